Context: an optimization exercise on an open-source flow, tuned for small area, a short achievable clock period and few clock cycles. The choices shown serve that exercise and are no tape-out recipe. Where RTL was checked, it was by simulation tests only, not by an equivalence proof against the original. Order is by start time. A run may have started before the one above it ended, and the first run may already hold edits. Not every run is shown, and edits may drop behaviour that the tests do not exercise. Function not checked in runs 5 to 14, 27 and 28: the RTL went through the layout flow alone.

==> flow/design.v <==
module DIV(
  input         clock,
  input         reset,
  output        io_in_ready,
  input         io_in_valid,
  input         io_in_bits_ctrl_flow_divw,
  input         io_in_bits_ctrl_flow_div_signed,
  input         io_in_bits_ctrl_flow_flush,
  input  [31:0] io_in_bits_ctrl_data_src1,
  input  [31:0] io_in_bits_ctrl_data_src2,
  input         io_out_ready,
  output        io_out_valid,
  output [31:0] io_out_bits_result_quotient,
  output [31:0] io_out_bits_result_remainder
);
  reg [63:0] dividend;  
  reg [31:0] divisor;  
  reg [31:0] S;  
  reg [1:0] state;  
  wire  _T = state == 2'h1;  
  reg [4:0] count;  
  wire  wrap_wrap = count == 5'h1f;  
  wire [4:0] _wrap_value_T_1 = count + 5'h1;  
  wire  s = _T & wrap_wrap;  
  wire [32:0] _res_div_T_1 = {1'h0,divisor};  
  wire [32:0] res_div = dividend[63:31] - _res_div_T_1;  
  wire [1:0] _GEN_2 = state == 2'h0 ? 2'h1 : state;  
  wire [31:0] _dividend_T_4 = 32'h0 - io_in_bits_ctrl_data_src1;  
  wire [31:0] _dividend_T_5 = io_in_bits_ctrl_flow_div_signed & io_in_bits_ctrl_data_src1[31] ? _dividend_T_4 :
    io_in_bits_ctrl_data_src1;  
  wire [63:0] _dividend_T_6 = {32'h0,_dividend_T_5};  
  wire [31:0] _divisor_T_3 = 32'h0 - io_in_bits_ctrl_data_src2;  
  wire  _S_T_1 = ~res_div[32];  
  wire [31:0] _S_T_3 = {S[31:1],1'h1};  
  wire [31:0] _S_T_5 = {S[31:1],1'h0};  
  wire [31:0] _S_T_6 = ~res_div[32] ? _S_T_3 : _S_T_5;  
  wire [32:0] _S_T_7 = {_S_T_6, 1'h0};  
  wire [32:0] _GEN_6 = count != 5'h1f ? _S_T_7 : {{1'd0}, _S_T_6};  
  wire [63:0] _dividend_T_14 = {res_div,dividend[30:0]};  
  wire [63:0] _dividend_T_15 = _S_T_1 ? _dividend_T_14 : dividend;  
  wire [64:0] _dividend_T_16 = {_dividend_T_15, 1'h0};  
  wire [32:0] _GEN_7 = 2'h1 == state ? _GEN_6 : {{1'd0}, S};  
  wire [64:0] _GEN_8 = 2'h1 == state ? _dividend_T_16 : {{1'd0}, dividend};  
  wire [64:0] _GEN_9 = 2'h0 == state ? {{1'd0}, _dividend_T_6} : _GEN_8;  
  wire [32:0] _GEN_11 = 2'h0 == state ? {{1'd0}, S} : _GEN_7;  
  wire [31:0] negative_s = 32'h0 - S;  
  wire [31:0] negative_r = 32'h0 - dividend[63:32];  
  wire [31:0] _T_13 = S[31] ? negative_s : S;  
  wire [31:0] _T_16 = dividend[63] ? negative_r : dividend[63:32];  
  wire [31:0] _T_18 = S[31] ? S : negative_s;  
  wire [31:0] _T_26 = dividend[63] ? dividend[63:32] : negative_r;  
  wire [1:0] _s_o_T_2 = {io_in_bits_ctrl_data_src1[31],io_in_bits_ctrl_data_src2[31]};  
  wire  _s_o_T_3 = 2'h0 == _s_o_T_2;  
  wire  _s_o_T_4 = 2'h1 == _s_o_T_2;  
  wire  _s_o_T_5 = 2'h2 == _s_o_T_2;  
  wire  _s_o_T_6 = 2'h3 == _s_o_T_2;  
  wire [31:0] _s_o_T_7 = _s_o_T_3 ? _T_13 : 32'h0;  
  wire [31:0] _s_o_T_8 = _s_o_T_4 ? _T_18 : 32'h0;  
  wire [31:0] _s_o_T_9 = _s_o_T_5 ? _T_18 : 32'h0;  
  wire [31:0] _s_o_T_10 = _s_o_T_6 ? _T_13 : 32'h0;  
  wire [31:0] _s_o_T_11 = _s_o_T_7 | _s_o_T_8;  
  wire [31:0] _s_o_T_12 = _s_o_T_11 | _s_o_T_9;  
  wire [31:0] s_o = _s_o_T_12 | _s_o_T_10;  
  wire [31:0] _r_o_T_7 = _s_o_T_3 ? _T_16 : 32'h0;  
  wire [31:0] _r_o_T_8 = _s_o_T_4 ? _T_16 : 32'h0;  
  wire [31:0] _r_o_T_9 = _s_o_T_5 ? _T_26 : 32'h0;  
  wire [31:0] _r_o_T_10 = _s_o_T_6 ? _T_26 : 32'h0;  
  wire [31:0] _r_o_T_11 = _r_o_T_7 | _r_o_T_8;  
  wire [31:0] _r_o_T_12 = _r_o_T_11 | _r_o_T_9;  
  wire [31:0] r_o = _r_o_T_12 | _r_o_T_10;  
  wire [64:0] _GEN_12 = reset ? 65'h0 : _GEN_9;  
  wire [32:0] _GEN_13 = reset ? 33'h0 : _GEN_11;  
  assign io_in_ready = 1'h1;  
  assign io_out_valid = state == 2'h2;  
  assign io_out_bits_result_quotient = io_in_bits_ctrl_flow_div_signed ? s_o : S;  
  assign io_out_bits_result_remainder = io_in_bits_ctrl_flow_div_signed ? r_o : dividend[63:32];  
  always @(posedge clock) begin
    dividend <= _GEN_12[63:0];  
    if (reset) begin  
      divisor <= 32'h0;  
    end else if (2'h0 == state) begin  
      if (io_in_bits_ctrl_flow_div_signed & io_in_bits_ctrl_data_src2[31]) begin  
        divisor <= _divisor_T_3;
      end else begin
        divisor <= io_in_bits_ctrl_data_src2;
      end
    end
    S <= _GEN_13[31:0];  
    if (reset) begin  
      state <= 2'h0;  
    end else if (io_in_valid & ~io_in_bits_ctrl_flow_flush) begin  
      if (state == 2'h2) begin  
        state <= 2'h0;  
      end else if (_T & s) begin  
        state <= 2'h2;  
      end else begin
        state <= _GEN_2;
      end
    end else begin
      state <= 2'h0;  
    end
    if (reset) begin  
      count <= 5'h0;  
    end else if (_T & io_in_valid & ~io_in_bits_ctrl_flow_flush) begin  
      count <= _wrap_value_T_1;  
    end else begin
      count <= 5'h0;  
    end
  end
endmodule
==> flow/run.sh <==
#!/bin/bash
# synth_recipe.tcl (not shown) runs the flow's synth.tcl, then flattens the netlist and writes it again
# the make line also repeats each setting of config.mk as NAME=value (left out here)
make -C /OpenROAD-flow-scripts/flow DESIGN_CONFIG=/design/flow/config.mk WORK_HOME=/design/flow/orfs CLKGATE_MAP_FILE= SYNTH_SCRIPT=/design/flow/synth_recipe.tcl finish
==> flow/config.mk <==
export PLATFORM = sky130hd
export DESIGN_NAME = DIV
export DESIGN_NICKNAME = DIV
export VERILOG_FILES = /design/flow/design.v
export SDC_FILE = /design/flow/constraint.sdc
export NUM_CORES = 4
export LEC_CHECK = 0
export CAP_MARGIN = 20
export CORE_MARGIN = 2
export CORE_UTILIZATION = 40
export PLACE_DENSITY = 0.6
export SLEW_MARGIN = 20
==> flow/constraint.sdc <==
create_clock -name core_clock -period 8.0 [get_ports {clock}]
set_input_delay 1.6000 -clock core_clock [delete_from_list [all_inputs] [get_ports {clock}]]
set_output_delay 1.6000 -clock core_clock [all_outputs]
set_load 0.01 [all_outputs]
==> results of run 1 <==
cells by family after synthesis:
group | after synthesis | share of synthesized area
and+or+nand+nor | 456 | 0.216
AOI/OAI and AO/OA | 384 | 0.233
xor gates and xnor gates | 137 | 0.126
DFF | 135 | 0.277
buffers and inverters | 135 | 0.0566
muxes | 40 | 0.0413
adders and majority gates | 39 | 0.0508
other | 1 | 0.000384
cells in the final DEF (no fill, tap or decap), types with 15 or more instances in the layout:
cell	netlist	routed
nor4_1	15	15
nor2_1	143	140
o31ai_1	15	15
clkbuf_16	0	17
a211oi_1	25	25
nor3_1	39	39
o21ai_0	90	90
xor2_1	64	64
a21oi_1	169	169
mux2i_1	38	38
a21o_1	18	18
inv_1	57	57
xnor2_1	71	71
ha_1	38	38
clkdlybuf4s50_1	0	132
nand2_1	144	144
nand3_1	27	27
dfxtp_1	135	133
metal layers:
metal / global-route usage / up-vias / wire length, µm / part of all wire
met4: 0.0410 / 4 / 239 / 0.0091
met3: 0.0540 / 24 / 1580 / 0.060
met5: 0 / - / 26 / 0.00099
met2: 0.317 / 184 / 11700 / 0.45
met1: 0.291 / 4284 / 12700 / 0.48
li1: - / 4832 / - / -
final timing paths:
| path | start | to | slack, ns | cells past startpoint |
|---|---|---|---|---|
| min | divisor[31] | divisor[31] | 0.45 | 2 |
| max reg2reg | dividend[32] | dividend[54] | 4.50 | 12 |
| min reg2reg | divisor[31] | divisor[31] | 0.45 | 2 |
| max | io_in_bits_ctrl_data_src1[31] | io_out_bits_result_quotient[4] | 2.17 | 7 |
per-stage QoR:
step / instances / area, µm² / utilization
global placement: 1712 / 11200 / 0.465
CTS: 1744 / 11900 / 0.492
floorplan: 1327 / 9760 / -
finish: 1744 / 11900 / 0.492
global route: 1744 / 11900 / 0.492
detailed placement: 1712 / 11200 / 0.465
final cells by class:
class                           count  area share
Tap cell                          324      0.0342
Sequential cell                   135       0.228
Clock inverter                     14      0.0168
Timing Repair Buffer              139       0.116
Multi-Input combinational cell   1057       0.550
Clock buffer                       18      0.0370
Inverter                           57      0.0180
cell usage after synthesis (3+ instances only):
master | n | area share
a211oi_1 | 25 | 0.019
a21o_1 | 18 | 0.014
a21oi_1 | 169 | 0.087
a221oi_1 | 3 | 0.0027
a311oi_1 | 5 | 0.0045
a31oi_1 | 14 | 0.0090
and2_1 | 8 | 0.0051
and3_1 | 8 | 0.0051
and3b_1 | 3 | 0.0027
buf_1 | 6 | 0.0023
buf_2 | 3 | 0.0015
buf_4 | 3 | 0.0023
buf_6 | 4 | 0.0046
clkbuf_1 | 62 | 0.024
dfxtp_1 | 135 | 0.28
ha_1 | 38 | 0.049
inv_1 | 57 | 0.022
mux2i_1 | 38 | 0.039
nand2_1 | 144 | 0.055
nand2b_1 | 8 | 0.0051
nand3_1 | 27 | 0.014
nand4_1 | 14 | 0.0090
nand4b_1 | 3 | 0.0027
nor2_1 | 143 | 0.055
nor2b_1 | 10 | 0.0064
nor3_1 | 39 | 0.020
nor3b_1 | 5 | 0.0038
nor4_1 | 15 | 0.0096
o211ai_1 | 8 | 0.0062
o21a_1 | 4 | 0.0031
o21ai_0 | 90 | 0.046
o21ai_1 | 8 | 0.0041
o31ai_1 | 15 | 0.012
o41ai_1 | 4 | 0.0036
or2_2 | 3 | 0.0019
or3_1 | 12 | 0.0077
or4_1 | 8 | 0.0062
xnor2_1 | 71 | 0.064
xor2_1 | 64 | 0.057
worst register-to-register path, stage by stage, from the launching register on:
cell and delay [ns]:
dfxtp_1 0.45, inv_1 0.17, fa_1 0.46, nor2b_1 0.18
o2111ai_1 0.17, a21oi_1 0.28, o21a_1 0.27, a31oi_4 0.15
o2bb2ai_4 0.22, xnor2_4 0.14, buf_4 0.47, mux2i_1 0.18
a211oi_1 0.25
sequential cells by signal (all words and copies together) (netlist names):
name,cells
divisor,32
count,5
S,32
state,2
dividend,64
==> results_dict.tcl, run 1 <==
set metrics [dict create \
    gp_congestion 0.923 \
    place.port_buffers 133 \
    wire_per_inst_um 15.1 \
    hold_violations 0 \
    cp_max_fo 17 \
    insertion_delay_ns 0.42 \
    multiInputGateArea_um2 6530 \
    cts_max_level 4 \
    synth-edff-count 0 \
    grt_pass1_wl_um 43300 \
    status "no timing/DRC/antenna violations" \
    drtPass1Iterations 5 \
    die_h_um 160 \
    crit_path_top_delay_cell "clkdlybuf4s50_1" \
    num_antenna_cells 0 \
    clkTransAtPathRegs_ns 0.06 \
    grt_max_degree 92 \
    die_w_um 160 \
    crit_path_cell_trace "clkdlybuf4s50_1 -> xor2_1 -> xor2_1 -> nand2_1 -> a21oi_1 -> xor2_1 -> clkdlybuf4s50_1" \
    fmax_mhz 171 \
    netlist_area_um2 9760 \
    nNetsFinal 1517 \
    core-area_um2 24100 \
    cts_resized 0 \
    fin_skew_ns 0.00731 \
    rsz0062_at_grt "no" \
    maxSlewViolCount 0 \
    cts_tree "done" \
    antenna_found_initial 4 \
    fin_crit_sh 0.729 \
    drtIter0Drc 545 \
    overflow 0 \
    cp.arrival_ns 4.23 \
    grt_pass1_vias 8474 \
    end_kind "output port" \
    setup_ws_ns 2.17 \
    core.rowCount 57 \
    ys_seq_area_frac 0.277 \
    worst_pin_slew_ns 1.02 \
    routed_wirelength_um 26300 \
    clk_root_buffer_cell "clkbuf_16" \
    crit_buf_inv 2 \
    synth_seq_cells 135 \
    fin_crit_ns 5.83 \
    max-cap-violations 0 \
    ff_latch_area_um2 2710 \
    grt_usage 0.206 \
    hold_path_class "flop to flop" \
    clk_path_buf_depth 2 \
    cpMostUsedCell "xor2_1" \
    critPathMaxStageDelay_ns 0.72 \
    setup_viol 0 \
    initial_core_util 0.405 \
    ys_types 66 \
    yosysWarnings 1 \
    drc 0 \
    num_vias 9328 \
    io_pins 137 \
    dp_hpwl_um 19400 \
    worst_setup_path_start_kind "primary input" \
    setup.worst_path.class "primary input to output port" \
    nFillCells 2405 \
    hold_buffers 0 \
    clock-sinks 135 \
    synth_nets 1437 \
    syn_inst 1327 \
    cpLargestDelayFamily "buffers and inverters" \
    avgSynthCellArea_um2 7.35 \
    tns_ns 0 \
    fin_hold_ws_ns 0.452 \
    post_cts_buffers 0 \
    area_growth_syn_to_layout_pct 21.6 \
    async_reset_ff_frac 0 \
    routed_via_density 5.35 \
    die_area_um2 25700 \
    max-slew-margin-rel 0.321 \
    final_antenna_net_count 0 \
    cts_buffers 17 \
    synth-main-ff-cell "dfxtp_1" \
    place_ws_ns 2.12 \
    critPathRequiredTime_ns 6.40 \
    drive_gt1_frac 0.0437 \
]
Testbench counts, summed over its fixed seeds: cycles 54,400.
Power of run 1 is not shown: the default activity estimate is doubtful for this run.
==> run 2, diff against run 1 <==
==> flow/design.v (replaced) <==
module DIV(
  input         clock,
  input         reset,
  output        io_in_ready,
  input         io_in_valid,
  input         io_in_bits_ctrl_flow_divw,
  input         io_in_bits_ctrl_flow_div_signed,
  input         io_in_bits_ctrl_flow_flush,
  input  [31:0] io_in_bits_ctrl_data_src1,
  input  [31:0] io_in_bits_ctrl_data_src2,
  input         io_out_ready,
  output        io_out_valid,
  output [31:0] io_out_bits_result_quotient,
  output [31:0] io_out_bits_result_remainder
);
  localparam [1:0] S_LOAD = 2'd0, S_ALIGN = 2'd1, S_ITER = 2'd2, S_DONE = 2'd3;
  function [1:0] lz2(input [1:0] v);
    lz2 = {~v[1] & ~v[0], ~v[1]};
  endfunction
  function [2:0] lz4(input [3:0] v);
    reg [1:0] h, l;
    begin
      h = lz2(v[3:2]); l = lz2(v[1:0]);
      lz4 = {h[1] & l[1], h[1], h[1] ? l[0] : h[0]};
    end
  endfunction
  function [3:0] lz8(input [7:0] v);
    reg [2:0] h, l;
    begin
      h = lz4(v[7:4]); l = lz4(v[3:0]);
      lz8 = {h[2] & l[2], h[2], h[2] ? l[1:0] : h[1:0]};
    end
  endfunction
  function [4:0] lz16(input [15:0] v);
    reg [3:0] h, l;
    begin
      h = lz8(v[15:8]); l = lz8(v[7:0]);
      lz16 = {h[3] & l[3], h[3], h[3] ? l[2:0] : h[2:0]};
    end
  endfunction
  function [5:0] lzc32(input [31:0] v);
    reg [4:0] h, l;
    begin
      h = lz16(v[31:16]); l = lz16(v[15:0]);
      lzc32 = (h[4] & l[4]) ? 6'd32 : {1'b0, h[4], h[4] ? l[3:0] : h[3:0]};
    end
  endfunction
  wire [31:0] a  = io_in_bits_ctrl_data_src1;
  wire [31:0] b  = io_in_bits_ctrl_data_src2;
  wire        sg = io_in_bits_ctrl_flow_div_signed;
  wire        go = io_in_valid & ~io_in_bits_ctrl_flow_flush;
  reg  [1:0]  state;
  reg  [32:0] X;       
  reg  [32:0] E;       
  reg  [31:0] Q;       
  reg  [4:0]  cnt;     
  reg         neg_a;   
  reg         neg_q;   
  wire        sa  = sg & a[31];
  wire        sb  = sg & b[31];
  wire        nq  = sa ^ sb;
  wire [31:0] ap  = a ^ {32{sa}};    
  wire [31:0] bp  = b ^ {32{sb}};    
  wire        dz  = (b == 32'd0);
  wire [6:0]  sfull = {1'b0, lzc32(bp)} - {1'b0, lzc32(ap)} + {6'd0, sa};
  wire        short = sfull[6];                
  wire [4:0]  s   = (sfull[5] | sfull[4:0] == 5'd31) ? 5'd31 : sfull[4:0];
  wire [31:0] qdz = (sg & ~a[31]) ? 32'd1 : 32'hffffffff;
  wire        cin  = ~neg_q;
  wire [32:0] T    = X + E + {32'd0, cin};
  wire        tz   = ((X ^ E) == {(X[31:0] | E[31:0]), cin});
  wire        acc  = neg_a ? (T[32] | tz) : ~T[32];
  wire [32:0] Esh  = (E << cnt) | ({33{~neg_q}} & ~({33{1'b1}} << cnt));
  always @(posedge clock) begin
    if (reset) begin
      state <= S_LOAD;
    end else if (!go) begin
      state <= S_LOAD;
    end else begin
      case (state)
        S_LOAD:  state <= (dz | short) ? S_DONE : S_ALIGN;
        S_ALIGN: state <= (neg_q & ~acc) ? S_DONE : S_ITER;
        S_ITER:  state <= (cnt == 5'd0) ? S_DONE : S_ITER;
        default: state <= S_LOAD;
      endcase
    end
  end
  always @(posedge clock) begin
    case (state)
      S_LOAD: begin
        X     <= {sa, a};
        E     <= {b[31] & sg, b} ^ {33{~nq}};
        Q     <= dz ? qdz : 32'd0;
        cnt   <= s;
        neg_a <= sa;
        neg_q <= nq;
      end
      S_ALIGN: begin
        if (neg_q & acc) X <= T;
        Q <= {32{neg_q & acc}};
        E <= Esh;
      end
      S_ITER: begin
        if (acc) X <= T;
        Q   <= {Q[30:0], acc ^ neg_q};
        E   <= {E[32], E[32:1]};
        cnt <= cnt - 5'd1;
      end
      default: ;
    endcase
  end
  assign io_in_ready = 1'b1;
  assign io_out_valid = (state == S_DONE);
  assign io_out_bits_result_quotient = Q;
  assign io_out_bits_result_remainder = X[31:0];
endmodule
==> results_dict.tcl, run 2 <==
set metrics [dict create \
    status "no timing/DRC/antenna violations" \
    initial_core_util 0.406 \
    drive_gt1_frac 0.0693 \
    fmax_mhz 152 \
    overflow 0 \
    r2r_start "neg_q" \
    die_area_um2 30400 \
    max-cap-violations 0 \
    grt_pass1_wl_um 55200 \
    wire_per_inst_um 20.0 \
    synth_nets 1532 \
    cpMostUsedCell "a21oi_1" \
    avgSynthCellArea_um2 8.47 \
    place.port_buffers 133 \
    synth-main-ff-cell "edfxtp_1" \
    syn_inst 1372 \
    synth.top_cell.area_share 0.271 \
    rrSetupSlack_ns 3.35 \
    worst_setup_path_start_kind "primary input" \
    grt_usage 0.230 \
    cp_max_fo 18 \
    antenna_found_initial 0 \
    setup.worst_path.class "primary input to flop" \
    cts_tree "done" \
    worst_pin_slew_ns 1.10 \
    area_growth_syn_to_layout_pct 14.1 \
    fin_hold_ws_ns 0.538 \
    synth_seq_cells 107 \
    critPathRequiredTime_ns 8.09 \
    fin_crit_ns 6.56 \
    drtPass1Iterations 6 \
    crit_path_top_delay_cell "clkdlybuf4s50_1" \
    setup_viol 0 \
    cts_resized 0 \
    fin_skew_ns 0.0152 \
    finish.utilization 0.463 \
    end_kind "flop" \
    netlist.top_cell.by_area "edfxtp_1" \
    top_regs "E x33, X x33, Q x32" \
    crit_buf_inv 3 \
    nNetsFinal 1569 \
    io_pins 137 \
    cpLargestDelayFamily "compound AO/OA/AOI/OAI gates" \
    final_antenna_net_count 0 \
    hold_buffers 0 \
    clock-sinks 107 \
    gp_congestion 0.944 \
    clk_root_buffer_cell "clkbuf_16" \
    hold_path_class "flop to flop" \
    fin_crit_sh 0.820 \
    die_h_um 174 \
    tns_ns 0 \
    crit_start "io_in_bits_ctrl_data_src1[31]" \
    crit_path_cell_trace "clkdlybuf4s50_1 -> nand2_2 -> inv_1 -> nor2_1 -> a2bb2oi_1 -> a21oi_1 -> buf_4 -> a21oi_1 -> a2bb2oi_1 -> o221ai_1 -> a21o_1 -> ha_1 -> ha_1 -> a21o_1 -> a21oi_1 -> o21bai_1 -> a21oi_1 -> xnor2_1 -> or2_2 -> nor2_1 -> a21oi_1" \
    critical_path_depth 21 \
    cts_buffers 9 \
    yosysWarnings 1 \
    ys_seq_area_frac 0.275 \
    rsz0062_at_grt "no" \
    drc 0 \
    async_reset_ff_frac 0 \
    final_common_cell "nand2_1" \
    grt_max_degree 56 \
    r2r_cells 16 \
    ys_top_cells_by_area "edfxtp_1, ha_1, nand2_1, a21oi_1, mux4_2" \
    cp.arrival_ns 6.65 \
    num_vias 10400 \
    clk_path_buf_depth 2 \
    r2r-end "X[3]" \
    yosys.cell_count.top_type "nand2_1" \
    routed_wirelength_um 35900 \
    netlist_area_um2 11600 \
    ys_types 81 \
    die_w_um 174 \
    dp_hpwl_um 27000 \
    critPathMaxStageDelay_ns 0.78 \
    insertion_delay_ns 0.38 \
    max-slew-margin-rel 0.266 \
    mostFrequentLayoutCells "nand2_1, clkdlybuf4s50_1, edfxtp_1, inv_1, nor2_1" \
    cts_max_level 3 \
    worstSetupEndpoint "cnt[1]" \
    synthTopCellsByCount "nand2_1, edfxtp_1, inv_1, nor2_1, a21oi_1" \
    hold_violations 0 \
    drtIter0Drc 1139 \
    core.rowCount 62 \
    core-area_um2 28600 \
    synth-edff-count 105 \
    routed_via_density 5.80 \
    num_antenna_cells 0 \
    grt_pass1_vias 9746 \
    clkTransAtPathRegs_ns 0.09 \
    post_cts_buffers 0 \
    maxSlewViolCount 0 \
]
run 2: cell count changes after synthesis, moves of 23 or more:
cell / change
ha_1: +48
inv_1: +43
a21o_1: +38
buf_4: +32
a21oi_1: -76
nor2_1: -47
xnor2_1: -23
edfxtp_1: +105
dfxtp_1: -133
run 2: how the worst min path moves through the flow:
stage / start / to / depth (start not counted)
2_1_floorplan: Q[9] / Q[10] / 1
3_3_place_gp: Q[2] / Q[3] / 1
5_1_grt: Q[25] / Q[26] / 1
3_5_place_dp: Q[13] / Q[14] / 1
4_1_cts: Q[28] / Q[29] / 1
6_report: Q[28] / Q[29] / 1
run 2: kinds of logic after synthesis:
family	after synthesis	share of synthesized area
multiplexers	68	0.0816
adder cells (fa/ha/maj)	89	0.0977
buffers and inverters	227	0.0880
AND/OR/NAND/NOR	397	0.156
flip-flops	107	0.275
other	1	0.000323
AO/OA/AOI/OAI	390	0.231
XOR/XNOR	93	0.0701
run 2: worst reg2reg max path: cells and delay by family, from the launching register on:
kind	cells	cell delay (ns)
AOI/OAI and AO/OA	5	1.30
xor gates and xnor gates	1	0.20
adders and majority gates	3	0.89
buffers and inverters	5	1.03
DFF	1	0.34
muxes	1	0.23
and+or+nand+nor	1	0.25
run 2: cell type report:
type                       count  area (µm²)
multi-input combinational   1038        7430
fill                        2823       15400
tap                          384         480
timing repair buffer         150        1460
sequential                   107        3190
clock inverter                 7        88.8
inverter                     103         387
clock buffer                   9         225
run 2: metal layers:
metal / routed length [µm] / part of all wire / vias up / track usage
li1: - / - / 5001 / -
met1: 16200 / 0.45 / 5022 / 0.317
met2: 16800 / 0.47 / 372 / 0.376
met3: 1960 / 0.054 / 39 / 0.0271
met4: 944 / 0.026 / 0 / 0.0707
met5: 0 / 0 / - / 0
run 2: stage by stage:
stage               cell area [µm²]  instances  worst slack, ns
CTS                           13300       1798             1.49
global route                  13300       1798             1.17
global placement              12900       1781             1.28
finish                        13300       1798             1.44
floorplan                     11600       1372             2.96
detailed placement            12900       1782             1.12
Testbench counts for the RTL of run 2, summed over its fixed seeds: cycles 16,851.
Power of run 2 is not shown: the default activity estimate is doubtful for this run.
==> run 3, diff against run 2 <==
--- a/flow/config.mk
+++ b/flow/config.mk
@@ -6,7 +6,9 @@
 export NUM_CORES = 4
 export LEC_CHECK = 0
+export ABC_CLOCK_PERIOD_IN_PS = 2000
 export CAP_MARGIN = 20
 export CORE_MARGIN = 2
 export CORE_UTILIZATION = 40
 export PLACE_DENSITY = 0.6
+export SETUP_SLACK_MARGIN = 5
 export SLEW_MARGIN = 20
==> results_dict.tcl, run 3 <==
set metrics [dict create \
    status "no timing/DRC/antenna violations" \
    multiInputGateArea_um2 8250 \
    place.port_buffers 133 \
    insertion_delay_ns 0.37 \
    busiest_layer "met2" \
    critPathMaxStageDelay_ns 0.57 \
    synth_seq_cells 107 \
    grt_usage 0.254 \
    cp.arrival_ns 4.94 \
    nFillCells 2644 \
    yosys.cell_count.top_type "nand2_1" \
    hold_path_class "flop to flop" \
    fin_crit_sh 0.579 \
    fin_skew_ns 0.0126 \
    crit_path_cell_trace "buf_2 -> or4_4 -> o22ai_4 -> nand4_1 -> and3_4 -> a32oi_4 -> ha_4 -> inv_2 -> ha_4 -> fa_2 -> a21oi_2 -> nor2_1 -> nor2_2 -> o21bai_1 -> a21oi_1 -> xor2_1 -> o21ai_1 -> a21oi_1" \
    dp_hpwl_um 27500 \
    synth-main-ff-cell "edfxtp_1" \
    core-area_um2 28600 \
    die_w_um 174 \
    mostFrequentLayoutCells "nand2_1, buf_4, edfxtp_1, inv_1, nor2_1" \
    clock-sinks 107 \
    hold_buffers 0 \
    fin_crit_ns 4.63 \
    worst_setup_path_start_kind "primary input" \
    setup.worst_path.class "primary input to flop" \
    critPathRequiredTime_ns 8.31 \
    worst_pin_slew_ns 0.872 \
    avgSynthCellArea_um2 8.47 \
    nNetsFinal 1685 \
    drive_gt1_frac 0.237 \
    drtIter0Drc 1031 \
    area_growth_syn_to_layout_pct 30.4 \
    overflow 0 \
    drtPass1Iterations 5 \
    crit_path_top_delay_cell "or4_4" \
    max-slew-margin-rel 0.418 \
    async_reset_ff_frac 0 \
    antenna_found_initial 0 \
    final_common_cell "nand2_1" \
    syn_inst 1372 \
    ff_latch_area_um2 3200 \
    synthTopCellsByCount "nand2_1, edfxtp_1, inv_1, nor2_1, a21oi_1" \
    netlist.top_cell.by_area "edfxtp_1" \
    initial_core_util 0.406 \
    ys_top_cells_by_area "edfxtp_1, ha_1, nand2_1, a21oi_1, mux4_2" \
    num_vias 11100 \
    core.rowCount 62 \
    gp_congestion 0.897 \
    cts_tree "done" \
    die_h_um 174 \
    gr-usage-met1 0.340 \
    io_pins 137 \
    setup_viol 0 \
    die_area_um2 30400 \
    routed_wirelength_um 40000 \
    drc 0 \
    met2_usage 0.408 \
    routed_via_density 5.79 \
    synth-edff-count 105 \
    maxSlewViolCount 0 \
    wire_per_inst_um 20.9 \
    crit_buf_inv 2 \
    fmax_mhz 216 \
    synth_nets 1532 \
    cp_max_fo 5 \
    final_antenna_net_count 0 \
    ys_seq_area_frac 0.275 \
    clk_root_buffer_cell "clkbuf_16" \
    clk_path_buf_depth 2 \
    grt_pass1_wl_um 60000 \
    cts_max_level 3 \
    cpLargestDelayFamily "simple AND/OR/NAND/NOR gates" \
    yosysWarnings 1 \
    clkTransAtPathRegs_ns 0.09 \
    tns_ns 0 \
    cts_buffers 9 \
    grt_pass1_vias 10200 \
    ys_types 81 \
    max-cap-violations 0 \
    rsz0062_at_grt "yes" \
    synth.top_cell.area_share 0.271 \
    grt_max_degree 65 \
    top_regs "E x33, X x33, Q x32" \
    grt_util_met3 0.0422 \
    end_kind "flop" \
    netlist_area_um2 11600 \
    num_antenna_cells 0 \
    hold_violations 0 \
]
==> run 3: path summary, 6_finish.rpt <==
path / startpoint / endpoint / slack, ns / cells past startpoint
worst min-delay path: Q[25] / Q[26] / 0.55 / 1
worst max register to register: neg_q / X[2] / 4.02 / 18
worst max-delay path: io_in_bits_ctrl_data_src2[2] / state[1] / 3.37 / 18
worst min register to register: Q[25] / Q[26] / 0.55 / 1
==> run 3: logic make-up (layout without fill, tap and decap cells) <==
| group | Yosys count | after routing | synth area share |
|---|---|---|---|
| fa+ha+maj | 89 | 89 | 0.0977 |
| other cells | 1 | 1 | 0.000323 |
| compound gates | 390 | 390 | 0.231 |
| simple gates | 397 | 397 | 0.156 |
| xor+xnor | 93 | 93 | 0.0701 |
| mux | 68 | 68 | 0.0816 |
| flops | 107 | 107 | 0.275 |
| buf+inv | 227 | 385 | 0.0880 |
==> run 3: metrics by stage <==
| stage | instance area (µm²) | worst slack, ns | cells | util | hold WS [ns] |
|---|---|---|---|---|---|
| floorplan | 11900 | 3.40 | 1372 | - | 0.593 |
| global placement | 13100 | 1.61 | 1781 | 0.459 | 0.531 |
| detailed placement | 13100 | 1.56 | 1781 | 0.459 | 0.539 |
| CTS | 14400 | 3.38 | 1859 | 0.502 | 0.557 |
| global route | 15200 | 3.22 | 1914 | 0.530 | 0.580 |
| finish | 15200 | 3.37 | 1914 | 0.530 | 0.553 |
==> run 3: layout make-up <==
class                           count  share of cell area
Clock buffer                        9              0.0149
Clock inverter                      7             0.00553
Inverter                          103              0.0275
Multi-Input combinational cell   1038               0.544
Sequential cell                   107               0.211
Tap cell                          384              0.0317
Timing Repair Buffer              265               0.165
Timing Repair inverter              1            0.000578
==> run 3: routing by layer <==
metal  share of wire  routed length [µm]  vias up
met2            0.47               19000      392
met3           0.056                2240       60
met4           0.032                1290        0
met5               0                   0        -
met1            0.44               17500     5395
li1                -                   -     5235
==> run 3: repair_timing <==
item,CTS,global route
setup buffers,56,54
pin swaps,79,52
gates cloned,6,0
endpoints found under the setup margin,125,117
gates resized for setup,237,112
Power of run 3 is not shown: the default activity estimate is doubtful for this run.
==> run 4, diff against run 3 <==
--- a/flow/config.mk
+++ b/flow/config.mk
@@ -6,9 +6,9 @@
 export NUM_CORES = 4
 export LEC_CHECK = 0
-export ABC_CLOCK_PERIOD_IN_PS = 2000
+export ABC_CLOCK_PERIOD_IN_PS = 3000
 export CAP_MARGIN = 20
 export CORE_MARGIN = 2
 export CORE_UTILIZATION = 40
 export PLACE_DENSITY = 0.6
-export SETUP_SLACK_MARGIN = 5
+export SETUP_SLACK_MARGIN = 4.5
 export SLEW_MARGIN = 20
==> results_dict.tcl, run 4 <==
set metrics [dict create \
    worst_pin_slew_ns 1.07 \
    synth-edff-count 105 \
    mostFrequentLayoutCells "nand2_1, edfxtp_1, inv_1, nor2_1, a21oi_1" \
    async_reset_ff_frac 0 \
    dp_hpwl_um 27200 \
    clk_root_buffer_cell "clkbuf_16" \
    die_h_um 174 \
    routed_wirelength_um 38500 \
    cts_tree "done" \
    dpl_cell_area_um2 13100 \
    maxSlewViolCount 0 \
    antenna_found_initial 0 \
    fin_area_um2 14500 \
    critPathRequiredTime_ns 8.09 \
    synthTopCellsByCount "nand2_1, edfxtp_1, inv_1, nor2_1, a21oi_1" \
    insertion_delay_ns 0.38 \
    synth_nets 1532 \
    netlist.top_cell.by_area "edfxtp_1" \
    num_vias 10800 \
    fin_skew_ns 0.0164 \
    final_antenna_net_count 0 \
    drtPass1Iterations 5 \
    overflow 0 \
    gp_congestion 0.931 \
    synth_seq_cells 107 \
    place_ws_ns 1.47 \
    drive_gt1_frac 0.188 \
    area_growth_syn_to_layout_pct 24.6 \
    core.rowCount 62 \
    cts_max_level 3 \
    clock-sinks 107 \
    ys_types 81 \
    final_common_cell "nand2_1" \
    worst_setup_path_start_kind "primary input" \
    initial_core_util 0.406 \
    drc 0 \
    cts_buffers 9 \
    place.port_buffers 133 \
    wire_per_inst_um 20.7 \
    synth.top_cell.area_share 0.271 \
    tns_ns 0 \
    multiInputGateArea_um2 8040 \
    num_antenna_cells 0 \
    yosys.cell_count.top_type "nand2_1" \
    hold_buffers 0 \
    nNetsFinal 1632 \
    status "no timing/DRC/antenna violations" \
    hold_path_class "flop to flop" \
    max-cap-violations 0 \
    setup_viol 0 \
    die_w_um 174 \
    drtIter0Drc 1160 \
    grt_pass1_vias 10200 \
    netlist_area_um2 11600 \
    fin_crit_ns 4.65 \
    yosysWarnings 1 \
    fin_crit_sh 0.582 \
    clk_path_buf_depth 2 \
    ys_seq_area_frac 0.275 \
    rrSetupSlack_ns 4.12 \
    synth-main-ff-cell "edfxtp_1" \
    routed_via_density 5.83 \
    rsz0062_at_grt "yes" \
    crit_path_cell_trace "buf_2 -> or4_4 -> o22ai_4 -> nand4_1 -> and3_4 -> a32oi_4 -> ha_4 -> inv_2 -> ha_4 -> a21o_1 -> a21oi_2 -> buf_4 -> buf_4 -> buf_4 -> buf_4 -> xnor2_1 -> nor3_1 -> a21oi_1" \
    fmax_mhz 215 \
    max-slew-margin-rel 0.288 \
    crit_path_top_delay_cell "or4_4" \
    io_pins 137 \
    cp_max_fo 3 \
    core-area_um2 28600 \
    setup.worst_path.class "primary input to flop" \
    cp.arrival_ns 4.74 \
    grt_pass1_wl_um 58400 \
    grt_usage 0.246 \
    syn_inst 1372 \
    fin_hold_ws_ns 0.548 \
    grt_max_degree 56 \
    ff_latch_area_um2 3190 \
    avgSynthCellArea_um2 8.47 \
    cpMostUsedCell "buf_4" \
    die_area_um2 30400 \
    critPathMaxStageDelay_ns 0.57 \
    clkTransAtPathRegs_ns 0.09 \
    end_kind "flop" \
    setup_ws_ns 3.35 \
    nFillCells 2749 \
    top_regs "E x33, X x33, Q x32" \
    ys_top_cells_by_area "edfxtp_1, ha_1, nand2_1, a21oi_1, mux4_2" \
    hold_violations 0 \
]
[run 4: cell type report]
class,count,share of cell area
multi-input combinational,1039,0.555
sequential,107,0.220
timing repair buffer,211,0.141
clock buffer,9,0.0155
tap,384,0.0332
inverter,103,0.0280
clock inverter,7,0.00561
timing repair inverter,1,0.000605
[run 4: repair_timing]
| action | 4_1_cts | 5_1_grt |
|---|---|---|
| pin swaps | 63 | 35 |
| resized for setup | 214 | 55 |
| gates cloned | 6 | 1 |
| setup buffers | 49 | 9 |
| endpoints found under the hold margin | 0 | 0 |
| endpoints found under the setup margin | 83 | 73 |
[run 4: cells by family after synthesis]
group,count (synthesis),share of synthesized area
compound gates,390,0.231
xor+xnor,93,0.0701
fa+ha+maj,89,0.0977
buf+inv,227,0.0880
flops,107,0.275
mux,68,0.0816
other cells,1,0.000323
simple gates,397,0.156
[run 4: worst paths after layout]
| path | startpoint | to | cells past startpoint |
|---|---|---|---|
| worst max-delay path | io_in_bits_ctrl_data_src2[0] | cnt[3] | 18 |
| worst min-delay path | Q[10] | Q[11] | 1 |
| worst max register to register | neg_q | X[5] | 18 |
| worst min register to register | Q[10] | Q[11] | 1 |
[run 4: per-layer routing]
layer / share of wire / GRT usage
met2: 0.46 / 0.399
met3: 0.062 / 0.0486
met5: 0 / 0
met4: 0.033 / 0.0795
met1: 0.44 / 0.328
[run 4: worst max-delay path: cells and delay by family]
family	cells	cell delay, ns
AOI/OAI and AO/OA	5	0.73
buffers and inverters	6	0.67
and+or+nand+nor	4	1.17
adders and majority gates	2	0.43
xor gates and xnor gates	1	0.12
[run 4: stage by stage]
step,util,instances
6_report,0.506,1861
3_3_place_gp,0.458,1780
4_1_cts,0.497,1851
2_1_floorplan,-,1372
3_5_place_dp,0.458,1780
5_1_grt,0.506,1861
Power of run 4 is not shown: the default activity estimate is doubtful for this run.
==> run 5, diff against run 4 <==
--- a/flow/design.v
+++ b/flow/design.v
@@ -63,6 +63,9 @@
   wire [31:0] bp  = b ^ {32{sb}};    
   wire        dz  = (b == 32'd0);
-  wire [6:0]  sfull = {1'b0, lzc32(bp)} - {1'b0, lzc32(ap)} + {6'd0, sa};
-  wire        short = sfull[6];                
+  wire [5:0]  lza = lzc32(ap);
+  wire [5:0]  lzb = lzc32(bp);
+  wire        short = sa ? (lza > lzb + 6'd1) : (lza > lzb);    
+  reg  [5:0]  la, lb;
+  wire [6:0]  sfull = {1'b0, lb} - {1'b0, la} + {6'd0, neg_a};
   wire [4:0]  s   = (sfull[5] | sfull[4:0] == 5'd31) ? 5'd31 : sfull[4:0];
   wire [31:0] qdz = (sg & ~a[31]) ? 32'd1 : 32'hffffffff;
@@ -71,5 +74,5 @@
   wire        tz   = ((X ^ E) == {(X[31:0] | E[31:0]), cin});
   wire        acc  = neg_a ? (T[32] | tz) : ~T[32];
-  wire [32:0] Esh  = (E << cnt) | ({33{~neg_q}} & ~({33{1'b1}} << cnt));
+  wire [32:0] Esh  = (E << s) | ({33{~neg_q}} & ~({33{1'b1}} << s));
   always @(posedge clock) begin
     if (reset) begin
@@ -92,5 +95,6 @@
         E     <= {b[31] & sg, b} ^ {33{~nq}};
         Q     <= dz ? qdz : 32'd0;
-        cnt   <= s;
+        la    <= lza;
+        lb    <= lzb;
         neg_a <= sa;
         neg_q <= nq;
@@ -100,4 +104,5 @@
         Q <= {32{neg_q & acc}};
         E <= Esh;
+        cnt <= s;
       end
       S_ITER: begin
==> results_dict.tcl, run 5 <==
set metrics [dict create \
    holdPathEnd "cnt[0]" \
    synth.top_cell.area_share 0.271 \
    rrSetupSlack_ns 3.78 \
    drtIter0Drc 2002 \
    top_regs "E x33, X x33, Q x32" \
    grt_max_degree 58 \
    ys_seq_area_frac 0.274 \
    clock-sinks 119 \
    netlist_area_um2 13000 \
    die_h_um 184 \
    fin_skew_ns 0.0126 \
    dp_hpwl_um 36400 \
    fin_crit_ns 4.50 \
    routed_via_density 6.56 \
    mostFrequentLayoutCells "buf_4, edfxtp_1, a21oi_1, inv_1, nand2_1" \
    end_kind "flop" \
    nNetsFinal 1997 \
    cp.arrival_ns 4.81 \
    die_area_um2 33900 \
    overflow 0 \
    place.port_buffers 133 \
    synth_nets 1763 \
    synthTopCellsByCount "a21oi_1, nand2_1, edfxtp_1, inv_1, o21ai_0" \
    cts_tree "done" \
    final_antenna_net_count 0 \
    cts_buffers 17 \
    clk_root_buffer_cell "clkbuf_16" \
    hold_violations 0 \
    place_ws_ns 1.52 \
    grt_pass1_wl_um 81900 \
    grt_usage 0.321 \
    setup_viol 0 \
    io_pins 137 \
    core-area_um2 31700 \
    r2r_start "E[8]" \
    drive_gt1_frac 0.324 \
    r2r_cells 14 \
    async_reset_ff_frac 0 \
    initial_core_util 0.409 \
    yosysWarnings 1 \
    fmax_mhz 222 \
    drtPass1Iterations 10 \
    clk_path_buf_depth 2 \
    ys_top_cells_by_area "edfxtp_1, ha_1, a21oi_1, o21ai_0, nand2_1" \
    final_common_cell "buf_4" \
    area_growth_syn_to_layout_pct 45.0 \
    worst_setup_path_start_kind "primary input" \
    synth_seq_cells 119 \
    gp_congestion 0.981 \
    antenna_found_initial 0 \
    max-cap-violations 0 \
    num_vias 14700 \
    insertion_delay_ns 0.45 \
    min-delay-start "cnt[0]" \
    cts_max_level 4 \
    critPathRequiredTime_ns 8.31 \
    netlist.top_cell.by_area "edfxtp_1" \
    grt_pass1_vias 13400 \
    nFillCells 2693 \
    cp_max_fo 5 \
    ys_types 94 \
    synth-edff-count 117 \
    clkTransAtPathRegs_ns 0.06 \
    whs_path_depth 1 \
    num_antenna_cells 0 \
    syn_inst 1595 \
    fin_crit_sh 0.563 \
    avgSynthCellArea_um2 8.13 \
    max-slew-margin-rel 0.312 \
    tns_ns 0 \
    core.rowCount 65 \
    setup.worst_path.class "primary input to flop" \
    rsz0062_at_grt "yes" \
    status "no timing/DRC/antenna violations" \
    synth-main-ff-cell "edfxtp_1" \
    hold_path_class "flop to flop" \
    finish.utilization 0.593 \
    routed_wirelength_um 57900 \
    yosys.cell_count.top_type "a21oi_1" \
    maxSlewViolCount 0 \
    r2r-end "X[16]" \
    die_w_um 184 \
    wire_per_inst_um 25.8 \
    worst_pin_slew_ns 1.03 \
    setup_ws_ns 3.50 \
    drc 0 \
]
==> run 5: cell types whose count changed after synthesis, moves of 14 or more <==
cell and change:
nor3_1 +23, nand2_1 -27, a22oi_1 +14, o21ai_0 +39, a21oi_1 +73, clkbuf_1 +21, mux4_2 -17, a21o_1 -38
buf_2 -16
==> run 5: cell families after synthesis <==
group | Yosys count | share of synthesized area
multiplexers | 51 | 0.0444
AND/OR/NAND/NOR | 455 | 0.172
other | 1 | 0.000289
buffers and inverters | 243 | 0.0828
AO/OA/AOI/OAI | 534 | 0.265
flip-flops | 119 | 0.274
adder cells (fa/ha/maj) | 97 | 0.0953
XOR/XNOR | 95 | 0.0664
==> run 5: metal layers <==
| metal | track usage | up-vias | share of wire |
|---|---|---|---|
| met4 | 0.162 | 0 | 0.057 |
| met2 | 0.475 | 1043 | 0.43 |
| met5 | 0 | - | 0 |
| met3 | 0.0681 | 270 | 0.11 |
| met1 | 0.440 | 7040 | 0.40 |
| li1 | - | 6362 | - |
==> run 5: how the worst max path moves through the flow <==
stage                                         start        to  slack [ns]
floorplan           io_in_bits_ctrl_flow_div_signed  state[1]        3.42
global placement      io_in_bits_ctrl_data_src1[31]  state[1]        1.66
detailed placement    io_in_bits_ctrl_data_src1[31]  state[1]        1.52
CTS                 io_in_bits_ctrl_flow_div_signed  state[1]        3.49
global route          io_in_bits_ctrl_data_src1[10]  state[1]        3.35
finish                io_in_bits_ctrl_data_src2[12]  state[1]        3.50
==> run 5: layout make-up <==
class / instances / area (µm²) / area share
well taps: 402 / 503 / 0.0268
inverters: 114 / 440 / 0.0234
flip-flops and latches: 119 / 3550 / 0.189
multi-input cells: 1241 / 10300 / 0.551
clock inverters: 15 / 216 / 0.0115
repair buffers: 336 / 3300 / 0.176
clock buffers: 17 / 425 / 0.0226
==> run 5: timing repair <==
action                                  in CTS  in global routing
pin swaps                                   83                100
cloned                                      14                  1
endpoints found under the setup margin     115                112
buffers inserted                           110                 63
resized for setup                          366                190
hold buffers                                 0                  0
==> run 5: critical path, stage by stage <==
cell	delay [ns]
buf_4	0.14
nor4_4	0.30
nand2_2	0.10
o21ai_4	0.09
nand2b_4	0.08
or4_4	0.55
a31o_4	0.26
ha_4	0.27
inv_4	0.03
ha_4	0.20
nor2b_4	0.12
o21a_1	0.16
o21a_1	0.16
o21ai_1	0.13
nand2b_1	0.08
a21oi_2	0.16
o22ai_2	0.12
o21ai_2	0.16
a21oi_1	0.07
==> run 5: metrics by stage <==
| stage | cells | hold slack, ns | area (µm²) |
|---|---|---|---|
| 2_1_floorplan | 1595 | 0.528 | 13300 |
| 3_3_place_gp | 2024 | 0.599 | 14600 |
| 3_5_place_dp | 2024 | 0.612 | 14600 |
| 4_1_cts | 2180 | 0.620 | 17600 |
| 5_1_grt | 2244 | 0.650 | 18800 |
| 6_report | 2244 | 0.613 | 18800 |
Power of run 5 is not shown: the default activity estimate is doubtful for this run.
==> run 6, diff against run 5 <==
--- a/flow/config.mk
+++ b/flow/config.mk
@@ -6,9 +6,9 @@
 export NUM_CORES = 4
 export LEC_CHECK = 0
-export ABC_CLOCK_PERIOD_IN_PS = 3000
+export ABC_CLOCK_PERIOD_IN_PS = 3500
 export CAP_MARGIN = 20
 export CORE_MARGIN = 2
 export CORE_UTILIZATION = 40
 export PLACE_DENSITY = 0.6
-export SETUP_SLACK_MARGIN = 4.5
+export SETUP_SLACK_MARGIN = 4.7
 export SLEW_MARGIN = 20
==> results_dict.tcl, run 6 <==
set metrics [dict create \
    cts_max_level 4 \
    die_area_um2 33900 \
    yosys.cell_count.top_type "a21oi_1" \
    grt_usage 0.333 \
    fin_crit_ns 4.55 \
    antenna_found_initial 0 \
    cpLargestDelayFamily "compound AO/OA/AOI/OAI gates" \
    clk_root_buffer_cell "clkbuf_16" \
    grt_max_degree 65 \
    netlist.top_cell.by_area "edfxtp_1" \
    top_regs "E x33, X x33, Q x32" \
    grt_pass1_wl_um 84900 \
    grt_pass1_vias 13900 \
    fin_skew_ns 0.0108 \
    ys_top_cells_by_area "edfxtp_1, ha_1, a21oi_1, o21ai_0, nand2_1" \
    drtPass1Iterations 8 \
    synthMuxAreaShare 0.0444 \
    setup_viol 0 \
    initial_core_util 0.409 \
    dp_hpwl_um 35700 \
    clk_path_buf_depth 2 \
    synthTopCellsByCount "a21oi_1, nand2_1, edfxtp_1, inv_1, o21ai_0" \
    nFillCells 2539 \
    final_antenna_net_count 0 \
    synth-edff-count 117 \
    overflow 0 \
    crit_buf_inv 5 \
    synth_seq_cells 119 \
    finish.utilization 0.617 \
    synth_xor_area_frac 0.0664 \
    wire_per_inst_um 26.9 \
    fin_crit_sh 0.569 \
    mostFrequentLayoutCells "buf_4, edfxtp_1, inv_1, a21oi_1, nand2_1" \
    routed_via_density 6.70 \
    setup.worst_path.class "primary input to flop" \
    num_vias 15500 \
    place.port_buffers 133 \
    critPathMaxStageDelay_ns 0.37 \
    rsz0062_at_grt "yes" \
    clock-sinks 119 \
    io_pins 137 \
    cp.arrival_ns 4.87 \
    drive_gt1_frac 0.363 \
    synth_compound_gate_area_share 0.265 \
    clkTransAtPathRegs_ns 0.06 \
    dpl_cell_area_um2 14600 \
    fin_area_um2 19600 \
    synth_nets 1763 \
    critPathRequiredTime_ns 8.31 \
    ff_latch_area_um2 3550 \
    async_reset_ff_frac 0 \
    synth.top_cell.area_share 0.271 \
    max-cap-violations 0 \
    max-slew-margin-rel 0.0815 \
    drtIter0Drc 2344 \
    fmax_mhz 220 \
    drc 0 \
    synth_top_family_by_area "compound AO/OA/AOI/OAI gates" \
    synthAdderAreaFrac 0.0953 \
    cp_max_fo 5 \
    setup_ws_ns 3.45 \
    synth-main-ff-cell "edfxtp_1" \
    synth-simple-area-share 0.172 \
    status "no timing/DRC/antenna violations" \
    routed_wirelength_um 62100 \
    avgSynthCellArea_um2 8.13 \
    crit_path_cell_trace "buf_12 -> buf_8 -> and2_4 -> buf_12 -> mux2i_4 -> nor2_4 -> a211o_4 -> a211oi_4 -> a21oi_2 -> inv_2 -> ha_4 -> inv_4 -> ha_4 -> nor2b_4 -> o21a_1 -> o21a_1 -> o21ai_1 -> nand2b_1 -> a21oi_2 -> o22ai_2 -> o21ai_1 -> a21oi_1" \
    nNetsFinal 2063 \
    die_h_um 184 \
    ys_seq_area_frac 0.274 \
    syn_inst 1595 \
    place_ws_ns 1.45 \
    hold_buffers 0 \
    netlist_area_um2 13000 \
    die_w_um 184 \
    area_growth_syn_to_layout_pct 51.0 \
    crit_path_top_delay_cell "a211o_4" \
    worst_setup_path_start_kind "primary input" \
    insertion_delay_ns 0.45 \
    hold_violations 0 \
    hold_path_class "flop to flop" \
    multiInputGateArea_um2 10600 \
    cts_buffers 17 \
    cts_tree "done" \
    end_kind "flop" \
    maxSlewViolCount 0 \
    worst_pin_slew_ns 1.37 \
    core.rowCount 65 \
    final_common_cell "buf_4" \
    core-area_um2 31700 \
    tns_ns 0 \
    gp_congestion 0.959 \
    rrSetupSlack_ns 3.68 \
    yosysWarnings 1 \
    ys_types 94 \
]
run 6: final timing paths:
check	from	endpoint	cells past startpoint
setup reg to reg	E[10]	X[16]	17
hold / removal	cnt[0]	cnt[0]	1
hold reg to reg	cnt[0]	cnt[0]	1
setup / recovery	io_in_bits_ctrl_flow_div_signed	state[1]	22
run 6: cells by family (layout without fill, tap and decap cells):
| group | count (synthesis) | count (layout) |
|---|---|---|
| AOI/OAI and AO/OA | 534 | 535 |
| xor gates and xnor gates | 95 | 95 |
| adders and majority gates | 97 | 97 |
| buffers and inverters | 243 | 548 |
| DFF | 119 | 119 |
| muxes | 51 | 51 |
| other | 1 | 2 |
| and+or+nand+nor | 455 | 462 |
run 6: layout make-up:
| type | count | share of cell area |
|---|---|---|
| inverter | 114 | 0.0229 |
| multi-input combinational | 1241 | 0.542 |
| sequential | 119 | 0.182 |
| clock buffer | 17 | 0.0217 |
| timing repair buffer | 401 | 0.199 |
| tap | 402 | 0.0257 |
| timing repair inverter | 1 | 0.000447 |
| clock inverter | 15 | 0.00652 |
| antenna | 1 | 0.000128 |
run 6: through the flow:
stage          std cells  hold WS [ns]
6_report            2311         0.616
5_1_grt             2310         0.645
4_1_cts             2243         0.611
3_5_place_dp        2022         0.601
3_3_place_gp        2022         0.580
2_1_floorplan       1595         0.528
run 6: repair_timing:
item / in CTS / in global routing
resized for setup: 478 / 158
pin swaps: 140 / 109
setup buffers: 173 / 66
gates cloned: 16 / 1
setup endpoints to repair: 121 / 116
run 6: per-layer routing:
metal  global-route usage  share of wire  up-vias
li1                     -              -     6503
met1                0.435           0.38     7353
met2                0.488           0.42     1253
met3                0.104           0.13      369
met4                0.178          0.070        0
met5                    0              0        -
run 6: worst reg2reg max path: stages, from the launching register on:
cell and delay (ns):
edfxtp_1 0.60, inv_1 0.20, ha_1 0.45, and3_1 0.26, nand4_1 0.11, or3_1 0.41
nand2_2 0.12, o21ai_4 0.08, o31ai_4 0.32, a21oi_4 0.13, xnor2_2 0.19, mux2_4 0.35
ha_4 0.18, inv_4 0.06, a21oi_4 0.06, and3_4 0.29, buf_12 0.14, buf_16 0.14
Power of run 6 is not shown: the default activity estimate is doubtful for this run.
==> run 7, diff against run 6 <==
--- a/flow/design.v
+++ b/flow/design.v
@@ -60,12 +60,12 @@
   wire        sb  = sg & b[31];
   wire        nq  = sa ^ sb;
-  wire [31:0] ap  = a ^ {32{sa}};    
+  wire [31:0] ap  = sa ? {~a[30:0], 1'b1} : a;
   wire [31:0] bp  = b ^ {32{sb}};    
   wire        dz  = (b == 32'd0);
   wire [5:0]  lza = lzc32(ap);
   wire [5:0]  lzb = lzc32(bp);
-  wire        short = sa ? (lza > lzb + 6'd1) : (lza > lzb);    
+  wire        short = (lza > lzb);    
   reg  [5:0]  la, lb;
-  wire [6:0]  sfull = {1'b0, lb} - {1'b0, la} + {6'd0, neg_a};
+  wire [6:0]  sfull = {1'b0, lb} - {1'b0, la};
   wire [4:0]  s   = (sfull[5] | sfull[4:0] == 5'd31) ? 5'd31 : sfull[4:0];
   wire [31:0] qdz = (sg & ~a[31]) ? 32'd1 : 32'hffffffff;
--- a/flow/config.mk
+++ b/flow/config.mk
@@ -6,9 +6,9 @@
 export NUM_CORES = 4
 export LEC_CHECK = 0
-export ABC_CLOCK_PERIOD_IN_PS = 3500
+export ABC_CLOCK_PERIOD_IN_PS = 3000
 export CAP_MARGIN = 20
 export CORE_MARGIN = 2
 export CORE_UTILIZATION = 40
 export PLACE_DENSITY = 0.6
-export SETUP_SLACK_MARGIN = 4.7
+export SETUP_SLACK_MARGIN = 4.0
 export SLEW_MARGIN = 20
==> results_dict.tcl, run 7 <==
set metrics [dict create \
    status "no timing/DRC/antenna violations" \
    critPathRequiredTime_ns 8.33 \
    drtPass1Iterations 6 \
    clock-sinks 119 \
    drtIter0Drc 1461 \
    ys_types 85 \
    grt_util_met3 0.0417 \
    maxSlewViolCount 0 \
    worst_pin_slew_ns 0.912 \
    setup_viol 0 \
    end_kind "flop" \
    fin_crit_ns 4.60 \
    num_antenna_cells 0 \
    mostFrequentLayoutCells "nand2_1, edfxtp_1, inv_1, nor2_1, clkdlybuf4s50_1" \
    nFillCells 2889 \
    cp_max_fo 9 \
    grt_pass1_wl_um 71400 \
    die_area_um2 32900 \
    die_w_um 181 \
    clk_root_buffer_cell "clkbuf_16" \
    yosys.cell_count.top_type "nand2_1" \
    top_regs "E x33, X x33, Q x32" \
    max-slew-margin-rel 0.389 \
    final_antenna_net_count 0 \
    synth_seq_cells 119 \
    syn_inst 1492 \
    overflow 0 \
    wire_per_inst_um 24.1 \
    synth-edff-count 117 \
    core-area_um2 30800 \
    synth_nets 1649 \
    routed_wirelength_um 48700 \
    grt_pass1_vias 11600 \
    clkTransAtPathRegs_ns 0.06 \
    cts_buffers 17 \
    synth-main-ff-cell "edfxtp_1" \
    avgSynthCellArea_um2 8.44 \
    drive_gt1_frac 0.156 \
    nNetsFinal 1763 \
    fin_skew_ns 0.0183 \
    place_inst 1915 \
    gp_congestion 0.942 \
    cts_tree "done" \
    clk_path_buf_depth 2 \
    yosysWarnings 1 \
    max-cap-violations 0 \
    netlist_area_um2 12600 \
    final_common_cell "nand2_1" \
    initial_core_util 0.408 \
    antenna_found_initial 0 \
    synth.top_cell.area_share 0.279 \
    ys_seq_area_frac 0.282 \
    setup.worst_path.class "primary input to flop" \
    dp_hpwl_um 34400 \
    fin_cells 2015 \
    hold_path_class "flop to flop" \
    grt_usage 0.282 \
    routed_via_density 6.28 \
    cp.arrival_ns 4.93 \
    area_growth_syn_to_layout_pct 25.3 \
    drc 0 \
    place.port_buffers 133 \
    io_pins 137 \
    cts_max_level 4 \
    worst_setup_path_start_kind "primary input" \
    hold_violations 0 \
    num_vias 12700 \
    netlist.top_cell.by_area "edfxtp_1" \
    finish.utilization 0.512 \
    gr-usage-met1 0.400 \
    rsz0062_at_grt "yes" \
    core.rowCount 64 \
    async_reset_ff_frac 0 \
    tns_ns 0 \
    met2_usage 0.442 \
    die_h_um 181 \
    fin_crit_sh 0.575 \
    ys_top_cells_by_area "edfxtp_1, ha_1, nand2_1, mux2i_1, a21oi_1" \
    insertion_delay_ns 0.45 \
    synthTopCellsByCount "nand2_1, edfxtp_1, inv_1, nor2_1, a21oi_1" \
    busiest_layer "met2" \
    grt_max_degree 54 \
    fmax_mhz 217 \
]
run 7: cell types whose count changed after synthesis, moves of 10 or more:
| cell | previous run | this run |
|---|---|---|
| a22oi_1 | 19 | 8 |
| o21ai_0 | 108 | 64 |
| mux2i_1 | 26 | 49 |
| nand2_1 | 118 | 131 |
| o221ai_1 | 6 | 16 |
| buf_2 | 9 | 19 |
| a21oi_1 | 166 | 92 |
| nor3_1 | 54 | 32 |
| clkbuf_1 | 69 | 58 |
| ha_1 | 94 | 83 |
| a21o_1 | 18 | 58 |
run 7: kinds of logic (layout without fill, tap and decap cells):
group / count (synthesis) / after routing / share of synthesized area
adders and majority gates: 86 / 86 / 0.0873
buffers and inverters: 240 / 364 / 0.0861
DFF: 119 / 119 / 0.282
and+or+nand+nor: 407 / 408 / 0.148
muxes: 77 / 77 / 0.0685
other: 1 / 1 / 0.000298
AOI/OAI and AO/OA: 461 / 463 / 0.256
xor gates and xnor gates: 101 / 101 / 0.0714
run 7: final cells by class:
cell class	count	area, µm²	area share
clock buffer	17	425	0.0270
clock inverter	15	156	0.00991
inverter	113	438	0.0278
multi-input combinational	1136	8480	0.538
sequential	119	3550	0.225
tap	396	495	0.0314
timing repair buffer	219	2230	0.141
run 7: final timing paths:
kind                                 start  endpoint  slack (ns)  cells after the start
max          io_in_bits_ctrl_data_src1[31]  state[1]        3.40                     20
min                                   Q[9]     Q[10]        0.55                      1
max reg2reg                          neg_q      Q[8]        3.90                     20
min reg2reg                           Q[9]     Q[10]        0.55                      1
run 7: what timing repair did:
action                                  CTS  global route
cloned                                    7             6
pin swaps                                24            29
buffers inserted                         23            32
hold endpoints to repair                  0             0
hold buffers                              0             0
endpoints found under the setup margin   86            87
resized for setup                        74            76
run 7: critical path, cell delays in order:
cell and delay (ns):
buf_2 0.20, nand2_8 0.11, clkinvlp_4 0.11, buf_12 0.15, or3_4 0.34, o32ai_4 0.28, nand2_2 0.16, nor2_4 0.14
o21ai_4 0.08, o22ai_4 0.25, ha_4 0.24, nor2b_2 0.14, o21a_1 0.17, o21a_1 0.17, o21ai_1 0.13, nand2b_1 0.09
a21oi_2 0.16, o21ai_2 0.11, a21oi_2 0.21, nor2_1 0.06
run 7: through the flow:
stage / setup WS [ns] / cell area [µm²] / hold WS, ns
6_report: 3.40 / 15800 / 0.551
4_1_cts: 3.33 / 15100 / 0.550
5_1_grt: 3.25 / 15800 / 0.565
2_1_floorplan: 3.39 / 12700 / 0.533
3_3_place_gp: 1.69 / 14000 / 0.525
3_5_place_dp: 1.66 / 14000 / 0.531
run 7: per-layer routing:
layer,vias up,wire length (µm)
li1,5732,-
met1,6134,20900
met2,697,22100
met3,96,4170
met4,0,1590
met5,-,0
Power of run 7 is not shown: the default activity estimate is doubtful for this run.
==> run 8, diff against run 7 <==
--- a/flow/design.v
+++ b/flow/design.v
@@ -71,6 +71,22 @@
   wire [31:0] qdz = (sg & ~a[31]) ? 32'd1 : 32'hffffffff;
   wire        cin  = ~neg_q;
-  wire [32:0] T    = X + E + {32'd0, cin};
-  wire        tz   = ((X ^ E) == {(X[31:0] | E[31:0]), cin});
+  wire [32:0] ap_p = X ^ E;
+  wire [32:0] ap_g = X & E;
+  reg  [32:0] pg_g, pg_p;
+  reg  [32:0] cg, cp;
+  integer k, d;
+  always @(*) begin
+    pg_g = {ap_g[32:1], ap_g[0] | (ap_p[0] & cin)};
+    pg_p = {ap_p[32:1], 1'b0};
+    for (d = 1; d < 33; d = d * 2) begin
+      cg = pg_g; cp = pg_p;
+      for (k = d; k < 33; k = k + 1) begin
+        pg_g[k] = cg[k] | (cp[k] & cg[k-d]);
+        pg_p[k] = cp[k] & cp[k-d];
+      end
+    end
+  end
+  wire [32:0] T    = ap_p ^ {pg_g[31:0], cin};
+  wire        tz   = &(ap_p ~^ {(X[31:0] | E[31:0]), cin});
   wire        acc  = neg_a ? (T[32] | tz) : ~T[32];
   wire [32:0] Esh  = (E << s) | ({33{~neg_q}} & ~({33{1'b1}} << s));
==> results_dict.tcl, run 8 <==
set metrics [dict create \
    status "no timing/DRC/antenna violations" \
    top_regs "E x33, X x33, Q x32" \
    drive_gt1_frac 0.166 \
    clock-sinks 119 \
    ys_top_cells_by_area "edfxtp_1, ha_1, xnor2_1, a21oi_1, o21ai_0" \
    clk_root_buffer_cell "clkbuf_16" \
    end_kind "flop" \
    num_vias 12800 \
    synthTopCellsByCount "nand2_1, a21oi_1, edfxtp_1, inv_1, o21ai_0" \
    area_growth_syn_to_layout_pct 27.2 \
    dp_hpwl_um 33900 \
    max-slew-margin-rel 0.380 \
    synth_xor_area_frac 0.0699 \
    rsz0062_at_grt "yes" \
    clkTransAtPathRegs_ns 0.06 \
    setup.worst_path.class "primary input to flop" \
    maxSlewViolCount 0 \
    cts_tree "done" \
    clk_path_buf_depth 2 \
    ys_seq_area_frac 0.281 \
    gp_congestion 0.983 \
    fin_area_um2 16100 \
    fin_crit_sh 0.586 \
    fin_crit_ns 4.69 \
    synth_nets 1656 \
    synth.top_cell.area_share 0.278 \
    die_h_um 182 \
    mostFrequentLayoutCells "edfxtp_1, nand2_1, inv_1, a21oi_1, clkdlybuf4s50_1" \
    grt_pass1_wl_um 72600 \
    max-cap-violations 0 \
    insertion_delay_ns 0.44 \
    core-area_um2 31300 \
    critPathRequiredTime_ns 8.29 \
    overflow 0 \
    synth_seq_cells 119 \
    cts_max_level 4 \
    nFillCells 2913 \
    fmax_mhz 213 \
    final_antenna_net_count 0 \
    synth_top_family_by_area "compound AO/OA/AOI/OAI gates" \
    final_common_cell "edfxtp_1" \
    synthMuxAreaShare 0.0723 \
    synthAdderAreaFrac 0.0874 \
    async_reset_ff_frac 0 \
    grt_max_degree 58 \
    setup_ws_ns 3.31 \
    wire_per_inst_um 24.2 \
    initial_core_util 0.404 \
    worst_pin_slew_ns 0.923 \
    hold_violations 0 \
    cp_max_fo 5 \
    fin_skew_ns 0.0108 \
    io_pins 137 \
    synth-main-ff-cell "edfxtp_1" \
    place_ws_ns 1.44 \
    grt_pass1_vias 11800 \
    place.port_buffers 133 \
    core.rowCount 65 \
    setup_viol 0 \
    drc 0 \
    num_antenna_cells 0 \
    drtPass1Iterations 8 \
    synth-simple-area-share 0.153 \
    worst_setup_path_start_kind "primary input" \
    hold_path_class "flop to flop" \
    tns_ns 0 \
    netlist_area_um2 12600 \
    avgSynthCellArea_um2 8.44 \
    syn_inst 1499 \
    ys_types 90 \
    synth_compound_gate_area_share 0.245 \
    cp.arrival_ns 4.98 \
    routed_wirelength_um 49000 \
    drtIter0Drc 1390 \
    yosys.cell_count.top_type "nand2_1" \
    yosysWarnings 1 \
    routed_via_density 6.30 \
    dpl_cell_area_um2 14000 \
    die_w_um 182 \
    antenna_found_initial 0 \
    grt_usage 0.286 \
    netlist.top_cell.by_area "edfxtp_1" \
    nNetsFinal 1769 \
    synth-edff-count 117 \
    die_area_um2 33100 \
    cts_buffers 17 \
]
run 8: timing repair:
action                                 in CTS  in global routing
setup endpoints to repair                  78                 78
hold buffers                                0                  0
endpoints found under the hold margin       0                  0
pin swaps                                  28                 30
gates cloned                               10                  2
resized for setup                          98                 86
setup buffers                              29                 36
run 8: final cells by class:
| cell class | instances | area [µm²] | share of cell area |
|---|---|---|---|
| clock buffer | 18 | 429 | 0.0267 |
| clock inverter | 13 | 204 | 0.0127 |
| inverter | 111 | 430 | 0.0267 |
| multi-input combinational | 1137 | 8630 | 0.536 |
| sequential | 119 | 3550 | 0.221 |
| tap | 402 | 503 | 0.0313 |
| timing repair buffer | 225 | 2330 | 0.145 |
| timing repair inverter | 1 | 7.51 | 0.000467 |
run 8: critical path, cell delays in order:
cell        delay [ns]
buf_6             0.09
buf_6             0.13
nand2_8           0.06
clkinvlp_4        0.15
buf_12            0.17
or3_4             0.35
o32ai_4           0.32
nand2_2           0.14
nor2_1            0.14
or3_4             0.16
o31a_1            0.24
ha_2              0.23
nor2b_4           0.04
o21a_1            0.17
o21a_1            0.16
o21ai_1           0.13
nand2b_1          0.09
a21oi_2           0.19
a31oi_4           0.07
o21ai_2           0.23
a21oi_1           0.10
run 8: metrics by stage:
stage | utilization | instances | hold WS (ns)
4_1_cts | 0.493 | 1988 | 0.608
3_5_place_dp | 0.447 | 1918 | 0.605
2_1_floorplan | - | 1499 | 0.528
3_3_place_gp | 0.446 | 1917 | 0.574
6_report | 0.514 | 2026 | 0.600
5_1_grt | 0.514 | 2026 | 0.643
run 8: final timing paths:
path	startpoint	slack, ns	depth (start not counted)	endpoint
max	io_in_bits_ctrl_data_src1[31]	3.31	21	state[1]
min	cnt[4]	0.60	2	state[0]
max reg2reg	neg_q	3.81	20	X[5]
min reg2reg	cnt[4]	0.60	2	state[0]
run 8: cell families after synthesis:
logic type      after synthesis
compound gates              474
xor+xnor                    101
fa+ha+maj                    86
buf+inv                     248
flops                       119
mux                          80
other cells                   1
simple gates                390
run 8: metal layers:
layer / GRT usage / part of all wire / up-vias
li1: - / - / 5764
met4: 0.0966 / 0.031 / 0
met1: 0.406 / 0.43 / 6194
met5: 0 / 0 / -
met2: 0.439 / 0.45 / 699
met3: 0.0509 / 0.086 / 107
Power of run 8 is not shown: the default activity estimate is doubtful for this run.
==> run 9, diff against run 8 <==
==> flow/design.v (replaced) <==
module DIV(
  input         clock,
  input         reset,
  output        io_in_ready,
  input         io_in_valid,
  input         io_in_bits_ctrl_flow_divw,
  input         io_in_bits_ctrl_flow_div_signed,
  input         io_in_bits_ctrl_flow_flush,
  input  [31:0] io_in_bits_ctrl_data_src1,
  input  [31:0] io_in_bits_ctrl_data_src2,
  input         io_out_ready,
  output        io_out_valid,
  output [31:0] io_out_bits_result_quotient,
  output [31:0] io_out_bits_result_remainder
);
  localparam [2:0] S_LOAD = 3'd0, S_ALIGN = 3'd1, S_ITER = 3'd2, S_CORR = 3'd3,
                   S_RESTORE = 3'd4, S_DONE = 3'd5;
  function [1:0] lz2(input [1:0] v);
    lz2 = {~v[1] & ~v[0], ~v[1]};
  endfunction
  function [2:0] lz4(input [3:0] v);
    reg [1:0] h, l;
    begin
      h = lz2(v[3:2]); l = lz2(v[1:0]);
      lz4 = {h[1] & l[1], h[1], h[1] ? l[0] : h[0]};
    end
  endfunction
  function [3:0] lz8(input [7:0] v);
    reg [2:0] h, l;
    begin
      h = lz4(v[7:4]); l = lz4(v[3:0]);
      lz8 = {h[2] & l[2], h[2], h[2] ? l[1:0] : h[1:0]};
    end
  endfunction
  function [4:0] lz16(input [15:0] v);
    reg [3:0] h, l;
    begin
      h = lz8(v[15:8]); l = lz8(v[7:0]);
      lz16 = {h[3] & l[3], h[3], h[3] ? l[2:0] : h[2:0]};
    end
  endfunction
  function [5:0] lzc32(input [31:0] v);
    reg [4:0] h, l;
    begin
      h = lz16(v[31:16]); l = lz16(v[15:0]);
      lzc32 = (h[4] & l[4]) ? 6'd32 : {1'b0, h[4], h[4] ? l[3:0] : h[3:0]};
    end
  endfunction
  wire [31:0] a  = io_in_bits_ctrl_data_src1;
  wire [31:0] b  = io_in_bits_ctrl_data_src2;
  wire        sg = io_in_bits_ctrl_flow_div_signed;
  wire        go = io_in_valid & ~io_in_bits_ctrl_flow_flush;
  reg  [2:0]  state;
  reg  [32:0] X;       
  reg  [32:0] E;       
  reg  [31:0] Q;       
  reg  [4:0]  cnt;     
  reg  [5:0]  la, lb;  
  reg         neg_a;   
  reg         neg_q;   
  reg         inv;     
  reg         done;    
  wire        sa  = sg & a[31];
  wire        sb  = sg & b[31];
  wire        nq  = sa ^ sb;
  wire [31:0] ap  = sa ? {~a[30:0], 1'b1} : a;
  wire [31:0] bp  = b ^ {32{sb}};
  wire [5:0]  lza = lzc32(ap);
  wire [5:0]  lzb = lzc32(bp);
  wire        dz  = (b == 32'd0);
  wire [31:0] sm1 = ap  | {1'b0, ap[31:1]};
  wire [31:0] sm2 = sm1 | {2'b0, sm1[31:2]};
  wire [31:0] sm4 = sm2 | {4'b0, sm2[31:4]};
  wire [31:0] sm8 = sm4 | {8'b0, sm4[31:8]};
  wire [31:0] sma = sm8 | {16'b0, sm8[31:16]};
  wire        short = |(bp & ~sma);
  wire [31:0] qdz = (sg & ~a[31]) ? 32'd1 : 32'hffffffff;
  wire [6:0]  sfull = {1'b0, lb} - {1'b0, la};
  wire [4:0]  s   = (sfull[5] | sfull[4:0] == 5'd31) ? 5'd31 : sfull[4:0];
  wire [32:0] Esh = E << s;
  wire [33:0] T1  = {X, 1'b1} + {E ^ {33{inv}}, inv};
  wire [32:0] T   = T1[33:1];
  wire        acc = neg_a ? (T[32] | (T == 33'd0)) : ~T[32];
  always @(posedge clock) begin
    if (reset) begin
      done <= 1'b0;
    end else if (!go) begin
      done <= 1'b0;
    end else begin
      case (state)
        S_LOAD:    done <= dz | short;
        S_ITER:    done <= (cnt == 5'd0) & acc;
        S_CORR:    done <= 1'b1;
        S_RESTORE: done <= 1'b1;
        default:   done <= 1'b0;
      endcase
    end
  end
  always @(posedge clock) begin
    if (reset) begin
      state <= S_LOAD;
    end else if (!go) begin
      state <= S_LOAD;
    end else begin
      case (state)
        S_LOAD:    state <= (dz | short) ? S_DONE : S_ALIGN;
        S_ALIGN:   state <= (neg_q & ~acc) ? S_RESTORE : S_ITER;
        S_ITER:    state <= (cnt != 5'd0) ? S_ITER : (acc ? S_DONE : S_CORR);
        S_CORR:    state <= S_DONE;
        S_RESTORE: state <= S_DONE;
        default:   state <= S_LOAD;
      endcase
    end
  end
  always @(posedge clock) begin
    case (state)
      S_LOAD: begin
        X     <= {sa, a};
        E     <= {sb, b};
        Q     <= dz ? qdz : 32'd0;
        la    <= lza;
        lb    <= lzb;
        neg_a <= sa;
        neg_q <= nq;
        inv   <= ~nq;
      end
      S_ALIGN: begin
        if (neg_q) X <= T;
        Q   <= {32{neg_q}};
        E   <= Esh;
        cnt <= s;
        inv <= ~neg_q;
      end
      S_ITER: begin
        X   <= T;
        Q   <= {Q[30:0], acc ^ neg_q};
        if (cnt != 5'd0) E <= {E[32], E[32:1]};
        cnt <= cnt - 5'd1;
        inv <= acc ^ neg_q;
      end
      S_CORR: begin
        X <= T;
      end
      S_RESTORE: begin
        X <= {neg_a, a};
        Q <= 32'd0;
      end
      default: ;
    endcase
  end
  assign io_in_ready = 1'b1;
  assign io_out_valid = done;
  assign io_out_bits_result_quotient = Q;
  assign io_out_bits_result_remainder = X[31:0];
endmodule
==> results_dict.tcl, run 9 <==
set metrics [dict create \
    status "no timing/DRC/antenna violations" \
    synth_seq_cells 122 \
    grt_pass1_vias 11500 \
    crit_start "inv" \
    ys_types 89 \
    grt_pass1_wl_um 68900 \
    die_w_um 179 \
    clkTransAtPathRegs_ns 0.07 \
    netlist.top_cell.by_area "edfxtp_1" \
    avgSynthCellArea_um2 8.54 \
    crit_path_top_delay_cell "edfxtp_1" \
    gp_congestion 0.941 \
    hold_violations 0 \
    async_reset_ff_frac 0 \
    max-slew-margin-rel 0.411 \
    setup_viol 0 \
    ys_seq_area_frac 0.297 \
    area_growth_syn_to_layout_pct 26.0 \
    critPathRequiredTime_ns 8.18 \
    place_ws_ns 1.58 \
    r2r_start "inv" \
    yosysWarnings 1 \
    fin_crit_sh 0.545 \
    critPathMaxStageDelay_ns 0.41 \
    initial_core_util 0.408 \
    syn_inst 1429 \
    drtIter0Drc 1673 \
    synth.top_cell.area_share 0.290 \
    worst_pin_slew_ns 0.877 \
    cpMostUsedCell "buf_8" \
    routed_wirelength_um 45700 \
    num_antenna_cells 0 \
    grt_util_met3 0.0500 \
    grt_max_degree 55 \
    num_vias 12400 \
    top_regs "E x33, X x33, Q x32" \
    setup.worst_path.class "flop to flop" \
    netlist_area_um2 12200 \
    yosys.cell_count.top_type "nand2_1" \
    mostFrequentLayoutCells "clkdlybuf4s50_1, edfxtp_1, nand2_1, o21ai_0, a21oi_1" \
    end_kind "flop" \
    drc 0 \
    overflow 0 \
    cts_max_level 4 \
    place.port_buffers 133 \
    final_antenna_net_count 0 \
    routed_via_density 6.50 \
    busiest_layer "met2" \
    synth-main-ff-cell "edfxtp_1" \
    ys_top_cells_by_area "edfxtp_1, mux2i_1, ha_1, a21oi_1, o21ai_0" \
    gr-usage-met1 0.397 \
    tns_ns 0 \
    cp_max_fo 8 \
    clock-sinks 122 \
    die_area_um2 31900 \
    met2_usage 0.439 \
    insertion_delay_ns 0.43 \
    antenna_found_initial 0 \
    worst_setup_path_start_kind "flop" \
    core.rowCount 63 \
    synthTopCellsByCount "nand2_1, edfxtp_1, a21oi_1, o21ai_0" \
    hold_path_class "flop to flop" \
    maxSlewViolCount 0 \
    final_common_cell "clkdlybuf4s50_1" \
    nNetsFinal 1614 \
    die_h_um 179 \
    wire_per_inst_um 24.0 \
    finish.utilization 0.514 \
    cp.arrival_ns 4.55 \
    synth_nets 1543 \
    fmax_mhz 229 \
    drive_gt1_frac 0.179 \
    clk_root_buffer_cell "clkbuf_16" \
    rsz0062_at_grt "yes" \
    drtPass1Iterations 6 \
    crit_path_cell_trace "buf_8 -> buf_8 -> xor2_1 -> ha_1 -> a21o_1 -> a221oi_4 -> buf_6 -> o21bai_1 -> xnor2_1 -> nand2_1 -> nand4bb_4 -> nor4_4 -> a41oi_2 -> or2_1 -> ha_4 -> o31ai_1 -> a221o_1" \
    setup_ws_ns 3.64 \
    core-area_um2 29900 \
    cts_buffers 17 \
    clk_path_buf_depth 2 \
    cts_tree "done" \
    grt_usage 0.284 \
    max-cap-violations 0 \
    dp_hpwl_um 33900 \
    synth-edff-count 118 \
    fin_crit_ns 4.36 \
    fin_skew_ns 0.0140 \
    io_pins 137 \
    min-delay-start "Q[2]" \
]
[run 9: cell types whose count changed in the layout (fill, tap and decap cells not counted), sizes merged, moves of 18 or more]
cell / change
clkdlybuf4s50: +24
ha: -40
xnor2: -53
a21o: +32
xor2: +18
inv: -55
a21oi: -22
buf: -41
mux2i: +27
[run 9: final cells by class]
type                       instances  area (µm²)
timing repair inverter             2        15.0
clock inverter                    15         151
timing repair buffer             186        1840
multi-input combinational       1125        8650
clock buffer                      17         425
inverter                          46         176
tap                              390         488
sequential                       122        3620
fill                            2807       14500
[run 9: layer usage]
metal	vias to the layer above	wire length [µm]
met5	-	0
met4	0	1470
met3	85	4170
met2	683	20500
met1	5970	19600
li1	5623	-
[run 9: metrics by stage]
step / instances / hold WS (ns) / cell area [µm²]
after CTS: 1890 / 0.550 / 14900
after global routing: 1903 / 0.569 / 15400
after floorplan: 1429 / 0.563 / 12200
final: 1903 / 0.548 / 15400
after global placement: 1829 / 0.529 / 13500
after detailed placement: 1829 / 0.537 / 13500
[run 9: logic make-up (layout without fill, tap and decap cells)]
group | after synthesis | after routing | share of synthesized area
buf+inv | 183 | 266 | 0.0683
mux | 111 | 111 | 0.0949
flops | 122 | 122 | 0.297
fa+ha+maj | 43 | 43 | 0.0447
xor+xnor | 66 | 66 | 0.0474
simple gates | 407 | 408 | 0.168
other cells | 1 | 1 | 0.000307
compound gates | 496 | 496 | 0.279
[run 9: critical path: cells and delay by family, from the launching register on]
family / cells / cell delay [ns]
AO/OA/AOI/OAI: 6 / 1.18
AND/OR/NAND/NOR: 4 / 1.01
adder cells (fa/ha/maj): 2 / 0.62
buffers and inverters: 3 / 0.48
flip-flops: 1 / 0.41
XOR/XNOR: 2 / 0.39
[run 9: repair_timing]
item                                    4_1_cts  5_1_grt
endpoints found under the setup margin       74       63
gates resized for setup                     113       79
gates cloned                                  4        0
hold buffers                                  0        0
pin swaps                                    27       24
buffers inserted                             25       12
[run 9: path summary, 6_finish.rpt]
kind,depth (start not counted),slack [ns],end
setup / recovery,17,3.64,inv
hold / removal,1,0.55,Q[3]
setup reg to reg,17,3.64,inv
hold reg to reg,1,0.55,Q[3]
Power of run 9 is not shown: the default activity estimate is doubtful for this run.
==> run 10, diff against run 9 <==
--- a/flow/config.mk
+++ b/flow/config.mk
@@ -11,4 +11,4 @@
 export CORE_UTILIZATION = 40
 export PLACE_DENSITY = 0.6
-export SETUP_SLACK_MARGIN = 4.0
+export SETUP_SLACK_MARGIN = 4.5
 export SLEW_MARGIN = 20
==> results_dict.tcl, run 10 <==
set metrics [dict create \
    min-delay-start "Q[2]" \
    grt_pass1_vias 11600 \
    maxSlewViolCount 0 \
    crit_start "inv" \
    netlist_area_um2 12200 \
    gr-usage-met1 0.390 \
    synth-simple-area-share 0.168 \
    nFillCells 2659 \
    io_pins 137 \
    r2r_cells 17 \
    hold_buffers 0 \
    top_regs "E x33, X x33, Q x32" \
    netlist.top_cell.by_area "edfxtp_1" \
    fin_skew_ns 0.0192 \
    drtIter0Drc 1877 \
    fmax_mhz 220 \
    clk_path_buf_depth 2 \
    die_w_um 179 \
    setup.worst_path.class "flop to flop" \
    end_kind "flop" \
    antenna_found_initial 1 \
    synth_nets 1543 \
    num_antenna_cells 0 \
    worst_pin_slew_ns 1.09 \
    grt_usage 0.288 \
    nNetsFinal 1669 \
    met2_usage 0.445 \
    setup_viol 0 \
    ys_top_cells_by_area "edfxtp_1, mux2i_1, ha_1, a21oi_1, o21ai_0" \
    final_antenna_net_count 0 \
    core.rowCount 63 \
    r2r-end "inv" \
    ys_seq_area_frac 0.297 \
    synth.top_cell.area_share 0.290 \
    syn_inst 1429 \
    insertion_delay_ns 0.43 \
    cp.arrival_ns 4.71 \
    holdPathEnd "Q[3]" \
    synthTopCellsByCount "nand2_1, edfxtp_1, a21oi_1, o21ai_0" \
    critPathRequiredTime_ns 8.17 \
    busiest_layer "met2" \
    routed_wirelength_um 48500 \
    yosysWarnings 1 \
    grt_util_met3 0.0600 \
    area_growth_syn_to_layout_pct 34.8 \
    synth_xor_area_frac 0.0474 \
    clock-sinks 122 \
    overflow 0 \
    synthMuxAreaShare 0.0949 \
    mostFrequentLayoutCells "edfxtp_1, nand2_1, clkdlybuf4s50_1, o21ai_0, buf_4" \
    drive_gt1_frac 0.240 \
    max-slew-margin-rel 0.270 \
    initial_core_util 0.408 \
    num_vias 12900 \
    routed_via_density 6.57 \
    synth_compound_gate_area_share 0.279 \
    final_common_cell "edfxtp_1" \
    synth-edff-count 118 \
    status "no timing/DRC/antenna violations" \
    rrSetupSlack_ns 3.46 \
    cp_max_fo 7 \
    tns_ns 0 \
    place.port_buffers 133 \
    max-cap-violations 0 \
    synth_top_family_by_area "compound AO/OA/AOI/OAI gates" \
    ys_types 89 \
    avgSynthCellArea_um2 8.54 \
    hold_path_class "flop to flop" \
    ff_latch_area_um2 3620 \
    r2r_start "inv" \
    hold_violations 0 \
    multiInputGateArea_um2 9140 \
    worst_setup_path_start_kind "flop" \
    drtPass1Iterations 8 \
    cts_max_level 4 \
    synthAdderAreaFrac 0.0447 \
    fin_crit_ns 4.54 \
    die_h_um 179 \
    whs_path_depth 1 \
    fin_crit_sh 0.568 \
    synth-main-ff-cell "edfxtp_1" \
    async_reset_ff_frac 0 \
    rsz0062_at_grt "yes" \
    gp_congestion 0.921 \
    core-area_um2 29900 \
    clk_root_buffer_cell "clkbuf_16" \
    cts_buffers 17 \
    clkTransAtPathRegs_ns 0.06 \
    dp_hpwl_um 33600 \
    drc 0 \
    grt_pass1_wl_um 69300 \
    cts_tree "done" \
    yosys.cell_count.top_type "nand2_1" \
    grt_max_degree 71 \
    synth_seq_cells 122 \
    die_area_um2 31900 \
    wire_per_inst_um 24.8 \
]
==> run 10: routing by layer <==
metal,routed length [µm],part of all wire
met1,19600,0.40
met2,21800,0.45
met3,4960,0.10
met4,2120,0.044
met5,13,0.00027
==> run 10: area by class of cell <==
class / instances / share of cell area
clock buffer: 18 / 0.0261
timing repair buffer: 238 / 0.144
clock inverter: 14 / 0.0119
timing repair inverter: 1 / 0.000685
tap: 390 / 0.0297
sequential: 122 / 0.220
multi-input combinational: 1129 / 0.555
inverter: 46 / 0.0121
==> run 10: worst max-delay path by stage <==
stage / slack [ns] / cells after the start / end
global placement: 2.41 / 13 / state[2]
global route: 3.37 / 17 / inv
detailed placement: 2.36 / 13 / state[2]
CTS: 3.52 / 17 / inv
finish: 3.46 / 17 / inv
floorplan: 4.07 / 16 / inv
==> run 10: worst max-delay path, stage by stage, from the launching register on <==
cell       delay, ns
edfxtp_1        0.52
buf_6           0.20
buf_16          0.15
xor2_4          0.17
ha_4            0.30
buf_4           0.15
a21oi_2         0.17
o21ai_2         0.10
o21a_1          0.23
or3_1           0.35
a21oi_2         0.20
nand4bb_4       0.15
nor4_4          0.38
a41oi_2         0.23
or2_1           0.30
ha_4            0.28
o31ai_1         0.06
a221o_1         0.33
==> run 10: through the flow <==
| step | std cells | area (µm²) | hold slack, ns | util | worst slack [ns] |
|---|---|---|---|---|---|
| after CTS | 1903 | 15500 | 0.547 | 0.518 | 3.52 |
| after detailed placement | 1826 | 13500 | 0.534 | 0.453 | 2.36 |
| after floorplan | 1429 | 12400 | 0.564 | - | 4.07 |
| after global placement | 1826 | 13500 | 0.526 | 0.453 | 2.41 |
| final | 1958 | 16500 | 0.546 | 0.551 | 3.46 |
| after global routing | 1958 | 16500 | 0.559 | 0.551 | 3.37 |
==> run 10: cell families after synthesis <==
group | Yosys count
AO/OA/AOI/OAI | 496
XOR/XNOR | 66
adder cells (fa/ha/maj) | 43
buffers and inverters | 183
flip-flops | 122
multiplexers | 111
other | 1
AND/OR/NAND/NOR | 407
==> run 10: timing repair <==
action / CTS / global route
gates cloned: 9 / 7
setup endpoints to repair: 85 / 79
pin swaps: 38 / 50
gates resized for setup: 192 / 150
buffers inserted: 36 / 48
Power of run 10 is not shown: the default activity estimate is doubtful for this run.
==> run 11, diff against run 10 <==
--- a/flow/design.v
+++ b/flow/design.v
@@ -59,5 +59,5 @@
   reg         neg_a;   
   reg         neg_q;   
-  reg         inv;     
+  reg         m;       
   reg         done;    
   wire        sa  = sg & a[31];
@@ -79,7 +79,10 @@
   wire [4:0]  s   = (sfull[5] | sfull[4:0] == 5'd31) ? 5'd31 : sfull[4:0];
   wire [32:0] Esh = E << s;
-  wire [33:0] T1  = {X, 1'b1} + {E ^ {33{inv}}, inv};
+  wire        inv = m ^ neg_q;         
+  wire [32:0] Y   = E ^ {33{inv}};
+  wire [33:0] T1  = {X, 1'b1} + {Y, inv};
   wire [32:0] T   = T1[33:1];
-  wire        acc = neg_a ? (T[32] | (T == 33'd0)) : ~T[32];
+  wire        tz  = &((X ^ Y) ~^ {X[31:0] | Y[31:0], inv});
+  wire        acc = neg_a ? (T[32] | tz) : ~T[32];
   always @(posedge clock) begin
     if (reset) begin
@@ -123,5 +126,5 @@
         neg_a <= sa;
         neg_q <= nq;
-        inv   <= ~nq;
+        m     <= 1'b1;
       end
       S_ALIGN: begin
@@ -130,5 +133,5 @@
         E   <= Esh;
         cnt <= s;
-        inv <= ~neg_q;
+        m   <= 1'b1;
       end
       S_ITER: begin
@@ -137,5 +140,5 @@
         if (cnt != 5'd0) E <= {E[32], E[32:1]};
         cnt <= cnt - 5'd1;
-        inv <= acc ^ neg_q;
+        m   <= acc;
       end
       S_CORR: begin
--- a/flow/config.mk
+++ b/flow/config.mk
@@ -11,4 +11,4 @@
 export CORE_UTILIZATION = 40
 export PLACE_DENSITY = 0.6
-export SETUP_SLACK_MARGIN = 4.5
+export SETUP_SLACK_MARGIN = 4.0
 export SLEW_MARGIN = 20
==> results_dict.tcl, run 11 <==
set metrics [dict create \
    critPathMaxStageDelay_ns 0.53 \
    clk_path_buf_depth 2 \
    io_pins 137 \
    rsz0062_at_grt "yes" \
    status "no timing/DRC/antenna violations" \
    end_kind "flop" \
    dp_hpwl_um 36600 \
    ys_types 91 \
    synth_seq_cells 122 \
    crit_path_cell_trace "xnor2_4 -> buf_4 -> buf_16 -> buf_4 -> xnor2_4 -> inv_1 -> ha_4 -> nand3_2 -> o21a_1 -> o21ai_4 -> a41oi_2 -> a21oi_2 -> or3_1 -> nand4_1 -> buf_4 -> ha_2 -> o221ai_1" \
    netlist_area_um2 13100 \
    synth-edff-count 118 \
    synthTopCellsByCount "nand2_1, edfxtp_1, inv_1, o21ai_0, clkbuf_1" \
    syn_inst 1615 \
    clk_root_buffer_cell "clkbuf_16" \
    clock-sinks 122 \
    overflow 0 \
    core.rowCount 66 \
    yosys.cell_count.top_type "nand2_1" \
    crit_start "neg_q" \
    die_w_um 185 \
    ys_top_cells_by_area "edfxtp_1, ha_1, nand2_1, xnor2_1, o21ai_0" \
    final_antenna_net_count 0 \
    max-slew-margin-rel 0.347 \
    final_common_cell "nand2_1" \
    grt_max_degree 62 \
    max-cap-violations 0 \
    core-area_um2 32500 \
    hold_buffers 0 \
    place_inst 2052 \
    antenna_found_initial 0 \
    gp_congestion 0.957 \
    tns_ns 0 \
    drtPass1Iterations 6 \
    fin_crit_sh 0.501 \
    worst_pin_slew_ns 0.976 \
    maxSlewViolCount 0 \
    place.port_buffers 133 \
    cpMostUsedCell "buf_4" \
    drtIter0Drc 1754 \
    cts_max_level 4 \
    critPathRequiredTime_ns 8.17 \
    crit_path_top_delay_cell "edfxtp_1" \
    cp.arrival_ns 4.18 \
    die_area_um2 34300 \
    ys_seq_area_frac 0.276 \
    synth.top_cell.area_share 0.270 \
    die_h_um 185 \
    async_reset_ff_frac 0 \
    routed_via_density 6.38 \
    hold_violations 0 \
    synth_nets 1758 \
    min-delay-start "Q[10]" \
    fmax_mhz 249 \
    setup.worst_path.class "flop to flop" \
    mostFrequentLayoutCells "nand2_1, clkdlybuf4s50_1, edfxtp_1, inv_1, o21ai_0" \
    setup_viol 0 \
    wire_per_inst_um 24.2 \
    initial_core_util 0.405 \
    fin_skew_ns 0.0172 \
    fin_cells 2128 \
    insertion_delay_ns 0.45 \
    netlist.top_cell.by_area "edfxtp_1" \
    grt_pass1_wl_um 74900 \
    drc 0 \
    grt_usage 0.292 \
    clkTransAtPathRegs_ns 0.07 \
    fin_crit_ns 4.01 \
    grt_pass1_vias 12500 \
    routed_wirelength_um 51500 \
    num_antenna_cells 0 \
    cts_tree "done" \
    cp_max_fo 9 \
    yosysWarnings 1 \
    drive_gt1_frac 0.146 \
    r2r_start "neg_q" \
    synth-main-ff-cell "edfxtp_1" \
    area_growth_syn_to_layout_pct 25.3 \
    top_regs "E x33, X x33, Q x32" \
    nNetsFinal 1816 \
    num_vias 13600 \
    hold_path_class "flop to flop" \
    worst_setup_path_start_kind "flop" \
    avgSynthCellArea_um2 8.13 \
    finish.utilization 0.507 \
    cts_buffers 17 \
]
[run 11: cell count changes after synthesis, moves of 13 or more]
cell,before,now
ha_1,42,71
nand2_1,119,161
mux2_2,34,7
nor2_1,71,85
o31ai_1,19,6
xnor2_1,22,60
mux2i_1,76,29
clkbuf_1,76,93
inv_1,46,112
[run 11: worst paths after layout]
path / end / slack [ns] / cells after the start
max: Q[0] / 3.99 / 17
min: Q[11] / 0.55 / 1
max reg2reg: Q[0] / 3.99 / 17
min reg2reg: Q[11] / 0.55 / 1
[run 11: critical path: cells and delay by family (launching register included)]
| family | cells | cell delay [ns] |
|---|---|---|
| AND/OR/NAND/NOR | 3 | 0.36 |
| XOR/XNOR | 2 | 0.46 |
| flip-flops | 1 | 0.53 |
| adder cells (fa/ha/maj) | 2 | 0.64 |
| AO/OA/AOI/OAI | 5 | 0.97 |
| buffers and inverters | 5 | 0.76 |
[run 11: area by class of cell]
cell class | count | area [µm²]
Timing Repair Buffer | 193 | 1870
Clock inverter | 15 | 200
Multi-Input combinational cell | 1226 | 9340
Sequential cell | 122 | 3620
Tap cell | 442 | 553
Inverter | 113 | 433
Clock buffer | 17 | 425
Fill cell | 3077 | 16000
[run 11: per-layer routing]
metal | GRT usage | vias to the layer above | part of all wire
met4 | 0.113 | 0 | 0.039
met1 | 0.410 | 6506 | 0.42
li1 | - | 6087 | -
met2 | 0.439 | 843 | 0.43
met3 | 0.0586 | 134 | 0.10
met5 | 0 | - | 0
[run 11: repair_timing]
action | 4_1_cts | 5_1_grt
gates cloned | 2 | 2
buffers inserted | 15 | 25
hold endpoints to repair | 0 | 0
endpoints found under the setup margin | 65 | 75
pin swaps | 9 | 20
gates resized for setup | 77 | 107
[run 11: per-stage QoR]
stage                     cell area [µm²]  hold slack (ns)  setup WS (ns)
after floorplan                     13200            0.569           4.01
after global placement              14400            0.526           2.66
after detailed placement            14400            0.536           2.63
after CTS                           15700            0.549           3.96
after global routing                16500            0.570           3.91
final                               16500            0.547           3.99
[run 11: logic make-up after synthesis]
family | after synthesis | synth area share
AND/OR/NAND/NOR | 468 | 0.173
other | 1 | 0.000286
adder cells (fa/ha/maj) | 72 | 0.0692
buffers and inverters | 268 | 0.0894
XOR/XNOR | 108 | 0.0726
AO/OA/AOI/OAI | 533 | 0.281
flip-flops | 122 | 0.276
multiplexers | 43 | 0.0388
Power of run 11 is not shown: the default activity estimate is doubtful for this run.
==> run 12, diff against run 11 <==
--- a/flow/design.v
+++ b/flow/design.v
@@ -59,5 +59,5 @@
   reg         neg_a;   
   reg         neg_q;   
-  reg         m;       
+  reg         inv;     
   reg         done;    
   wire        sa  = sg & a[31];
@@ -79,10 +79,7 @@
   wire [4:0]  s   = (sfull[5] | sfull[4:0] == 5'd31) ? 5'd31 : sfull[4:0];
   wire [32:0] Esh = E << s;
-  wire        inv = m ^ neg_q;         
-  wire [32:0] Y   = E ^ {33{inv}};
-  wire [33:0] T1  = {X, 1'b1} + {Y, inv};
+  wire [33:0] T1  = {X, 1'b1} + {E ^ {33{inv}}, inv};
   wire [32:0] T   = T1[33:1];
-  wire        tz  = &((X ^ Y) ~^ {X[31:0] | Y[31:0], inv});
-  wire        acc = neg_a ? (T[32] | tz) : ~T[32];
+  wire        acc = neg_a ? (T[32] | (T == 33'd0)) : ~T[32];
   always @(posedge clock) begin
     if (reset) begin
@@ -126,5 +123,5 @@
         neg_a <= sa;
         neg_q <= nq;
-        m     <= 1'b1;
+        inv   <= ~nq;
       end
       S_ALIGN: begin
@@ -133,5 +130,5 @@
         E   <= Esh;
         cnt <= s;
-        m   <= 1'b1;
+        inv <= ~neg_q;
       end
       S_ITER: begin
@@ -140,5 +137,5 @@
         if (cnt != 5'd0) E <= {E[32], E[32:1]};
         cnt <= cnt - 5'd1;
-        m   <= acc;
+        inv <= acc ^ neg_q;
       end
       S_CORR: begin
--- a/flow/config.mk
+++ b/flow/config.mk
@@ -11,4 +11,4 @@
 export CORE_UTILIZATION = 40
 export PLACE_DENSITY = 0.6
-export SETUP_SLACK_MARGIN = 4.0
+export SETUP_SLACK_MARGIN = 3.5
 export SLEW_MARGIN = 20
==> results_dict.tcl, run 12 <==
set metrics [dict create \
    status "no timing/DRC/antenna violations" \
    synthMuxAreaShare 0.0949 \
    area_growth_syn_to_layout_pct 20.8 \
    avgSynthCellArea_um2 8.54 \
    synth-main-ff-cell "edfxtp_1" \
    met2_usage 0.429 \
    core.rowCount 63 \
    mostFrequentLayoutCells "clkdlybuf4s50_1, edfxtp_1, nand2_1, o21ai_0, a21oi_1" \
    setup_viol 0 \
    fin_hold_ws_ns 0.547 \
    grt_pass1_vias 11200 \
    grt_max_degree 56 \
    r2r_start "inv" \
    synthAdderAreaFrac 0.0447 \
    netlist.top_cell.by_area "edfxtp_1" \
    drtPass1Iterations 7 \
    tns_ns 0 \
    yosys.cell_count.top_type "nand2_1" \
    synth_compound_gate_area_share 0.279 \
    holdPathEnd "Q[11]" \
    drc 0 \
    routed_wirelength_um 45400 \
    place_inst 1827 \
    whs_path_depth 1 \
    clk_root_buffer_cell "clkbuf_16" \
    hold_violations 0 \
    synth.top_cell.area_share 0.290 \
    fin_skew_ns 0.0152 \
    dp_hpwl_um 33700 \
    grt_pass1_wl_um 67400 \
    ys_top_cells_by_area "edfxtp_1, mux2i_1, ha_1, a21oi_1, o21ai_0" \
    place_ws_ns 2.09 \
    clkTransAtPathRegs_ns 0.08 \
    syn_inst 1429 \
    place.port_buffers 133 \
    insertion_delay_ns 0.44 \
    fin_crit_ns 4.45 \
    wire_per_inst_um 24.2 \
    synthTopCellsByCount "nand2_1, edfxtp_1, a21oi_1, o21ai_0" \
    max-slew-margin-rel 0.284 \
    die_area_um2 31900 \
    cts_tree "done" \
    num_antenna_cells 0 \
    overflow 0 \
    busiest_layer "met2" \
    core-area_um2 29900 \
    top_regs "E x33, X x33, Q x32" \
    grt_usage 0.279 \
    worst_setup_path_start_kind "flop" \
    r2r_cells 15 \
    clock-sinks 122 \
    fin_cells 1878 \
    hold_buffers 0 \
    clk_path_buf_depth 2 \
    cts_max_level 4 \
    nNetsFinal 1589 \
    synth_xor_area_frac 0.0474 \
    crit_path_cell_trace "buf_4 -> buf_4 -> xor2_1 -> ha_1 -> nand2_1 -> o21ai_0 -> a32oi_1 -> nand2_1 -> a311oi_2 -> nor4_2 -> a41oi_2 -> or2_1 -> ha_1 -> o31ai_1 -> a221o_1" \
    antenna_found_initial 1 \
    synth_seq_cells 122 \
    die_h_um 179 \
    async_reset_ff_frac 0 \
    crit_path_top_delay_cell "o21ai_0" \
    rrSetupSlack_ns 3.55 \
    fin_crit_sh 0.556 \
    netlist_area_um2 12200 \
    rsz0062_at_grt "yes" \
    setup.worst_path.class "flop to flop" \
    routed_via_density 6.48 \
    synth-edff-count 118 \
    hold_path_class "flop to flop" \
    ys_types 89 \
    maxSlewViolCount 0 \
    r2r-end "inv" \
    synth_top_family_by_area "compound AO/OA/AOI/OAI gates" \
    cp_max_fo 14 \
    worst_pin_slew_ns 1.07 \
    end_kind "flop" \
    die_w_um 179 \
    final_antenna_net_count 0 \
    num_vias 12200 \
    drive_gt1_frac 0.130 \
    setup_ws_ns 3.55 \
    grt_util_met3 0.0452 \
    gp_congestion 0.954 \
    gr-usage-met1 0.393 \
    synth-simple-area-share 0.168 \
    cts_buffers 17 \
    initial_core_util 0.408 \
    critPathMaxStageDelay_ns 0.67 \
    yosysWarnings 1 \
    critPathRequiredTime_ns 8.18 \
    ys_seq_area_frac 0.297 \
    synth_nets 1543 \
    max-cap-violations 0 \
    fmax_mhz 225 \
    drtIter0Drc 1612 \
    min-delay-start "Q[10]" \
    cp.arrival_ns 4.63 \
    io_pins 137 \
    final_common_cell "clkdlybuf4s50_1" \
]
run 12: kinds of logic (layout without fill, tap and decap cells):
family | Yosys count | count (layout)
muxes | 111 | 111
other | 1 | 1
buffers and inverters | 183 | 242
AOI/OAI and AO/OA | 496 | 496
DFF | 122 | 122
adders and majority gates | 43 | 43
xor gates and xnor gates | 66 | 66
and+or+nand+nor | 407 | 407
run 12: layout make-up:
class                   count  area, µm²
well taps                 390        488
repair inverters            1       7.51
fillers                  2865      15100
repair buffers            163       1620
flip-flops and latches    122       3620
clock buffers              17        425
multi-input cells        1124       8240
inverters                  46        176
clock inverters            15        170
run 12: through the flow:
| step | instance area [µm²] | util |
|---|---|---|
| after floorplan | 12200 | - |
| after global placement | 13500 | 0.451 |
| after detailed placement | 13500 | 0.451 |
| after CTS | 14200 | 0.477 |
| after global routing | 14700 | 0.493 |
| final | 14700 | 0.493 |
run 12: layer usage:
metal	share of wire	vias to the layer above	wire, µm
li1	-	5559	-
met1	0.44	5873	19900
met2	0.44	644	20200
met3	0.084	100	3790
met4	0.034	2	1530
met5	0.00029	-	13
run 12: timing repair:
item,4_1_cts,5_1_grt
resized for setup,25,66
hold endpoints to repair,0,0
buffers inserted,7,9
endpoints found under the setup margin,11,22
gates cloned,1,1
pin swaps,4,16
run 12: how the worst max path moves through the flow:
stage	depth (start not counted)	slack, ns	from	to
after floorplan	17	3.58	inv	inv
after global placement	13	2.11	io_in_bits_ctrl_flow_div_signed	state[2]
after detailed placement	13	2.09	io_in_bits_ctrl_flow_div_signed	state[2]
after CTS	15	3.47	inv	inv
after global routing	16	3.39	inv	inv
final	15	3.55	inv	inv
run 12: critical path, delay by kind of cell, from the launching register on:
kind	cells	cell delay, ns
fa+ha+maj	2	0.78
compound gates	6	1.55
buf+inv	2	0.39
xor+xnor	1	0.18
flops	1	0.38
simple gates	4	0.94
Power of run 12 is not shown: the default activity estimate is doubtful for this run.
==> run 13, diff against run 12 <==
--- a/flow/design.v
+++ b/flow/design.v
@@ -14,6 +14,6 @@
   output [31:0] io_out_bits_result_remainder
 );
-  localparam [2:0] S_LOAD = 3'd0, S_ALIGN = 3'd1, S_ITER = 3'd2, S_CORR = 3'd3,
-                   S_RESTORE = 3'd4, S_DONE = 3'd5;
+  localparam [2:0] S_LOAD = 3'd0, S_ALIGN = 3'd1, S_ITER = 3'd2,
+                   S_RESTORE = 3'd3, S_DONE = 3'd4;
   function [1:0] lz2(input [1:0] v);
     lz2 = {~v[1] & ~v[0], ~v[1]};
@@ -52,4 +52,5 @@
   wire        go = io_in_valid & ~io_in_bits_ctrl_flow_flush;
   reg  [2:0]  state;
+  reg         done;    
   reg  [32:0] X;       
   reg  [32:0] E;       
@@ -59,6 +60,4 @@
   reg         neg_a;   
   reg         neg_q;   
-  reg         inv;     
-  reg         done;    
   wire        sa  = sg & a[31];
   wire        sb  = sg & b[31];
@@ -78,36 +77,39 @@
   wire [6:0]  sfull = {1'b0, lb} - {1'b0, la};
   wire [4:0]  s   = (sfull[5] | sfull[4:0] == 5'd31) ? 5'd31 : sfull[4:0];
-  wire [32:0] Esh = E << s;
-  wire [33:0] T1  = {X, 1'b1} + {E ^ {33{inv}}, inv};
+  wire [32:0] Esh = (E << s) ^ {33{~neg_q}};
+  wire        cin = ~neg_q;
+  wire [33:0] T1  = {X, 1'b1} + {E, cin};
   wire [32:0] T   = T1[33:1];
-  wire        acc = neg_a ? (T[32] | (T == 33'd0)) : ~T[32];
-  always @(posedge clock) begin
-    if (reset) begin
-      done <= 1'b0;
-    end else if (!go) begin
-      done <= 1'b0;
-    end else begin
-      case (state)
-        S_LOAD:    done <= dz | short;
-        S_ITER:    done <= (cnt == 5'd0) & acc;
-        S_CORR:    done <= 1'b1;
-        S_RESTORE: done <= 1'b1;
-        default:   done <= 1'b0;
-      endcase
-    end
-  end
+  wire        tz  = &((X ^ E) ~^ {X[31:0] | E[31:0], cin});
+  wire        acc = neg_a ? (T[32] | tz) : ~T[32];
   always @(posedge clock) begin
     if (reset) begin
       state <= S_LOAD;
+      done  <= 1'b0;
     end else if (!go) begin
       state <= S_LOAD;
+      done  <= 1'b0;
     end else begin
       case (state)
-        S_LOAD:    state <= (dz | short) ? S_DONE : S_ALIGN;
-        S_ALIGN:   state <= (neg_q & ~acc) ? S_RESTORE : S_ITER;
-        S_ITER:    state <= (cnt != 5'd0) ? S_ITER : (acc ? S_DONE : S_CORR);
-        S_CORR:    state <= S_DONE;
-        S_RESTORE: state <= S_DONE;
-        default:   state <= S_LOAD;
+        S_LOAD: begin
+          state <= (dz | short) ? S_DONE : S_ALIGN;
+          done  <= dz | short;
+        end
+        S_ALIGN: begin
+          state <= (neg_q & ~acc) ? S_RESTORE : S_ITER;
+          done  <= 1'b0;
+        end
+        S_ITER: begin
+          state <= (cnt == 5'd0) ? S_DONE : S_ITER;
+          done  <= (cnt == 5'd0);
+        end
+        S_RESTORE: begin
+          state <= S_DONE;
+          done  <= 1'b1;
+        end
+        default: begin
+          state <= S_LOAD;
+          done  <= 1'b0;
+        end
       endcase
     end
@@ -123,26 +125,19 @@
         neg_a <= sa;
         neg_q <= nq;
-        inv   <= ~nq;
       end
       S_ALIGN: begin
-        if (neg_q) X <= T;
+        if (neg_q & acc) X <= T;
         Q   <= {32{neg_q}};
         E   <= Esh;
         cnt <= s;
-        inv <= ~neg_q;
       end
       S_ITER: begin
-        X   <= T;
+        if (acc) X <= T;
         Q   <= {Q[30:0], acc ^ neg_q};
-        if (cnt != 5'd0) E <= {E[32], E[32:1]};
+        E   <= {E[32], E[32:1]};
         cnt <= cnt - 5'd1;
-        inv <= acc ^ neg_q;
-      end
-      S_CORR: begin
-        X <= T;
       end
       S_RESTORE: begin
-        X <= {neg_a, a};
-        Q <= 32'd0;
+        Q   <= 32'd0;
       end
       default: ;
--- a/flow/config.mk
+++ b/flow/config.mk
@@ -11,4 +11,4 @@
 export CORE_UTILIZATION = 40
 export PLACE_DENSITY = 0.6
-export SETUP_SLACK_MARGIN = 3.5
+export SETUP_SLACK_MARGIN = 4.0
 export SLEW_MARGIN = 20
==> results_dict.tcl, run 13 <==
set metrics [dict create \
    crit_start "E[2]" \
    clk_root_buffer_cell "clkbuf_16" \
    routed_via_density 6.32 \
    drtPass1Iterations 5 \
    num_vias 12800 \
    yosysWarnings 1 \
    area_growth_syn_to_layout_pct 19.2 \
    synth-edff-count 117 \
    max-cap-violations 0 \
    async_reset_ff_frac 0 \
    fin_cells 2033 \
    nFillCells 3089 \
    cp_max_fo 9 \
    ys_types 92 \
    cts_tree "done" \
    syn_inst 1570 \
    synth.top_cell.area_share 0.277 \
    io_pins 137 \
    routed_wirelength_um 48800 \
    ys_top_cells_by_area "edfxtp_1, ha_1, a21oi_1, xnor2_1, o21ai_0" \
    synth_nets 1716 \
    fin_area_um2 15100 \
    netlist.top_cell.by_area "edfxtp_1" \
    setup.worst_path.class "flop to flop" \
    drtIter0Drc 1671 \
    tns_ns 0 \
    netlist_area_um2 12700 \
    avgSynthCellArea_um2 8.08 \
    grt_usage 0.288 \
    critPathRequiredTime_ns 8.21 \
    drive_gt1_frac 0.111 \
    synth-main-ff-cell "edfxtp_1" \
    r2r-end "X[0]" \
    finish.utilization 0.482 \
    ys_seq_area_frac 0.283 \
    place_inst 1971 \
    fin_skew_ns 0.00948 \
    wire_per_inst_um 24.0 \
    dp_hpwl_um 35700 \
    die_w_um 182 \
    insertion_delay_ns 0.44 \
    cts_max_level 4 \
    hold_violations 0 \
    fmax_mhz 252 \
    rrSetupSlack_ns 4.02 \
    num_antenna_cells 0 \
    grt_pass1_vias 11900 \
    die_area_um2 33200 \
    drc 0 \
    synth_seq_cells 121 \
    maxSlewViolCount 0 \
    nNetsFinal 1764 \
    worstSetupEndpoint "X[0]" \
    dpl_cell_area_um2 13900 \
    initial_core_util 0.404 \
    core.rowCount 65 \
    cts_buffers 17 \
    r2r_start "E[2]" \
    setup_viol 0 \
    clkTransAtPathRegs_ns 0.07 \
    fin_crit_ns 3.98 \
    grt_pass1_wl_um 72000 \
    end_kind "flop" \
    mostFrequentLayoutCells "clkdlybuf4s50_1, edfxtp_1, a21oi_1, nor2_1, inv_1" \
    worst_pin_slew_ns 0.913 \
    yosys.cell_count.top_type "nor2_1" \
    max-slew-margin-rel 0.390 \
    place.port_buffers 133 \
    cp.arrival_ns 4.18 \
    rsz0062_at_grt "yes" \
    hold_path_class "flop to flop" \
    hold_buffers 0 \
    antenna_found_initial 0 \
    core-area_um2 31400 \
    grt_max_degree 56 \
    clk_path_buf_depth 2 \
    synthTopCellsByCount "nor2_1, a21oi_1, edfxtp_1, inv_1, o21ai_0" \
    fin_crit_sh 0.497 \
    worst_setup_path_start_kind "flop" \
    status "no timing/DRC/antenna violations" \
    r2r_cells 15 \
    gp_congestion 0.941 \
    clock-sinks 121 \
    top_regs "E x33, X x33, Q x32" \
    final_antenna_net_count 0 \
    overflow 0 \
    final_common_cell "clkdlybuf4s50_1" \
    die_h_um 182 \
]
run 13: through the flow:
step	hold slack (ns)	setup slack (ns)
global placement	0.526	1.94
detailed placement	0.531	1.98
finish	0.541	4.02
CTS	0.544	3.87
global route	0.563	3.89
floorplan	0.504	4.19
run 13: worst min-delay path by stage:
stage,start,to,slack [ns],cells after the start
final,Q[5],Q[6],0.54,1
after global routing,Q[12],Q[13],0.56,1
after CTS,Q[5],Q[6],0.54,1
after detailed placement,Q[12],Q[13],0.53,1
after global placement,Q[15],Q[16],0.53,1
after floorplan,state[0],state[0],0.50,2
run 13: cell type report:
cell class                 instances  area [µm²]  share of cell area
clock inverter                    15         131             0.00868
timing repair buffer             176        1720               0.113
clock buffer                      17         425              0.0281
multi-input combinational       1195        8350               0.552
sequential                       121        3590               0.237
tap                              402         503              0.0332
inverter                         106         405              0.0268
timing repair inverter             1        7.51            0.000496
run 13: repair_timing:
action	CTS	global route
setup endpoints to repair	99	103
endpoints found under the hold margin	0	0
pin swaps	4	4
buffers inserted	8	18
resized for setup	53	62
cloned	3	1
run 13: worst max-delay path, cell delays in order, from the launching register on:
cell and delay (ns):
edfxtp_1 0.43, inv_1 0.15, ha_1 0.45, a21o_1 0.15, a21oi_1 0.09, a21oi_2 0.24
nor2_4 0.08, o311ai_2 0.22, buf_4 0.19, o21ai_4 0.08, o31ai_4 0.33, xnor2_2 0.18
mux2_4 0.40, ha_2 0.27, o221a_4 0.33, buf_12 0.15
run 13: routing by layer:
metal | GRT usage | part of all wire
met3 | 0.0507 | 0.095
met5 | 0 | 0
met1 | 0.397 | 0.42
met2 | 0.445 | 0.45
met4 | 0.125 | 0.041
run 13: cells by family after synthesis:
logic type	Yosys count	synth area share
AO/OA/AOI/OAI	516	0.269
AND/OR/NAND/NOR	469	0.183
buffers and inverters	257	0.0907
flip-flops	121	0.283
XOR/XNOR	85	0.0593
adder cells (fa/ha/maj)	75	0.0757
multiplexers	46	0.0385
other	1	0.000296
Power of run 13 is not shown: the default activity estimate is doubtful for this run.
==> run 14, diff against run 13 <==
--- a/flow/config.mk
+++ b/flow/config.mk
@@ -9,6 +9,6 @@
 export CAP_MARGIN = 20
 export CORE_MARGIN = 2
-export CORE_UTILIZATION = 40
-export PLACE_DENSITY = 0.6
+export CORE_UTILIZATION = 65
+export PLACE_DENSITY = 0.75
 export SETUP_SLACK_MARGIN = 4.0
 export SLEW_MARGIN = 20
==> results_dict.tcl, run 14 <==
set metrics [dict create \
    status "no timing/DRC/antenna violations" \
    final_common_cell "clkdlybuf4s50_1" \
    met2_usage 0.649 \
    num_vias 13400 \
    mostFrequentLayoutCells "clkdlybuf4s50_1, edfxtp_1, a21oi_1, nor2_1, inv_1" \
    nNetsFinal 1755 \
    area_growth_syn_to_layout_pct 17.1 \
    crit_path_top_delay_cell "ha_2" \
    busiest_layer "met2" \
    synthAdderAreaFrac 0.0757 \
    synth_compound_gate_area_share 0.269 \
    hold_violations 0 \
    core.rowCount 51 \
    end_kind "flop" \
    synth.top_cell.area_share 0.277 \
    hold_buffers 0 \
    syn_inst 1570 \
    synthTopCellsByCount "nor2_1, a21oi_1, edfxtp_1, inv_1, o21ai_0" \
    dpl_cell_area_um2 13700 \
    fin_crit_sh 0.496 \
    drive_gt1_frac 0.101 \
    synth_top_family_by_area "compound AO/OA/AOI/OAI gates" \
    synth_nets 1716 \
    cp.arrival_ns 4.15 \
    routed_via_density 7.10 \
    clkTransAtPathRegs_ns 0.07 \
    maxSlewViolCount 0 \
    ys_types 92 \
    worst_setup_path_start_kind "flop" \
    core-area_um2 19300 \
    max-slew-margin-rel 0.203 \
    drtPass1Iterations 6 \
    synth-main-ff-cell "edfxtp_1" \
    drc 0 \
    critPathRequiredTime_ns 8.18 \
    tns_ns 0 \
    overflow 0 \
    synth_xor_area_frac 0.0593 \
    cts_buffers 17 \
    antenna_found_initial 1 \
    rsz0062_at_grt "yes" \
    initial_core_util 0.656 \
    num_antenna_cells 0 \
    grt_util_met3 0.104 \
    grt_pass1_vias 11700 \
    hold_path_class "flop to flop" \
    setup_viol 0 \
    final_antenna_net_count 0 \
    fin_area_um2 14900 \
    cts_tree "done" \
    grt_pass1_wl_um 67000 \
    clk_root_buffer_cell "clkbuf_16" \
    insertion_delay_ns 0.43 \
    max-cap-violations 0 \
    clock-sinks 121 \
    place.port_buffers 133 \
    clk_path_buf_depth 2 \
    gp_congestion 1.02 \
    io_pins 137 \
    cpLargestDelayFamily "compound AO/OA/AOI/OAI gates" \
    die_area_um2 20700 \
    avgSynthCellArea_um2 8.08 \
    ys_top_cells_by_area "edfxtp_1, ha_1, a21oi_1, xnor2_1, o21ai_0" \
    cts_max_level 4 \
    fin_crit_ns 3.97 \
    async_reset_ff_frac 0 \
    synth-edff-count 117 \
    top_regs "E x33, X x33, Q x32" \
    cp_max_fo 28 \
    synthMuxAreaShare 0.0385 \
    setup.worst_path.class "flop to flop" \
    synth_seq_cells 121 \
    netlist.top_cell.by_area "edfxtp_1" \
    ys_seq_area_frac 0.283 \
    yosys.cell_count.top_type "nor2_1" \
    critPathMaxStageDelay_ns 0.59 \
    die_h_um 144 \
    grt_max_degree 67 \
    routed_wirelength_um 46200 \
    netlist_area_um2 12700 \
    fmax_mhz 252 \
    nFillCells 1392 \
    fin_skew_ns 0.0120 \
    worst_pin_slew_ns 1.19 \
    dp_hpwl_um 32300 \
    die_w_um 144 \
    wire_per_inst_um 24.5 \
    yosysWarnings 1 \
    synth-simple-area-share 0.183 \
    fin_hold_ws_ns 0.551 \
    gr-usage-met1 0.563 \
    crit_path_cell_trace "ha_2 -> nand3_1 -> mux2_2 -> nand2_4 -> a21oi_1 -> a211o_1 -> and3_4 -> o32ai_2 -> mux2i_1 -> a221o_1" \
    grt_usage 0.430 \
    crit_buf_inv 0 \
    drtIter0Drc 2125 \
]
-- run 14: what timing repair did --
action,4_1_cts,5_1_grt
setup buffers,5,16
gates resized for setup,41,58
setup endpoints to repair,105,102
cloned,3,2
pin swaps,3,6
-- run 14: path summary, 6_finish.rpt --
path,slack [ns],cells after the start,from,end
worst max-delay path,4.03,10,la[0],E[23]
worst min-delay path,0.55,1,Q[27],Q[28]
worst max register to register,4.03,10,la[0],E[23]
worst min register to register,0.55,1,Q[27],Q[28]
-- run 14: area by class of cell --
cell class	count	area [µm²]	share of cell area
multi-input combinational	1197	8350	0.562
clock inverter	15	176	0.0119
clock buffer	17	425	0.0286
sequential	121	3590	0.242
inverter	106	398	0.0268
timing repair buffer	166	1590	0.107
tap	265	332	0.0223
-- run 14: cells by family (layout without fill, tap and decap cells) --
family | after synthesis | in the layout
compound gates | 516 | 519
other cells | 1 | 1
xor+xnor | 85 | 85
simple gates | 469 | 470
flops | 121 | 121
mux | 46 | 47
buf+inv | 257 | 304
fa+ha+maj | 75 | 75
-- run 14: metal layers --
layer / wire length (µm) / up-vias
met3: 6620 / 252
met1: 16500 / 6132
met5: 15 / -
li1: - / 5855
met2: 19900 / 1150
met4: 3140 / 2
-- run 14: through the flow --
| stage | setup WS [ns] | instances | utilization |
|---|---|---|---|
| after floorplan | 4.19 | 1570 | - |
| after global placement | 2.26 | 1829 | 0.710 |
| after detailed placement | 2.19 | 1829 | 0.710 |
| after CTS | 3.97 | 1869 | 0.750 |
| after global routing | 3.96 | 1887 | 0.769 |
| final | 4.03 | 1887 | 0.769 |
Power of run 14 is not shown: the default activity estimate is doubtful for this run.
==> run 15, diff against run 14 <==
--- a/flow/design.v
+++ b/flow/design.v
@@ -83,4 +83,6 @@
   wire        tz  = &((X ^ E) ~^ {X[31:0] | E[31:0], cin});
   wire        acc = neg_a ? (T[32] | tz) : ~T[32];
+  wire        stp = (state == S_ALIGN) ? neg_q : (state != S_LOAD);
+  wire        xen = acc & stp;
   always @(posedge clock) begin
     if (reset) begin
@@ -116,4 +118,6 @@
   end
   always @(posedge clock) begin
+    la <= lza;
+    lb <= lzb;
     case (state)
       S_LOAD: begin
@@ -121,25 +125,24 @@
         E     <= {sb, b};
         Q     <= dz ? qdz : 32'd0;
-        la    <= lza;
-        lb    <= lzb;
         neg_a <= sa;
         neg_q <= nq;
       end
       S_ALIGN: begin
-        if (neg_q & acc) X <= T;
+        if (xen) X <= T;
         Q   <= {32{neg_q}};
         E   <= Esh;
         cnt <= s;
       end
-      S_ITER: begin
-        if (acc) X <= T;
+      S_RESTORE: begin
+        Q   <= 32'd0;
+        E   <= {E[32], E[32:1]};
+        cnt <= cnt - 5'd1;
+      end
+      default: begin
+        if (xen) X <= T;
         Q   <= {Q[30:0], acc ^ neg_q};
         E   <= {E[32], E[32:1]};
         cnt <= cnt - 5'd1;
       end
-      S_RESTORE: begin
-        Q   <= 32'd0;
-      end
-      default: ;
     endcase
   end
--- a/flow/config.mk
+++ b/flow/config.mk
@@ -9,6 +9,6 @@
 export CAP_MARGIN = 20
 export CORE_MARGIN = 2
-export CORE_UTILIZATION = 65
-export PLACE_DENSITY = 0.75
+export CORE_UTILIZATION = 40
+export PLACE_DENSITY = 0.6
 export SETUP_SLACK_MARGIN = 4.0
 export SLEW_MARGIN = 20
==> results_dict.tcl, run 15 <==
set metrics [dict create \
    status "no timing/DRC/antenna violations" \
    tns_ns 0 \
    r2r_cells 11 \
    maxSlewViolCount 0 \
    initial_core_util 0.404 \
    netlist.top_cell.by_area "dfxtp_1" \
    finish.utilization 0.489 \
    netlist_area_um2 12300 \
    worst_setup_path_start_kind "flop" \
    cp_max_fo 28 \
    hold_path_class "flop to flop" \
    critPathRequiredTime_ns 8.34 \
    overflow 0 \
    hold_buffers 0 \
    place.port_buffers 133 \
    clkTransAtPathRegs_ns 0.07 \
    grt_pass1_vias 12000 \
    core.rowCount 64 \
    avgSynthCellArea_um2 7.52 \
    top_regs "E x33, X x33, Q x32" \
    mostFrequentLayoutCells "nand2_1, clkdlybuf4s50_1, o21ai_0, a21oi_1, inv_1" \
    drtPass1Iterations 8 \
    ys_types 97 \
    async_reset_ff_frac 0 \
    max-slew-margin-rel 0.311 \
    core-area_um2 30400 \
    synth-main-ff-cell "dfxtp_1" \
    num_antenna_cells 0 \
    hold_violations 0 \
    fin_crit_ns 3.93 \
    synth_seq_cells 121 \
    clock-sinks 121 \
    setup_viol 0 \
    ys_top_cells_by_area "dfxtp_1, edfxtp_1, ha_1, nand2_1, a21oi_1" \
    area_growth_syn_to_layout_pct 21.1 \
    drive_gt1_frac 0.104 \
    yosysWarnings 1 \
    whs_path_depth 1 \
    worst_pin_slew_ns 1.03 \
    final_common_cell "nand2_1" \
    num_vias 13200 \
    die_h_um 179 \
    wire_per_inst_um 23.1 \
    drc 0 \
    fin_crit_sh 0.491 \
    synth-edff-count 41 \
    gp_congestion 0.995 \
    clk_path_buf_depth 2 \
    cts_tree "done" \
    setup.worst_path.class "flop to flop" \
    cts_buffers 17 \
    final_antenna_net_count 0 \
    rsz0062_at_grt "yes" \
    cp.arrival_ns 4.26 \
    nFillCells 3051 \
    insertion_delay_ns 0.45 \
    die_area_um2 32100 \
    routed_via_density 6.27 \
    grt_max_degree 69 \
    end_kind "flop" \
    die_w_um 179 \
    yosys.cell_count.top_type "nand2_1" \
    nNetsFinal 1833 \
    grt_usage 0.297 \
    drtIter0Drc 1567 \
    ys_seq_area_frac 0.231 \
    syn_inst 1632 \
    dp_hpwl_um 36800 \
    cts_max_level 4 \
    synth.top_cell.area_share 0.130 \
    io_pins 137 \
    fmax_mhz 255 \
    grt_pass1_wl_um 71600 \
    synthTopCellsByCount "nand2_1, a21oi_1, o21ai_0, nor2_1, inv_1" \
    clk_root_buffer_cell "clkbuf_16" \
    synth_nets 1776 \
    antenna_found_initial 0 \
    fin_skew_ns 0.0111 \
    max-cap-violations 0 \
    routed_wirelength_um 48400 \
]
==> run 15: repair_timing <==
item,in CTS,in global routing
pin swaps,7,7
cloned,3,0
endpoints found under the setup margin,112,120
buffers inserted,9,9
resized for setup,53,60
==> run 15: final timing paths <==
kind	startpoint	endpoint	slack (ns)
max	la[0]	E[30]	4.07
min	Q[1]	Q[2]	0.45
max reg2reg	la[0]	E[30]	4.07
min reg2reg	Q[1]	Q[2]	0.45
==> run 15: kinds of logic (layout without fill, tap and decap cells) <==
| logic type | Yosys count | after routing | synth area share |
|---|---|---|---|
| simple gates | 505 | 506 | 0.195 |
| mux | 63 | 63 | 0.0554 |
| flops | 121 | 121 | 0.231 |
| fa+ha+maj | 73 | 73 | 0.0756 |
| buf+inv | 248 | 317 | 0.0889 |
| compound gates | 539 | 539 | 0.295 |
| other cells | 1 | 1 | 0.000305 |
| xor+xnor | 82 | 82 | 0.0591 |
==> run 15: worst max-delay path, cell delays in order, from the launching register on <==
cell,delay [ns]
dfxtp_1,0.36
ha_4,0.49
inv_1,0.22
or4_4,0.58
nand2b_4,0.20
nand2_2,0.46
nand2_1,0.26
o221a_2,0.37
mux2i_1,0.28
xnor2_1,0.17
nand3_1,0.11
a32o_1,0.28
==> run 15: area by class of cell <==
type / count / area [µm²] / share of cell area
inverters: 115 / 440 / 0.0296
repair buffers: 170 / 1750 / 0.117
multi-input cells: 1264 / 8750 / 0.589
flip-flops and latches: 121 / 2840 / 0.191
clock buffers: 17 / 425 / 0.0286
well taps: 396 / 495 / 0.0333
clock inverters: 15 / 169 / 0.0114
==> run 15: per-stage QoR <==
stage | hold slack [ns] | worst slack [ns] | instance area (µm²) | std cells
3_5_place_dp | 0.436 | 2.07 | 13600 | 2045
3_3_place_gp | 0.432 | 2.02 | 13600 | 2044
2_1_floorplan | 0.478 | 4.03 | 12300 | 1632
5_1_grt | 0.460 | 3.98 | 14900 | 2098
6_report | 0.449 | 4.07 | 14900 | 2098
4_1_cts | 0.451 | 4.01 | 14600 | 2089
==> run 15: routing by layer <==
metal	GRT usage	wire length, µm
met5	0	0
met4	0.118	1900
met3	0.0403	4130
met2	0.461	21500
met1	0.414	20800
Testbench counts for the RTL of run 15, summed over its fixed seeds: cycles 16,913.
Power of run 15 is not shown: the default activity estimate is doubtful for this run.
==> run 16, diff against run 15 <==
--- a/flow/config.mk
+++ b/flow/config.mk
@@ -11,4 +11,4 @@
 export CORE_UTILIZATION = 40
 export PLACE_DENSITY = 0.6
-export SETUP_SLACK_MARGIN = 4.0
+export SETUP_SLACK_MARGIN = 4.4
 export SLEW_MARGIN = 20
==> results_dict.tcl, run 16 <==
set metrics [dict create \
    hold_violations 0 \
    fin_crit_sh 0.462 \
    tns_ns 0 \
    wire_per_inst_um 24.0 \
    cts_tree "done" \
    synth_seq_cells 121 \
    critPathMaxStageDelay_ns 0.58 \
    fin_skew_ns 0.0118 \
    synth-edff-count 41 \
    synth_top_family_by_area "compound AO/OA/AOI/OAI gates" \
    hold_buffers 0 \
    routed_wirelength_um 51600 \
    die_h_um 179 \
    maxSlewViolCount 0 \
    num_vias 13600 \
    synthAdderAreaFrac 0.0756 \
    yosys.cell_count.top_type "nand2_1" \
    syn_inst 1632 \
    worst_setup_path_start_kind "flop" \
    cp.arrival_ns 4.00 \
    synth.top_cell.area_share 0.130 \
    overflow 0 \
    antenna_found_initial 0 \
    async_reset_ff_frac 0 \
    grt_pass1_vias 12400 \
    final_common_cell "nand2_1" \
    clkTransAtPathRegs_ns 0.07 \
    status "no timing/DRC/antenna violations" \
    setup_viol 0 \
    final_antenna_net_count 0 \
    core-area_um2 30400 \
    ys_top_cells_by_area "dfxtp_1, edfxtp_1, ha_1, nand2_1, a21oi_1" \
    netlist.top_cell.by_area "dfxtp_1" \
    io_pins 137 \
    avgSynthCellArea_um2 7.52 \
    cp_max_fo 9 \
    nNetsFinal 1881 \
    synthTopCellsByCount "nand2_1, a21oi_1, o21ai_0, nor2_1, inv_1" \
    initial_core_util 0.404 \
    crit_buf_inv 0 \
    mostFrequentLayoutCells "nand2_1, o21ai_0, inv_1, a21oi_1, nor2_1" \
    gp_congestion 0.955 \
    cts_buffers 17 \
    hold_path_class "flop to flop" \
    max-cap-violations 0 \
    fin_crit_ns 3.69 \
    place_inst 2045 \
    ys_types 97 \
    grt_pass1_wl_um 75300 \
    end_kind "flop" \
    crit_path_cell_trace "xnor2_2 -> nand2_1 -> a21oi_2 -> nor2_4 -> mux2i_1 -> mux2i_1 -> o2bb2ai_1 -> a211oi_1 -> mux2i_1 -> nand2_1" \
    setup.worst_path.class "flop to flop" \
    clk_path_buf_depth 2 \
    max-slew-margin-rel 0.294 \
    fin_cells 2146 \
    crit_path_top_delay_cell "xnor2_2" \
    drtIter0Drc 1769 \
    routed_via_density 6.33 \
    synth-main-ff-cell "dfxtp_1" \
    grt_max_degree 61 \
    insertion_delay_ns 0.44 \
    synthMuxAreaShare 0.0554 \
    cpMostUsedCell "mux2i_1" \
    die_area_um2 32100 \
    synth_nets 1776 \
    num_antenna_cells 0 \
    fin_hold_ws_ns 0.451 \
    drtPass1Iterations 6 \
    rsz0062_at_grt "yes" \
    cpLargestDelayFamily "compound AO/OA/AOI/OAI gates" \
    clk_root_buffer_cell "clkbuf_16" \
    drc 0 \
    critPathRequiredTime_ns 8.31 \
    synth_compound_gate_area_share 0.295 \
    cts_max_level 4 \
    top_regs "E x33, X x33, Q x32" \
    synth_xor_area_frac 0.0591 \
    netlist_area_um2 12300 \
    core.rowCount 64 \
    area_growth_syn_to_layout_pct 28.0 \
    clock-sinks 121 \
    ys_seq_area_frac 0.231 \
    drive_gt1_frac 0.168 \
    dp_hpwl_um 37500 \
    grt_usage 0.313 \
    yosysWarnings 1 \
    place.port_buffers 133 \
    fmax_mhz 271 \
    die_w_um 179 \
    synth-simple-area-share 0.195 \
    worst_pin_slew_ns 1.04 \
]
## run 16: metal layers
| layer | track usage | up-vias | share of wire |
|---|---|---|---|
| met5 | 0 | - | 0 |
| met4 | 0.132 | 0 | 0.048 |
| met3 | 0.0623 | 139 | 0.090 |
| li1 | - | 6151 | - |
| met2 | 0.486 | 767 | 0.45 |
| met1 | 0.423 | 6523 | 0.42 |
## run 16: kinds of logic (layout without fill, tap and decap cells)
logic type,Yosys count,after routing
adder cells (fa/ha/maj),73,73
flip-flops,121,121
other,1,1
multiplexers,63,63
AND/OR/NAND/NOR,505,507
XOR/XNOR,82,82
AO/OA/AOI/OAI,539,539
buffers and inverters,248,364
## run 16: repair_timing
| action | 4_1_cts | 5_1_grt |
|---|---|---|
| cloned | 4 | 2 |
| setup buffers | 24 | 39 |
| pin swaps | 25 | 31 |
| setup endpoints to repair | 115 | 122 |
| gates resized for setup | 183 | 85 |
## run 16: area by class of cell
| class | count | area [µm²] |
|---|---|---|
| inverter | 115 | 464 |
| clock inverter | 15 | 171 |
| timing repair inverter | 1 | 11.3 |
| tap | 396 | 495 |
| sequential | 121 | 2880 |
| clock buffer | 17 | 425 |
| timing repair buffer | 216 | 2080 |
| multi-input combinational | 1265 | 9190 |
| fill | 2987 | 14700 |
## run 16: path summary, 6_finish.rpt
| path | startpoint | depth (start not counted) | slack, ns | end |
|---|---|---|---|---|
| worst min register to register | Q[18] | 1 | 0.45 | Q[19] |
| worst max register to register | la[5] | 10 | 4.31 | E[18] |
| worst min-delay path | Q[18] | 1 | 0.45 | Q[19] |
| worst max-delay path | la[5] | 10 | 4.31 | E[18] |
## run 16: stage by stage
step / util / instance area (µm²) / setup WS [ns]
floorplan: - / 12300 / 4.40
global placement: 0.448 / 13600 / 1.94
detailed placement: 0.448 / 13600 / 1.87
CTS: 0.497 / 15100 / 4.40
global route: 0.516 / 15700 / 4.20
finish: 0.516 / 15700 / 4.31
## run 16: worst reg2reg max path, stage by stage (launching register included)
cell and delay, ns:
dfxtp_1 0.35, xnor2_2 0.59, nand2_1 0.25, a21oi_2 0.52
nor2_4 0.17, mux2i_1 0.31, mux2i_1 0.22, o2bb2ai_1 0.27
a211oi_1 0.36, mux2i_1 0.41, nand2_1 0.10
Power of run 16 is not shown: the default activity estimate is doubtful for this run.
==> run 17, diff against run 16 <==
--- a/flow/config.mk
+++ b/flow/config.mk
@@ -6,4 +6,5 @@
 export NUM_CORES = 4
 export LEC_CHECK = 0
+export ABC_AREA = 1
 export ABC_CLOCK_PERIOD_IN_PS = 3000
 export CAP_MARGIN = 20
==> results_dict.tcl, run 17 <==
set metrics [dict create \
    io_pins 137 \
    place.port_buffers 133 \
    drc 0 \
    area_growth_syn_to_layout_pct 18.6 \
    clk_path_buf_depth 2 \
    initial_core_util 0.407 \
    worst_pin_slew_ns 0.901 \
    hold_buffers 0 \
    crit_path_cell_trace "buf_4 -> nand2_8 -> o21ai_1 -> nand2_2 -> nor2_4 -> nand2_2 -> nor2_4 -> nand2_2 -> nor2_4 -> nand2_1 -> nand2_1 -> inv_1 -> nand3_2 -> o21ai_2 -> a21oi_1" \
    critPathMaxStageDelay_ns 0.27 \
    die_h_um 175 \
    gp_congestion 0.985 \
    synth_nets 2013 \
    mostFrequentLayoutCells "nand2_1, inv_1, nand3_1, o21ai_0, clkdlybuf4s50_1" \
    num_vias 13000 \
    r2r_cells 16 \
    clock-sinks 121 \
    grt_pass1_vias 11900 \
    overflow 0 \
    drtPass1Iterations 8 \
    crit_start "io_in_bits_ctrl_flow_div_signed" \
    ys_seq_area_frac 0.242 \
    clk_root_buffer_cell "clkbuf_16" \
    final_antenna_net_count 0 \
    num_antenna_cells 0 \
    worstSetupEndpoint "state[2]" \
    worst_setup_path_start_kind "primary input" \
    synth_top_family_by_area "simple AND/OR/NAND/NOR gates" \
    maxSlewViolCount 0 \
    avgSynthCellArea_um2 6.27 \
    critPathRequiredTime_ns 8.37 \
    yosysWarnings 1 \
    setup_viol 0 \
    max-cap-violations 0 \
    antenna_found_initial 2 \
    fin_skew_ns 0.0157 \
    core.rowCount 62 \
    setup.worst_path.class "primary input to flop" \
    rrSetupSlack_ns 4.54 \
    synth_xor_area_frac 0.0471 \
    hold_path_class "flop to flop" \
    status "no timing/DRC/antenna violations" \
    core-area_um2 28800 \
    grt_usage 0.301 \
    synthAdderAreaFrac 0.0792 \
    synth_compound_gate_area_share 0.150 \
    fin_crit_sh 0.439 \
    wire_per_inst_um 20.2 \
    cts_tree "done" \
    insertion_delay_ns 0.45 \
    cts_buffers 17 \
    ys_types 51 \
    synth-edff-count 41 \
    fmax_mhz 285 \
    top_regs "E x33, X x33, Q x32" \
    ys_top_cells_by_area "nand2_1, dfxtp_1, edfxtp_1, nand3_1, inv_1" \
    synth_seq_cells 121 \
    cts_max_level 4 \
    final_common_cell "nand2_1" \
    cp_max_fo 31 \
    dpl_cell_area_um2 13000 \
    routed_via_density 5.56 \
    grt_max_degree 60 \
    synthTopCellsByCount "nand2_1, inv_1, nand3_1, o21ai_0, nor2_1" \
    drive_gt1_frac 0.0672 \
    rsz0062_at_grt "yes" \
    hold_violations 0 \
    synth.top_cell.area_share 0.156 \
    dp_hpwl_um 36000 \
    crit_path_top_delay_cell "buf_4" \
    r2r-end "Q[0]" \
    max-slew-margin-rel 0.400 \
    fin_area_um2 13900 \
    netlist.top_cell.by_area "nand2_1" \
    synthMuxAreaShare 0 \
    yosys.cell_count.top_type "nand2_1" \
    synth-simple-area-share 0.349 \
    nNetsFinal 2079 \
    netlist_area_um2 11700 \
    end_kind "flop" \
    tns_ns 0 \
    fin_crit_ns 3.51 \
    die_area_um2 30700 \
    cp.arrival_ns 3.88 \
    die_w_um 175 \
    syn_inst 1869 \
    r2r_start "X[15]" \
    async_reset_ff_frac 0 \
    routed_wirelength_um 47100 \
    grt_pass1_wl_um 70000 \
    synth-main-ff-cell "dfxtp_1" \
    drtIter0Drc 1801 \
    clkTransAtPathRegs_ns 0.07 \
]
==> run 17: cell count changes in the layout (fill, tap and decap cells not counted), moves of 23 or more <==
cell,previous run,this run
a21o_1,47,6
a31oi_1,27,4
buf_4,72,12
clkdlybuf4s50_1,94,130
dlygate4sd2_1,26,0
inv_1,109,246
mux2i_1,48,0
nand2_1,166,486
nand3_1,56,245
o21ai_0,110,139
==> run 17: how the worst min path moves through the flow <==
stage / from / endpoint / slack [ns] / depth (start not counted)
final: Q[19] / Q[20] / 0.46 / 2
after global routing: Q[9] / Q[10] / 0.49 / 2
after CTS: Q[19] / Q[20] / 0.47 / 2
after detailed placement: Q[5] / Q[6] / 0.46 / 2
after global placement: Q[27] / Q[28] / 0.45 / 2
after floorplan: E[2] / E[1] / 0.48 / 2
==> run 17: cells by family (layout without fill, tap and decap cells) <==
family | count (synthesis) | count (layout)
compound gates | 320 | 320
xor+xnor | 63 | 63
simple gates | 933 | 936
other cells | 1 | 1
buf+inv | 358 | 434
fa+ha+maj | 73 | 73
flops | 121 | 121
==> run 17: layer usage <==
metal	track usage	up-vias	share of wire
met3	0.0524	114	0.087
li1	-	6241	-
met1	0.413	5961	0.43
met2	0.462	658	0.43
met4	0.131	0	0.044
met5	0	-	0
==> run 17: timing repair <==
action                                  in CTS  in global routing
resized for setup                           31                 35
pin swaps                                    2                  5
setup buffers                                0                  3
endpoints found under the setup margin      79                 74
gates cloned                                 1                  3
==> run 17: metrics by stage <==
step                instances  hold slack (ns)  worst slack, ns   util
floorplan                1869            0.476             4.66      -
CTS                      2326            0.467             4.40  0.478
finish                   2332            0.460             4.49  0.483
detailed placement       2293            0.458             2.99  0.453
global placement         2293            0.451             3.02  0.453
global route             2332            0.493             4.30  0.483
==> run 17: critical path: cells and delay by family <==
kind	cells	cell delay, ns
AND/OR/NAND/NOR	10	1.43
buffers and inverters	2	0.31
AO/OA/AOI/OAI	3	0.54
==> run 17: layout make-up <==
type / count / area (µm²)
clock buffers: 17 / 425
clock inverters: 15 / 169
fillers: 3027 / 14900
inverters: 255 / 971
multi-input cells: 1393 / 7580
flip-flops and latches: 121 / 2830
well taps: 384 / 480
repair buffers: 146 / 1420
repair inverters: 1 / 7.51
Power of run 17 is not shown: the default activity estimate is doubtful for this run.
==> run 18, diff against run 17 <==
--- a/flow/design.v
+++ b/flow/design.v
@@ -64,5 +64,5 @@
   wire        nq  = sa ^ sb;
   wire [31:0] ap  = sa ? {~a[30:0], 1'b1} : a;
-  wire [31:0] bp  = b ^ {32{sb}};
+  wire [31:0] bp  = sb ? {~b[31:1], 1'b1} : b;
   wire [5:0]  lza = lzc32(ap);
   wire [5:0]  lzb = lzc32(bp);
@@ -75,7 +75,11 @@
   wire        short = |(bp & ~sma);
   wire [31:0] qdz = (sg & ~a[31]) ? 32'd1 : 32'hffffffff;
-  wire [6:0]  sfull = {1'b0, lb} - {1'b0, la};
-  wire [4:0]  s   = (sfull[5] | sfull[4:0] == 5'd31) ? 5'd31 : sfull[4:0];
-  wire [32:0] Esh = (E << s) ^ {33{~neg_q}};
+  wire [4:0]  s   = lb[4:0] - la[4:0];
+  wire        f   = ~neg_q;
+  wire [32:0] sh1 = s[0] ? {E[31:0], f}               : E;
+  wire [32:0] sh2 = s[1] ? {sh1[30:0], {2{f}}}        : sh1;
+  wire [32:0] sh3 = s[2] ? {sh2[28:0], {4{f}}}        : sh2;
+  wire [32:0] sh4 = s[3] ? {sh3[24:0], {8{f}}}        : sh3;
+  wire [32:0] Esh = s[4] ? {sh4[16:0], {16{f}}}       : sh4;
   wire        cin = ~neg_q;
   wire [33:0] T1  = {X, 1'b1} + {E, cin};
@@ -123,5 +127,5 @@
       S_LOAD: begin
         X     <= {sa, a};
-        E     <= {sb, b};
+        E     <= {sb, b} ^ {33{~nq}};    
         Q     <= dz ? qdz : 32'd0;
         neg_a <= sa;
==> results_dict.tcl, run 18 <==
set metrics [dict create \
    status "no timing/DRC/antenna violations" \
    cts_tree "done" \
    synthTopCellsByCount "nand2_1, inv_1, o21ai_0, nor2_1, nand3_1" \
    routed_wirelength_um 46900 \
    worstSetupEndpoint "state[2]" \
    hold_buffers 0 \
    clkTransAtPathRegs_ns 0.06 \
    setup.worst_path.class "primary input to flop" \
    fin_crit_sh 0.434 \
    max-cap-violations 0 \
    cts_buffers 17 \
    grt_pass1_vias 11900 \
    ys_seq_area_frac 0.236 \
    nNetsFinal 2101 \
    rsz0062_at_grt "no" \
    num_antenna_cells 0 \
    die_w_um 176 \
    synth_nets 2032 \
    antenna_found_initial 2 \
    max-slew-margin-rel 0.540 \
    setup_viol 0 \
    whs_path_depth 2 \
    ys_top_cells_by_area "nand2_1, dfxtp_1, edfxtp_1, ha_1, inv_1" \
    drive_gt1_frac 0.0619 \
    syn_inst 1888 \
    synth-main-ff-cell "dfxtp_1" \
    drtIter0Drc 1147 \
    maxSlewViolCount 0 \
    r2r_cells 17 \
    final_antenna_net_count 0 \
    cp_max_fo 24 \
    synth-edff-count 42 \
    grt_usage 0.300 \
    gp_congestion 0.960 \
    drc 0 \
    grt_pass1_wl_um 70000 \
    fin_skew_ns 0.0128 \
    initial_core_util 0.403 \
    dp_hpwl_um 37700 \
    num_vias 12800 \
    die_area_um2 31100 \
    netlist_area_um2 11900 \
    rrSetupSlack_ns 4.62 \
    nFillCells 3093 \
    hold_path_class "flop to flop" \
    io_pins 137 \
    crit_start "io_in_bits_ctrl_data_src1[31]" \
    overflow 0 \
    place.port_buffers 133 \
    final_common_cell "nand2_1" \
    mostFrequentLayoutCells "nand2_1, inv_1, o21ai_0, nor2_1, nand3_1" \
    worst_pin_slew_ns 0.688 \
    fin_crit_ns 3.47 \
    busiest_layer "met2" \
    cp.arrival_ns 3.78 \
    tns_ns 0 \
    grt_util_met3 0.0491 \
    hold_violations 0 \
    core.rowCount 63 \
    end_kind "flop" \
    clk_root_buffer_cell "clkbuf_16" \
    synth_seq_cells 119 \
    yosys.cell_count.top_type "nand2_1" \
    synth.top_cell.area_share 0.166 \
    grt_max_degree 66 \
    clock-sinks 119 \
    fmax_mhz 288 \
    r2r-end "X[14]" \
    r2r_start "E[3]" \
    insertion_delay_ns 0.43 \
    clk_path_buf_depth 2 \
    wire_per_inst_um 19.9 \
    top_regs "E x33, X x33, Q x32" \
    core-area_um2 29500 \
    critPathRequiredTime_ns 8.32 \
    gr-usage-met1 0.401 \
    netlist.top_cell.by_area "nand2_1" \
    drtPass1Iterations 6 \
    area_growth_syn_to_layout_pct 18.8 \
    ys_types 50 \
    die_h_um 176 \
    routed_via_density 5.44 \
    yosysWarnings 1 \
    met2_usage 0.488 \
    worst_setup_path_start_kind "primary input" \
    avgSynthCellArea_um2 6.30 \
    async_reset_ff_frac 0 \
    cts_max_level 4 \
]
run 18: changes by cell type after synthesis, moves of 14 or more:
cell,before,now
nand2_1,487,526
mux2i_1,0,33
o211ai_1,12,31
inv_1,247,233
nand3_1,245,143
nor2_1,103,157
run 18: worst min-delay path by stage:
stage / startpoint / end / slack (ns)
2_1_floorplan: E[17] / E[16] / 0.48
3_3_place_gp: Q[20] / Q[21] / 0.45
3_5_place_dp: Q[21] / Q[22] / 0.46
4_1_cts: Q[21] / Q[22] / 0.47
5_1_grt: Q[22] / Q[23] / 0.49
6_report: Q[21] / Q[22] / 0.47
run 18: timing repair:
| action | 4_1_cts | 5_1_grt |
|---|---|---|
| setup buffers | 0 | 4 |
| endpoints found under the setup margin | 49 | 47 |
| cloned | 3 | 3 |
| gates resized for setup | 30 | 21 |
| pin swaps | 0 | 2 |
run 18: layer usage:
| layer | routed length (µm) | part of all wire |
|---|---|---|
| met5 | 0 | 0 |
| met4 | 1610 | 0.034 |
| met3 | 2900 | 0.062 |
| met2 | 21400 | 0.46 |
| met1 | 21000 | 0.45 |
run 18: area by class of cell:
cell class / count / area [µm²] / area share
clock buffers: 18 / 450 / 0.0319
flip-flops and latches: 119 / 2800 / 0.199
inverters: 239 / 905 / 0.0641
clock inverters: 14 / 133 / 0.00939
multi-input cells: 1427 / 7780 / 0.551
repair buffers: 152 / 1550 / 0.110
repair inverters: 1 / 7.51 / 0.000532
well taps: 390 / 488 / 0.0346
run 18: stage by stage:
step / cell area, µm² / util / instances / hold WS, ns / setup WS (ns)
finish: 14100 / 0.479 / 2360 / 0.467 / 4.53
global route: 14100 / 0.479 / 2360 / 0.489 / 4.39
CTS: 14000 / 0.474 / 2353 / 0.470 / 4.40
detailed placement: 13300 / 0.450 / 2318 / 0.462 / 2.41
global placement: 13300 / 0.450 / 2318 / 0.454 / 2.41
floorplan: 11900 / - / 1888 / 0.485 / 4.87
run 18: logic make-up (layout without fill, tap and decap cells):
family / count (synthesis) / in the layout / synth area share
XOR/XNOR: 54 / 54 / 0.0398
flip-flops: 119 / 119 / 0.236
multiplexers: 33 / 33 / 0.0278
AO/OA/AOI/OAI: 369 / 369 / 0.181
AND/OR/NAND/NOR: 894 / 897 / 0.313
adder cells (fa/ha/maj): 73 / 73 / 0.0787
buffers and inverters: 345 / 424 / 0.124
other: 1 / 1 / 0.000316
run 18: critical path, stage by stage:
cell	delay (ns)
clkbuf_4	0.39
nand2_8	0.15
buf_8	0.19
nand2_1	0.06
nand2_1	0.11
nand2_1	0.13
inv_1	0.08
nand2_1	0.15
nor2_4	0.07
nand3_1	0.08
nand3_1	0.08
nor2_1	0.17
nand3_1	0.11
nor2_2	0.19
nand2_1	0.07
nand2_1	0.09
a21oi_1	0.07
Testbench counts for the RTL of run 18, summed over its fixed seeds: cycles 16,908.
Power of run 18 is not shown: the default activity estimate is doubtful for this run.
==> run 19, diff against run 18 <==
--- a/flow/config.mk
+++ b/flow/config.mk
@@ -12,4 +12,4 @@
 export CORE_UTILIZATION = 40
 export PLACE_DENSITY = 0.6
-export SETUP_SLACK_MARGIN = 4.4
+export SETUP_SLACK_MARGIN = 4.7
 export SLEW_MARGIN = 20
==> results_dict.tcl, run 19 <==
set metrics [dict create \
    clock-sinks 119 \
    setup.worst_path.class "primary input to flop" \
    grt_util_met3 0.0515 \
    status "no timing/DRC/antenna violations" \
    fin_area_um2 15000 \
    routed_wirelength_um 48500 \
    tns_ns 0 \
    drc 0 \
    cts_buffers 17 \
    final_antenna_net_count 0 \
    num_vias 13100 \
    nFillCells 3001 \
    io_pins 137 \
    cpLargestDelayFamily "simple AND/OR/NAND/NOR gates" \
    ys_types 50 \
    mostFrequentLayoutCells "nand2_1, inv_1, o21ai_0, nand3_1, nor2_1" \
    dp_hpwl_um 37700 \
    core.rowCount 63 \
    maxSlewViolCount 0 \
    max-slew-margin-rel 0.528 \
    netlist_area_um2 11900 \
    num_antenna_cells 0 \
    drtIter0Drc 1285 \
    gp_congestion 0.960 \
    yosysWarnings 1 \
    drive_gt1_frac 0.130 \
    hold_buffers 0 \
    clk_root_buffer_cell "clkbuf_16" \
    synthTopCellsByCount "nand2_1, inv_1, o21ai_0, nor2_1, nand3_1" \
    ys_seq_area_frac 0.236 \
    ys_top_cells_by_area "nand2_1, dfxtp_1, edfxtp_1, ha_1, inv_1" \
    setup_ws_ns 4.73 \
    worst_pin_slew_ns 0.706 \
    end_kind "flop" \
    place.port_buffers 133 \
    met2_usage 0.489 \
    synth-main-ff-cell "dfxtp_1" \
    yosys.cell_count.top_type "nand2_1" \
    top_regs "E x33, X x33, Q x32" \
    fmax_mhz 306 \
    routed_via_density 5.46 \
    synth.top_cell.area_share 0.166 \
    critPathRequiredTime_ns 8.37 \
    grt_pass1_vias 12100 \
    syn_inst 1888 \
    cts_max_level 4 \
    wire_per_inst_um 20.2 \
    drtPass1Iterations 6 \
    initial_core_util 0.403 \
    crit_path_top_delay_cell "clkdlybuf4s50_1" \
    crit_path_cell_trace "clkdlybuf4s50_1 -> inv_1 -> o21ai_4 -> nand2_2 -> nor2_4 -> nand2_1 -> nor2_2 -> nand3_1 -> nand2_1 -> nor2_1 -> nand2_1 -> nor2_2 -> nand2_1 -> nand2_2 -> a21oi_2" \
    core-area_um2 29500 \
    antenna_found_initial 2 \
    async_reset_ff_frac 0 \
    die_h_um 176 \
    final_common_cell "nand2_1" \
    avgSynthCellArea_um2 6.30 \
    synth_seq_cells 119 \
    place_ws_ns 2.41 \
    fin_hold_ws_ns 0.467 \
    fin_crit_ns 3.27 \
    cpMostUsedCell "nand2_1" \
    gr-usage-met1 0.403 \
    grt_usage 0.303 \
    hold_path_class "flop to flop" \
    dpl_cell_area_um2 13300 \
    max-cap-violations 0 \
    netlist.top_cell.by_area "nand2_1" \
    cp_max_fo 3 \
    grt_max_degree 66 \
    busiest_layer "met2" \
    fin_skew_ns 0.0123 \
    clk_path_buf_depth 2 \
    crit_buf_inv 2 \
    overflow 0 \
    area_growth_syn_to_layout_pct 26.1 \
    cp.arrival_ns 3.63 \
    setup_viol 0 \
    fin_crit_sh 0.408 \
    nNetsFinal 2145 \
    clkTransAtPathRegs_ns 0.06 \
    insertion_delay_ns 0.43 \
    synth-edff-count 42 \
    rsz0062_at_grt "yes" \
    critPathMaxStageDelay_ns 0.49 \
    synth_nets 2032 \
    worst_setup_path_start_kind "primary input" \
    cts_tree "done" \
    die_area_um2 31100 \
    die_w_um 176 \
    hold_violations 0 \
    grt_pass1_wl_um 70900 \
]
## run 19: cell counts after synthesis
No cell type changed its count.
## run 19: path summary, 6_finish.rpt
check | end | cells after the start | from | slack [ns]
setup / recovery | state[2] | 15 | io_in_bits_ctrl_data_src1[10] | 4.73
hold / removal | Q[11] | 2 | Q[10] | 0.47
setup reg to reg | X[16] | 16 | E[1] | 4.80
hold reg to reg | Q[11] | 2 | Q[10] | 0.47
## run 19: tightest hold or removal path, cell delays in order (launching register included)
cell and delay [ns]:
dfxtp_1 0.31, nand3_1 0.07, nand2_1 0.05
## run 19: logic make-up (layout without fill, tap and decap cells)
kind of cell | Yosys count | after routing | synth area share
AND/OR/NAND/NOR | 894 | 900 | 0.313
AO/OA/AOI/OAI | 369 | 369 | 0.181
buffers and inverters | 345 | 465 | 0.124
flip-flops | 119 | 119 | 0.236
adder cells (fa/ha/maj) | 73 | 73 | 0.0787
XOR/XNOR | 54 | 54 | 0.0398
multiplexers | 33 | 33 | 0.0278
other | 1 | 1 | 0.000316
## run 19: layer usage
metal | share of wire | routed length (µm)
met1 | 0.44 | 21400
met2 | 0.46 | 22400
met3 | 0.062 | 3030
met4 | 0.036 | 1750
met5 | 0 | 0
## run 19: metrics by stage
step                      utilization  std cells
after global routing            0.508       2404
after floorplan                     -       1888
after detailed placement        0.450       2318
after CTS                       0.485       2368
final                           0.508       2404
after global placement          0.450       2318
## run 19: layout make-up
cell class                 instances  area (µm²)  area share
clock inverter                    14         133     0.00885
clock buffer                      18         450      0.0300
multi-input combinational       1430        8250       0.550
tap                              390         488      0.0326
timing repair inverter             2        12.5    0.000835
timing repair buffer             192        1940       0.129
sequential                       119        2810       0.187
inverter                         239         910      0.0607
## run 19: timing repair
item | 4_1_cts | 5_1_grt
setup buffers | 11 | 31
hold endpoints to repair | 0 | 0
pin swaps | 9 | 19
endpoints found under the setup margin | 114 | 66
resized for setup | 79 | 126
cloned | 7 | 5
Power of run 19 is not shown: the default activity estimate is doubtful for this run.
==> run 20, diff against run 19 <==
--- a/flow/config.mk
+++ b/flow/config.mk
@@ -8,8 +8,9 @@
 export ABC_AREA = 1
 export ABC_CLOCK_PERIOD_IN_PS = 3000
-export CAP_MARGIN = 20
+export CAP_MARGIN = 0
 export CORE_MARGIN = 2
 export CORE_UTILIZATION = 40
+export CTS_BUF_LIST = sky130_fd_sc_hd__clkbuf_8
 export PLACE_DENSITY = 0.6
 export SETUP_SLACK_MARGIN = 4.7
-export SLEW_MARGIN = 20
+export SLEW_MARGIN = 0
==> results_dict.tcl, run 20 <==
set metrics [dict create \
    overflow 0 \
    ys_types 50 \
    synthTopCellsByCount "nand2_1, inv_1, o21ai_0, nor2_1, nand3_1" \
    final_common_cell "nand2_1" \
    clk_root_buffer_cell "clkbuf_8" \
    clk_path_buf_depth 2 \
    die_area_um2 31100 \
    cts_max_level 4 \
    grt_usage 0.302 \
    clkTransAtPathRegs_ns 0.08 \
    rsz0062_at_grt "yes" \
    setup.worst_path.class "primary input to flop" \
    ys_seq_area_frac 0.236 \
    synth_nets 2032 \
    synth.top_cell.area_share 0.166 \
    final_antenna_net_count 0 \
    routed_wirelength_um 48400 \
    nNetsFinal 2142 \
    mostFrequentLayoutCells "nand2_1, inv_1, o21ai_0, nand3_1, nor2_1" \
    drive_gt1_frac 0.126 \
    core-area_um2 29500 \
    yosys.cell_count.top_type "nand2_1" \
    fin_crit_sh 0.406 \
    drtIter0Drc 1292 \
    synth-main-ff-cell "dfxtp_1" \
    routed_via_density 5.46 \
    top_regs "E x33, X x33, Q x32" \
    dp_hpwl_um 37700 \
    avgSynthCellArea_um2 6.30 \
    area_growth_syn_to_layout_pct 24.5 \
    io_pins 137 \
    worst_setup_path_start_kind "primary input" \
    netlist.top_cell.by_area "nand2_1" \
    nFillCells 3032 \
    fmax_mhz 308 \
    max-cap-violations 0 \
    syn_inst 1888 \
    place.port_buffers 133 \
    hold_path_class "flop to flop" \
    fin_skew_ns 0.0192 \
    die_w_um 176 \
    drc 0 \
    async_reset_ff_frac 0 \
    clock-sinks 119 \
    netlist_area_um2 11900 \
    setup_viol 0 \
    grt_pass1_vias 12000 \
    insertion_delay_ns 0.47 \
    fin_crit_ns 3.25 \
    yosysWarnings 1 \
    num_antenna_cells 0 \
    drtPass1Iterations 8 \
    wire_per_inst_um 20.2 \
    cts_buffers 17 \
    num_vias 13100 \
    worst_pin_slew_ns 0.701 \
    grt_pass1_wl_um 70500 \
    ys_top_cells_by_area "nand2_1, dfxtp_1, edfxtp_1, ha_1, inv_1" \
    synth-edff-count 42 \
    antenna_found_initial 2 \
    critPathRequiredTime_ns 8.40 \
    synth_seq_cells 119 \
    grt_max_degree 66 \
    gp_congestion 0.960 \
    max-slew-margin-rel 0.532 \
    status "no timing/DRC/antenna violations" \
    die_h_um 176 \
    maxSlewViolCount 0 \
    cp_max_fo 3 \
    core.rowCount 63 \
    cp.arrival_ns 3.65 \
    hold_violations 0 \
    initial_core_util 0.403 \
    cts_tree "done" \
    tns_ns 0 \
    end_kind "flop" \
]
==> run 20: cell counts after synthesis <==
Identical to the previous run, type by type.
==> run 20: per-layer routing <==
layer  routed length [µm]  global-route usage  share of wire
met4                 1810               0.112          0.037
met2                22100               0.489           0.46
met3                 3120              0.0508          0.064
met1                21300               0.403           0.44
met5                    0                   0              0
==> run 20: final timing paths <==
kind,slack [ns],cells after the start,start,endpoint
setup / recovery,4.75,15,io_in_bits_ctrl_data_src1[10],done
hold / removal,0.47,2,Q[21],Q[22]
setup reg to reg,4.78,17,E[1],X[18]
hold reg to reg,0.47,2,Q[21],Q[22]
==> run 20: cell type report <==
cell class / count / area [µm²] / area share
well taps: 390 / 488 / 0.0330
repair buffers: 190 / 1940 / 0.131
clock buffers: 17 / 234 / 0.0158
clock inverters: 15 / 163 / 0.0110
inverters: 239 / 910 / 0.0615
flip-flops and latches: 119 / 2810 / 0.190
repair inverters: 1 / 7.51 / 0.000508
multi-input cells: 1430 / 8240 / 0.557
==> run 20: critical path, cell delays in order <==
cell	delay (ns)
clkdlybuf4s50_1	0.48
inv_1	0.11
o21ai_4	0.21
nand2_2	0.11
nor2_4	0.17
nand2_1	0.08
nor2_2	0.22
nand3_1	0.10
nand2_1	0.08
nor2_1	0.05
nand2_1	0.08
nor2_2	0.07
nand2_1	0.09
nand2_2	0.06
a21oi_1	0.15
==> run 20: logic make-up after synthesis <==
family | after synthesis | share of synthesized area
compound gates | 369 | 0.181
xor+xnor | 54 | 0.0398
fa+ha+maj | 73 | 0.0787
buf+inv | 345 | 0.124
flops | 119 | 0.236
mux | 33 | 0.0278
other cells | 1 | 0.000316
simple gates | 894 | 0.313
==> run 20: timing repair <==
| item | 4_1_cts | 5_1_grt |
|---|---|---|
| endpoints found under the setup margin | 114 | 60 |
| gates cloned | 6 | 5 |
| pin swaps | 6 | 20 |
| gates resized for setup | 65 | 137 |
| hold buffers | 0 | 0 |
| setup buffers | 10 | 30 |
==> run 20: per-stage QoR <==
| stage | cells | hold slack [ns] | instance area [µm²] | setup slack, ns | util |
|---|---|---|---|---|---|
| final | 2401 | 0.470 | 14800 | 4.75 | 0.502 |
| after global routing | 2401 | 0.492 | 14800 | 4.68 | 0.502 |
| after CTS | 2366 | 0.472 | 14100 | 4.71 | 0.477 |
| after detailed placement | 2318 | 0.462 | 13300 | 2.41 | 0.450 |
| after global placement | 2318 | 0.454 | 13300 | 2.41 | 0.450 |
| after floorplan | 1888 | 0.485 | 11900 | 4.87 | - |
Power of run 20 is not shown: the default activity estimate is doubtful for this run.
==> run 21, diff against run 20 <==
==> flow/flow/run.sh (new file) <==
#!/bin/bash
export BUFFER_PORTS_ARGS="-buffer_cell sky130_fd_sc_hd__buf_1"
bash standard.sh > standard.log 2>&1
==> flow/standard.sh (new file) <==
#!/bin/bash
# synth_recipe.tcl (not shown) runs the flow's synth.tcl, then flattens the netlist and writes it again
# the make line also repeats each setting of config.mk as NAME=value (left out here)
make -C /OpenROAD-flow-scripts/flow DESIGN_CONFIG=/design/flow/config.mk WORK_HOME=/design/flow/orfs CLKGATE_MAP_FILE= SYNTH_SCRIPT=/design/flow/synth_recipe.tcl "${@:-finish}"
removed: flow/run.sh
==> results_dict.tcl, run 21 <==
set metrics [dict create \
    status "no timing/DRC/antenna violations" \
    fin_skew_ns 0.0211 \
    final_common_cell "nand2_1" \
    cts_tree "done" \
    drc 0 \
    avgSynthCellArea_um2 6.30 \
    die_h_um 176 \
    fin_crit_sh 0.410 \
    area_growth_syn_to_layout_pct 12.2 \
    synth-edff-count 42 \
    drtIter0Drc 1368 \
    grt_pass1_wl_um 69200 \
    worst_setup_path_start_kind "flop" \
    synth_nets 2032 \
    core.rowCount 63 \
    clkTransAtPathRegs_ns 0.09 \
    synthTopCellsByCount "nand2_1, inv_1, o21ai_0, nor2_1, nand3_1" \
    fin_cells 2368 \
    hold_buffers 0 \
    grt_usage 0.296 \
    die_area_um2 31100 \
    antenna_found_initial 0 \
    clock-sinks 119 \
    crit_path_cell_trace "inv_1 -> ha_1 -> a21oi_1 -> a21boi_1 -> o21ai_0 -> a31oi_1 -> nand3_1 -> nand2_1 -> nand2_1 -> nand2_1 -> nand3_1 -> nand2_1 -> buf_12" \
    async_reset_ff_frac 0 \
    syn_inst 1888 \
    setup_viol 0 \
    num_antenna_cells 0 \
    max-cap-violations 0 \
    clk_path_buf_depth 2 \
    initial_core_util 0.403 \
    cpMostUsedCell "nand2_1" \
    ys_top_cells_by_area "nand2_1, dfxtp_1, edfxtp_1, ha_1, inv_1" \
    cp_max_fo 33 \
    hold_violations 0 \
    cp.arrival_ns 3.43 \
    tns_ns 0 \
    netlist_area_um2 11900 \
    synth.top_cell.area_share 0.166 \
    gp_congestion 0.972 \
    drtPass1Iterations 6 \
    end_kind "flop" \
    dp_hpwl_um 37700 \
    clk_root_buffer_cell "clkbuf_8" \
    crit_path_top_delay_cell "dfxtp_1" \
    ys_types 50 \
    critPathMaxStageDelay_ns 0.46 \
    drive_gt1_frac 0.0713 \
    routed_via_density 5.41 \
    top_regs "E x33, X x33, Q x32" \
    place.port_buffers 133 \
    io_pins 137 \
    maxSlewViolCount 0 \
    fmax_mhz 305 \
    num_vias 12800 \
    nNetsFinal 2110 \
    grt_max_degree 66 \
    yosys.cell_count.top_type "nand2_1" \
    rsz0062_at_grt "yes" \
    max-slew-margin-rel 0.507 \
    routed_wirelength_um 46800 \
    hold_path_class "flop to flop" \
    grt_pass1_vias 11700 \
    cts_buffers 17 \
    fin_crit_ns 3.28 \
    netlist.top_cell.by_area "nand2_1" \
    core-area_um2 29500 \
    insertion_delay_ns 0.48 \
    wire_per_inst_um 19.8 \
    mostFrequentLayoutCells "nand2_1, inv_1, o21ai_0, nor2_1, nand3_1" \
    setup.worst_path.class "flop to flop" \
    cts_max_level 4 \
    ys_seq_area_frac 0.236 \
    worst_pin_slew_ns 0.736 \
    synth-main-ff-cell "dfxtp_1" \
    synth_seq_cells 119 \
    critPathRequiredTime_ns 8.16 \
    final_antenna_net_count 0 \
    yosysWarnings 1 \
    overflow 0 \
    die_w_um 176 \
    place_inst 2318 \
]
[run 21: cell counts after synthesis]
Identical to the previous run, type by type.
[run 21: worst max-delay path, delay by kind of cell, from the launching register on]
kind                       cells  cell delay (ns)
DFF                            1             0.46
adders and majority gates      1             0.40
AOI/OAI and AO/OA              4             0.94
buffers and inverters          2             0.36
and+or+nand+nor                6             0.75
[run 21: stage by stage]
step	hold slack, ns	cell area [µm²]	setup slack (ns)	utilization
floorplan	0.485	11900	4.87	-
global placement	0.453	12400	2.76	0.422
detailed placement	0.461	12400	2.73	0.422
CTS	0.472	13100	4.71	0.443
global route	0.485	13300	4.58	0.452
finish	0.467	13300	4.72	0.452
[run 21: cells by family after synthesis]
family                   count (synthesis)  share of synthesized area
adder cells (fa/ha/maj)                 73                     0.0787
buffers and inverters                  345                      0.124
AND/OR/NAND/NOR                        894                      0.313
other                                    1                   0.000316
multiplexers                            33                     0.0278
AO/OA/AOI/OAI                          369                      0.181
XOR/XNOR                                54                     0.0398
flip-flops                             119                      0.236
[run 21: cell type report]
class	instances	area [µm²]
inverters	239	906
flip-flops and latches	119	2800
multi-input cells	1426	7870
clock buffers	19	262
fillers	3256	16100
repair buffers	162	807
repair inverters	1	7.51
well taps	390	488
clock inverters	12	188
[run 21: routing by layer]
layer | vias to the layer above | track usage | wire length, µm
li1 | 6332 | - | -
met1 | 5911 | 0.403 | 20800
met2 | 502 | 0.485 | 21700
met3 | 66 | 0.0398 | 3060
met4 | 0 | 0.0926 | 1220
met5 | - | 0 | 0
[run 21: final timing paths]
check / start / endpoint / slack (ns) / cells after the start
max: E[19] / X[14] / 4.72 / 13
min: Q[18] / Q[19] / 0.47 / 2
max reg2reg: E[19] / X[14] / 4.72 / 13
min reg2reg: Q[18] / Q[19] / 0.47 / 2
[run 21: what timing repair did]
item,in CTS,in global routing
gates cloned,1,3
pin swaps,1,6
setup buffers,1,14
gates resized for setup,47,29
setup endpoints to repair,81,76
Power of run 21 is not shown: the default activity estimate is doubtful for this run.
==> run 22, diff against run 21 <==
--- a/flow/config.mk
+++ b/flow/config.mk
@@ -13,4 +13,4 @@
 export CTS_BUF_LIST = sky130_fd_sc_hd__clkbuf_8
 export PLACE_DENSITY = 0.6
-export SETUP_SLACK_MARGIN = 4.7
+export SETUP_SLACK_MARGIN = 5
 export SLEW_MARGIN = 0
==> results_dict.tcl, run 22 <==
set metrics [dict create \
    synth-edff-count 42 \
    synthMuxAreaShare 0.0278 \
    worst_pin_slew_ns 0.654 \
    r2r_cells 16 \
    cts_tree "done" \
    crit_buf_inv 4 \
    top_regs "E x33, X x33, Q x32" \
    syn_inst 1888 \
    synth_xor_area_frac 0.0398 \
    ys_top_cells_by_area "nand2_1, dfxtp_1, edfxtp_1, ha_1, inv_1" \
    overflow 0 \
    fin_skew_ns 0.0204 \
    ys_types 50 \
    netlist_area_um2 11900 \
    cp_max_fo 8 \
    cts_max_level 4 \
    routed_wirelength_um 50200 \
    grt_max_degree 66 \
    fin_crit_sh 0.390 \
    worst_setup_path_start_kind "primary input" \
    num_vias 13400 \
    crit_path_top_delay_cell "o21ai_4" \
    cp.arrival_ns 3.51 \
    fin_area_um2 15000 \
    netlist.top_cell.by_area "nand2_1" \
    synth_seq_cells 119 \
    r2r_start "E[1]" \
    final_common_cell "nand2_1" \
    end_kind "flop" \
    clkTransAtPathRegs_ns 0.08 \
    wire_per_inst_um 20.7 \
    tns_ns 0 \
    drive_gt1_frac 0.179 \
    setup.worst_path.class "primary input to flop" \
    grt_pass1_vias 12500 \
    place.port_buffers 133 \
    dp_hpwl_um 37700 \
    nNetsFinal 2169 \
    synth-main-ff-cell "dfxtp_1" \
    critPathRequiredTime_ns 8.39 \
    ys_seq_area_frac 0.236 \
    routed_via_density 5.52 \
    crit_path_cell_trace "buf_12 -> buf_16 -> nand2_8 -> o21ai_4 -> nand2_4 -> buf_4 -> nor2_4 -> and2_4 -> nand4_1 -> nand2_1 -> inv_1 -> nand2_1 -> nor2_4 -> nand2_2 -> nand2_2 -> a21oi_2" \
    die_w_um 176 \
    area_growth_syn_to_layout_pct 26.4 \
    hold_path_class "flop to flop" \
    max-slew-margin-rel 0.561 \
    drtPass1Iterations 6 \
    antenna_found_initial 4 \
    synthTopCellsByCount "nand2_1, inv_1, o21ai_0, nor2_1, nand3_1" \
    fmax_mhz 321 \
    rrSetupSlack_ns 5.04 \
    grt_usage 0.313 \
    die_area_um2 31100 \
    holdPathEnd "Q[31]" \
    grt_pass1_wl_um 73300 \
    yosys.cell_count.top_type "nand2_1" \
    dpl_cell_area_um2 12500 \
    clock-sinks 119 \
    min-delay-start "Q[30]" \
    mostFrequentLayoutCells "nand2_1, inv_1, o21ai_0, nand3_1, buf_1" \
    yosysWarnings 1 \
    cpLargestDelayFamily "simple AND/OR/NAND/NOR gates" \
    status "no timing/DRC/antenna violations" \
    maxSlewViolCount 0 \
    synth_top_family_by_area "simple AND/OR/NAND/NOR gates" \
    drtIter0Drc 1407 \
    r2r-end "X[14]" \
    synth_nets 2032 \
    hold_violations 0 \
    fin_crit_ns 3.12 \
    whs_path_depth 2 \
    die_h_um 176 \
    synthAdderAreaFrac 0.0787 \
    core-area_um2 29500 \
    core.rowCount 63 \
    gp_congestion 0.991 \
    synth_compound_gate_area_share 0.181 \
    synth-simple-area-share 0.313 \
    io_pins 137 \
    clk_path_buf_depth 2 \
    rsz0062_at_grt "yes" \
    max-cap-violations 0 \
    initial_core_util 0.403 \
    critPathMaxStageDelay_ns 0.22 \
    clk_root_buffer_cell "clkbuf_8" \
    drc 0 \
    num_antenna_cells 0 \
    setup_viol 0 \
    synth.top_cell.area_share 0.166 \
    avgSynthCellArea_um2 6.30 \
    async_reset_ff_frac 0 \
    cts_buffers 17 \
    final_antenna_net_count 0 \
    insertion_delay_ns 0.46 \
]
## run 22: worst max-delay path by stage
stage / from / endpoint / slack (ns) / cells after the start
4_1_cts: io_in_bits_ctrl_flow_div_signed / done / 5.00 / 16
2_1_floorplan: io_in_bits_ctrl_data_src1[31] / done / 4.95 / 16
5_1_grt: io_in_bits_ctrl_flow_div_signed / state[2] / 4.83 / 16
6_report: io_in_bits_ctrl_flow_div_signed / state[2] / 4.88 / 16
3_5_place_dp: io_in_bits_ctrl_flow_div_signed / done / 3.61 / 16
3_3_place_gp: io_in_bits_ctrl_flow_div_signed / done / 3.58 / 16
## run 22: layout make-up
cell class	instances	area, µm²
clock buffer	18	248
fill	3047	14500
timing repair buffer	212	1420
multi-input combinational	1434	8840
tap	390	488
clock inverter	14	245
timing repair inverter	2	12.5
sequential	119	2830
inverter	239	926
## run 22: metal layers
layer / GRT usage / vias up / part of all wire / routed length (µm)
li1: - / 6467 / - / -
met1: 0.415 / 6273 / 0.43 / 21400
met2: 0.511 / 550 / 0.46 / 23300
met3: 0.0497 / 114 / 0.072 / 3630
met4: 0.118 / 0 / 0.037 / 1860
met5: 0 / - / 0 / 0
## run 22: cells by family after synthesis
group           count (synthesis)
simple gates                  894
fa+ha+maj                      73
buf+inv                       345
flops                         119
xor+xnor                       54
mux                            33
compound gates                369
other cells                     1
## run 22: timing repair
action | 4_1_cts | 5_1_grt
buffers inserted | 32 | 30
pin swaps | 35 | 39
cloned | 18 | 1
gates resized for setup | 186 | 119
hold buffers | 0 | 0
endpoints found under the setup margin | 88 | 81
## run 22: worst reg2reg max path: stages (launching register included)
cell and delay (ns):
dfxtp_1 0.37, inv_1 0.13, ha_4 0.29, a21oi_1 0.20, nand2_2 0.13, a21oi_4 0.21, o21ai_4 0.08, nand2_1 0.10
nand2_2 0.10, nand2_2 0.12, nand2_1 0.07, nand2_1 0.11, nand3_1 0.11, nand2_2 0.18, nand3_4 0.18, buf_4 0.21
nand2_8 0.11
## run 22: per-stage QoR
stage / std cells / worst slack [ns] / hold WS (ns) / util
finish: 2428 / 4.88 / 0.467 / 0.509
floorplan: 1888 / 4.95 / 0.485 / -
CTS: 2397 / 5.00 / 0.473 / 0.484
global placement: 2315 / 3.58 / 0.453 / 0.424
detailed placement: 2315 / 3.61 / 0.462 / 0.424
global route: 2428 / 4.83 / 0.495 / 0.509
Power of run 22 is not shown: the default activity estimate is doubtful for this run.
==> run 23, diff against run 22 <==
--- a/flow/config.mk
+++ b/flow/config.mk
@@ -13,4 +13,4 @@
 export CTS_BUF_LIST = sky130_fd_sc_hd__clkbuf_8
 export PLACE_DENSITY = 0.6
-export SETUP_SLACK_MARGIN = 5
+export SETUP_SLACK_MARGIN = 4.4
 export SLEW_MARGIN = 0
==> results_dict.tcl, run 23 <==
set metrics [dict create \
    status "no timing/DRC/antenna violations" \
    clk_root_buffer_cell "clkbuf_8" \
    final_common_cell "nand2_1" \
    core-area_um2 29500 \
    routed_via_density 5.39 \
    ys_types 50 \
    drc 0 \
    fin_crit_sh 0.438 \
    cts_tree "done" \
    area_growth_syn_to_layout_pct 9.78 \
    synth-edff-count 42 \
    max-cap-violations 0 \
    holdPathEnd "Q[19]" \
    syn_inst 1888 \
    drt-met1-wl_um 20500 \
    initial_core_util 0.403 \
    whs_path_depth 2 \
    ys_top_cells_by_area "nand2_1, dfxtp_1, edfxtp_1, ha_1, inv_1" \
    r2r-end "X[14]" \
    synth-main-ff-cell "dfxtp_1" \
    place.port_buffers 133 \
    synthAdderAreaFrac 0.0787 \
    clkTransAtPathRegs_ns 0.08 \
    critPathMaxStageDelay_ns 0.27 \
    worst_pin_slew_ns 0.717 \
    die_w_um 176 \
    hold_path_class "flop to flop" \
    synth_top_family_by_area "simple AND/OR/NAND/NOR gates" \
    die_area_um2 31100 \
    gp_congestion 0.972 \
    cp.arrival_ns 3.91 \
    wl_met3_um 2970 \
    avgSynthCellArea_um2 6.30 \
    crit_path_top_delay_cell "nor2_1" \
    core.rowCount 63 \
    synthMuxAreaShare 0.0278 \
    io_pins 137 \
    setup_viol 0 \
    ys_seq_area_frac 0.236 \
    r2r_cells 13 \
    fmax_mhz 285 \
    clk_path_buf_depth 2 \
    synth_compound_gate_area_share 0.181 \
    synthTopCellsByCount "nand2_1, inv_1, o21ai_0, nor2_1, nand3_1" \
    crit_path_cell_trace "buf_2 -> nand2_8 -> buf_12 -> o21ai_1 -> nand2_1 -> nor2_2 -> nand2_1 -> nor2_1 -> nand3_1 -> nand2_1 -> nor2_1 -> nand2_1 -> nor2_1 -> nand2_1 -> nand2_1 -> a21oi_1" \
    wire_per_inst_um 19.6 \
    nFillCells 3282 \
    grt_usage 0.295 \
    rrSetupSlack_ns 4.68 \
    setup.worst_path.class "primary input to flop" \
    netlist.top_cell.by_area "nand2_1" \
    nNetsFinal 2095 \
    routed_wirelength_um 46200 \
    yosysWarnings 1 \
    clock-sinks 119 \
    maxSlewViolCount 0 \
    critPathRequiredTime_ns 8.40 \
    grt_pass1_vias 11700 \
    num_antenna_cells 0 \
    synth_seq_cells 119 \
    hold_violations 0 \
    rsz0062_at_grt "no" \
    dp_hpwl_um 37700 \
    mostFrequentLayoutCells "nand2_1, inv_1, o21ai_0, nor2_1, nand3_1" \
    drtIter0Drc 1242 \
    r2r_start "E[19]" \
    dpl_cell_area_um2 12400 \
    overflow 0 \
    die_h_um 176 \
    insertion_delay_ns 0.47 \
    async_reset_ff_frac 0 \
    cts_buffers 17 \
    cp_max_fo 40 \
    setup_ws_ns 4.49 \
    fin_area_um2 13000 \
    max-slew-margin-rel 0.520 \
    num_vias 12700 \
    met2_length_um 21300 \
    antenna_found_initial 0 \
    end_kind "flop" \
    place_ws_ns 2.73 \
    hold_buffers 0 \
    drtPass1Iterations 8 \
    fin_hold_ws_ns 0.468 \
    top_regs "E x33, X x33, Q x32" \
    tns_ns 0 \
    yosys.cell_count.top_type "nand2_1" \
    synth_xor_area_frac 0.0398 \
    worst_setup_path_start_kind "primary input" \
    cpMostUsedCell "nand2_1" \
    top_layer_used "met4" \
    synth.top_cell.area_share 0.166 \
    netlist_area_um2 11900 \
    synth-simple-area-share 0.313 \
    cts_max_level 4 \
    fin_crit_ns 3.51 \
    fin_skew_ns 0.0195 \
    final_antenna_net_count 0 \
    grt_max_degree 66 \
    grt_pass1_wl_um 69000 \
    synth_nets 2032 \
    drive_gt1_frac 0.0571 \
    min-delay-start "Q[18]" \
]
==> run 23: final cells by class <==
cell class | count | area, µm² | share of cell area
clock buffer | 19 | 262 | 0.0200
clock inverter | 12 | 188 | 0.0144
inverter | 239 | 905 | 0.0693
multi-input combinational | 1424 | 7730 | 0.593
sequential | 119 | 2800 | 0.215
tap | 390 | 488 | 0.0374
timing repair buffer | 149 | 661 | 0.0506
timing repair inverter | 1 | 7.51 | 0.000575
==> run 23: timing repair <==
| item | CTS | global route |
|---|---|---|
| resized for setup | 19 | 23 |
| setup endpoints to repair | 76 | 66 |
| pin swaps | 0 | 1 |
| cloned | 1 | 0 |
| setup buffers | 0 | 3 |
==> run 23: how the worst max path moves through the flow <==
stage | cells past startpoint | slack [ns] | from | end
after CTS | 17 | 4.40 | io_in_bits_ctrl_data_src1[31] | done
after global placement | 16 | 2.76 | io_in_bits_ctrl_data_src1[31] | done
after floorplan | 17 | 4.87 | io_in_bits_ctrl_data_src1[31] | done
after global routing | 16 | 4.41 | io_in_bits_ctrl_flow_div_signed | state[2]
final | 16 | 4.49 | io_in_bits_ctrl_flow_div_signed | done
after detailed placement | 10 | 2.73 | io_in_bits_ctrl_data_src1[31] | E[29]
==> run 23: kinds of logic after synthesis <==
group	count (synthesis)
AO/OA/AOI/OAI	369
XOR/XNOR	54
adder cells (fa/ha/maj)	73
buffers and inverters	345
flip-flops	119
multiplexers	33
other	1
AND/OR/NAND/NOR	894
==> run 23: critical path: cells and delay by family <==
| family | cells | cell delay (ns) |
|---|---|---|
| AO/OA/AOI/OAI | 2 | 0.37 |
| buffers and inverters | 2 | 0.46 |
| AND/OR/NAND/NOR | 12 | 1.44 |
==> run 23: metal layers <==
layer	vias to the layer above	track usage
met5	-	0
met4	0	0.101
met3	70	0.0426
met2	478	0.479
met1	5852	0.401
li1	6292	-
==> run 23: per-stage QoR <==
stage,util,cells
floorplan,-,1888
global placement,0.422,2318
detailed placement,0.422,2318
CTS,0.439,2350
global route,0.443,2353
finish,0.443,2353
Power of run 23 is not shown: the default activity estimate is doubtful for this run.
==> run 24, diff against run 23 <==
--- a/flow/config.mk
+++ b/flow/config.mk
@@ -10,7 +10,7 @@
 export CAP_MARGIN = 0
 export CORE_MARGIN = 2
-export CORE_UTILIZATION = 40
+export CORE_UTILIZATION = 60
 export CTS_BUF_LIST = sky130_fd_sc_hd__clkbuf_8
-export PLACE_DENSITY = 0.6
-export SETUP_SLACK_MARGIN = 4.4
+export PLACE_DENSITY = 0.7
+export SETUP_SLACK_MARGIN = 4.7
 export SLEW_MARGIN = 0
==> results_dict.tcl, run 24 <==
set metrics [dict create \
    status "no timing/DRC/antenna violations" \
    netlist_area_um2 11900 \
    synth_seq_cells 119 \
    drtIter0Drc 1796 \
    setup.worst_path.class "flop to flop" \
    synth-edff-count 42 \
    netlist.top_cell.by_area "nand2_1" \
    whs_path_depth 2 \
    worst_pin_slew_ns 1.23 \
    synthTopCellsByCount "nand2_1, inv_1, o21ai_0, nor2_1, nand3_1" \
    num_antenna_cells 0 \
    fin_crit_ns 3.25 \
    ys_seq_area_frac 0.236 \
    critPathRequiredTime_ns 8.32 \
    overflow 0 \
    cts_buffers 17 \
    place.port_buffers 133 \
    yosysWarnings 1 \
    cts_max_level 4 \
    grt_max_degree 95 \
    rrSetupSlack_ns 4.75 \
    end_kind "flop" \
    fin_crit_sh 0.406 \
    max-cap-violations 0 \
    grt_util_met3 0.102 \
    core.rowCount 51 \
    setup_viol 0 \
    tns_ns 0 \
    die_h_um 145 \
    grt_usage 0.408 \
    grt_pass1_wl_um 64700 \
    syn_inst 1888 \
    hold_buffers 0 \
    ys_types 50 \
    grt_pass1_vias 12000 \
    drc 0 \
    hold_violations 0 \
    area_growth_syn_to_layout_pct 11.0 \
    drive_gt1_frac 0.0841 \
    rsz0062_at_grt "yes" \
    clock-sinks 119 \
    mostFrequentLayoutCells "nand2_1, inv_1, o21ai_0, nand3_1, nor2_1" \
    top_regs "E x33, X x33, Q x32" \
    maxSlewViolCount 0 \
    io_pins 137 \
    synth_nets 2032 \
    die_area_um2 20900 \
    gp_congestion 1.04 \
    insertion_delay_ns 0.47 \
    multiInputGateArea_um2 7910 \
    holdPathEnd "Q[18]" \
    ff_latch_area_um2 2800 \
    final_antenna_net_count 0 \
    yosys.cell_count.top_type "nand2_1" \
    async_reset_ff_frac 0 \
    fin_cells 2250 \
    max-slew-margin-rel 0.182 \
    drtPass1Iterations 9 \
    r2r-end "E[6]" \
    r2r_cells 12 \
    hold_path_class "flop to flop" \
    routed_wirelength_um 43800 \
    place_inst 2191 \
    r2r_start "la[0]" \
    met2_usage 0.662 \
    cp_max_fo 35 \
    clkTransAtPathRegs_ns 0.08 \
    ys_top_cells_by_area "nand2_1, dfxtp_1, edfxtp_1, ha_1, inv_1" \
    min-delay-start "Q[17]" \
    num_vias 13400 \
    clk_root_buffer_cell "clkbuf_8" \
    nFillCells 1816 \
    initial_core_util 0.611 \
    fmax_mhz 308 \
    gr-usage-met1 0.515 \
    antenna_found_initial 0 \
    synth.top_cell.area_share 0.166 \
    routed_via_density 5.94 \
    fin_skew_ns 0.0149 \
    worst_setup_path_start_kind "flop" \
    avgSynthCellArea_um2 6.30 \
    nNetsFinal 2116 \
    cts_tree "done" \
    final_common_cell "nand2_1" \
    die_w_um 145 \
    fin_hold_ws_ns 0.474 \
    busiest_layer "met2" \
    cp.arrival_ns 3.57 \
    clk_path_buf_depth 2 \
    dp_hpwl_um 33200 \
    core-area_um2 19500 \
    wire_per_inst_um 19.5 \
    synth-main-ff-cell "dfxtp_1" \
]
[run 24: changes by cell type in the layout (fill, tap and decap cells not counted), sizes merged, moves of 2 or more]
cell and delta:
buf +18, bufinv -3, clkinv +3, inv +2
[run 24: how the worst max path moves through the flow]
stage                                     from  depth (start not counted)  slack, ns        to
2_1_floorplan    io_in_bits_ctrl_data_src1[31]                         17       4.87      done
3_3_place_gp     io_in_bits_ctrl_data_src1[31]                         11       3.49     E[30]
3_5_place_dp     io_in_bits_ctrl_data_src1[31]                         11       3.46     E[30]
4_1_cts        io_in_bits_ctrl_flow_div_signed                         19       4.73      done
5_1_grt        io_in_bits_ctrl_flow_div_signed                         18       4.64  state[2]
6_report                                 la[0]                         12       4.75      E[6]
[run 24: cell type report]
cell class / instances / share of cell area
well taps: 265 / 0.0251
multi-input cells: 1426 / 0.599
inverters: 239 / 0.0686
repair inverters: 1 / 0.000569
clock inverters: 15 / 0.0108
flip-flops and latches: 119 / 0.212
repair buffers: 168 / 0.0654
clock buffers: 17 / 0.0177
[run 24: critical path, cell delays in order, from the launching register on]
cell and delay (ns):
dfxtp_1 0.40, ha_1 0.18, inv_1 0.06, fa_1 0.42, xor2_2 0.16, buf_4 0.43
inv_1 0.38, nand2_1 0.15, o21ai_0 0.12, o21ai_0 0.41, nand2_1 0.18, nand2_1 0.10
o211ai_1 0.09
[run 24: kinds of logic after synthesis]
group                    Yosys count  synth area share
multiplexers                      33            0.0278
other                              1          0.000316
XOR/XNOR                          54            0.0398
adder cells (fa/ha/maj)           73            0.0787
AND/OR/NAND/NOR                  894             0.313
AO/OA/AOI/OAI                    369             0.181
flip-flops                       119             0.236
buffers and inverters            345             0.124
[run 24: through the flow]
| step | instance area (µm²) | util | setup WS, ns |
|---|---|---|---|
| finish | 13200 | 0.678 | 4.75 |
| global route | 13200 | 0.678 | 4.64 |
| CTS | 12900 | 0.664 | 4.73 |
| detailed placement | 12200 | 0.629 | 3.46 |
| global placement | 12200 | 0.629 | 3.49 |
| floorplan | 11900 | - | 4.87 |
[run 24: metal layers]
metal / share of wire / vias up
met5: 0 / -
met4: 0.051 / 0
met3: 0.11 / 173
met2: 0.45 / 856
met1: 0.39 / 5999
li1: - / 6348
[run 24: what timing repair did]
item | CTS | global route
gates cloned | 4 | 2
setup buffers | 9 | 12
pin swaps | 5 | 11
setup endpoints to repair | 81 | 66
gates resized for setup | 44 | 50
Power of run 24 is not shown: the default activity estimate is doubtful for this run.
==> run 25, diff against run 24 <==
--- a/flow/config.mk
+++ b/flow/config.mk
@@ -10,7 +10,7 @@
 export CAP_MARGIN = 0
 export CORE_MARGIN = 2
-export CORE_UTILIZATION = 60
+export CORE_UTILIZATION = 40
 export CTS_BUF_LIST = sky130_fd_sc_hd__clkbuf_8
-export PLACE_DENSITY = 0.7
-export SETUP_SLACK_MARGIN = 4.7
+export PLACE_DENSITY = 0.6
+export SETUP_SLACK_MARGIN = 4.95
 export SLEW_MARGIN = 0
==> results_dict.tcl, run 25 <==
set metrics [dict create \
    initial_core_util 0.403 \
    yosys.cell_count.top_type "nand2_1" \
    fin_crit_ns 3.10 \
    grt_pass1_wl_um 71300 \
    final_common_cell "nand2_1" \
    ys_types 50 \
    die_w_um 176 \
    rsz0062_at_grt "yes" \
    fin_area_um2 14400 \
    critPathRequiredTime_ns 8.40 \
    worst_setup_path_start_kind "primary input" \
    routed_wirelength_um 48700 \
    fin_skew_ns 0.0156 \
    place_inst 2317 \
    num_antenna_cells 0 \
    worst_pin_slew_ns 0.706 \
    netlist_area_um2 11900 \
    fin_hold_ws_ns 0.467 \
    maxSlewViolCount 0 \
    clkTransAtPathRegs_ns 0.09 \
    io_pins 137 \
    cpMostUsedCell "nand2_1" \
    synth.top_cell.area_share 0.166 \
    core.rowCount 63 \
    dpl_cell_area_um2 12500 \
    hold_violations 0 \
    grt_pass1_vias 12100 \
    crit_path_cell_trace "buf_12 -> buf_12 -> nand2_8 -> nand2_1 -> nand2_1 -> nand2_1 -> nor2_1 -> inv_1 -> nor2_1 -> nand3_1 -> nand2_1 -> nor2_1 -> nand2_1 -> nor2_2 -> nand2_1 -> nand2_2 -> a21oi_2" \
    synthTopCellsByCount "nand2_1, inv_1, o21ai_0, nor2_1, nand3_1" \
    cts_tree "done" \
    grt_max_degree 66 \
    top_regs "E x33, X x33, Q x32" \
    max-cap-violations 0 \
    drc 0 \
    cp_max_fo 9 \
    num_vias 13300 \
    grt_usage 0.304 \
    synth-main-ff-cell "dfxtp_1" \
    area_growth_syn_to_layout_pct 21.3 \
    drtIter0Drc 1397 \
    drtPass1Iterations 5 \
    critPathMaxStageDelay_ns 0.24 \
    synth_nets 2032 \
    wire_per_inst_um 20.3 \
    nFillCells 3158 \
    overflow 0 \
    synth_seq_cells 119 \
    antenna_found_initial 0 \
    routed_via_density 5.56 \
    nNetsFinal 2138 \
    clock-sinks 119 \
    dp_hpwl_um 37600 \
    hold_path_class "flop to flop" \
    gp_congestion 0.996 \
    crit_path_top_delay_cell "nor2_1" \
    cts_buffers 17 \
    clk_path_buf_depth 2 \
    end_kind "flop" \
    cp.arrival_ns 3.50 \
    rrSetupSlack_ns 5.05 \
    tns_ns 0 \
    die_h_um 176 \
    setup_viol 0 \
    final_antenna_net_count 0 \
    fmax_mhz 323 \
    avgSynthCellArea_um2 6.30 \
    place.port_buffers 133 \
    mostFrequentLayoutCells "nand2_1, inv_1, o21ai_0, nand3_1, buf_1" \
    clk_root_buffer_cell "clkbuf_8" \
    cts_max_level 4 \
    status "no timing/DRC/antenna violations" \
    netlist.top_cell.by_area "nand2_1" \
    insertion_delay_ns 0.47 \
    core-area_um2 29500 \
    ys_top_cells_by_area "nand2_1, dfxtp_1, edfxtp_1, ha_1, inv_1" \
    async_reset_ff_frac 0 \
    synth-edff-count 42 \
    yosysWarnings 1 \
    fin_cells 2396 \
    ys_seq_area_frac 0.236 \
    max-slew-margin-rel 0.529 \
    setup.worst_path.class "primary input to flop" \
    drive_gt1_frac 0.157 \
    die_area_um2 31100 \
    syn_inst 1888 \
    fin_crit_sh 0.387 \
]
==> run 25: cell counts after synthesis <==
Identical to the previous run, type by type.
==> run 25: cell type report <==
cell class,count,area [µm²],share of cell area
inverter,239,927,0.0643
timing repair inverter,2,12.5,0.000868
multi-input combinational,1432,8670,0.601
sequential,119,2830,0.196
timing repair buffer,183,1100,0.0761
tap,390,488,0.0338
clock inverter,13,143,0.00989
clock buffer,18,248,0.0172
==> run 25: kinds of logic after synthesis <==
kind of cell / count (synthesis) / synth area share
simple gates: 894 / 0.313
flops: 119 / 0.236
mux: 33 / 0.0278
other cells: 1 / 0.000316
xor+xnor: 54 / 0.0398
buf+inv: 345 / 0.124
compound gates: 369 / 0.181
fa+ha+maj: 73 / 0.0787
==> run 25: through the flow <==
step | utilization | setup slack (ns)
4_1_cts | 0.465 | 4.95
3_3_place_gp | 0.424 | 2.94
6_report | 0.489 | 4.90
5_1_grt | 0.489 | 4.84
3_5_place_dp | 0.424 | 2.99
2_1_floorplan | - | 4.95
==> run 25: worst max-delay path, delay by kind of cell <==
family,cells,cell delay [ns]
buf+inv,3,0.32
simple gates,13,1.45
compound gates,1,0.13
==> run 25: metal layers <==
layer | global-route usage | wire, µm
met5 | 0 | 0
met4 | 0.0978 | 1630
met3 | 0.0422 | 3500
met2 | 0.506 | 22700
met1 | 0.406 | 20800
==> run 25: path summary, 6_finish.rpt <==
kind,start,depth (start not counted),end
max,io_in_bits_ctrl_flow_div_signed,17,done
min,Q[4],2,Q[5]
max reg2reg,E[6],17,X[14]
min reg2reg,Q[4],2,Q[5]
==> run 25: timing repair <==
action                     4_1_cts  5_1_grt
hold buffers                     0        0
pin swaps                       18       29
cloned                          11        6
setup endpoints to repair      120       77
gates resized for setup        136      134
setup buffers                   19       12
Power of run 25 is not shown: the default activity estimate is doubtful for this run.
==> run 26, diff against run 25 <==
--- a/flow/config.mk
+++ b/flow/config.mk
@@ -10,7 +10,7 @@
 export CAP_MARGIN = 0
 export CORE_MARGIN = 2
-export CORE_UTILIZATION = 40
+export CORE_UTILIZATION = 60
 export CTS_BUF_LIST = sky130_fd_sc_hd__clkbuf_8
-export PLACE_DENSITY = 0.6
-export SETUP_SLACK_MARGIN = 4.95
+export PLACE_DENSITY = 0.7
+export SETUP_SLACK_MARGIN = 4.85
 export SLEW_MARGIN = 0
==> results_dict.tcl, run 26 <==
set metrics [dict create \
    fin_crit_sh 0.405 \
    fmax_mhz 309 \
    num_vias 13900 \
    synth-edff-count 42 \
    clkTransAtPathRegs_ns 0.09 \
    cts_max_level 4 \
    maxSlewViolCount 0 \
    ys_types 50 \
    routed_wirelength_um 46700 \
    grt_pass1_vias 12100 \
    max-cap-violations 0 \
    netlist_area_um2 11900 \
    tns_ns 0 \
    ys_seq_area_frac 0.236 \
    status "no timing/DRC/antenna violations" \
    nFillCells 1691 \
    die_h_um 145 \
    setup_viol 0 \
    ys_top_cells_by_area "nand2_1, dfxtp_1, edfxtp_1, ha_1, inv_1" \
    clock-sinks 119 \
    die_area_um2 20900 \
    fin_skew_ns 0.0151 \
    area_growth_syn_to_layout_pct 16.4 \
    synth_seq_cells 119 \
    crit_path_top_delay_cell "nand2_1" \
    initial_core_util 0.611 \
    insertion_delay_ns 0.48 \
    rsz0062_at_grt "yes" \
    netlist.top_cell.by_area "nand2_1" \
    critPathMaxStageDelay_ns 0.23 \
    drc 0 \
    critPathRequiredTime_ns 8.41 \
    antenna_found_initial 1 \
    worst_pin_slew_ns 1.04 \
    avgSynthCellArea_um2 6.30 \
    setup.worst_path.class "primary input to flop" \
    core.rowCount 51 \
    core-area_um2 19500 \
    yosys.cell_count.top_type "nand2_1" \
    r2r-end "X[2]" \
    final_common_cell "nand2_1" \
    rrSetupSlack_ns 4.89 \
    r2r_cells 14 \
    drtPass1Iterations 10 \
    hold_violations 0 \
    end_kind "flop" \
    synth_nets 2032 \
    final_antenna_net_count 0 \
    top_regs "E x33, X x33, Q x32" \
    synth.top_cell.area_share 0.166 \
    synthTopCellsByCount "nand2_1, inv_1, o21ai_0, nor2_1, nand3_1" \
    hold_buffers 0 \
    routed_via_density 6.09 \
    yosysWarnings 1 \
    drive_gt1_frac 0.128 \
    cp.arrival_ns 3.65 \
    crit_start "io_in_bits_ctrl_flow_div_signed" \
    grt_max_degree 95 \
    worst_setup_path_start_kind "primary input" \
    cts_buffers 17 \
    overflow 0 \
    wire_per_inst_um 20.5 \
    grt_usage 0.415 \
    num_antenna_cells 0 \
    synth-main-ff-cell "dfxtp_1" \
    r2r_start "E[25]" \
    fin_hold_ws_ns 0.471 \
    async_reset_ff_frac 0 \
    dp_hpwl_um 33200 \
    grt_pass1_wl_um 65500 \
    cts_tree "done" \
    gp_congestion 1.04 \
    io_pins 137 \
    mostFrequentLayoutCells "nand2_1, inv_1, o21ai_0, nand3_1, buf_1" \
    crit_path_cell_trace "buf_8 -> buf_8 -> nand2_8 -> buf_16 -> nand2_1 -> nand2_1 -> nor2_1 -> nand2_1 -> nor2_2 -> nand3_1 -> nand3_1 -> nor2_1 -> nand3_1 -> nor2_4 -> nand2_2 -> nand2_4 -> a21oi_2" \
    nNetsFinal 2141 \
    drtIter0Drc 2310 \
    syn_inst 1888 \
    place.port_buffers 133 \
    cp_max_fo 9 \
    hold_path_class "flop to flop" \
    clk_root_buffer_cell "clkbuf_8" \
    max-slew-margin-rel 0.304 \
    worstSetupEndpoint "state[2]" \
    fin_crit_ns 3.24 \
    die_w_um 145 \
    clk_path_buf_depth 2 \
]
==> run 26: cell types whose count changed in the layout (fill, tap and decap cells not counted), moves of 5 or more <==
cell | previous run | this run
nand2_2 | 42 | 35
inv_1 | 222 | 228
dfxtp_1 | 60 | 73
ha_4 | 17 | 0
a21oi_1 | 74 | 81
o21ai_0 | 148 | 154
ha_1 | 42 | 59
dfxtp_2 | 14 | 4
nand2_1 | 480 | 486
nand2_8 | 8 | 3
a21oi_2 | 9 | 2
==> run 26: worst min-delay path by stage <==
stage | endpoint | startpoint | depth (start not counted) | slack [ns]
after CTS | Q[23] | Q[22] | 2 | 0.47
after detailed placement | Q[18] | Q[17] | 2 | 0.46
after global routing | Q[23] | Q[22] | 2 | 0.50
after global placement | Q[25] | Q[24] | 2 | 0.45
final | Q[23] | Q[22] | 2 | 0.47
after floorplan | E[16] | E[17] | 2 | 0.48
==> run 26: logic make-up (layout without fill, tap and decap cells) <==
group / count (synthesis) / count (layout) / synth area share
and+or+nand+nor: 894 / 895 / 0.313
AOI/OAI and AO/OA: 369 / 370 / 0.181
buffers and inverters: 345 / 465 / 0.124
DFF: 119 / 119 / 0.236
adders and majority gates: 73 / 73 / 0.0787
xor gates and xnor gates: 54 / 54 / 0.0398
muxes: 33 / 33 / 0.0278
other: 1 / 1 / 0.000316
==> run 26: layer usage <==
metal | global-route usage | share of wire | vias up
li1 | - | - | 6396
met1 | 0.526 | 0.37 | 6165
met2 | 0.666 | 0.45 | 1032
met3 | 0.100 | 0.12 | 263
met4 | 0.191 | 0.064 | 0
met5 | 0 | 0 | -
==> run 26: what timing repair did <==
action,CTS,global route
buffers inserted,17,21
pin swaps,8,29
endpoints found under the setup margin,113,84
gates cloned,5,9
resized for setup,67,123
==> run 26: per-stage QoR <==
step	cells	instance area, µm²	setup WS, ns	utilization
2_1_floorplan	1888	11900	4.87	-
3_3_place_gp	2191	12200	3.49	0.629
3_5_place_dp	2191	12200	3.46	0.629
4_1_cts	2245	13100	4.81	0.672
5_1_grt	2275	13800	4.67	0.711
6_report	2275	13800	4.76	0.711
==> run 26: critical path, delay by kind of cell <==
| kind | cells | cell delay, ns |
|---|---|---|
| AOI/OAI and AO/OA | 1 | 0.14 |
| buffers and inverters | 3 | 0.39 |
| and+or+nand+nor | 13 | 1.51 |
==> run 26: layout make-up <==
type	count	area, µm²	area share
multi-input combinational	1426	8190	0.592
sequential	119	2810	0.203
timing repair buffer	191	1190	0.0858
inverter	239	918	0.0664
tap	265	332	0.0240
clock buffer	17	234	0.0169
clock inverter	15	143	0.0103
timing repair inverter	3	20.0	0.00145
Power of run 26 is not shown: the default activity estimate is doubtful for this run.
==> run 27, diff against run 26 <==
--- a/flow/design.v
+++ b/flow/design.v
@@ -58,4 +58,5 @@
   reg  [4:0]  cnt;     
   reg  [5:0]  la, lb;  
+  reg         lo;      
   reg         neg_a;   
   reg         neg_q;   
@@ -75,5 +76,7 @@
   wire        short = |(bp & ~sma);
   wire [31:0] qdz = (sg & ~a[31]) ? 32'd1 : 32'hffffffff;
-  wire [4:0]  s   = lb[4:0] - la[4:0];
+  wire        p2  = ~|(a[30:0] & ~a[31:1]);
+  wire [4:0]  s   = lb[4:0] - la[4:0] - {4'd0, lo};
+  wire        lt  = lo & (la == lb);
   wire        f   = ~neg_q;
   wire [32:0] sh1 = s[0] ? {E[31:0], f}               : E;
@@ -103,5 +106,5 @@
         end
         S_ALIGN: begin
-          state <= (neg_q & ~acc) ? S_RESTORE : S_ITER;
+          state <= ((neg_q & ~acc) | lt) ? S_RESTORE : S_ITER;
           done  <= 1'b0;
         end
@@ -124,4 +127,5 @@
     la <= lza;
     lb <= lzb;
+    lo <= sa & ~p2;
     case (state)
       S_LOAD: begin
--- a/flow/config.mk
+++ b/flow/config.mk
@@ -10,7 +10,7 @@
 export CAP_MARGIN = 0
 export CORE_MARGIN = 2
-export CORE_UTILIZATION = 60
+export CORE_UTILIZATION = 40
 export CTS_BUF_LIST = sky130_fd_sc_hd__clkbuf_8
-export PLACE_DENSITY = 0.7
+export PLACE_DENSITY = 0.6
 export SETUP_SLACK_MARGIN = 4.85
 export SLEW_MARGIN = 0
==> results_dict.tcl, run 27 <==
set metrics [dict create \
    status "no timing/DRC/antenna violations" \
    hold_violations 0 \
    fin_crit_ns 3.15 \
    ys_seq_area_frac 0.232 \
    insertion_delay_ns 0.48 \
    cts_max_level 4 \
    tns_ns 0 \
    worst_setup_path_start_kind "flop" \
    synth.top_cell.area_share 0.169 \
    worst_pin_slew_ns 0.821 \
    gp_congestion 0.997 \
    routed_via_density 5.54 \
    rrSetupSlack_ns 4.85 \
    mostFrequentLayoutCells "nand2_1, inv_1, buf_1, o21ai_0, nand3_1" \
    overflow 0 \
    synth_nets 2078 \
    maxSlewViolCount 0 \
    yosysWarnings 1 \
    wire_per_inst_um 20.3 \
    synthTopCellsByCount "nand2_1, inv_1, o21ai_0, nor2_1, nand3_1" \
    ys_top_cells_by_area "nand2_1, dfxtp_1, edfxtp_1, ha_1, o21ai_0" \
    netlist.top_cell.by_area "nand2_1" \
    end_kind "flop" \
    drtIter0Drc 1442 \
    top_regs "E x33, X x33, Q x32" \
    cp.arrival_ns 3.37 \
    antenna_found_initial 2 \
    grt_pass1_wl_um 73100 \
    crit_start "la[0]" \
    drc 0 \
    fin_skew_ns 0.0143 \
    drive_gt1_frac 0.177 \
    fmax_mhz 317 \
    hold_buffers 0 \
    initial_core_util 0.405 \
    yosys.cell_count.top_type "nand2_1" \
    place.port_buffers 133 \
    worstSetupEndpoint "E[31]" \
    max-cap-violations 0 \
    io_pins 137 \
    setup_viol 0 \
    cts_tree "done" \
    routed_wirelength_um 49800 \
    grt_pass1_vias 12700 \
    setup.worst_path.class "flop to flop" \
    max-slew-margin-rel 0.452 \
    rsz0062_at_grt "yes" \
    ys_types 65 \
    cts_buffers 17 \
    syn_inst 1932 \
    clkTransAtPathRegs_ns 0.09 \
    drtPass1Iterations 6 \
    fin_area_um2 14800 \
    area_growth_syn_to_layout_pct 20.2 \
    fin_crit_sh 0.394 \
    dpl_cell_area_um2 12800 \
    r2r_cells 15 \
    core-area_um2 30400 \
    final_antenna_net_count 0 \
    grt_max_degree 69 \
    core.rowCount 64 \
    cp_max_fo 5 \
    r2r-end "E[31]" \
    clk_root_buffer_cell "clkbuf_8" \
    final_common_cell "nand2_1" \
    netlist_area_um2 12300 \
    grt_usage 0.294 \
    die_w_um 180 \
    r2r_start "la[0]" \
    nNetsFinal 2193 \
    die_area_um2 32200 \
    hold_path_class "flop to flop" \
    critPathRequiredTime_ns 8.22 \
    num_vias 13600 \
    avgSynthCellArea_um2 6.38 \
    clock-sinks 122 \
    synth-main-ff-cell "dfxtp_1" \
    async_reset_ff_frac 0 \
    synth_seq_cells 122 \
    num_antenna_cells 0 \
    die_h_um 180 \
    synth-edff-count 42 \
    dp_hpwl_um 37600 \
    clk_path_buf_depth 2 \
]
-- run 27: cell types whose count changed after synthesis, moves of 11 or more --
cell and delta:
mux2i_1 -26, nor2_1 -21, a31o_2 +28, nand2_1 +30, nand3_1 -22, a21oi_1 -11, o21ai_0 +19, o221ai_1 -13
xnor2_1 +11
-- run 27: metrics by stage --
stage,util,setup WS [ns],instances,hold slack (ns)
floorplan,-,4.93,1932,0.487
global placement,0.421,3.30,2366,0.460
detailed placement,0.421,3.29,2366,0.470
CTS,0.463,4.81,2435,0.489
global route,0.487,4.73,2455,0.505
finish,0.487,4.85,2455,0.485
-- run 27: cell families (layout without fill, tap and decap cells) --
kind of cell,count (synthesis),after routing,share of synthesized area
flip-flops,122,122,0.232
buffers and inverters,356,478,0.126
AND/OR/NAND/NOR,900,905,0.310
AO/OA/AOI/OAI,400,400,0.194
other,1,1,0.000304
adder cells (fa/ha/maj),75,75,0.0780
XOR/XNOR,71,71,0.0535
multiplexers,7,7,0.00569
-- run 27: cell type report --
| class | count | area [µm²] |
|---|---|---|
| multi-input cells | 1459 | 8730 |
| well taps | 396 | 495 |
| repair inverters | 1 | 7.51 |
| clock buffers | 17 | 234 |
| fillers | 3278 | 15600 |
| clock inverters | 14 | 148 |
| repair buffers | 199 | 1360 |
| flip-flops and latches | 122 | 2880 |
| inverters | 247 | 957 |
-- run 27: critical path, cell delays in order, from the launching register on --
cell and delay, ns:
dfxtp_2 0.33, inv_2 0.05, fa_1 0.58, inv_2 0.06, ha_4 0.17, nor2_4 0.11, fa_2 0.48, buf_12 0.18
inv_16 0.09, buf_12 0.14, mux2i_4 0.25, nand2_1 0.08, nand2_1 0.08, nand2_1 0.07, nand3_2 0.10, o2111ai_2 0.12
-- run 27: per-layer routing --
metal	GRT usage	routed length [µm]	up-vias
li1	-	-	6566
met1	0.373	20600	6329
met2	0.493	23500	597
met3	0.0585	3720	118
met4	0.109	1940	0
met5	0	0	-
-- run 27: how the worst min path moves through the flow --
stage                     start  cells after the start    end
after floorplan           E[17]                      2  E[16]
after global placement     Q[6]                      1   Q[7]
after detailed placement   Q[6]                      1   Q[7]
after CTS                  Q[1]                      1   Q[2]
after global routing       Q[7]                      1   Q[8]
final                      Q[6]                      1   Q[7]
-- run 27: timing repair --
action                                  CTS  global route
buffers inserted                         26            14
gates resized for setup                 148           170
gates cloned                             12             6
endpoints found under the setup margin   85           112
pin swaps                                31            52
Power of run 27 is not shown: the default activity estimate is doubtful for this run.
==> run 28, diff against run 27 <==
--- a/flow/config.mk
+++ b/flow/config.mk
@@ -13,4 +13,4 @@
 export CTS_BUF_LIST = sky130_fd_sc_hd__clkbuf_8
 export PLACE_DENSITY = 0.6
-export SETUP_SLACK_MARGIN = 4.85
+export SETUP_SLACK_MARGIN = 4.7
 export SLEW_MARGIN = 0
==> results_dict.tcl, run 28 <==
set metrics [dict create \
    status "no timing/DRC/antenna violations" \
    hold_violations 0 \
    grt_usage 0.289 \
    drtPass1Iterations 6 \
    fin_crit_ns 3.23 \
    die_w_um 180 \
    setup.worst_path.class "flop to flop" \
    fin_skew_ns 0.0129 \
    overflow 0 \
    fmax_mhz 310 \
    synth_nets 2078 \
    clock-sinks 122 \
    cts_tree "done" \
    die_area_um2 32200 \
    async_reset_ff_frac 0 \
    hold_path_class "flop to flop" \
    drc 0 \
    tns_ns 0 \
    synth-edff-count 42 \
    synth-main-ff-cell "dfxtp_1" \
    end_kind "flop" \
    insertion_delay_ns 0.48 \
    yosysWarnings 1 \
    mostFrequentLayoutCells "nand2_1, inv_1, o21ai_0, buf_1" \
    clk_path_buf_depth 2 \
    max-slew-margin-rel 0.439 \
    ys_types 65 \
    nFillCells 3346 \
    drtIter0Drc 1453 \
    gp_congestion 0.997 \
    die_h_um 180 \
    synth_seq_cells 122 \
    fin_crit_sh 0.404 \
    netlist_area_um2 12300 \
    wire_per_inst_um 20.0 \
    routed_via_density 5.53 \
    place.port_buffers 133 \
    cp.arrival_ns 3.58 \
    nNetsFinal 2173 \
    worst_setup_path_start_kind "flop" \
    ys_top_cells_by_area "nand2_1, dfxtp_1, edfxtp_1, ha_1, o21ai_0" \
    antenna_found_initial 2 \
    final_antenna_net_count 0 \
    num_vias 13500 \
    grt_pass1_wl_um 71900 \
    cts_buffers 17 \
    io_pins 137 \
    maxSlewViolCount 0 \
    top_regs "E x33, X x33, Q x32" \
    max-cap-violations 0 \
    setup_viol 0 \
    clk_root_buffer_cell "clkbuf_8" \
    synth.top_cell.area_share 0.169 \
    initial_core_util 0.405 \
    core-area_um2 30400 \
    synthTopCellsByCount "nand2_1, inv_1, o21ai_0, nor2_1, nand3_1" \
    rsz0062_at_grt "yes" \
    cts_max_level 4 \
    grt_pass1_vias 12400 \
    cp_max_fo 5 \
    final_common_cell "nand2_1" \
    dp_hpwl_um 37600 \
    drive_gt1_frac 0.125 \
    ys_seq_area_frac 0.232 \
    core.rowCount 64 \
    avgSynthCellArea_um2 6.38 \
    syn_inst 1932 \
    routed_wirelength_um 48800 \
    critPathRequiredTime_ns 8.35 \
    area_growth_syn_to_layout_pct 15.1 \
    clkTransAtPathRegs_ns 0.09 \
    grt_max_degree 69 \
    worst_pin_slew_ns 0.840 \
    rrSetupSlack_ns 4.77 \
    netlist.top_cell.by_area "nand2_1" \
    yosys.cell_count.top_type "nand2_1" \
]
[run 28: cell counts after synthesis]
No cell type changed its count.
[run 28: area by class of cell]
type | instances | area [µm²] | share of cell area
flip-flops and latches | 122 | 2870 | 0.202
repair buffers | 183 | 1170 | 0.0826
clock buffers | 17 | 234 | 0.0165
well taps | 396 | 495 | 0.0349
diodes | 2 | 5.00 | 0.000353
inverters | 247 | 941 | 0.0663
clock inverters | 14 | 148 | 0.0104
multi-input cells | 1456 | 8320 | 0.587
[run 28: kinds of logic (layout without fill, tap and decap cells)]
kind of cell             after synthesis  in the layout  share of synthesized area
AO/OA/AOI/OAI                        400            400                      0.194
XOR/XNOR                              71             71                     0.0535
adder cells (fa/ha/maj)               75             75                     0.0780
buffers and inverters                356            461                      0.126
flip-flops                           122            122                      0.232
multiplexers                           7              7                    0.00569
other                                  1              3                   0.000304
AND/OR/NAND/NOR                      900            902                      0.310
[run 28: worst max-delay path, stage by stage, from the launching register on]
cell and delay, ns:
dfxtp_4 0.39, inv_2 0.05, fa_1 0.56, inv_1 0.08, ha_4 0.17, nor2_4 0.11, fa_2 0.48, buf_12 0.17
inv_8 0.09, clkbuf_16 0.16, nand2_1 0.09, o21ai_2 0.10, nand2_1 0.09, o21ai_2 0.10, nand2_1 0.09, nand2_2 0.11
nand2_1 0.07, nand2_1 0.09, o211ai_1 0.09
[run 28: worst paths after layout]
check / end / cells after the start / startpoint
setup / recovery: E[5] / 18 / lo
hold / removal: Q[7] / 1 / Q[6]
setup reg to reg: E[5] / 18 / lo
hold reg to reg: Q[7] / 1 / Q[6]
[run 28: repair_timing]
action,4_1_cts,5_1_grt
cloned,4,9
gates resized for setup,74,103
hold buffers,0,0
buffers inserted,11,14
pin swaps,9,27
setup endpoints to repair,82,86
[run 28: routing by layer]
metal | part of all wire | track usage | up-vias
met5 | 0 | 0 | -
met4 | 0.038 | 0.105 | 0
met3 | 0.085 | 0.0531 | 105
met2 | 0.47 | 0.486 | 594
met1 | 0.41 | 0.370 | 6265
li1 | - | - | 6524
[run 28: metrics by stage]
step / cell area (µm²) / util / setup slack (ns) / hold slack [ns] / cells
2_1_floorplan: 12300 / - / 4.93 / 0.487 / 1932
3_3_place_gp: 12800 / 0.421 / 3.30 / 0.460 / 2366
3_5_place_dp: 12800 / 0.421 / 3.29 / 0.470 / 2366
4_1_cts: 13600 / 0.446 / 4.71 / 0.489 / 2412
5_1_grt: 14200 / 0.466 / 4.64 / 0.505 / 2435
6_report: 14200 / 0.466 / 4.77 / 0.485 / 2437
Power of run 28 is not shown: the default activity estimate is doubtful for this run.
==> run 29, diff against run 28 <==
--- a/flow/design.v
+++ b/flow/design.v
@@ -58,5 +58,4 @@
   reg  [4:0]  cnt;     
   reg  [5:0]  la, lb;  
-  reg         lo;      
   reg         neg_a;   
   reg         neg_q;   
@@ -76,7 +75,5 @@
   wire        short = |(bp & ~sma);
   wire [31:0] qdz = (sg & ~a[31]) ? 32'd1 : 32'hffffffff;
-  wire        p2  = ~|(a[30:0] & ~a[31:1]);
-  wire [4:0]  s   = lb[4:0] - la[4:0] - {4'd0, lo};
-  wire        lt  = lo & (la == lb);
+  wire [4:0]  s   = lb[4:0] - la[4:0];
   wire        f   = ~neg_q;
   wire [32:0] sh1 = s[0] ? {E[31:0], f}               : E;
@@ -106,5 +103,5 @@
         end
         S_ALIGN: begin
-          state <= ((neg_q & ~acc) | lt) ? S_RESTORE : S_ITER;
+          state <= (neg_q & ~acc) ? S_RESTORE : S_ITER;
           done  <= 1'b0;
         end
@@ -127,5 +124,4 @@
     la <= lza;
     lb <= lzb;
-    lo <= sa & ~p2;
     case (state)
       S_LOAD: begin
--- a/flow/config.mk
+++ b/flow/config.mk
@@ -13,4 +13,5 @@
 export CTS_BUF_LIST = sky130_fd_sc_hd__clkbuf_8
 export PLACE_DENSITY = 0.6
-export SETUP_SLACK_MARGIN = 4.7
+export SETUP_SLACK_MARGIN = 4.85
 export SLEW_MARGIN = 0
+export TNS_END_PERCENT = 50
==> results_dict.tcl, run 29 <==
set metrics [dict create \
    status "no timing/DRC/antenna violations" \
    final_antenna_net_count 0 \
    synth-edff-count 42 \
    drive_gt1_frac 0.110 \
    nNetsFinal 2123 \
    die_w_um 176 \
    io_pins 137 \
    ys_top_cells_by_area "nand2_1, dfxtp_1, edfxtp_1, ha_1, inv_1" \
    fin_crit_sh 0.388 \
    nFillCells 3198 \
    die_h_um 176 \
    setup_viol 0 \
    synth_nets 2032 \
    synth_top_family_by_area "simple AND/OR/NAND/NOR gates" \
    synthTopCellsByCount "nand2_1, inv_1, o21ai_0, nor2_1, nand3_1" \
    avgSynthCellArea_um2 6.30 \
    fmax_mhz 322 \
    grt_pass1_wl_um 70300 \
    worst_pin_slew_ns 0.746 \
    clk_root_buffer_cell "clkbuf_8" \
    routed_via_density 5.44 \
    cp.arrival_ns 3.48 \
    initial_core_util 0.403 \
    synth_compound_gate_area_share 0.181 \
    grt_usage 0.301 \
    gp_congestion 0.972 \
    rsz0062_at_grt "yes" \
    dp_hpwl_um 37700 \
    cts_tree "done" \
    insertion_delay_ns 0.47 \
    yosysWarnings 1 \
    tns_ns 0 \
    routed_wirelength_um 47600 \
    synthAdderAreaFrac 0.0787 \
    antenna_found_initial 0 \
    worst_setup_path_start_kind "primary input" \
    crit_start "io_in_bits_ctrl_flow_div_signed" \
    area_growth_syn_to_layout_pct 15.9 \
    fin_crit_ns 3.11 \
    r2r_start "E[5]" \
    place.port_buffers 133 \
    drc 0 \
    async_reset_ff_frac 0 \
    grt_pass1_vias 11900 \
    final_common_cell "nand2_1" \
    synth-main-ff-cell "dfxtp_1" \
    drtIter0Drc 1315 \
    syn_inst 1888 \
    netlist.top_cell.by_area "nand2_1" \
    rrSetupSlack_ns 4.99 \
    grt_max_degree 66 \
    clock-sinks 119 \
    num_vias 12900 \
    end_kind "flop" \
    synthMuxAreaShare 0.0278 \
    cp_max_fo 26 \
    synth_xor_area_frac 0.0398 \
    die_area_um2 31100 \
    yosys.cell_count.top_type "nand2_1" \
    top_regs "E x33, X x33, Q x32" \
    cts_buffers 17 \
    hold_violations 0 \
    setup.worst_path.class "primary input to flop" \
    netlist_area_um2 11900 \
    mostFrequentLayoutCells "nand2_1, inv_1, o21ai_0, nand3_1, nor2_1" \
    ys_seq_area_frac 0.236 \
    hold_path_class "flop to flop" \
    cts_max_level 4 \
    clk_path_buf_depth 2 \
    clkTransAtPathRegs_ns 0.08 \
    synth.top_cell.area_share 0.166 \
    synth-simple-area-share 0.313 \
    critPathRequiredTime_ns 8.37 \
    max-slew-margin-rel 0.501 \
    num_antenna_cells 0 \
    core-area_um2 29500 \
    ys_types 50 \
    wire_per_inst_um 20.0 \
    max-cap-violations 0 \
    min-delay-start "Q[18]" \
    overflow 0 \
    synth_seq_cells 119 \
    maxSlewViolCount 0 \
    fin_skew_ns 0.0185 \
    core.rowCount 63 \
    drtPass1Iterations 6 \
]
## run 29: cell types whose count changed in the layout (fill, tap and decap cells not counted), sizes merged, moves of 16 or more
cell and change:
nor2 +16, mux2i +26, nand2 -37, nand3 +19, a31o -31
## run 29: cells by family after synthesis
family	count (synthesis)
AND/OR/NAND/NOR	894
adder cells (fa/ha/maj)	73
buffers and inverters	345
multiplexers	33
AO/OA/AOI/OAI	369
XOR/XNOR	54
other	1
flip-flops	119
## run 29: critical path, cell delays in order
cell,delay [ns]
buf_12,0.13
nand2_8,0.09
inv_1,0.31
nand2_1,0.16
nand2_4,0.21
buf_6,0.24
clkinvlp_4,0.24
nand2_1,0.11
nand3_1,0.18
o2111ai_1,0.20
## run 29: area by class of cell
| type | instances | area [µm²] | share of cell area |
|---|---|---|---|
| repair buffers | 173 | 986 | 0.0716 |
| repair inverters | 2 | 12.5 | 0.000909 |
| clock inverters | 12 | 188 | 0.0136 |
| inverters | 239 | 912 | 0.0662 |
| well taps | 390 | 488 | 0.0354 |
| multi-input cells | 1427 | 8110 | 0.589 |
| clock buffers | 19 | 262 | 0.0190 |
| flip-flops and latches | 119 | 2820 | 0.205 |
## run 29: per-stage QoR
stage	std cells	setup slack [ns]	utilization	cell area, µm²	hold WS (ns)
finish	2381	4.89	0.467	13800	0.468
global route	2381	4.76	0.467	13800	0.485
CTS	2369	4.84	0.455	13400	0.472
detailed placement	2318	2.73	0.422	12400	0.461
floorplan	1888	4.87	-	11900	0.485
global placement	2318	2.76	0.422	12400	0.453
## run 29: repair_timing
item	CTS	global route
setup buffers	15	7
pin swaps	12	15
hold buffers	0	0
gates resized for setup	86	81
endpoints found under the hold margin	0	0
endpoints found under the setup margin	86	74
cloned	5	5
## run 29: worst paths after layout
check,end,cells after the start
max reg2reg,X[8],17
max,E[29],10
min,Q[19],2
min reg2reg,Q[19],2
## run 29: layer usage
layer / global-route usage / share of wire / vias up / wire, µm
met2: 0.493 / 0.47 / 512 / 22200
met1: 0.408 / 0.44 / 5977 / 21000
met4: 0.0964 / 0.029 / 0 / 1410
met5: 0 / 0 / - / 0
met3: 0.0394 / 0.063 / 81 / 3010
li1: - / - / 6374 / -
Testbench counts for the RTL of run 29, summed over its fixed seeds: cycles 16,908.
Power of run 29 is not shown: the default activity estimate is doubtful for this run.
==> run 30, diff against run 29 <==
--- a/flow/config.mk
+++ b/flow/config.mk
@@ -15,3 +15,2 @@
 export SETUP_SLACK_MARGIN = 4.85
 export SLEW_MARGIN = 0
-export TNS_END_PERCENT = 50
==> results_dict.tcl, run 30 <==
set metrics [dict create \
    grt_util_met3 0.0394 \
    hold_path_class "flop to flop" \
    drtIter0Drc 1328 \
    cp.arrival_ns 3.47 \
    worst_pin_slew_ns 0.765 \
    gr-usage-met1 0.408 \
    synth-main-ff-cell "dfxtp_1" \
    antenna_found_initial 0 \
    dpl_cell_area_um2 12400 \
    die_w_um 176 \
    fin_area_um2 13800 \
    routed_via_density 5.49 \
    clkTransAtPathRegs_ns 0.08 \
    max-slew-margin-rel 0.488 \
    synth-edff-count 42 \
    cts_tree "done" \
    area_growth_syn_to_layout_pct 16.3 \
    rsz0062_at_grt "yes" \
    core-area_um2 29500 \
    final_antenna_net_count 0 \
    synth_nets 2032 \
    top_regs "E x33, X x33, Q x32" \
    cts_max_level 4 \
    die_area_um2 31100 \
    drtPass1Iterations 6 \
    cts_buffers 17 \
    ys_top_cells_by_area "nand2_1, dfxtp_1, edfxtp_1, ha_1, inv_1" \
    busiest_layer "met2" \
    nNetsFinal 2125 \
    ys_seq_area_frac 0.236 \
    routed_wirelength_um 47800 \
    gp_congestion 0.972 \
    wire_per_inst_um 20.1 \
    netlist_area_um2 11900 \
    grt_usage 0.301 \
    place.port_buffers 133 \
    die_h_um 176 \
    initial_core_util 0.403 \
    multiInputGateArea_um2 8140 \
    cp_max_fo 10 \
    ff_latch_area_um2 2820 \
    drc 0 \
    met2_usage 0.494 \
    yosys.cell_count.top_type "nand2_1" \
    clock-sinks 119 \
    grt_pass1_vias 11900 \
    setup.worst_path.class "primary input to flop" \
    io_pins 137 \
    end_kind "flop" \
    synth_seq_cells 119 \
    overflow 0 \
    grt_max_degree 66 \
    num_antenna_cells 0 \
    synth.top_cell.area_share 0.166 \
    final_common_cell "nand2_1" \
    insertion_delay_ns 0.48 \
    status "no timing/DRC/antenna violations" \
    num_vias 13100 \
    avgSynthCellArea_um2 6.30 \
    ys_types 50 \
    fin_skew_ns 0.0195 \
    dp_hpwl_um 37700 \
    core.rowCount 63 \
    async_reset_ff_frac 0 \
    netlist.top_cell.by_area "nand2_1" \
    tns_ns 0 \
    clk_path_buf_depth 2 \
    yosysWarnings 1 \
    fin_crit_ns 3.06 \
    maxSlewViolCount 0 \
    max-cap-violations 0 \
    worst_setup_path_start_kind "primary input" \
    nFillCells 3193 \
    grt_pass1_wl_um 70400 \
    synthTopCellsByCount "nand2_1, inv_1, o21ai_0, nor2_1, nand3_1" \
    clk_root_buffer_cell "clkbuf_8" \
    fin_crit_sh 0.383 \
    drive_gt1_frac 0.115 \
    fmax_mhz 326 \
    mostFrequentLayoutCells "nand2_1, inv_1, o21ai_0, nand3_1, nor2_1" \
    syn_inst 1888 \
    setup_viol 0 \
    hold_violations 0 \
    critPathRequiredTime_ns 8.41 \
]
run 30: metal layers:
metal | wire [µm] | part of all wire
met1 | 20600 | 0.43
met2 | 22300 | 0.47
met3 | 3590 | 0.075
met4 | 1340 | 0.028
met5 | 0 | 0
run 30: timing repair:
item	in CTS	in global routing
gates resized for setup	87	90
setup buffers	15	8
cloned	5	6
pin swaps	12	15
hold endpoints to repair	0	0
endpoints found under the setup margin	86	74
hold buffers	0	0
run 30: kinds of logic after synthesis:
group / synth area share
other cells: 0.000316
compound gates: 0.181
mux: 0.0278
fa+ha+maj: 0.0787
buf+inv: 0.124
simple gates: 0.313
xor+xnor: 0.0398
flops: 0.236
run 30: final cells by class:
cell class | count | area share
repair inverters | 3 | 0.00127
inverters | 239 | 0.0663
clock inverters | 12 | 0.0136
clock buffers | 19 | 0.0189
flip-flops and latches | 119 | 0.204
well taps | 390 | 0.0353
repair buffers | 174 | 0.0719
multi-input cells | 1427 | 0.589
run 30: metrics by stage:
| step | hold WS [ns] | instances | util | worst slack (ns) |
|---|---|---|---|---|
| final | 0.468 | 2383 | 0.469 | 4.94 |
| after CTS | 0.472 | 2369 | 0.455 | 4.85 |
| after global routing | 0.485 | 2383 | 0.469 | 4.82 |
| after detailed placement | 0.461 | 2318 | 0.422 | 2.73 |
| after floorplan | 0.485 | 1888 | - | 4.87 |
| after global placement | 0.453 | 2318 | 0.422 | 2.76 |
run 30: worst max-delay path, cell delays in order:
cell and delay (ns):
buf_12 0.13, nand2_8 0.10, buf_16 0.17, o21ai_4 0.22
nand2_2 0.11, nor2_4 0.26, nand2_4 0.10, inv_1 0.10
nand3_1 0.08, nand2_1 0.08, nor2_1 0.06, nand2_1 0.12
nor2_4 0.07, nand2_1 0.06, nand2_1 0.06, a21oi_1 0.12
run 30: path summary, 6_finish.rpt:
path         depth (start not counted)                       startpoint  endpoint  slack (ns)
max reg2reg                         15                            E[27]      X[0]        5.00
min reg2reg                          2                            Q[18]     Q[19]        0.47
max                                 16  io_in_bits_ctrl_flow_div_signed      done        4.94
min                                  2                            Q[18]     Q[19]        0.47
Power of run 30 is not shown: the default activity estimate is doubtful for this run.
==> run 31, diff against run 30 <==
--- a/flow/config.mk
+++ b/flow/config.mk
@@ -11,5 +11,5 @@
 export CORE_MARGIN = 2
 export CORE_UTILIZATION = 40
-export CTS_BUF_LIST = sky130_fd_sc_hd__clkbuf_8
+export CTS_BUF_LIST = sky130_fd_sc_hd__clkbuf_4 sky130_fd_sc_hd__clkbuf_8
 export PLACE_DENSITY = 0.6
 export SETUP_SLACK_MARGIN = 4.85
==> results_dict.tcl, run 31 <==
set metrics [dict create \
    yosys.cell_count.top_type "nand2_1" \
    synth.top_cell.area_share 0.166 \
    antenna_found_initial 0 \
    final_common_cell "nand2_1" \
    area_growth_syn_to_layout_pct 16.3 \
    cts_tree "done" \
    fin_crit_sh 0.383 \
    ys_top_cells_by_area "nand2_1, dfxtp_1, edfxtp_1, ha_1, inv_1" \
    insertion_delay_ns 0.48 \
    critical_path_depth 16 \
    crit_path_top_delay_cell "nor2_4" \
    top_regs "E x33, X x33, Q x32" \
    critPathRequiredTime_ns 8.41 \
    routed_wirelength_um 47800 \
    fin_crit_ns 3.06 \
    drtPass1Iterations 6 \
    cts_buffers 17 \
    synth_seq_cells 119 \
    maxSlewViolCount 0 \
    drtIter0Drc 1328 \
    avgSynthCellArea_um2 6.30 \
    gr-usage-met1 0.408 \
    tns_ns 0 \
    whs_path_depth 2 \
    dp_hpwl_um 37700 \
    core.rowCount 63 \
    synth-simple-area-share 0.313 \
    setup_viol 0 \
    synth_nets 2032 \
    num_vias 13100 \
    met2_usage 0.494 \
    critPathMaxStageDelay_ns 0.26 \
    grt_pass1_vias 11900 \
    status "no timing/DRC/antenna violations" \
    grt_pass1_wl_um 70400 \
    netlist_area_um2 11900 \
    wire_per_inst_um 20.1 \
    max-cap-violations 0 \
    drc 0 \
    mostFrequentLayoutCells "nand2_1, inv_1, o21ai_0, nand3_1, nor2_1" \
    rrSetupSlack_ns 5.00 \
    async_reset_ff_frac 0 \
    syn_inst 1888 \
    clk_root_buffer_cell "clkbuf_8" \
    num_antenna_cells 0 \
    cpLargestDelayFamily "simple AND/OR/NAND/NOR gates" \
    die_area_um2 31100 \
    synthAdderAreaFrac 0.0787 \
    r2r_cells 15 \
    fin_skew_ns 0.0195 \
    crit_start "io_in_bits_ctrl_flow_div_signed" \
    worst_setup_path_start_kind "primary input" \
    place.port_buffers 133 \
    synth_compound_gate_area_share 0.181 \
    r2r_start "E[27]" \
    clkTransAtPathRegs_ns 0.08 \
    worstSetupEndpoint "done" \
    drive_gt1_frac 0.115 \
    die_w_um 176 \
    crit_buf_inv 3 \
    synthTopCellsByCount "nand2_1, inv_1, o21ai_0, nor2_1, nand3_1" \
    synth_xor_area_frac 0.0398 \
    hold_violations 0 \
    fmax_mhz 326 \
    end_kind "flop" \
    rsz0062_at_grt "yes" \
    clock-sinks 119 \
    gp_congestion 0.972 \
    routed_via_density 5.49 \
    cp.arrival_ns 3.47 \
    grt_usage 0.301 \
    grt_util_met3 0.0394 \
    max-slew-margin-rel 0.488 \
    synth-main-ff-cell "dfxtp_1" \
    place_ws_ns 2.73 \
    yosysWarnings 1 \
    crit_path_cell_trace "buf_12 -> nand2_8 -> buf_16 -> o21ai_4 -> nand2_2 -> nor2_4 -> nand2_4 -> inv_1 -> nand3_1 -> nand2_1 -> nor2_1 -> nand2_1 -> nor2_4 -> nand2_1 -> nand2_1 -> a21oi_1" \
    cts_max_level 4 \
    r2r-end "X[0]" \
    hold_path_class "flop to flop" \
    worst_pin_slew_ns 0.765 \
    clk_path_buf_depth 2 \
    overflow 0 \
    die_h_um 176 \
    initial_core_util 0.403 \
    final_antenna_net_count 0 \
    core-area_um2 29500 \
    ys_seq_area_frac 0.236 \
    nNetsFinal 2125 \
    io_pins 137 \
    setup.worst_path.class "primary input to flop" \
    ys_types 50 \
    cp_max_fo 10 \
    netlist.top_cell.by_area "nand2_1" \
    synth_top_family_by_area "simple AND/OR/NAND/NOR gates" \
    cpMostUsedCell "nand2_1" \
    busiest_layer "met2" \
    grt_max_degree 66 \
    setup_ws_ns 4.94 \
    synthMuxAreaShare 0.0278 \
    synth-edff-count 42 \
]
run 31: cell counts after synthesis:
Identical to the previous run, type by type.
run 31: metrics by stage:
step | area [µm²] | instances | hold slack, ns | util
floorplan | 11900 | 1888 | 0.485 | -
global placement | 12400 | 2318 | 0.453 | 0.422
detailed placement | 12400 | 2318 | 0.461 | 0.422
CTS | 13400 | 2369 | 0.472 | 0.455
global route | 13800 | 2383 | 0.485 | 0.469
finish | 13800 | 2383 | 0.468 | 0.469
run 31: layout make-up:
type | instances | area, µm²
Timing Repair inverter | 3 | 17.5
Multi-Input combinational cell | 1427 | 8140
Tap cell | 390 | 488
Fill cell | 3193 | 15700
Sequential cell | 119 | 2820
Timing Repair Buffer | 174 | 993
Clock inverter | 12 | 188
Inverter | 239 | 916
Clock buffer | 19 | 262
run 31: cells by family after synthesis:
group	Yosys count
flip-flops	119
buffers and inverters	345
other	1
AO/OA/AOI/OAI	369
multiplexers	33
adder cells (fa/ha/maj)	73
XOR/XNOR	54
AND/OR/NAND/NOR	894
run 31: worst register-to-register path, stage by stage (launching register included):
cell	delay, ns
dfxtp_2	0.42
inv_1	0.10
ha_1	0.45
nand2_1	0.15
nor2_2	0.21
nand2_1	0.08
nor4_1	0.18
nand2_1	0.16
nand2_1	0.10
nand2_1	0.08
nand2_1	0.08
nand2_1	0.06
nand2_2	0.13
nand3_1	0.13
nand2_4	0.17
clkbuf_16	0.22
run 31: repair_timing:
action                     in CTS  in global routing
gates resized for setup        87                 90
pin swaps                      12                 15
setup endpoints to repair      86                 74
cloned                          5                  6
hold buffers                    0                  0
setup buffers                  15                  8
run 31: layer usage:
metal  vias up  share of wire  routed length, µm
met5         -              0                  0
met1      6076           0.43              20600
met3        75          0.075               3590
met4         0          0.028               1340
li1       6374              -                  -
met2       560           0.47              22300
run 31: worst min path at each step:
| stage | from | endpoint |
|---|---|---|
| final | Q[18] | Q[19] |
| after global routing | Q[21] | Q[22] |
| after detailed placement | Q[11] | Q[12] |
| after floorplan | E[17] | E[16] |
| after global placement | Q[20] | Q[21] |
| after CTS | Q[18] | Q[19] |
Power of run 31 is not shown: the default activity estimate is doubtful for this run.
==> run 32, diff against run 31 <==
--- a/flow/config.mk
+++ b/flow/config.mk
@@ -11,5 +11,6 @@
 export CORE_MARGIN = 2
 export CORE_UTILIZATION = 40
-export CTS_BUF_LIST = sky130_fd_sc_hd__clkbuf_4 sky130_fd_sc_hd__clkbuf_8
+export CTS_BUF_LIST = sky130_fd_sc_hd__clkbuf_8
+export GPL_ROUTABILITY_DRIVEN = 0
 export PLACE_DENSITY = 0.6
 export SETUP_SLACK_MARGIN = 4.85
==> results_dict.tcl, run 32 <==
set metrics [dict create \
    synth_xor_area_frac 0.0398 \
    critPathRequiredTime_ns 8.36 \
    cts_max_level 4 \
    insertion_delay_ns 0.48 \
    drtPass1Iterations 6 \
    tns_ns 0 \
    hold_path_class "flop to flop" \
    io_pins 137 \
    grt_usage 0.283 \
    fmax_mhz 315 \
    synth-simple-area-share 0.313 \
    synthAdderAreaFrac 0.0787 \
    nNetsFinal 2135 \
    synth_nets 2032 \
    num_antenna_cells 0 \
    crit_path_cell_trace "buf_2 -> buf_12 -> nand2_8 -> o21ai_4 -> nand2_2 -> nor2_4 -> buf_4 -> o211ai_1 -> o21ai_0 -> nand2_1 -> a21oi_1 -> a2bb2oi_1" \
    nFillCells 3106 \
    synth_seq_cells 119 \
    routed_via_density 5.59 \
    grt_pass1_vias 11900 \
    synthTopCellsByCount "nand2_1, inv_1, o21ai_0, nor2_1, nand3_1" \
    final_antenna_net_count 0 \
    yosysWarnings 1 \
    synth.top_cell.area_share 0.166 \
    netlist_area_um2 11900 \
    area_growth_syn_to_layout_pct 17.4 \
    drtIter0Drc 1511 \
    antenna_found_initial 0 \
    hold_violations 0 \
    crit_path_top_delay_cell "a2bb2oi_1" \
    synth_compound_gate_area_share 0.181 \
    die_h_um 176 \
    drc 0 \
    hold_buffers 0 \
    grt_max_degree 66 \
    routed_wirelength_um 46000 \
    synth-main-ff-cell "dfxtp_1" \
    setup.worst_path.class "primary input to flop" \
    ys_seq_area_frac 0.236 \
    cts_buffers 17 \
    wire_per_inst_um 19.2 \
    core.rowCount 63 \
    die_area_um2 31100 \
    worst_setup_path_start_kind "primary input" \
    place.port_buffers 133 \
    max-slew-margin-rel 0.538 \
    maxSlewViolCount 0 \
    rsz0062_at_grt "yes" \
    async_reset_ff_frac 0 \
    initial_core_util 0.403 \
    fin_skew_ns 0.0140 \
    top_regs "E x33, X x33, Q x32" \
    cp.arrival_ns 3.54 \
    yosys.cell_count.top_type "nand2_1" \
    ys_top_cells_by_area "nand2_1, dfxtp_1, edfxtp_1, ha_1, inv_1" \
    fin_crit_sh 0.397 \
    synthMuxAreaShare 0.0278 \
    drive_gt1_frac 0.111 \
    setup_viol 0 \
    netlist.top_cell.by_area "nand2_1" \
    dp_hpwl_um 35100 \
    die_w_um 176 \
    status "no timing/DRC/antenna violations" \
    grt_pass1_wl_um 66900 \
    cp_max_fo 8 \
    critPathMaxStageDelay_ns 0.33 \
    cts_tree "done" \
    worst_pin_slew_ns 0.694 \
    final_common_cell "nand2_1" \
    clk_path_buf_depth 2 \
    syn_inst 1888 \
    clk_root_buffer_cell "clkbuf_8" \
    clkTransAtPathRegs_ns 0.08 \
    synth_top_family_by_area "simple AND/OR/NAND/NOR gates" \
    mostFrequentLayoutCells "nand2_1, inv_1, o21ai_0, nand3_1, nor2_1" \
    ys_types 50 \
    num_vias 13400 \
    overflow 0 \
    fin_crit_ns 3.18 \
    max-cap-violations 0 \
    synth-edff-count 42 \
    avgSynthCellArea_um2 6.30 \
    end_kind "flop" \
    core-area_um2 29500 \
    clock-sinks 119 \
]
## run 32: area by class of cell
cell class                      count  area, µm²  share of cell area
Timing Repair inverter              2       12.5            0.000897
Clock buffer                       18        248              0.0178
Timing Repair Buffer              181       1090              0.0780
Sequential cell                   119       2810               0.202
Clock inverter                     14        183              0.0131
Inverter                          239        916              0.0657
Tap cell                          390        488              0.0350
Multi-Input combinational cell   1431       8200               0.588
## run 32: what timing repair did
action | in CTS | in global routing
endpoints found under the hold margin | 0 | 0
setup endpoints to repair | 84 | 73
gates cloned | 6 | 8
pin swaps | 4 | 19
gates resized for setup | 47 | 100
setup buffers | 2 | 29
## run 32: final timing paths
kind | start | depth (start not counted) | end | slack [ns]
setup reg to reg | lb[0] | 14 | E[6] | 4.90
hold / removal | Q[12] | 2 | Q[13] | 0.46
hold reg to reg | Q[12] | 2 | Q[13] | 0.46
setup / recovery | io_in_bits_ctrl_data_src1[31] | 12 | la[0] | 4.82
## run 32: layer usage
layer	wire, µm	up-vias	global-route usage
li1	-	6387	-
met1	19000	6151	0.378
met2	20700	726	0.458
met3	4140	124	0.0351
met4	2120	0	0.121
met5	0	-	0
## run 32: stage by stage
| step | utilization | hold WS [ns] | cell area (µm²) | worst slack, ns | cells |
|---|---|---|---|---|---|
| floorplan | - | 0.485 | 11900 | 4.87 | 1888 |
| global placement | 0.421 | 0.452 | 12400 | 3.32 | 2317 |
| detailed placement | 0.421 | 0.460 | 12400 | 3.30 | 2317 |
| CTS | 0.447 | 0.472 | 13200 | 4.85 | 2357 |
| global route | 0.473 | 0.488 | 14000 | 4.73 | 2394 |
| finish | 0.473 | 0.464 | 14000 | 4.82 | 2394 |
## run 32: cell families (layout without fill, tap and decap cells)
group	Yosys count	in the layout
buf+inv	345	454
mux	33	33
xor+xnor	54	54
other cells	1	1
fa+ha+maj	73	73
simple gates	894	901
compound gates	369	369
flops	119	119
## run 32: worst max-delay path, delay by kind of cell
family	cells	cell delay (ns)
buffers and inverters	3	0.48
AND/OR/NAND/NOR	4	0.49
AO/OA/AOI/OAI	5	0.96
Power of run 32 is not shown: the default activity estimate is doubtful for this run.
==> run 33, diff against run 32 <==
--- a/flow/config.mk
+++ b/flow/config.mk
@@ -12,6 +12,5 @@
 export CORE_UTILIZATION = 40
 export CTS_BUF_LIST = sky130_fd_sc_hd__clkbuf_8
-export GPL_ROUTABILITY_DRIVEN = 0
-export PLACE_DENSITY = 0.6
+export PLACE_DENSITY = 0.75
 export SETUP_SLACK_MARGIN = 4.85
 export SLEW_MARGIN = 0
==> results_dict.tcl, run 33 <==
set metrics [dict create \
    status "no timing/DRC/antenna violations" \
    core.rowCount 63 \
    insertion_delay_ns 0.47 \
    async_reset_ff_frac 0 \
    end_kind "flop" \
    hold_violations 0 \
    cp.arrival_ns 3.63 \
    cts_buffers 17 \
    mostFrequentLayoutCells "nand2_1, inv_1, o21ai_0, nand3_1, buf_1" \
    maxSlewViolCount 0 \
    r2r_cells 13 \
    hold_path_class "flop to flop" \
    antenna_found_initial 1 \
    overflow 0 \
    tns_ns 0 \
    routed_via_density 5.62 \
    ff_latch_area_um2 2810 \
    ys_seq_area_frac 0.236 \
    grt_max_degree 95 \
    synthTopCellsByCount "nand2_1, inv_1, o21ai_0, nor2_1, nand3_1" \
    synth_seq_cells 119 \
    fin_skew_ns 0.00984 \
    clk_path_buf_depth 2 \
    multiInputGateArea_um2 8540 \
    grt_pass1_vias 12000 \
    num_vias 13600 \
    core-area_um2 29500 \
    whs_path_depth 2 \
    hold_buffers 0 \
    clkTransAtPathRegs_ns 0.08 \
    drtPass1Iterations 9 \
    ys_types 50 \
    die_w_um 176 \
    grt_pass1_wl_um 69300 \
    worst_pin_slew_ns 0.998 \
    fin_hold_ws_ns 0.467 \
    yosysWarnings 1 \
    initial_core_util 0.403 \
    routed_wirelength_um 49200 \
    avgSynthCellArea_um2 6.30 \
    nFillCells 3031 \
    fin_crit_ns 3.22 \
    fin_crit_sh 0.403 \
    top_regs "E x33, X x33, Q x32" \
    cp_max_fo 15 \
    cts_tree "done" \
    setup.worst_path.class "primary input to flop" \
    clock-sinks 119 \
    setup_viol 0 \
    wire_per_inst_um 20.4 \
    grt_usage 0.296 \
    synth_nets 2032 \
    critPathRequiredTime_ns 8.41 \
    drtIter0Drc 1514 \
    place.port_buffers 133 \
    fmax_mhz 310 \
    dp_hpwl_um 36800 \
    max-slew-margin-rel 0.334 \
    netlist.top_cell.by_area "nand2_1" \
    yosys.cell_count.top_type "nand2_1" \
    synth-edff-count 42 \
    clk_root_buffer_cell "clkbuf_8" \
    drc 0 \
    final_common_cell "nand2_1" \
    netlist_area_um2 11900 \
    die_h_um 176 \
    ys_top_cells_by_area "nand2_1, dfxtp_1, edfxtp_1, ha_1, inv_1" \
    io_pins 137 \
    max-cap-violations 0 \
    num_antenna_cells 0 \
    finish.utilization 0.493 \
    synth-main-ff-cell "dfxtp_1" \
    rsz0062_at_grt "yes" \
    gp_congestion 0.977 \
    nNetsFinal 2157 \
    syn_inst 1888 \
    cts_max_level 4 \
    area_growth_syn_to_layout_pct 22.4 \
    die_area_um2 31100 \
    final_antenna_net_count 0 \
    drive_gt1_frac 0.159 \
    synth.top_cell.area_share 0.166 \
    worst_setup_path_start_kind "primary input" \
]
## run 33: worst paths after layout
check	from	endpoint	slack [ns]
worst min-delay path	Q[17]	Q[18]	0.47
worst min register to register	Q[17]	Q[18]	0.47
worst max register to register	E[6]	X[0]	4.88
worst max-delay path	io_in_bits_ctrl_flow_div_signed	done	4.78
## run 33: cells by family after synthesis
| family | synth area share |
|---|---|
| other | 0.000316 |
| muxes | 0.0278 |
| DFF | 0.236 |
| xor gates and xnor gates | 0.0398 |
| AOI/OAI and AO/OA | 0.181 |
| adders and majority gates | 0.0787 |
| and+or+nand+nor | 0.313 |
| buffers and inverters | 0.124 |
## run 33: metrics by stage
stage	cells	area [µm²]	worst slack [ns]
2_1_floorplan	1888	11900	4.87
3_3_place_gp	2318	12400	3.51
3_5_place_dp	2318	12400	3.49
4_1_cts	2376	13400	4.82
5_1_grt	2415	14500	4.74
6_report	2415	14500	4.78
## run 33: area by class of cell
type,count,share of cell area
Inverter,239,0.0630
Sequential cell,119,0.193
Clock buffer,18,0.0170
Multi-Input combinational cell,1427,0.587
Timing Repair inverter,3,0.00120
Clock inverter,13,0.0121
Tap cell,390,0.0335
Timing Repair Buffer,206,0.0927
## run 33: repair_timing
item	4_1_cts	5_1_grt
pin swaps	12	43
buffers inserted	21	29
cloned	6	10
setup endpoints to repair	87	82
gates resized for setup	74	192
## run 33: layer usage
metal,vias to the layer above,track usage,share of wire
li1,6432,-,-
met5,-,0,0
met2,735,0.489,0.46
met1,6265,0.378,0.40
met4,0,0.129,0.049
met3,143,0.0547,0.087
## run 33: critical path: stages
cell and delay (ns):
buf_8 0.08, buf_12 0.11, buf_4 0.11, buf_12 0.15, nand2_8 0.13, buf_4 0.17, xnor2_1 0.51, nand3_1 0.18
nand3_2 0.13, nor2_4 0.05, nand3_2 0.09, nor2_4 0.06, nand2_2 0.06, nand2_2 0.05, a21oi_1 0.15
Power of run 33 is not shown: the default activity estimate is doubtful for this run.

-- re-timing with driven ports --
The results above use ideal ports. As a check the final layouts listed here were re-extracted and re-timed, cells and wires unchanged.
Step 1, drivers: a clkbuf_16 drives clock and a buf_2 each remaining input, both assumed.
Step 2 also shifts input and output timing later by t, the mid clock arrival at the registers, as if the neighbouring blocks saw the same clock.
a / b / c = ideal ports / drivers / drivers and shift; a / b = the first two.
run | t, ns | setup slack, ns | hold WS [ns] | worst setup path at the end | latest minus earliest clock arrival (ns)
run 1 | 0.464 | 2.165 / 2.143 / 2.143 | 0.452 / 0.452 / 0.452 | input to output | 0.008 / 0.008
run 2 | 0.419 | 1.436 / 1.464 / 1.045 | 0.538 / 0.538 / 0.538 | input to register | 0.015 / 0.015
run 3 | 0.418 | 3.366 / 3.390 / 2.972 | 0.553 / 0.553 / 0.553 | input to register | 0.012 / 0.013
run 4 | 0.418 | 3.346 / 3.371 / 2.953 | 0.548 / 0.548 / 0.548 | input to register | 0.017 / 0.017
run 5 | 0.498 | 3.497 / 3.505 / 3.007 | 0.613 / 0.613 / 0.613 | input to register | 0.012 / 0.012
run 6 | 0.492 | 3.448 / 3.436 / 2.944 | 0.616 / 0.616 / 0.616 | input to register | 0.011 / 0.010
run 7 | 0.490 | 3.397 / 3.418 / 2.928 | 0.551 / 0.551 / 0.551 | input to register | 0.019 / 0.018
run 8 | 0.485 | 3.311 / 3.332 / 2.847 | 0.600 / 0.600 / 0.600 | input to register | 0.011 / 0.010
run 9 | 0.479 | 3.639 / 3.639 / 3.636 | 0.548 / 0.548 / 0.548 | input to register | 0.014 / 0.014
run 10 | 0.476 | 3.456 / 3.456 / 3.456 | 0.546 / 0.546 / 0.546 | register to register | 0.019 / 0.019
run 11 | 0.495 | 3.990 / 3.990 / 3.642 | 0.547 / 0.547 / 0.547 | input to register | 0.018 / 0.017
run 12 | 0.485 | 3.548 / 3.548 / 3.172 | 0.547 / 0.547 / 0.547 | input to register | 0.017 / 0.016
run 13 | 0.489 | 4.024 / 4.024 / 3.598 | 0.541 / 0.541 / 0.541 | input to register | 0.009 / 0.010
run 14 | 0.476 | 4.034 / 4.034 / 3.587 | 0.551 / 0.551 / 0.551 | input to register | 0.013 / 0.013
run 15 | 0.490 | 4.074 / 4.074 / 3.650 | 0.449 / 0.449 / 0.449 | input to register | 0.011 / 0.011
run 16 | 0.485 | 4.307 / 4.307 / 4.014 | 0.451 / 0.451 / 0.451 | input to register | 0.012 / 0.012
run 17 | 0.496 | 4.487 / 4.518 / 4.022 | 0.460 / 0.460 / 0.460 | input to register | 0.016 / 0.016
run 18 | 0.477 | 4.532 / 4.554 / 4.077 | 0.467 / 0.467 / 0.467 | input to register | 0.014 / 0.014
run 19 | 0.476 | 4.734 / 4.762 / 4.286 | 0.467 / 0.467 / 0.467 | input to register | 0.014 / 0.014
run 20 | 0.510 | 4.753 / 4.744 / 4.270 | 0.470 / 0.470 / 0.470 | input to register | 0.019 / 0.019
run 21 | 0.512 | 4.724 / 4.724 / 4.272 | 0.467 / 0.467 / 0.467 | input to register | 0.021 / 0.021
run 22 | 0.499 | 4.880 / 4.861 / 4.362 | 0.467 / 0.467 / 0.467 | input to register | 0.021 / 0.021
run 23 | 0.506 | 4.492 / 4.515 / 4.009 | 0.468 / 0.468 / 0.468 | input to register | 0.020 / 0.020
run 24 | 0.504 | 4.752 / 4.752 / 4.285 | 0.474 / 0.474 / 0.474 | input to register | 0.015 / 0.015
run 25 | 0.506 | 4.903 / 4.895 / 4.389 | 0.467 / 0.467 / 0.467 | input to register | 0.016 / 0.016
run 26 | 0.513 | 4.761 / 4.753 / 4.240 | 0.471 / 0.471 / 0.471 | input to register | 0.015 / 0.016
run 27 | 0.520 | 4.846 / 4.846 / 4.416 | 0.485 / 0.485 / 0.485 | input to register | 0.016 / 0.016
run 28 | 0.518 | 4.771 / 4.771 / 4.306 | 0.485 / 0.485 / 0.485 | input to register | 0.015 / 0.015
run 29 | 0.510 | 4.894 / 4.779 / 4.268 | 0.468 / 0.468 / 0.468 | input to register | 0.019 / 0.019
run 30 | 0.519 | 4.936 / 4.831 / 4.312 | 0.468 / 0.468 / 0.468 | input to register | 0.019 / 0.020
run 31 | 0.519 | 4.936 / 4.831 / 4.312 | 0.468 / 0.468 / 0.468 | input to register | 0.019 / 0.020
run 32 | 0.523 | 4.821 / 4.850 / 4.327 | 0.464 / 0.464 / 0.464 | input to register | 0.014 / 0.014
run 33 | 0.512 | 4.778 / 4.770 / 4.259 | 0.467 / 0.467 / 0.467 | input to register | 0.010 / 0.011
After both steps setup and hold are still met in every run listed. The setup slack of run 29, which loses most, moves by -0.115 ns with the drivers and by -0.626 ns with both steps.
